This design comes from an exercise in tuning for a short achievable clock period and few clock cycles on the open sky130 flow, not from production work.
The RTL was checked by simulation tests, not by an equivalence proof against the original design.
Order is by start time. A run may have started before the one above it ended, and the first run may already hold edits.
Some runs may be left out. An edit can pass the tests and still lose a function that they never use.

$ cat design.v
module pc(
    input wire clk,
    input wire rst,
    input wire branchEnable_i,
    input wire [31:0] branchAddr_i,
    input wire [5:0] stall,
    output reg [31:0] pc_o
    );
    always @ (posedge clk) begin
        if(rst == 1'b1) begin
            pc_o <= 32'h80000000;
        end else if(stall[0] == 1'b0) begin
            if(branchEnable_i == 1'b1) begin
                pc_o <= branchAddr_i;
            end else begin
                pc_o <= pc_o + 4'h4;
            end
        end 
    end
 endmodule
module IF_ID(
    input wire clk,
    input wire rst,
    input wire [31:0] pc_i,
    input wire [31:0] inst_i,
    input wire [5:0] stall,
    output reg [31:0] pc_o,
    output reg [31:0] inst_o
);
    always @ (posedge clk) begin
        if(rst == 1'b1) begin
            pc_o <= 32'b0;
            inst_o <= 32'b0;
        end else if(stall[2] == 1'b0 && stall[1] == 1'b1) begin
        	pc_o <= 32'b0;
        	inst_o <= 32'b0;
        end else if(stall[1] == 1'b0) begin
            pc_o <= pc_i;
            inst_o <= inst_i;
        end
    end
endmodule
module ID(
    input wire clk,
    input wire rst,
    input wire [31:0] inst_i,
    input wire [31:0] pc_i,
    input wire [31:0] readData1_i,
    input wire [31:0] readData2_i,
    input wire [31:0] HI_data_i,
    input wire [31:0] LO_data_i,
    input wire [4:0] EX_writeAddr_i,
    input wire EX_writeEnable_i,
    input wire[1:0] EX_writeHILO_i,
    input wire [31:0] EX_writeHI_data_i,
    input wire [31:0] EX_writeLO_data_i,
    input wire [4:0] MEM_writeAddr_i,
    input wire MEM_writeEnable_i,
    input wire [1:0] MEM_writeHILO_i,
    input wire [31:0] MEM_writeHI_data_i,
    input wire [31:0] MEM_writeLO_data_i,
    input wire [3:0] EX_ramOp_i,
    output reg [4:0] readAddr1_o,
    output reg [4:0] readAddr2_o,
    output reg readEnable1_o,
    output reg readEnable2_o,
    output reg [4:0] writeAddr_o,
    output reg writeEnable_o,
    output reg [1:0] writeHILO_o,
    output reg [31:0] oprand1_o,
    output reg [31:0] oprand2_o,
    output reg branchEnable_o,
    output reg [31:0] branchAddr_o,
    output reg [4:0] ALUop_o,
    output reg signed_o,
    output wire [31:0] inst_o,
    output wire [31:0] pc_o,
    output reg pauseRequest
);
	assign inst_o = inst_i;
	assign pc_o = pc_i;
    wire [5:0] inst_op = inst_i[31:26];
    wire [4:0] inst_rs = inst_i[25:21];
    wire [4:0] inst_rt = inst_i[20:16];
    wire [4:0] inst_rd = inst_i[15:11];
    wire [4:0] inst_shamt = inst_i[10:6];
    wire [5:0] inst_func = inst_i[5:0];
    reg [1:0] readHILO;
    reg [31:0] imm;
    wire load_conflict;
    wire [31:0] pc_plus_4, pc_plus_8;
    assign pc_plus_4 = pc_i + 32'h4;
    assign pc_plus_8 = pc_i + 32'h8;
    assign load_conflict = (EX_ramOp_i == 4'b1000) || 
    					   (EX_ramOp_i == 4'b0110) || 
    					   (EX_ramOp_i == 4'b0111) || 
    					   (EX_ramOp_i == 4'b0100) || 
    					   (EX_ramOp_i == 4'b0101);
    always @(*) begin
    	if(rst == 1'b1) begin
    		pauseRequest <= 1'b0;
    	end else begin
    		if(EX_writeAddr_i == readAddr1_o && readEnable1_o == 1'b1 || 
    		   EX_writeAddr_i == readAddr2_o && readEnable2_o == 1'b1) begin
    			pauseRequest <= load_conflict;
    		end else begin
    			pauseRequest <= 1'b0;
    		end
    	end
    end
    always @ (*) begin
    	if (rst == 1'b1) begin
    		oprand1_o <= 32'b0;
    	end else if(readHILO == 2'b10 && EX_writeHILO_i[1] == 1'b1) begin
    		oprand1_o <= EX_writeHI_data_i;
    	end else if(readHILO == 2'b01 && EX_writeHILO_i[0] == 1'b1) begin
    		oprand1_o <= EX_writeLO_data_i;
    	end else if(readHILO == 2'b10 && MEM_writeHILO_i[1] == 1'b1) begin
    		oprand1_o <= MEM_writeHI_data_i;
    	end else if(readHILO == 2'b01 && MEM_writeHILO_i[0] == 1'b1) begin
    		oprand1_o <= MEM_writeLO_data_i;
    	end else if(readHILO == 2'b10) begin
    		oprand1_o <= HI_data_i;
    	end else if(readHILO == 2'b01) begin
    		oprand1_o <= LO_data_i;	
    	end else if(readEnable1_o == 1'b1 && EX_writeEnable_i == 1'b1 &&
    				EX_writeAddr_i == readAddr1_o && readAddr1_o != 5'b0) begin
    		oprand1_o <= EX_writeLO_data_i;
  		end else if(readEnable1_o == 1'b1 && MEM_writeEnable_i == 1'b1 &&
  					MEM_writeAddr_i == readAddr1_o && readAddr1_o != 5'b0) begin
  			oprand1_o <= MEM_writeLO_data_i;
  		end else if(readEnable1_o == 1'b1) begin
  			oprand1_o <= readData1_i;
  		end else if(readEnable1_o == 1'b0) begin
  			oprand1_o <= imm;
  		end else begin
  			oprand1_o <= 32'b0;
  		end
  	end
  	always @ (*) begin
		if (rst == 1'b1) begin
			oprand2_o <= 32'b0;
		end else if(readEnable2_o == 1'b1 && EX_writeEnable_i == 1'b1 &&
					EX_writeAddr_i == readAddr2_o && readAddr2_o != 5'b0) begin
			oprand2_o <= EX_writeLO_data_i;
		end else if(readEnable2_o == 1'b1 && MEM_writeEnable_i == 1'b1 &&
					MEM_writeAddr_i == readAddr2_o && readAddr2_o != 5'b0) begin
			oprand2_o <= MEM_writeLO_data_i;
		end else if(readEnable2_o == 1'b1) begin
			oprand2_o <= readData2_i;
		end else if(readEnable2_o == 1'b0) begin
			oprand2_o <= imm;
		end else begin
			oprand2_o <= 32'b0;
		end
	end
    always @ (*) begin
        if(rst == 1'b1) begin
            readAddr1_o <= 5'b0;
            readAddr2_o <= 5'b0;
            readEnable1_o <= 1'b0;
            readEnable2_o <= 1'b0;
            readHILO <= 2'b00;
            imm <= 32'b0;
            writeAddr_o <= 4'b0;
            writeEnable_o <= 1'b0;
            branchEnable_o <= 1'b0;
            branchAddr_o <= 32'b0;
            writeHILO_o <= 2'b00;
            ALUop_o <= 5'b00000;
            signed_o <= 1'b0;
         end else begin
			readAddr1_o <= 5'b0;
			readAddr2_o <= 5'b0;
			readEnable1_o <= 1'b0;
			readEnable2_o <= 1'b0;
			readHILO <= 2'b00;
			imm <= 32'b0;
			writeAddr_o <= 5'b0;
			writeEnable_o <= 1'b0;
			branchEnable_o <= 1'b0;
			branchAddr_o <= 32'b0;
			ALUop_o <= 5'b00000;
			writeHILO_o <= 2'b00;
			signed_o <= 1'b0;
          	case (inst_op)
                6'b101011: begin
                	readEnable1_o <= 1'b1;
                	readAddr1_o <= inst_rs;
                	readEnable2_o <= 1'b1;
                	readAddr2_o <= inst_rt;
                	ALUop_o <= 5'b01110;	
                end
                6'b101000: begin
                	readEnable1_o <= 1'b1;
                	readAddr1_o <= inst_rs;
                	readEnable2_o <= 1'b1;
                	readAddr2_o <= inst_rt;
                	ALUop_o <= 5'b01100;
                end
                6'b101001: begin
					readEnable1_o <= 1'b1;
					readAddr1_o <= inst_rs;
					readEnable2_o <= 1'b1;
					readAddr2_o <= inst_rt;
					ALUop_o <= 5'b01101;
				end
                6'b100011: begin
                	readEnable1_o <= 1'b1;
                	readAddr1_o <= inst_rs;
                	writeEnable_o <= 1'b1;
                	writeAddr_o <= inst_rt;
                	imm <= {{16{inst_i[15]}}, inst_i[15:0]};
                	ALUop_o <= 5'b10011;
                end
                6'b100000: begin
					readEnable1_o <= 1'b1;
					readAddr1_o <= inst_rs;
					writeEnable_o <= 1'b1;
					writeAddr_o <= inst_rt;
					imm <= {{16{inst_i[15]}}, inst_i[15:0]};
					ALUop_o <= 5'b10001;
				end
				6'b100001: begin
					readEnable1_o <= 1'b1;
					readAddr1_o <= inst_rs;
					writeEnable_o <= 1'b1;
					writeAddr_o <= inst_rt;
					imm <= {{16{inst_i[15]}}, inst_i[15:0]};
					ALUop_o <= 5'b10010;
				end
				6'b100100: begin
					readEnable1_o <= 1'b1;
					readAddr1_o <= inst_rs;
					writeEnable_o <= 1'b1;
					writeAddr_o <= inst_rt;
					imm <= {{16{inst_i[15]}}, inst_i[15:0]};
					ALUop_o <= 5'b01111;
				end
				6'b100101: begin
					readEnable1_o <= 1'b1;
					readAddr1_o <= inst_rs;
					writeEnable_o <= 1'b1;
					writeAddr_o <= inst_rt;
					imm <= {{16{inst_i[15]}}, inst_i[15:0]};
					ALUop_o <= 5'b10000;
				end
                6'b001000: begin
                	readEnable1_o <= 1'b1;
                	readAddr1_o <= inst_rs;
                	writeEnable_o <= 1'b1;
                	writeAddr_o <= inst_rt;
                	imm <= {{16{inst_i[15]}}, inst_i[15:0]};
                	signed_o <= 1'b1;
                	ALUop_o <= 5'b00010;
                end
                6'b001001: begin
                	readEnable1_o <= 1'b1;
					readAddr1_o <= inst_rs;
					writeEnable_o <= 1'b1;
					writeAddr_o <= inst_rt;
					imm <= {{16{inst_i[15]}}, inst_i[15:0]};
					ALUop_o <= 5'b00010;
				end
				6'b001010: begin
					readEnable1_o <= 1'b1;
					readAddr1_o <= inst_rs;
					writeEnable_o <= 1'b1;
					writeAddr_o <= inst_rt;
					imm <= {{16{inst_i[15]}}, inst_i[15:0]};
					signed_o <= 1'b1;
					ALUop_o <= 5'b10110;
				end
				6'b001011: begin
					readEnable1_o <= 1'b1;
					readAddr1_o <= inst_rs;
					writeEnable_o <= 1'b1;
					writeAddr_o <= inst_rt;
					imm <= {{16{inst_i[15]}}, inst_i[15:0]};
					ALUop_o <= 5'b10110;
				end
				6'b001100: begin
					readEnable1_o <= 1'b1;
					readAddr1_o <= inst_rs;
					imm <= {16'b0, inst_i[15:0]};
					writeEnable_o <= 1'b1;
					writeAddr_o <= inst_rt;
					ALUop_o <= 5'b00101;
				end
                6'b001101: begin
					readEnable1_o <= 1'b1;
					readAddr1_o <= inst_rs;
					imm <= {16'b0, inst_i[15:0]};
					writeEnable_o <= 1'b1;
					writeAddr_o <= inst_rt;
					ALUop_o <= 5'b00110;	
				end
				6'b001110: begin
					readEnable1_o <= 1'b1;
					readAddr1_o <= inst_rs;
					imm <= {16'b0, inst_i[15:0]};
					writeEnable_o <= 1'b1;
					writeAddr_o <= inst_rt;
					ALUop_o <= 5'b00111;	
				end
				6'b001111: begin
					imm <= {inst_i[15:0], 16'b0};
					writeEnable_o <= 1'b1;
					writeAddr_o <= inst_rt;
					ALUop_o <= 5'b00001;
				end
				6'b000010: begin
    				branchEnable_o <= 1'b1;
    				branchAddr_o <= {pc_plus_4[31:28], inst_i[25:0], 2'b0};
    			end
    			6'b000011: begin
    				branchEnable_o <= 1'b1;
					writeEnable_o <= 1'b1;
					writeAddr_o <= 5'd31;
					ALUop_o <= 5'b10101;
					imm <= pc_plus_8;
    				branchAddr_o <= {pc_plus_4[31:28], inst_i[25:0], 2'b0};
    			end
    			6'b000100: begin
    				readEnable1_o <= 1'b1;
    				readAddr1_o <= inst_rs;
    				readEnable2_o <= 1'b1;
    				readAddr2_o <= inst_rt;
    				if(oprand1_o == oprand2_o) begin
    					branchEnable_o <= 1'b1;
    					branchAddr_o <= pc_plus_4 + {{14{inst_i[15]}}, inst_i[15:0], 2'b0};
    				end else begin
    					branchEnable_o <= 1'b0;
    				end
    			end
    			6'b000101: begin
					readEnable1_o <= 1'b1;
					readAddr1_o <= inst_rs;
					readEnable2_o <= 1'b1;
					readAddr2_o <= inst_rt;
					if(oprand1_o != oprand2_o) begin
						branchEnable_o <= 1'b1;
						branchAddr_o <= pc_plus_4 + {{14{inst_i[15]}}, inst_i[15:0], 2'b0};
					end else begin
						branchEnable_o <= 1'b0;
					end
				end
    			6'b000110: begin
    				readEnable1_o <= 1'b1;
    				readAddr1_o <= inst_rs;
    				if(oprand1_o[31] == 1'b1 || oprand1_o == 32'b0) begin
    					branchEnable_o <= 1'b1;
    					branchAddr_o <= pc_plus_4 + {{14{inst_i[15]}}, inst_i[15:0], 2'b0};
					end else begin
						branchEnable_o <= 1'b0;
					end
				end
    			6'b000111: begin
					readEnable1_o <= 1'b1;
					readAddr1_o <= inst_rs;
					if(oprand1_o[31] != 1'b1 && oprand1_o != 32'b0) begin
						branchEnable_o <= 1'b1;
						branchAddr_o <= pc_plus_4 + {{14{inst_i[15]}}, inst_i[15:0], 2'b0};
					end else begin
						branchEnable_o <= 1'b0;
					end
				end
            	6'b000000: begin
            		case(inst_func)
            			6'b100000: begin
            				readEnable1_o <= 1'b1;
            				readAddr1_o <= inst_rs;
            				readEnable2_o <= 1'b1;
            				readAddr2_o <= inst_rt;
            				writeEnable_o <= 1'b1;
            				writeAddr_o <= inst_rd;
            				signed_o <= 1'b1;
            				ALUop_o <= 5'b00010;
            			end
            			6'b100001: begin
							readEnable1_o <= 1'b1;
							readAddr1_o <= inst_rs;
							readEnable2_o <= 1'b1;
							readAddr2_o <= inst_rt;
							writeEnable_o <= 1'b1;
							writeAddr_o <= inst_rd;
							ALUop_o <= 5'b00010;
						end
						6'b100010: begin
							readEnable1_o <= 1'b1;
							readAddr1_o <= inst_rs;
							readEnable2_o <= 1'b1;
							readAddr2_o <= inst_rt;
							writeEnable_o <= 1'b1;
							writeAddr_o <= inst_rd;
							signed_o <= 1'b1;
							ALUop_o <= 5'b00011;
						end
            			6'b100011: begin
							readEnable1_o <= 1'b1;
							readAddr1_o <= inst_rs;
							readEnable2_o <= 1'b1;
							readAddr2_o <= inst_rt;
							writeEnable_o <= 1'b1;
							writeAddr_o <= inst_rd;
							ALUop_o <= 5'b00011;
						end
						6'b100100: begin
							readEnable1_o <= 1'b1;
							readAddr1_o <= inst_rs;
							readEnable2_o <= 1'b1;
							readAddr2_o <= inst_rt;
							writeEnable_o <= 1'b1;
							writeAddr_o <= inst_rd;
							ALUop_o <= 5'b00101;
						end
						6'b100101: begin
							readEnable1_o <= 1'b1;
							readAddr1_o <= inst_rs;
							readEnable2_o <= 1'b1;
							readAddr2_o <= inst_rt;
							writeEnable_o <= 1'b1;
							writeAddr_o <= inst_rd;
							ALUop_o <= 5'b00110;
						end
						6'b100110: begin
							readEnable1_o <= 1'b1;
							readAddr1_o <= inst_rs;
							readEnable2_o <= 1'b1;
							readAddr2_o <= inst_rt;
							writeEnable_o <= 1'b1;
							writeAddr_o <= inst_rd;
							ALUop_o <= 5'b00111;
						end	
						6'b100111: begin
							readEnable1_o <= 1'b1;
							readAddr1_o <= inst_rs;
							readEnable2_o <= 1'b1;
							readAddr2_o <= inst_rt;
							writeEnable_o <= 1'b1;
							writeAddr_o <= inst_rd;
							ALUop_o <= 5'b01000;
						end	
						6'b101010: begin
							readEnable1_o <= 1'b1;
							readAddr1_o <= inst_rs;
							readEnable2_o <= 1'b1;
							readAddr2_o <= inst_rt;
							writeEnable_o <= 1'b1;
							writeAddr_o <= inst_rd;
							signed_o <= 1'b1;
							ALUop_o <= 5'b10110;
						end	
						6'b101011: begin
							readEnable1_o <= 1'b1;
							readAddr1_o <= inst_rs;
							readEnable2_o <= 1'b1;
							readAddr2_o <= inst_rt;
							writeEnable_o <= 1'b1;
							writeAddr_o <= inst_rd;
							ALUop_o <= 5'b10110;
						end	
						6'b000000: begin	
							readEnable1_o <= 1'b1;
							readAddr1_o <= inst_rt;
							imm <= inst_shamt;
							writeEnable_o <= 1'b1;
							writeAddr_o <= inst_rd;
							ALUop_o <= 5'b01001;
						end
						6'b000010: begin	
							readEnable1_o <= 1'b1;
							readAddr1_o <= inst_rt;
							imm <= inst_shamt;
							writeEnable_o <= 1'b1;
							writeAddr_o <= inst_rd;
							ALUop_o <= 5'b01010;
						end
						6'b000011: begin	
							readEnable1_o <= 1'b1;
							readAddr1_o <= inst_rt;
							imm <= inst_shamt;
							writeEnable_o <= 1'b1;
							writeAddr_o <= inst_rd;
							ALUop_o <= 5'b01011;
						end
						6'b000100: begin	
							readEnable1_o <= 1'b1;
							readAddr1_o <= inst_rt;
							readEnable2_o <= 1'b1;
							readAddr2_o <= inst_rs;
							writeEnable_o <= 1'b1;
							writeAddr_o <= inst_rd;
							ALUop_o <= 5'b01001;
						end
						6'b000110: begin	
							readEnable1_o <= 1'b1;
							readAddr1_o <= inst_rt;
							readEnable2_o <= 1'b1;
							readAddr2_o <= inst_rs;
							writeEnable_o <= 1'b1;
							writeAddr_o <= inst_rd;
							ALUop_o <= 5'b01010;
						end
						6'b000111: begin	
							readEnable1_o <= 1'b1;
							readAddr1_o <= inst_rt;
							readEnable2_o <= 1'b1;
							readAddr2_o <= inst_rs;
							writeEnable_o <= 1'b1;
							writeAddr_o <= inst_rd;
							ALUop_o <= 5'b01011;
						end
						6'b011000: begin
            				writeHILO_o <= 2'b11;
            				readEnable1_o <= 1'b1;
            				readAddr1_o <= inst_rs;
            				readEnable2_o <= 1'b1;
            				readAddr2_o <= inst_rt;
							signed_o <= 1'b1;
            				ALUop_o <= 5'b10100;
            			end
						6'b011001: begin
							writeHILO_o <= 2'b11;
            				readEnable1_o <= 1'b1;
            				readAddr1_o <= inst_rs;
            				readEnable2_o <= 1'b1;
            				readAddr2_o <= inst_rt;
            				ALUop_o <= 5'b10100;
            			end
						6'b011010: begin
            				writeHILO_o <= 2'b11;
            				readEnable1_o <= 1'b1;
            				readAddr1_o <= inst_rs;
            				readEnable2_o <= 1'b1;
            				readAddr2_o <= inst_rt;
							signed_o <= 1'b1;
            				ALUop_o <= 5'b00100;
            			end
						6'b011011: begin
            				writeHILO_o <= 2'b11;
            				readEnable1_o <= 1'b1;
            				readAddr1_o <= inst_rs;
            				readEnable2_o <= 1'b1;
            				readAddr2_o <= inst_rt;
            				ALUop_o <= 5'b00100;
            			end
            			6'b010000: begin
            				readHILO <= 2'b10;
            				writeEnable_o <= 1'b1;
            				writeAddr_o <= inst_rd;
            				ALUop_o <= 5'b00001;
            			end
            			6'b010001: begin
							readEnable1_o <= 1'b1;
							readAddr1_o <= inst_rs;
            				writeHILO_o <= 2'b10;
            				ALUop_o <= 5'b00001;
            			end
            			6'b010010: begin
            				readHILO <= 2'b01;
            				writeEnable_o <= 1'b1;
            				writeAddr_o <= inst_rd;
            				ALUop_o <= 5'b00001;
            			end
            			6'b010011: begin
							readEnable1_o <= 1'b1;
							readAddr1_o <= inst_rs;
            				writeHILO_o <= 2'b01;
            				ALUop_o <= 5'b00001;
            			end
						6'b001000: begin
							readEnable1_o <= 1'b1;
							readAddr1_o <= inst_rs;
							branchEnable_o <= 1'b1;
							branchAddr_o <= oprand1_o;
						end
						6'b001001: begin
							readEnable1_o <= 1'b1;
							readAddr1_o <= inst_rs;
							writeEnable_o <= 1'b1;
							writeAddr_o <= inst_rd;
							imm <= pc_plus_8;
							ALUop_o <= 5'b10101;
							branchEnable_o <= 1'b1;
							branchAddr_o <= oprand1_o;
						end
            		endcase
            	end
				6'b000001: begin
					case(inst_rt) 
						5'b00000: begin
							readEnable1_o <= 1'b1;
							readAddr1_o <= inst_rs;
							if(oprand1_o[31] == 1'b1) begin
								branchEnable_o <= 1'b1;
								branchAddr_o <= pc_plus_4 + {{14{inst_i[15]}}, inst_i[15:0], 2'b0};
							end else begin
								branchEnable_o <= 1'b0;
							end
						end
						5'b00001: begin
							readEnable1_o <= 1'b1;
							readAddr1_o <= inst_rs;
							if(oprand1_o[31] == 1'b0) begin
								branchEnable_o <= 1'b1;
								branchAddr_o <= pc_plus_4 + {{14{inst_i[15]}}, inst_i[15:0], 2'b0};
							end else begin
								branchEnable_o <= 1'b0;
							end
						end
						5'b10000: begin
							readEnable1_o <= 1'b1;
							readAddr1_o <= inst_rs;
							writeEnable_o <= 1'b1;
							writeAddr_o <= 5'd31;
							imm <= pc_plus_8;
							ALUop_o <= 5'b10101;
							if(oprand1_o[31] == 1) begin
								branchEnable_o <= 1'b1;
								branchAddr_o <= pc_plus_4 + {{14{inst_i[15]}}, inst_i[15:0], 2'b0};
							end else begin
								branchEnable_o <= 1'b0;
							end
						end
						5'b10001: begin
							readEnable1_o <= 1'b1;
							readAddr1_o <= inst_rs;
							writeEnable_o <= 1'b1;
							writeAddr_o <= 5'd31;
							imm <= pc_plus_8;
							ALUop_o <= 5'b10101;
							if(oprand1_o[31] == 0) begin
								branchEnable_o <= 1'b1;
								branchAddr_o <= pc_plus_4 + {{14{inst_i[15]}}, inst_i[15:0], 2'b0};
							end else begin
								branchEnable_o <= 1'b0;
							end
						end
					endcase
				end
            endcase
        end
    end
endmodule
module registers(
    input wire clk,
    input wire rst,
    input wire readEnable1_i,
    input wire readEnable2_i,
    input wire[4:0] readAddr1_i,
    input wire[4:0] readAddr2_i,
    input wire writeEnable_i,
    input wire[4:0] writeAddr_i,
    input wire[31:0] writeData_i,
    output reg[31:0] readData1_o,
    output reg[31:0] readData2_o
);
    reg[31:0] register[31:0];
    always @ (posedge clk) begin
        if(rst == 1'b0) begin
            if(writeEnable_i == 1'b1 && writeAddr_i != 5'b0) begin
                register[writeAddr_i] <= writeData_i;
            end
        end
    end
    always @ (*) begin
        if(rst == 1'b1) begin
            readData1_o <= 32'b0;
        end else if(readEnable1_i == 1'b0) begin
            readData1_o <= 32'b0;
        end else if(readAddr1_i == 5'b0) begin
            readData1_o <= 32'b0;
        end else if(readAddr1_i == writeAddr_i && writeEnable_i == 1'b1) begin
        	readData1_o <= writeData_i;
        end else begin
            readData1_o <= register[readAddr1_i];
        end
    end
    always @ (*) begin
		if(rst == 1'b1) begin
			readData2_o <= 32'b0;
		end else if(readEnable2_i == 1'b0) begin
			readData2_o <= 32'b0;
		end else if(readAddr2_i == 5'b0) begin
			readData2_o <= 32'b0;
		end else if(readAddr2_i == writeAddr_i && writeEnable_i == 1'b1) begin
			readData2_o <= writeData_i;
		end else begin
			readData2_o <= register[readAddr2_i];
		end
     end
endmodule            
module ID_EX(
    input wire clk,
    input wire rst,
    input wire [4:0] ALUop_i,
    input wire [31:0] oprand1_i,
    input wire [31:0] oprand2_i,
    input wire [4:0] writeAddr_i,
    input wire writeEnable_i,
    input wire [1:0] writeHILO_i,
    input wire [5:0] stall,
    input wire signed_i,
    input wire [31:0] inst_i,
    input wire [31:0] pc_i,
    output reg [4:0] ALUop_o,
    output reg [31:0] oprand1_o,
    output reg [31:0] oprand2_o,
    output reg [4:0] writeAddr_o,
    output reg writeEnable_o,
    output reg [1:0] writeHILO_o,
    output reg signed_o,
    output reg [31:0] inst_o,
    output reg [31:0] pc_o
);
    always @ (posedge clk) begin
        if(rst == 1'b1) begin
            ALUop_o <= 5'b00000;
            oprand1_o <= 32'b0;
            oprand2_o <= 32'b0;
            writeAddr_o <= 5'b0;
            writeEnable_o <= 1'b0;
            writeHILO_o <= 2'b0;
            signed_o <= 1'b0;
            inst_o <= 32'b0;
            pc_o <= 32'b0;
        end else if(stall[2] == 1'b1 && stall[3] == 1'b0) begin
        	ALUop_o <= 5'b00000;
			oprand1_o <= 32'b0;
			oprand2_o <= 32'b0;
			writeAddr_o <= 5'b0;
			writeEnable_o <= 1'b0;
			writeHILO_o <= 2'b0;
			signed_o <= 1'b0;
			inst_o <= 32'b0;
			pc_o <= 32'b0;
        end else if(stall[2] == 1'b0) begin
            ALUop_o <= ALUop_i;
            oprand1_o <= oprand1_i;
            oprand2_o <= oprand2_i;
            writeEnable_o <= writeEnable_i;
            writeAddr_o <= writeAddr_i;
            writeHILO_o <= writeHILO_i; 
            signed_o <= signed_i;
            inst_o <= inst_i;
            pc_o <= pc_i;
        end
    end
endmodule
module EX(
    input wire clk,
    input wire rst,
    input wire [4:0] ALUop_i,
    input wire [31:0] oprand1_i,
    input wire [31:0] oprand2_i,
    input wire [4:0] writeAddr_i,
    input wire writeEnable_i,
    input wire [1:0] writeHILO_i,
    input wire signed_i,
    input wire [63:0] result_div_i,
    input wire success_i,
    input wire [31:0] inst_i,
    input wire [31:0] pc_i,
    output reg [4:0] writeAddr_o,
    output reg writeEnable_o,
    output reg [1:0] writeHILO_o,
    output reg [31:0] HI_data_o,
    output reg [31:0] LO_data_o,
    output reg signed_o,
    output reg [31:0] dividend_o,
    output reg [31:0] divider_o,
    output reg start_o,
    output reg pauseRequest,
    output reg [31:0] storeData_o,
    output reg [3:0] ramOp_o,
    output reg [31:0] pc_o
);
    wire [32:0] temp = {1'b0, oprand1_i} - {1'b0, oprand2_i};
    always @ (*) begin
        if(rst == 1'b1) begin
            writeAddr_o <= 5'b0;
            writeEnable_o <= 1'b0;
            writeHILO_o <= 2'b00;
            HI_data_o <= 32'b0;
            LO_data_o <= 32'b0;
            signed_o <= 1'b0;
            dividend_o <= 32'b0;
            divider_o <= 32'b0;
            start_o <= 32'b0;
            storeData_o <= 32'b0;
            pc_o <= 32'b0;
            ramOp_o <= 4'b0000;
            pauseRequest <= 1'b0;
        end else begin
			writeAddr_o <= writeAddr_i;
			writeEnable_o <= writeEnable_i;
			writeHILO_o <= writeHILO_i;
			pc_o <= pc_i;
			HI_data_o <= 32'b0;
			LO_data_o <= 32'b0;
			signed_o <= 1'b0;
			dividend_o <= 32'b0;
			divider_o <= 32'b0;
			start_o <= 32'b0;
            storeData_o <= 32'b0;
			ramOp_o <= 4'b0000;
			pauseRequest <= 1'b0;
            case (ALUop_i)
				5'b00001: begin
					if(writeHILO_i == 2'b10) begin
						HI_data_o <= oprand1_i;
					end else if(writeHILO_i == 2'b01) begin
						LO_data_o <= oprand1_i;
					end else begin
						LO_data_o <= oprand1_i;
					end
				end
				5'b00010: begin
					{HI_data_o, LO_data_o} <= oprand1_i + oprand2_i;
				end
				5'b00011: begin
					{HI_data_o, LO_data_o} <= {oprand1_i[31], oprand1_i} - {oprand2_i[31], oprand2_i};
				end
				5'b00101: begin
					{HI_data_o, LO_data_o} <= oprand1_i & oprand2_i;
				end
                5'b00110: begin
					{HI_data_o, LO_data_o} <= oprand1_i | oprand2_i;
			 	end
				5'b00111: begin
					{HI_data_o, LO_data_o} <= oprand1_i ^ oprand2_i;
			 	end
				5'b01000: begin
					{HI_data_o, LO_data_o} <= ~(oprand1_i | oprand2_i);
			 	end
                5'b01001: begin
					{HI_data_o, LO_data_o} <= oprand1_i << oprand2_i;
				end
				5'b01010: begin
					{HI_data_o, LO_data_o} <= oprand1_i >> oprand2_i;
				end
				5'b01011: begin
					{HI_data_o, LO_data_o} <= ($signed(oprand1_i)) >>> oprand2_i;
				end
				5'b10101: begin
					{HI_data_o, LO_data_o} <= oprand2_i;
				end
				5'b10110: begin
					if(signed_i == 1'b1) begin
						if(oprand1_i[31] == 1'b1 && oprand2_i[31] == 1'b0) begin
							LO_data_o <= 1'b1;
						end else if(oprand1_i[31] == 1'b0 && oprand2_i[31] == 1'b1) begin
							LO_data_o <= 1'b0;
						end else begin
							LO_data_o <= (oprand1_i < oprand2_i);
						end
					end else begin
						LO_data_o <= temp[32];
					end
				end
                5'b10100: begin
					if(signed_i == 1'b1) begin
                		{HI_data_o, LO_data_o} <= ($signed(oprand1_i)) * ($signed(oprand2_i));
					end else begin
						{HI_data_o, LO_data_o} <= {1'b0, oprand1_i} * {1'b0, oprand2_i};
					end
                end
                5'b00100: begin
                	if(success_i == 1'b0) begin
                		dividend_o <= oprand1_i;
                		divider_o <= oprand2_i;
                		signed_o <= signed_i;
                		start_o <= 1'b1;
                		pauseRequest <= 1'b1;
                	end else if(success_i == 1'b1) begin
                		start_o <= 1'b0;
                		pauseRequest <= 1'b0;
                		{HI_data_o, LO_data_o} <= result_div_i;
               		end 
               	end
               	5'b01110: begin
               		storeData_o <= oprand2_i;
               		LO_data_o <= oprand1_i + {{16{inst_i[15]}}, inst_i[15:0]};
               		ramOp_o <= 4'b0011;
               	end
               	5'b01100: begin
               		storeData_o <= oprand2_i;
               		LO_data_o <= oprand1_i + {{16{inst_i[15]}}, inst_i[15:0]};
               		ramOp_o <= 4'b0001;
               	end
               	5'b01101: begin
					storeData_o <= oprand2_i;
					LO_data_o <= oprand1_i + {{16{inst_i[15]}}, inst_i[15:0]};
					ramOp_o <= 4'b0010;
				end
               	5'b10011: begin
               		LO_data_o <= oprand1_i + oprand2_i;
               		ramOp_o <= 4'b1000;
               	end	
				5'b10001: begin
					LO_data_o <= oprand1_i + oprand2_i;
					ramOp_o <= 4'b0110;
				end	
				5'b10010: begin
					LO_data_o <= oprand1_i + oprand2_i;
					ramOp_o <= 4'b0111;
				end	
				5'b01111: begin
					LO_data_o <= oprand1_i + oprand2_i;
					ramOp_o <= 4'b0100;
				end	
				5'b10000: begin
					LO_data_o <= oprand1_i + oprand2_i;
					ramOp_o <= 4'b0101;
				end	
				5'b10101: begin
					LO_data_o <= oprand2_i;
               	end
                default: begin
                end
            endcase
        end
    end
endmodule
module EX_MEM(
    input wire clk,
    input wire rst,
    input wire [31:0] HI_data_i,
    input wire [31:0] LO_data_i,
    input wire [4:0] writeAddr_i,
    input wire writeEnable_i,
    input wire [1:0] writeHILO_i,
    input wire [5:0] stall,
    input wire [3:0] ramOp_i,
    input wire [31:0] storeData_i,
    input wire [31:0] pc_i,
    output reg [4:0] writeAddr_o,
    output reg writeEnable_o,
    output reg [1:0] writeHILO_o,
    output reg [31:0] HI_data_o,
    output reg [31:0] LO_data_o,
    output reg [3:0] ramOp_o,
    output reg [31:0] storeData_o,
    output reg [31:0] pc_o
);
    always @ (posedge clk) begin
        if (rst == 1'b1) begin 
            HI_data_o <= 32'b0;
            LO_data_o <= 32'b0;
            writeEnable_o <= 1'b0;
            writeAddr_o <= 5'b0;
            writeHILO_o <= 2'b00;
            ramOp_o <= 4'b0000;
            storeData_o <= 32'b0;
        end else if(stall[3] == 1'b1 && stall[4] == 1'b0) begin
        	HI_data_o <= 32'b0;
			LO_data_o <= 32'b0;
			writeEnable_o <= 1'b0;
			writeAddr_o <= 5'b0;
			writeHILO_o <= 2'b00;
			ramOp_o <= 4'b0000;
			storeData_o <= 32'b0;
        end else if(stall[3] == 1'b0) begin
            HI_data_o <= HI_data_i;
            LO_data_o <= LO_data_i;
            writeEnable_o <= writeEnable_i;
            writeAddr_o <= writeAddr_i;
            writeHILO_o <= writeHILO_i;
            ramOp_o <= ramOp_i;
            storeData_o <= storeData_i;
        end
    end
endmodule
module MEM(
    input wire clk,
    input wire rst,
    input wire [4:0] writeAddr_i,
    input wire writeEnable_i,
    input wire [1:0] writeHILO_i,
    input wire [31:0] HI_data_i,
    input wire [31:0] LO_data_i,
    input wire [31:0] storeData_i,
    input wire [3:0] ramOp_i,
    input wire success_i,
    input wire [31:0] load_data_i,
    output reg [4:0] writeAddr_o,
    output reg writeEnable_o,
    output reg [1:0] writeHILO_o,
    output reg [31:0] HI_data_o,
    output reg [31:0] LO_data_o,
    output reg [3:0] ramOp_o,
    output reg [31:0] ramAddr_o,
 	output reg [31:0] storeData_o,
    output reg pauseRequest
);
    always @ (*) begin
        if (rst == 1'b1) begin 
            HI_data_o <= 32'b0;
            LO_data_o <= 32'b0;
            writeEnable_o <= 1'b0;
            writeAddr_o <= 5'b0;
            writeHILO_o <= 2'b00;
            ramOp_o <= 4'b0000;
            ramAddr_o <= 32'b0;
            storeData_o <= 32'b0;
            pauseRequest <= 1'b0;
        end else begin
            HI_data_o <= HI_data_i;
            LO_data_o <= LO_data_i;
            writeEnable_o <= writeEnable_i;
            writeAddr_o <= writeAddr_i;
            writeHILO_o <= writeHILO_i;
            ramOp_o <= ramOp_i;
            ramAddr_o <= LO_data_i;
            storeData_o <= storeData_i;
            if(ramOp_i == 4'b0000) begin
            	pauseRequest <= 1'b0;
            end else if(success_i == 1'b0) begin
            	pauseRequest <= 1'b1;
            end	else begin
            	pauseRequest <= 1'b0;
            	LO_data_o <= load_data_i;
            end
        end
    end
endmodule
module MEM_WB(
    input wire clk,
    input wire rst,
    input wire [4:0] writeAddr_i,
    input wire writeEnable_i,
    input wire [1:0] writeHILO_i,
    input wire [31:0] HI_data_i,
    input wire [31:0] LO_data_i,
    input wire [5:0] stall,
    output reg [4:0] writeAddr_o,
    output reg writeEnable_o,
    output reg [1:0] writeHILO_o,
    output reg [31:0] HI_data_o,
    output reg [31:0] LO_data_o
);
    always @ (posedge clk) begin
        if (rst == 1'b1) begin 
            HI_data_o <= 32'b0;
            LO_data_o <= 32'b0;
            writeEnable_o <= 1'b0;
            writeAddr_o <= 5'b0;
            writeHILO_o <= 2'b00;
        end else if(stall[4] == 1'b1 && stall[5] == 1'b0) begin
        	HI_data_o <= 32'b0;
			LO_data_o <= 32'b0;
			writeEnable_o <= 1'b0;
			writeAddr_o <= 5'b0;
			writeHILO_o <= 2'b00;
        end else if(stall[4] == 1'b0) begin
            HI_data_o <= HI_data_i;
            LO_data_o <= LO_data_i;
            writeEnable_o <= writeEnable_i;
            writeAddr_o <= writeAddr_i;
            writeHILO_o <= writeHILO_i;
        end
    end
endmodule
module HILO(
	input wire clk,
	input wire rst,
	input wire [1:0] writeEnable_i,
	input wire [31:0] HI_data_i,
	input wire [31:0] LO_data_i,
	output reg [31:0] HI_data_o,
	output reg [31:0] LO_data_o
);
	reg [63:0] HILO;
	always @(*) begin
		if(rst == 1'b1) begin
			HI_data_o <= 32'b0;
			LO_data_o <= 32'b0;
		end else if(writeEnable_i == 2'b10) begin
			HI_data_o <= HI_data_i;
			LO_data_o <= HILO[31:0];
		end else if(writeEnable_i == 2'b01) begin
			HI_data_o <= HILO[63:32];
			LO_data_o <= LO_data_i;
		end else if(writeEnable_i == 2'b11) begin
			HI_data_o <= HI_data_i;
			LO_data_o <= LO_data_i;	
		end else begin
			HI_data_o <= HILO[63:32];
			LO_data_o <= HILO[31:0];
		end
	end
	always @(posedge clk) begin
		if(rst == 1'b0) begin 
			if(writeEnable_i == 2'b11) begin
				HILO <= {HI_data_i, LO_data_i};
			end else if(writeEnable_i == 2'b10) begin
				HILO[63:32] <= HI_data_i;
			end else if(writeEnable_i == 2'b01) begin
				HILO[31:0] <= LO_data_i;
			end
		end
	end
endmodule
module control(
	input wire rst,
	input wire stall_from_exe, 
	input wire stall_from_id,
	input wire stall_from_mem,
	output reg [5:0] stall
);
	always @(*) begin
		if(rst == 1'b1) begin
			stall <= 6'b0;
		end else if(stall_from_mem == 1'b1) begin
			stall <= 6'b011111;	
		end else if(stall_from_exe == 1'b1) begin
			stall <= 6'b001111;
		end else if(stall_from_id == 1'b1) begin
			stall <= 6'b000111;
		end else begin
			stall <= 6'b0;
		end
	end
endmodule
module div(
	input wire clk,
	input wire rst,
	input wire signed_i,
	input wire [31:0] dividend_i,
	input wire [31:0] divider_i,
	input wire concell_i,
	input wire start_i,
	output reg [63:0] result_o,
	output reg success_o
);
	wire [32:0] div_temp;
	reg [31:0] divider;
	reg [64:0] dividend;
	reg [5:0] cnt;
	reg [1:0] state, nstate;
	wire [31:0] temp_dividend;
	wire [31:0] temp_divider;
	assign div_temp = {1'b0, dividend[63:32]} - {1'b0, divider};
	assign temp_dividend = (signed_i == 1'b1 && dividend_i[31] == 1'b1) ? (~dividend_i + 1'b1) : dividend_i;
	assign temp_divider = (signed_i == 1'b1 && divider_i[31] == 1'b1) ? (~divider_i + 1'b1) : divider_i;
	parameter DIV_FREE = 2'b00,
			  DIV_ZERO = 2'b01,
			  DIV_ON = 2'b10,
			  DIV_END = 2'b11;
	always @(posedge clk) begin
		if(rst == 1'b1) begin
			state <= DIV_FREE;
		end else begin
			state <= nstate;
		end
	end
	always @(*) begin
		case(state) 
			DIV_FREE: begin
				if(start_i == 1'b1 && divider_i == 32'b0 && concell_i == 1'b0) begin
					nstate <= DIV_ZERO;
				end else if(start_i == 1'b1 && divider_i != 32'b0 && concell_i == 1'b0) begin
					nstate <= DIV_ON;
				end else begin
					nstate <= DIV_FREE;
				end
			end
			DIV_ZERO: begin
				nstate <= DIV_END;
			end
			DIV_ON: begin
				if(concell_i == 1'b0 && cnt[5] == 1'b0) begin
					nstate <= DIV_ON;
				end else if(concell_i == 1'b0 && cnt[5] == 1'b1) begin
					nstate <= DIV_END;
				end else begin
					nstate <= DIV_FREE;
				end
			end
			DIV_END: begin
				if(start_i == 1'b0) begin
					nstate <= DIV_FREE;
				end else begin
					nstate <= DIV_END;
				end
			end
		endcase
	end
	always @(posedge clk) begin
		if(rst == 1'b1) begin
			result_o <= 64'b0;
			success_o <= 1'b0;
		end else begin
			case(state) 
				DIV_FREE: begin
				    if(start_i == 1'b1 && divider_i != 32'b0 && concell_i == 1'b0) begin
                        cnt <= 6'b0;
                        divider <= temp_divider;
                        dividend <= {32'b0, temp_dividend, 1'b0};
                    end
					success_o <= 1'b0;
					result_o <= 64'b0; 
				end
				DIV_ZERO: begin
					result_o <= 64'b0;
					success_o <= 1'b0;
				end
				DIV_ON: begin
				    if(concell_i == 1'b0 && cnt[5] == 1'b0) begin
                        if(div_temp[32] == 1'b1) begin
                            dividend <= {dividend[63:0], 1'b0};
                        end else begin
                            dividend <= {div_temp[31:0], dividend[31:0], 1'b1};
                        end
                        cnt <= cnt + 1'b1;
                    end else if(concell_i == 1'b0 && cnt[5] == 1'b1) begin
                        if(signed_i == 1'b1 && dividend_i[31] != divider_i[31]) begin
                            dividend[31:0] <= ~dividend[31:0] + 1'b1;
                        end
                        if(signed_i == 1'b1 && dividend_i[31] ^ dividend[64] == 1'b1) begin
                            dividend[64:33] <= ~dividend[64:33] + 1'b1;
                        end 
                        cnt <= 6'b0;
                    end
					result_o <= 64'b0;
					success_o <= 1'b0;
				end
				DIV_END: begin
					result_o <= {dividend[64:33], dividend[31:0]};
					success_o <= ~success_o;
				end
			endcase	
		end	
	end			
endmodule
module MMU(
	input wire clk,
	input wire rst,
	input wire [31:0] data_ramAddr_i,
	input wire [31:0] inst_ramAddr_i,
	input wire [3:0] ramOp_i,
	input wire [31:0] storeData_i,
	input wire [31:0] load_data_i,
	input wire [31:0] load_inst_i,
	output reg [3:0] ramOp_o,
	output reg [31:0] load_data_o,
	output reg [31:0] load_inst_o,
	output reg [31:0] storeData_o,
	output reg [19:0] instAddr_o,
	output reg [19:0] dataAddr_o
);
	always @(*) begin 
		if(rst == 1'b1) begin
			ramOp_o <= 4'b0000;
			load_data_o <= 32'b0;
			load_inst_o <= 32'b0;
			storeData_o <= 32'b0;
			instAddr_o <= 20'b0;
			dataAddr_o <= 20'b0;
		end else begin
			ramOp_o <= ramOp_i;
			load_data_o <= load_data_i;
			load_inst_o <= load_inst_i;
			storeData_o <= storeData_i;
			instAddr_o <= inst_ramAddr_i[21:2];
			dataAddr_o <= data_ramAddr_i[21:2];
		end
	end
endmodule
module sram_control (
	input wire clk50,
	input wire rst,
	input wire [19:0] ramAddr_i,
	input wire [31:0] storeData_i,
	input wire [3:0] ramOp_i,
	output reg [31:0] loadData_o,
	output reg WE_n_o,
	output reg OE_n_o,
	output reg CE_n_o,
	output reg [3:0] be_n_o,
	output reg [19:0] ramAddr_o,
	output reg success_o,
	output wire [31:0] data_o,
	input wire [31:0] data_i
);	
	reg [2:0] state, nstate;
	reg [31:0] readData;
	reg [31:0] loadData_r;
	parameter IDLE = 3'b00,
			  READ = 3'b01,
			  WRITE = 3'b10,
			  READEND = 3'b11,
			  WRITEEND = 3'b100;
	assign data_o = storeData_i;
	always @(posedge clk50) begin
		if(rst == 1'b1 || ramOp_i == 4'b0) begin
			state <= IDLE;
		end else begin
			state <= nstate;
		end
	end
	always @(*) begin
		case(ramOp_i) 
			4'b0110: begin
				readData = {{24{data_i[7]}}, data_i[7:0]};
			end
			4'b0100: begin
				readData = {24'b0, data_i[31:24]};
			end
			4'b0111: begin
				readData = {{16{data_i[15]}}, data_i[15:0]};
			end
			4'b0101: begin
				readData = {16'b0, data_i[31:16]};
			end
			default: begin
				readData = data_i;
			end
		endcase
	end
	always @(posedge clk50) begin
		if(state == READ) begin
			loadData_r <= readData;
		end
	end
    always @(*) begin
		WE_n_o = 1'b1;
		CE_n_o = 1'b1;
		OE_n_o = 1'b1;
		be_n_o = 4'b1111;
		ramAddr_o = 20'b0;
		loadData_o = 32'b0;
		success_o = 1'b0;
		nstate = IDLE;
    	if(rst == 1'b0 && ramOp_i != 4'b0) begin
			CE_n_o = 1'b0;
			ramAddr_o = ramAddr_i;
			case(state) 
				IDLE: begin
					case(ramOp_i) 
						4'b1000, 4'b0110, 4'b0111, 4'b0100, 4'b0101: begin
							nstate = READ;
						end
						4'b0011, 4'b0001, 4'b0010: begin
							nstate = WRITE;
						end
						default: begin
							nstate = IDLE;
						end
					endcase
				end
				READ: begin
					OE_n_o = 1'b0;
					be_n_o = 4'b0;
					loadData_o = readData;
					nstate = READEND;
				end
				WRITE: begin
					WE_n_o = 1'b0;
					case(ramOp_i)
						4'b0010: be_n_o = 4'b1100;
						4'b0001: be_n_o = 4'b1110;
						default: be_n_o = 4'b0000;
					endcase
					nstate = WRITEEND;
				end
				READEND: begin
					OE_n_o = 1'b0;
					be_n_o = 4'b0;
					loadData_o = loadData_r;
					success_o = 1'b1;
					nstate = IDLE;
				end
				WRITEEND: begin
					success_o = 1'b1;
					nstate = IDLE;
				end
				default: begin
					nstate = IDLE;
				end
			endcase
		end			
    end
endmodule	
module CPU(
    input wire clk,
    input wire rst,
    output wire [19:0] instAddr_o,
    input wire [31:0] inst_i,
    output wire [19:0] dataAddr_o,
    output wire data_WE_n_o,
    output wire data_OE_n_o,
    output wire data_CE_n_o,
    output wire [3:0] data_be_n_o,
    output wire [31:0] data_o,
    input wire [31:0] data_i
);
    wire [31:0] pc_pc_o;
    wire [31:0] IF_ID_pc_o;
    wire [31:0] IF_ID_inst_o;
    wire [31:0] reg_readData1_o, reg_readData2_o;
    wire [31:0] HILO_HI_data_o, HILO_LO_data_o;
    wire [4:0] ID_readAddr1_o, ID_readAddr2_o;
    wire ID_readEnable1_o, ID_readEnable2_o;
    wire ID_writeEnable_o;
    wire [4:0] ID_writeAddr_o;
    wire [31:0] ID_oprand1_o, ID_oprand2_o;
    wire [4:0] ID_ALUop_o;
    wire ID_branchEnable_o;
    wire [31:0] ID_branchAddr_o;
    wire [1:0] ID_writeHILO_o;
    wire ID_signed_o;
    wire [31:0] ID_inst_o, ID_pc_o;
    wire ID_pause_o;
    wire [4:0] ID_EX_ALUop_o;
    wire [31:0] ID_EX_oprand1_o, ID_EX_oprand2_o;
    wire [4:0] ID_EX_writeAddr_o;
    wire ID_EX_writeEnable_o;
    wire [1:0] ID_EX_writeHILO_o;
    wire ID_EX_signed_o;
    wire [31:0] ID_EX_inst_o, ID_EX_pc_o;
    wire [31:0] EX_HI_data_o, EX_LO_data_o;
    wire [4:0] EX_writeAddr_o;
    wire EX_writeEnable_o;
    wire [1:0] EX_writeHILO_o;
    wire [31:0] EX_dividend_o, EX_divider_o;
    wire EX_pause_o, EX_signed_o, EX_start_o;
    wire [31:0] EX_storeData_o;
    wire [3:0] EX_ramOp_o;
    wire [31:0] EX_MEM_HI_data_o, EX_MEM_LO_data_o;
    wire [4:0] EX_MEM_writeAddr_o;
    wire EX_MEM_writeEnable_o;
    wire [1:0] EX_MEM_writeHILO_o;
    wire [31:0] EX_MEM_storeData_o;
    wire [3:0] EX_MEM_ramOp_o;
    wire [31:0] MEM_HI_data_o, MEM_LO_data_o;
    wire [4:0] MEM_writeAddr_o;
    wire MEM_writeEnable_o;
    wire [1:0] MEM_writeHILO_o;
    wire [3:0] MEM_ramOp_o;
    wire [31:0] MEM_ramAddr_o;
    wire [31:0] MEM_storeData_o;
    wire MEM_pause_o;
    wire [31:0] MEM_WB_HI_data_o, MEM_WB_LO_data_o;
    wire [4:0] MEM_WB_writeAddr_o;
    wire MEM_WB_writeEnable_o; 
    wire [1:0] MEM_WB_writeHILO_o;
    wire [5:0] ctr_stall_o;
    wire [63:0] DIV_result_o;
    wire DIV_success_o;
     wire [31:0] ext_load_data_o; 
     wire [19:0] ext_ramAddr_o;
     wire ext_success_o, ext_CE_n_o, ext_WE_n_o, ext_OE_n_o;
     wire [3:0] ext_be_n_o;
    wire [31:0] MMU_load_data_o, MMU_load_inst_o, MMU_storeData_o;
    wire [3:0] MMU_ramOp_o;
    wire [19:0] MMU_instAddr_o, MMU_dataAddr_o;
    assign instAddr_o = MMU_instAddr_o;
	assign data_CE_n_o = ext_CE_n_o,  data_WE_n_o = ext_WE_n_o, 
		   data_OE_n_o = ext_OE_n_o;
	assign data_be_n_o = ext_be_n_o;
	assign dataAddr_o = ext_ramAddr_o;
    pc pc0(
        .clk(clk),                              .rst(rst), 
        .branchEnable_i(ID_branchEnable_o),    	.branchAddr_i(ID_branchAddr_o), 
        .pc_o(pc_pc_o),							.stall(ctr_stall_o)
    );
    IF_ID IF_ID0(
        .clk(clk),                              .rst(rst), 
        .pc_i(pc_pc_o),                         .inst_i(MMU_load_inst_o), 
        .pc_o(IF_ID_pc_o),                      .inst_o(IF_ID_inst_o),
        .stall(ctr_stall_o)
    );
    ID ID0(
        .clk(clk),                              .rst(rst), 
        .inst_i(IF_ID_inst_o),                  .pc_i(IF_ID_pc_o), 
        .readData1_i(reg_readData1_o),          .readData2_i(reg_readData2_o),
        .HI_data_i(HILO_HI_data_o),				.LO_data_i(HILO_LO_data_o),
        .EX_writeEnable_i(EX_writeEnable_o),	.EX_writeAddr_i(EX_writeAddr_o),
        .EX_writeHI_data_i(EX_HI_data_o),		.EX_writeLO_data_i(EX_LO_data_o),
        .EX_writeHILO_i(EX_writeHILO_o),		.MEM_writeEnable_i(MEM_writeEnable_o),
        .MEM_writeAddr_i(MEM_writeAddr_o), 		.MEM_writeHI_data_i(MEM_HI_data_o),
        .MEM_writeLO_data_i(MEM_LO_data_o),		.MEM_writeHILO_i(MEM_writeHILO_o),
        .readAddr1_o(ID_readAddr1_o),           .readAddr2_o(ID_readAddr2_o), 
        .readEnable1_o(ID_readEnable1_o),       .readEnable2_o(ID_readEnable2_o), 
        .writeEnable_o(ID_writeEnable_o),       .writeAddr_o(ID_writeAddr_o),
        .oprand1_o(ID_oprand1_o),               .oprand2_o(ID_oprand2_o), 
        .branchEnable_o(ID_branchEnable_o),     .branchAddr_o(ID_branchAddr_o), 
        .ALUop_o(ID_ALUop_o),					.writeHILO_o(ID_writeHILO_o),
        .signed_o(ID_signed_o),					.inst_o(ID_inst_o),
        .pc_o(ID_pc_o),							.pauseRequest(ID_pause_o),
        .EX_ramOp_i(EX_ramOp_o)
    );
    registers regs0(
        .clk(clk),                              .rst(rst), 
        .readEnable1_i(ID_readEnable1_o),       .readEnable2_i(ID_readEnable2_o), 
        .readAddr1_i(ID_readAddr1_o),           .readAddr2_i(ID_readAddr2_o),
        .writeEnable_i(MEM_WB_writeEnable_o),   .writeAddr_i(MEM_WB_writeAddr_o), 
        .writeData_i(MEM_WB_LO_data_o),         .readData1_o(reg_readData1_o), 
        .readData2_o(reg_readData2_o)
    );
    ID_EX ID_EX0(
        .clk(clk),                              .rst(rst), 
        .ALUop_i(ID_ALUop_o),                   .oprand1_i(ID_oprand1_o), 
        .oprand2_i(ID_oprand2_o),               .writeAddr_i(ID_writeAddr_o),
        .writeEnable_i(ID_writeEnable_o),       .ALUop_o(ID_EX_ALUop_o), 
        .oprand1_o(ID_EX_oprand1_o),            .oprand2_o(ID_EX_oprand2_o), 
        .writeAddr_o(ID_EX_writeAddr_o),        .writeEnable_o(ID_EX_writeEnable_o),
        .writeHILO_i(ID_writeHILO_o),			.writeHILO_o(ID_EX_writeHILO_o),
        .stall(ctr_stall_o),					.signed_o(ID_EX_signed_o),
        .signed_i(ID_signed_o),					.inst_i(ID_inst_o),
        .pc_i(ID_pc_o),							.inst_o(ID_EX_inst_o),
        .pc_o(ID_EX_pc_o)
    );
    EX EX0(
    	.clk(clk), 								.rst(rst), 
    	.ALUop_i(ID_EX_ALUop_o),				.writeHILO_i(ID_EX_writeHILO_o),
    	.oprand1_i(ID_EX_oprand1_o),			.oprand2_i(ID_EX_oprand2_o), 			
    	.writeAddr_i(ID_EX_writeAddr_o),		.writeEnable_i(ID_EX_writeEnable_o), 	
    	.HI_data_o(EX_HI_data_o),				.LO_data_o(EX_LO_data_o),				
    	.writeHILO_o(EX_writeHILO_o),			.writeAddr_o(EX_writeAddr_o),			
    	.writeEnable_o(EX_writeEnable_o),		.signed_o(EX_signed_o),
    	.start_o(EX_start_o),					.divider_o(EX_divider_o),
    	.dividend_o(EX_dividend_o),				.result_div_i(DIV_result_o),
    	.success_i(DIV_success_o),				.pauseRequest(EX_pause_o),
    	.signed_i(ID_EX_signed_o),				.inst_i(ID_EX_inst_o),
    	.pc_i(ID_EX_pc_o),						.ramOp_o(EX_ramOp_o),
    	.storeData_o(EX_storeData_o)
    );
    EX_MEM EX_MEM0(
    	.clk(clk), 								.rst(rst), 
    	.HI_data_i(EX_HI_data_o),				.LO_data_i(EX_LO_data_o),
    	.writeAddr_i(EX_writeAddr_o), 			.writeHILO_i(EX_writeHILO_o),
    	.writeEnable_i(EX_writeEnable_o), 		.HI_data_o(EX_MEM_HI_data_o),
    	.LO_data_o(EX_MEM_LO_data_o),			.writeHILO_o(EX_MEM_writeHILO_o),
    	.writeAddr_o(EX_MEM_writeAddr_o), 		.writeEnable_o(EX_MEM_writeEnable_o),
    	.stall(ctr_stall_o),					.storeData_i(EX_storeData_o),
    	.ramOp_i(EX_ramOp_o),					.storeData_o(EX_MEM_storeData_o),
    	.ramOp_o(EX_MEM_ramOp_o)
    );
    MEM MEM0(
    	.clk(clk), 								.rst(rst), 
        .HI_data_i(EX_MEM_HI_data_o),			.LO_data_i(EX_MEM_LO_data_o),			
        .writeAddr_i(EX_MEM_writeAddr_o), 		.writeHILO_i(EX_MEM_writeHILO_o),
        .LO_data_o(MEM_LO_data_o),				.HI_data_o(MEM_HI_data_o),
        .writeEnable_i(EX_MEM_writeEnable_o), 	.writeHILO_o(MEM_writeHILO_o),
        .writeAddr_o(MEM_writeAddr_o), 			.writeEnable_o(MEM_writeEnable_o),
        .storeData_i(EX_MEM_storeData_o),		.ramOp_i(EX_MEM_ramOp_o),
        .storeData_o(MEM_storeData_o),			.ramOp_o(MEM_ramOp_o),
        .ramAddr_o(MEM_ramAddr_o),				.load_data_i(MMU_load_data_o),
        .success_i(ext_success_o),				.pauseRequest(MEM_pause_o)
    );
   	MEM_WB MEM_WB0(
		.clk(clk), 								.rst(rst), 
		.HI_data_i(MEM_HI_data_o),				.LO_data_i(MEM_LO_data_o),			
		.writeAddr_i(MEM_writeAddr_o), 			.writeHILO_i(MEM_writeHILO_o),
		.LO_data_o(MEM_WB_LO_data_o),			.HI_data_o(MEM_WB_HI_data_o),
		.writeEnable_i(MEM_writeEnable_o), 		.writeHILO_o(MEM_WB_writeHILO_o),
		.writeAddr_o(MEM_WB_writeAddr_o), 		.writeEnable_o(MEM_WB_writeEnable_o),
		.stall(ctr_stall_o)
        );
    HILO HILO0(
    	.clk(clk),								.rst(rst),
    	.writeEnable_i(MEM_WB_writeHILO_o),		.HI_data_i(MEM_WB_HI_data_o),
    	.LO_data_i(MEM_WB_LO_data_o),			.HI_data_o(HILO_HI_data_o),
    	.LO_data_o(HILO_LO_data_o)
    );
    control control0(
    	.rst(rst),								.stall_from_exe(EX_pause_o),
    	.stall(ctr_stall_o),					.stall_from_id(ID_pause_o),
    	.stall_from_mem(MEM_pause_o)
    );
    div div0(
    	.clk(clk),								.rst(rst),
    	.signed_i(EX_signed_o),					.dividend_i(EX_dividend_o),
    	.divider_i(EX_divider_o),				.start_i(EX_start_o),
    	.concell_i(1'b0),						.result_o(DIV_result_o),
    	.success_o(DIV_success_o)
    );
    sram_control sram_control0(
    	.clk50(clk),							.rst(rst),
    	.ramAddr_i(MMU_dataAddr_o),				.storeData_i(MMU_storeData_o),
    	.ramOp_i(MMU_ramOp_o),					.loadData_o(ext_load_data_o),
    	.CE_n_o(ext_CE_n_o),					.WE_n_o(ext_WE_n_o),						
    	.OE_n_o(ext_OE_n_o),					.be_n_o(ext_be_n_o),
    	.data_o(data_o),						.data_i(data_i),
    	.success_o(ext_success_o),
    	.ramAddr_o(ext_ramAddr_o)
    );
    MMU MMU0(
    	.rst(rst),
    	.data_ramAddr_i(MEM_ramAddr_o),
    	.inst_ramAddr_i(pc_pc_o),
    	.ramOp_i(MEM_ramOp_o),
    	.storeData_i(MEM_storeData_o),
    	.load_data_i(ext_load_data_o),
    	.load_inst_i(inst_i),
    	.ramOp_o(MMU_ramOp_o),
    	.load_data_o(MMU_load_data_o),
    	.load_inst_o(MMU_load_inst_o),
    	.storeData_o(MMU_storeData_o),
    	.instAddr_o(MMU_instAddr_o),
    	.dataAddr_o(MMU_dataAddr_o)
    );
endmodule
$ cat run.sh
#!/bin/bash
# synth_recipe.tcl (not shown) runs the flow's synth.tcl, then flattens the netlist and writes it again
# the make line also repeats each setting of config.mk as NAME=value (left out here)
make -C /OpenROAD-flow-scripts/flow DESIGN_CONFIG=/design/flow/config.mk WORK_HOME=/design/flow/orfs CLKGATE_MAP_FILE= SYNTH_SCRIPT=/design/flow/synth_recipe.tcl finish
$ cat config.mk
export PLATFORM = sky130hd
export DESIGN_NAME = CPU
export DESIGN_NICKNAME = CPU
export VERILOG_FILES = /design/flow/design.v
export SDC_FILE = /design/flow/constraint.sdc
export NUM_CORES = 8
export LEC_CHECK = 0
export CAP_MARGIN = 50
export CORE_MARGIN = 2
export CORE_UTILIZATION = 40
export PLACE_DENSITY = 0.6
export SLEW_MARGIN = 50
$ cat constraint.sdc
create_clock -name core_clock -period 17.0 [get_ports {clk}]
set_input_delay 3.4000 -clock core_clock [delete_from_list [all_inputs] [get_ports {clk}]]
set_output_delay 3.4000 -clock core_clock [all_outputs]
set_load 0.01 [all_outputs]
==> summary.md, run 1 <==
| Metric | Value |
|---|---|
| Fin. Hold Viols | `0` |
| RSZ-0062 raised after global routing | `no` |
| Fillers | `38475` |
| Drt total wl | `881 mm` |
| CTS Buf Count | `191` |
| Multi-input gate area | `102000 um2` |
| Register-to-Register Path Depth | `33` |
| Post-Route Setup TNS | `0 ns` |
| Commonest non-fill, non-tap cell in the layout | `nand2_1` |
| Core area | `393000 um2` |
| Die area | `399000 um2` |
| XOR/XNOR Fraction of Synth Area | `2.07%` |
| Max Slew Vio Count | `0` |
| Setup bufs post-CTS | `0` |
| Slew headroom | `40.3%` |
| Initial drt markers | `24272` |
| DP Area | `168000 um2` |
| Largest net degree at the start of global routing | `135` |
| Vias per inst | `6.72` |
| Post-synthesis mux area share | `4.09%` |
| Fin Hold WS | `0.410 ns` |
| Starting Density | `40.2%` |
| Synth unique cells | `124` |
| Gr usage total | `43.0%` |
| Worst-Margin Slew | `0.887 ns` |
| Syn-to-layout area delta | `11.0%` |
| WHS Endpoint | `HILO0.HILO[37]` |
| Total number of yosys warnings | `14` |
| Post-Place Cells | `22405` |
| Final Setup Violations | `0` |
| Clock tree buffer depth | `4` |
| Hold buffer count at cts | `0` |
| Sink Count | `1663` |
| Worst-Skew Late Latency | `0.95 ns` |
| DRC | `0` |
| Nets | `19523` |
| H-tree levels | `4` |
| Register area share after synthesis | `28.9%` |
| Grt total ovfl | `0` |
| Yosys reg bits | `1663` |
| Post-synthesis cell count | `17604` |
| Vias in the first global route | `145474` |
| Simple-gate share of the synthesized area | `17.4%` |
| Wirelength per Cell | `38.6 um` |
| Crit path max-delay cell type | `dfxtp_4` |
| Cell Rows | `230` |
| Ys async rst share | `0%` |
| TritonCTS clock tree | `yes` |
| Biggest area consumer among synthesized cells | `edfxtp_1` |
| Worst reg2reg startpoint | `ID_EX0.oprand2_o[2]` |
| Final cell count without fillers | `22846` |
| Fmax | `0.0715 GHz` |
| Post-route minimum period | `13.99 ns` |
| Crit path DAT | `14.72 ns` |
| Clk_skew | `0.122 ns` |
| Reg2reg end | `pc0.pc_o[28]` |
| Clk pin slew, worst setup/hold paths | `0.07 ns` |
| TritonRoute pass-1 iters | `14` |
| I/O pins | `145` |
| Setup slack, reg-to-reg | `3.01 ns` |
| Critical path launch point type | `register` |
| Vias | `153440` |
| Synth Area in Adders | `23.4%` |
| Post-Syn Area per Cell | `8.96 um2` |
| Synth Area in Compound Gates | `16.4%` |
| CP Capture Type | `register` |
| Largest family of logic cells by synthesized area | `adder cells` |
| Worst Path Max Fanout | `31` |
| Worst hold path class | `reg -> reg` |
| Routed Antenna Nets | `0` |
| Most frequent cells in the layout | `nand2_1 (2565), inv_1 (1770), fa_1 (1476)` |
| Die Span Y | `632 um` |
| Max-cap violations | `0` |
| Synth top area cells | `edfxtp_1 (23%), fa_1 (19%), nand2_1 (6.1%)` |
| Share of cells above drive strength 1 | `10.0%` |
| GPL Wtd Cong | `1.12` |
| Most Frequent Cell on Critical Path | `fa_1` |
| Clk Tree Root Cell | `clkbuf_16` |
| Register Area | `45600 um2` |
| Yosys top cell area share | `23.3%` |
| CTS resizes | `0` |
| CP max stage delay | `0.73 ns` |
| Outcome | `complete, no violations` |
| Die X | `632 um` |
| # port buffers | `144` |
| Hold Path Stages | `0` |
| Hold_sp | `MEM_WB0.HI_data_o[5]` |
| Synth Flop Type | `edfxtp_1` |
| Finished Cell Area | `175000 um2` |
| Setup CP Type | `reg -> reg` |
| Post-synth EDFFs | `1223` |
| Tcrit/Tclk final | `82.3%` |
| Global-route wire length before repair | `1200 mm` |
| Worst path required time | `17.73 ns` |
| Dpl hpwl | `639 mm` |
| Post-Syn Area | `158000 um2` |
| Antenna violations before repair | `106` |
==> worst max-delay path: cells and delay by family (launching register included) <==
| family | cells | cell delay, ns |
|---|---|---|
| xor+xnor | 2 | 0.35 |
| fa+ha+maj | 9 | 4.76 |
| buf+inv | 6 | 1.71 |
| simple gates | 13 | 4.90 |
| compound gates | 3 | 1.23 |
| flops | 1 | 0.73 |
==> layout make-up <==
| cell class | count | share of cell area, % |
|---|---|---|
| Antenna cell | 91 | 0.130 |
| Tap cell | 5220 | 3.73 |
| Clock buffer | 227 | 2.86 |
| Clock inverter | 107 | 0.669 |
| Inverter | 1822 | 3.91 |
| Sequential cell | 1663 | 26.1 |
| Timing Repair Buffer | 863 | 4.30 |
| Multi-Input combinational cell | 12853 | 58.3 |
==> synth_stat cells, drive strengths merged (45+ instances only) <==
library cell	n
a211o	47
a21o	142
clkbuf	754
o22ai	159
a31oi	218
nor2b	113
nand4	139
inv	1796
a221o	51
buf	543
nand2b	65
a22o	61
ha	586
a222oi	45
mux2	124
edfxtp	1223
nor4	102
o31ai	85
o21ai	640
a221oi	117
xnor2	259
nand3	737
o211ai	137
o2111ai	47
nor3	240
mux2i	304
xor2	114
fa	1477
o221ai	77
a21oi	856
dfxtp	440
a311oi	135
a2111oi	71
a211oi	274
nor2	1425
and2	177
and3	252
or3	71
o21a	62
mux4	89
a22oi	119
nand2	2586
==> metrics by stage <==
| step | setup WS, ns | util, % |
|---|---|---|
| after floorplan | 4.80 | - |
| after global placement | 2.22 | 42.4 |
| after detailed placement | 3.66 | 42.8 |
| after CTS | 3.53 | 44.4 |
| after global routing | 2.46 | 44.5 |
| final | 3.01 | 44.6 |
==> routing by layer <==
| metal | routed length, um | track usage, % |
|---|---|---|
| met1 | 304000 | 50.7 |
| met2 | 361000 | 61.6 |
| met3 | 121000 | 16.1 |
| met4 | 94000 | 37.1 |
| met5 | 641 | 0.592 |
==> flip-flops by register name, summed over array words and instances (netlist names), 64 cells and up <==
| signal | flops |
|---|---|
| regs0.register | 1024 |
| div0.result_o | 64 |
| HILO0.HILO | 64 |
| div0.dividend | 65 |
==> cell families (layout without fill, tap and decap cells) <==
| group | Yosys count | count (layout) |
|---|---|---|
| buf+inv | 3119 | 3019 |
| flops | 1663 | 1663 |
| fa+ha+maj | 2063 | 2063 |
| simple gates | 6095 | 6095 |
| xor+xnor | 373 | 373 |
| mux | 517 | 517 |
| other cells | 1 | 123 |
| compound gates | 3773 | 3773 |
==> worst max path at each step <==
| stage | startpoint | to | slack (ns) | depth (start not counted) |
|---|---|---|---|---|
| finish | ID_EX0.oprand2_o[2] | pc0.pc_o[28] | 3.01 | 33 |
| global route | ID_EX0.oprand2_o[2] | pc0.pc_o[28] | 2.46 | 33 |
| CTS | ID_EX0.oprand2_o[2] | pc0.pc_o[31] | 3.53 | 33 |
| detailed placement | ID_EX0.oprand2_o[2] | pc0.pc_o[31] | 3.66 | 33 |
| global placement | ID_EX0.oprand1_o[31] | pc0.pc_o[31] | 2.22 | 33 |
| floorplan | ID_EX0.oprand2_o[3] | pc0.pc_o[5] | 4.80 | 47 |
Testbench counts, summed over its fixed seeds: cycles 62,224.
Power of run 1 is not shown: the default activity estimate is doubtful for this run.
==> run 2: too many edits to list; what changed since run 1 <==
design.v: 1606 -> 2487 lines; modules unchanged: 0
  mul2s: new, 1968 lines, shown in part
  ksadd: new, 31 lines
  mdiv: new, 72 lines
  CPU: edited, 221 -> 416 lines
  removed: pc, IF_ID, ID, registers, ID_EX, EX, EX_MEM, MEM, MEM_WB, HILO, control, div, MMU, sram_control
==> module mul2s as of run 2, first 117 of 1968 lines <==
module mul2s(
    input wire clk,
    input wire sgn,
    input wire [31:0] a,
    input wire [31:0] b,
    output wire [63:0] p
);
    wire xs = sgn & a[31];
    wire ys = sgn & b[31];
    reg r0_0;
    reg r0_1;
    reg r1_0;
    reg r2_0;
    reg r2_1;
    reg r3_0;
    reg r3_1;
    reg r4_0;
    reg r4_1;
    reg r5_0;
    reg r5_1;
    reg r6_0;
    reg r6_1;
    reg r7_0;
    reg r7_1;
    reg r8_0;
    reg r8_1;
    reg r9_0;
    reg r9_1;
    reg r10_0;
    reg r10_1;
    reg r11_0;
    reg r11_1;
    reg r12_0;
    reg r12_1;
    reg r13_0;
    reg r13_1;
    reg r14_0;
    reg r14_1;
    reg r15_0;
    reg r15_1;
    reg r16_0;
    reg r16_1;
    reg r17_0;
    reg r17_1;
    reg r18_0;
    reg r18_1;
    reg r19_0;
    reg r19_1;
    reg r20_0;
    reg r20_1;
    reg r21_0;
    reg r21_1;
    reg r22_0;
    reg r22_1;
    reg r23_0;
    reg r23_1;
    reg r24_0;
    reg r24_1;
    reg r25_0;
    reg r25_1;
    reg r26_0;
    reg r26_1;
    reg r27_0;
    reg r27_1;
    reg r28_0;
    reg r28_1;
    reg r29_0;
    reg r29_1;
    reg r30_0;
    reg r30_1;
    reg r31_0;
    reg r31_1;
    reg r32_0;
    reg r32_1;
    reg r33_0;
    reg r33_1;
    reg r34_0;
    reg r34_1;
    reg r35_0;
    reg r35_1;
    reg r36_0;
    reg r36_1;
    reg r37_0;
    reg r37_1;
    reg r38_0;
    reg r38_1;
    reg r39_0;
    reg r39_1;
    reg r40_0;
    reg r40_1;
    reg r41_0;
    reg r41_1;
    reg r42_0;
    reg r42_1;
    reg r43_0;
    reg r43_1;
    reg r44_0;
    reg r44_1;
    reg r45_0;
    reg r45_1;
    reg r46_0;
    reg r46_1;
    reg r47_0;
    reg r47_1;
    reg r48_0;
    reg r48_1;
    reg r49_0;
    reg r49_1;
    reg r50_0;
    reg r50_1;
    reg r51_0;
    reg r51_1;
    reg r52_0;
    reg r52_1;
    reg r53_0;
    reg r53_1;
    reg r54_0;
==> module ksadd as of run 2 <==
module ksadd #(parameter W = 32) (
    input wire [W-1:0] a,
    input wire [W-1:0] b,
    input wire ci,
    output wire [W-1:0] s,
    output wire co
);
    localparam L = (W <= 2) ? 1 : (W <= 4) ? 2 : (W <= 8) ? 3 : (W <= 16) ? 4 :
                   (W <= 32) ? 5 : (W <= 64) ? 6 : 7;
    wire [W-1:0] p0 = a ^ b;
    wire [W-1:0] g [0:L];
    wire [W-1:0] p [0:L];
    assign g[0] = {a[W-1:1] & b[W-1:1], (a[0] & b[0]) | (p0[0] & ci)};
    assign p[0] = p0;
    genvar i, j;
    generate
        for (i = 0; i < L; i = i + 1) begin : lvl
            for (j = 0; j < W; j = j + 1) begin : bitj
                if (j >= (1 << i)) begin : comb
                    assign g[i+1][j] = g[i][j] | (p[i][j] & g[i][j - (1 << i)]);
                    assign p[i+1][j] = p[i][j] & p[i][j - (1 << i)];
                end else begin : pass
                    assign g[i+1][j] = g[i][j];
                    assign p[i+1][j] = p[i][j];
                end
            end
        end
    endgenerate
    assign s = p0 ^ {g[L][W-2:0], ci};
    assign co = g[L][W-1];
endmodule
==> module mdiv as of run 2 <==
module mdiv(
    input wire clk,
    input wire rst,
    input wire start,           
    input wire [31:0] na,       
    input wire [31:0] nb,       
    output wire busy,           
    output wire done,           
    output wire [31:0] q,
    output wire [31:0] r
);
    reg        run;
    reg [31:0] rr, qq;
    reg [31:0] bb;              
    reg [33:0] b3;              
    reg [4:0]  digits;          
    function [5:0] clz;
        input [31:0] v;
        integer i;
        begin
            clz = 6'd32;
            for (i = 0; i < 32; i = i + 1)
                if (v[i]) clz = 6'd31 - i[5:0];
        end
    endfunction
    wire [5:0] zn = clz(na);
    wire [5:0] zd = clz(nb);
    wire       dsmall = zd < zn;          
    wire [5:0] kk = zd - zn;
    wire [4:0] m  = {kk[4:1], 1'b0};      
    wire [31:0] b0 = nb << m;
    wire [33:0] nb3;
    ksadd #(34) mul3(.a({2'b0, nb}), .b({1'b0, nb, 1'b0}), .ci(1'b0), .s(nb3), .co());
    wire [33:0] b30 = nb3 << m;
    wire [4:0] nd0 = {1'b0, m[4:1]} + 5'd1;
    wire [33:0] d1, d2, d3;
    wire c1, c2, c3;            
    ksadd #(34) sub1(.a({2'b0, rr}), .b(~{2'b0, bb}), .ci(1'b1), .s(d1), .co(c1));
    ksadd #(34) sub2(.a({2'b0, rr}), .b(~{1'b0, bb, 1'b0}), .ci(1'b1), .s(d2), .co(c2));
    ksadd #(34) sub3(.a({2'b0, rr}), .b(~b3), .ci(1'b1), .s(d3), .co(c3));
    wire [1:0]  dig = c3 ? 2'd3 : c2 ? 2'd2 : c1 ? 2'd1 : 2'd0;
    wire [31:0] rn  = c3 ? d3[31:0] : c2 ? d2[31:0] : c1 ? d1[31:0] : rr;
    wire last = digits == 5'd1;
    assign busy = run;
    assign done = (start && dsmall) || (run && last);
    assign q = run ? {qq[29:0], dig} : 32'b0;
    assign r = run ? rn : na;
    always @(posedge clk) begin
        if (rst) begin
            run <= 1'b0;
        end else if (start) begin
            run <= !dsmall;
        end else if (run && last) begin
            run <= 1'b0;
        end
    end
    always @(posedge clk) begin
        if (start) begin
            rr <= na;
            qq <= 32'b0;
            bb <= b0;
            b3 <= b30;
            digits <= nd0;
        end else if (run) begin
            rr <= rn;
            qq <= {qq[29:0], dig};
            bb <= bb >> 2;
            b3 <= b3 >> 2;
            digits <= digits - 5'd1;
        end
    end
endmodule
==> module CPU as of run 2 <==
module CPU(
    input wire clk,
    input wire rst,
    output wire [19:0] instAddr_o,
    input wire [31:0] inst_i,
    output wire [19:0] dataAddr_o,
    output wire data_WE_n_o,
    output wire data_OE_n_o,
    output wire data_CE_n_o,
    output wire [3:0] data_be_n_o,
    output wire [31:0] data_o,
    input wire [31:0] data_i
);
    reg [31:0] pc;
    reg [31:0] d_inst, d_pc, d_pc4;
    reg        e_wen;           
    reg [4:0]  e_dst;
    reg        e_load;
    reg [2:0]  e_ltype;         
    reg        e_store;
    reg [1:0]  e_stype;         
    reg [15:0] e_imm;
    reg [31:0] e_a, e_b;
    reg        e_fa_m, e_fa_w, e_fb_m, e_fb_w;
    reg [13:0] e_op;            
    reg        e_mthi, e_mtlo, e_mult, e_div, e_sgn;
    reg [31:0] e_ma, e_mb;      
    reg        e_msgn;
    reg [31:0] e_da, e_db;      
    reg        e_nq, e_nr;      
    reg        e_late;          
    reg        e_brl;           
    reg [2:0]  e_cond;
    reg        e_pred;          
    reg [31:0] e_alt;           
    reg        e_lhi;
    reg        m_wen;
    reg [4:0]  m_dst;
    reg        m_load;
    reg [2:0]  m_ltype;
    reg [31:0] m_res;
    reg [19:0] m_addr;
    reg [31:0] m_sdata;
    reg        m_we_n, m_oe_n, m_ce_n;
    reg [3:0]  m_be_n;
    reg        m_mult;
    reg        m_late, m_lhi;
    reg        w_wen;
    reg [4:0]  w_dst;
    reg [31:0] w_res;
    reg [31:0] hi, lo;          
    reg        hi_n, lo_n;      
    reg        dv_nq, dv_nr;
    reg [31:0] rf [0:31];
    localparam OP_ADD = 0, OP_SUB = 1, OP_AND = 2, OP_OR = 3, OP_XOR = 4,
               OP_NOR = 5, OP_SLT = 6, OP_SLTU = 7, OP_SLL = 8, OP_SRL = 9,
               OP_SRA = 10, OP_PASSB = 11, OP_MFHI = 12, OP_MFLO = 13;
    assign instAddr_o = pc[21:2];
    wire [5:0]  op     = d_inst[31:26];
    wire [4:0]  rs     = d_inst[25:21];
    wire [4:0]  rt     = d_inst[20:16];
    wire [4:0]  rd     = d_inst[15:11];
    wire [4:0]  shamt  = d_inst[10:6];
    wire [5:0]  funct  = d_inst[5:0];
    wire [15:0] imm16  = d_inst[15:0];
    wire [31:0] simm   = {{16{imm16[15]}}, imm16};
    wire [31:0] zimm   = {16'b0, imm16};
    wire [31:0] pc4    = d_pc4;
    wire [31:0] pc8    = d_pc4 + 32'd4;
    reg        rs_use, rt_use;  
    reg [1:0]  a_sel;           
    reg [1:0]  b_sel;           
    reg [31:0] b_imm;
    reg        i_wen;
    reg [4:0]  i_dst;
    reg        i_load, i_store;
    reg [2:0]  i_ltype;
    reg [1:0]  i_stype;
    reg [13:0] i_op;
    reg        i_mthi, i_mtlo, i_mult, i_div, i_sgn, i_mf;
    reg        i_br, i_jr, i_j;        
    reg [2:0]  i_cond;                 
    always @(*) begin
        rs_use = 1'b0; rt_use = 1'b0; a_sel = 2'd2; b_sel = 2'd2;
        b_imm = 32'b0;
        i_wen = 1'b0; i_dst = rd;
        i_load = 1'b0; i_store = 1'b0; i_ltype = 3'd0; i_stype = 2'd0;
        i_op = 14'b0;
        i_mthi = 1'b0; i_mtlo = 1'b0; i_mult = 1'b0; i_div = 1'b0; i_sgn = 1'b0; i_mf = 1'b0;
        i_br = 1'b0; i_jr = 1'b0; i_j = 1'b0; i_cond = 3'd0;
        case (op)
            6'h00: begin
                case (funct)
                    6'h20, 6'h21: begin rs_use = 1; a_sel = 0; rt_use = 1; b_sel = 0; i_wen = 1; i_op[OP_ADD] = 1; end
                    6'h22, 6'h23: begin rs_use = 1; a_sel = 0; rt_use = 1; b_sel = 0; i_wen = 1; i_op[OP_SUB] = 1; end
                    6'h24: begin rs_use = 1; a_sel = 0; rt_use = 1; b_sel = 0; i_wen = 1; i_op[OP_AND] = 1; end
                    6'h25: begin rs_use = 1; a_sel = 0; rt_use = 1; b_sel = 0; i_wen = 1; i_op[OP_OR] = 1; end
                    6'h26: begin rs_use = 1; a_sel = 0; rt_use = 1; b_sel = 0; i_wen = 1; i_op[OP_XOR] = 1; end
                    6'h27: begin rs_use = 1; a_sel = 0; rt_use = 1; b_sel = 0; i_wen = 1; i_op[OP_NOR] = 1; end
                    6'h2A: begin rs_use = 1; a_sel = 0; rt_use = 1; b_sel = 0; i_wen = 1; i_op[OP_SLT] = 1; end
                    6'h2B: begin rs_use = 1; a_sel = 0; rt_use = 1; b_sel = 0; i_wen = 1; i_op[OP_SLTU] = 1; end
                    6'h00: begin rt_use = 1; a_sel = 1; b_imm = {27'b0, shamt}; i_wen = 1; i_op[OP_SLL] = 1; end
                    6'h02: begin rt_use = 1; a_sel = 1; b_imm = {27'b0, shamt}; i_wen = 1; i_op[OP_SRL] = 1; end
                    6'h03: begin rt_use = 1; a_sel = 1; b_imm = {27'b0, shamt}; i_wen = 1; i_op[OP_SRA] = 1; end
                    6'h04: begin rt_use = 1; a_sel = 1; rs_use = 1; b_sel = 1; i_wen = 1; i_op[OP_SLL] = 1; end
                    6'h06: begin rt_use = 1; a_sel = 1; rs_use = 1; b_sel = 1; i_wen = 1; i_op[OP_SRL] = 1; end
                    6'h07: begin rt_use = 1; a_sel = 1; rs_use = 1; b_sel = 1; i_wen = 1; i_op[OP_SRA] = 1; end
                    6'h18: begin rs_use = 1; a_sel = 0; rt_use = 1; b_sel = 0; i_mult = 1; i_sgn = 1; end
                    6'h19: begin rs_use = 1; a_sel = 0; rt_use = 1; b_sel = 0; i_mult = 1; end
                    6'h1A: begin rs_use = 1; a_sel = 0; rt_use = 1; b_sel = 0; i_div = 1; i_sgn = 1; end
                    6'h1B: begin rs_use = 1; a_sel = 0; rt_use = 1; b_sel = 0; i_div = 1; end
                    6'h10: begin i_wen = 1; i_op[OP_MFHI] = 1; i_mf = 1; end
                    6'h12: begin i_wen = 1; i_op[OP_MFLO] = 1; i_mf = 1; end
                    6'h11: begin rs_use = 1; a_sel = 0; i_mthi = 1; end
                    6'h13: begin rs_use = 1; a_sel = 0; i_mtlo = 1; end
                    6'h08: begin rs_use = 1; a_sel = 0; i_jr = 1; end
                    6'h09: begin rs_use = 1; a_sel = 0; i_jr = 1; i_wen = 1; b_imm = pc8; i_op[OP_PASSB] = 1; end
                    default: ;
                endcase
            end
            6'h01: begin
                case (rt)
                    5'h00: begin rs_use = 1; a_sel = 0; i_br = 1; i_cond = 3'd4; end
                    5'h01: begin rs_use = 1; a_sel = 0; i_br = 1; i_cond = 3'd5; end
                    5'h10: begin rs_use = 1; a_sel = 0; i_br = 1; i_cond = 3'd4; i_wen = 1; i_dst = 5'd31; b_imm = pc8; i_op[OP_PASSB] = 1; end
                    5'h11: begin rs_use = 1; a_sel = 0; i_br = 1; i_cond = 3'd5; i_wen = 1; i_dst = 5'd31; b_imm = pc8; i_op[OP_PASSB] = 1; end
                    default: ;
                endcase
            end
            6'h02: begin i_j = 1; end
            6'h03: begin i_j = 1; i_wen = 1; i_dst = 5'd31; b_imm = pc8; i_op[OP_PASSB] = 1; end
            6'h04: begin rs_use = 1; a_sel = 0; rt_use = 1; b_sel = 0; i_br = 1; i_cond = 3'd0; end
            6'h05: begin rs_use = 1; a_sel = 0; rt_use = 1; b_sel = 0; i_br = 1; i_cond = 3'd1; end
            6'h06: begin rs_use = 1; a_sel = 0; i_br = 1; i_cond = 3'd2; end
            6'h07: begin rs_use = 1; a_sel = 0; i_br = 1; i_cond = 3'd3; end
            6'h08, 6'h09: begin rs_use = 1; a_sel = 0; b_imm = simm; i_wen = 1; i_dst = rt; i_op[OP_ADD] = 1; end
            6'h0A: begin rs_use = 1; a_sel = 0; b_imm = simm; i_wen = 1; i_dst = rt; i_op[OP_SLT] = 1; end
            6'h0B: begin rs_use = 1; a_sel = 0; b_imm = simm; i_wen = 1; i_dst = rt; i_op[OP_SLTU] = 1; end
            6'h0C: begin rs_use = 1; a_sel = 0; b_imm = zimm; i_wen = 1; i_dst = rt; i_op[OP_AND] = 1; end
            6'h0D: begin rs_use = 1; a_sel = 0; b_imm = zimm; i_wen = 1; i_dst = rt; i_op[OP_OR] = 1; end
            6'h0E: begin rs_use = 1; a_sel = 0; b_imm = zimm; i_wen = 1; i_dst = rt; i_op[OP_XOR] = 1; end
            6'h0F: begin b_imm = {imm16, 16'b0}; i_wen = 1; i_dst = rt; i_op[OP_PASSB] = 1; end
            6'h23: begin rs_use = 1; a_sel = 0; i_wen = 1; i_dst = rt; i_load = 1; i_ltype = 3'd0; end
            6'h20: begin rs_use = 1; a_sel = 0; i_wen = 1; i_dst = rt; i_load = 1; i_ltype = 3'd1; end
            6'h24: begin rs_use = 1; a_sel = 0; i_wen = 1; i_dst = rt; i_load = 1; i_ltype = 3'd2; end
            6'h21: begin rs_use = 1; a_sel = 0; i_wen = 1; i_dst = rt; i_load = 1; i_ltype = 3'd3; end
            6'h25: begin rs_use = 1; a_sel = 0; i_wen = 1; i_dst = rt; i_load = 1; i_ltype = 3'd4; end
            6'h2B: begin rs_use = 1; a_sel = 0; rt_use = 1; b_sel = 0; i_store = 1; i_stype = 2'd0; end
            6'h28: begin rs_use = 1; a_sel = 0; rt_use = 1; b_sel = 0; i_store = 1; i_stype = 2'd1; end
            6'h29: begin rs_use = 1; a_sel = 0; rt_use = 1; b_sel = 0; i_store = 1; i_stype = 2'd2; end
            default: ;
        endcase
    end
    wire i_wen_nz = i_wen && (i_dst != 5'd0);
    wire s_nz = rs_use && (rs != 5'd0);
    wire t_nz = rt_use && (rt != 5'd0);
    wire s_hit_e = s_nz && e_wen && (e_dst == rs);
    wire t_hit_e = t_nz && e_wen && (e_dst == rt);
    wire e_lres = e_load | e_late;    
    wire m_lres = m_load | m_late;
    wire s_hit_m = s_nz && m_wen && (m_dst == rs);
    wire t_hit_m = t_nz && m_wen && (m_dst == rt);
    wire s_hit_w = s_nz && w_wen && (w_dst == rs);
    wire t_hit_w = t_nz && w_wen && (w_dst == rt);
    wire [31:0] rf_s = rf[rs];
    wire [31:0] rf_t = rf[rt];
    wire [31:0] id_s = !s_nz ? 32'b0 :
                       (s_hit_m && !m_lres) ? m_res :
                       s_hit_w ? w_res : rf_s;
    wire [31:0] id_t = !t_nz ? 32'b0 :
                       (t_hit_m && !m_lres) ? m_res :
                       t_hit_w ? w_res : rf_t;
    wire [31:0] id_a = (a_sel == 2'd0) ? id_s : (a_sel == 2'd1) ? id_t : 32'b0;
    wire [31:0] id_b = (b_sel == 2'd0) ? id_t : (b_sel == 2'd1) ? id_s : b_imm;
    wire a_hit_e = (a_sel == 2'd0) ? s_hit_e : (a_sel == 2'd1) ? t_hit_e : 1'b0;
    wire b_hit_e = (b_sel == 2'd0) ? t_hit_e : (b_sel == 2'd1) ? s_hit_e : 1'b0;
    wire a_hit_ml = m_lres && ((a_sel == 2'd0) ? s_hit_m : (a_sel == 2'd1) ? t_hit_m : 1'b0);
    wire b_hit_ml = m_lres && ((b_sel == 2'd0) ? t_hit_m : (b_sel == 2'd1) ? s_hit_m : 1'b0);
    wire [31:0] ex_a = e_fa_m ? m_res : e_fa_w ? w_res : e_a;
    wire [31:0] ex_b = e_fb_m ? m_res : e_fb_w ? w_res : e_b;
    wire [31:0] hi_v = hi_n ? (32'b0 - hi) : hi;
    wire [31:0] lo_v = lo_n ? (32'b0 - lo) : lo;
    wire [31:0] ex_sum, ex_dif;
    wire        ex_geu;
    ksadd #(32) alu_add(.a(ex_a), .b(ex_b), .ci(1'b0), .s(ex_sum), .co());
    ksadd #(32) alu_sub(.a(ex_a), .b(~ex_b), .ci(1'b1), .s(ex_dif), .co(ex_geu));
    wire        ex_ltu = !ex_geu;
    wire        ex_lts = (ex_a[31] != ex_b[31]) ? ex_a[31] : ex_ltu;
    wire        sh_big = |ex_b[31:5];
    wire [31:0] ex_sll = sh_big ? 32'b0 : (ex_a << ex_b[4:0]);
    wire [31:0] ex_srl = sh_big ? 32'b0 : (ex_a >> ex_b[4:0]);
    wire signed [31:0] ex_sra0 = $signed(ex_a) >>> ex_b[4:0];
    wire [31:0] ex_sra = sh_big ? {32{ex_a[31]}} : ex_sra0;
    wire [31:0] ex_res =
          ({32{e_op[OP_ADD]}}   & ex_sum)
        | ({32{e_op[OP_SUB]}}   & ex_dif)
        | ({32{e_op[OP_AND]}}   & (ex_a & ex_b))
        | ({32{e_op[OP_OR]}}    & (ex_a | ex_b))
        | ({32{e_op[OP_XOR]}}   & (ex_a ^ ex_b))
        | ({32{e_op[OP_NOR]}}   & ~(ex_a | ex_b))
        | ({32{e_op[OP_SLT]}}   & {31'b0, ex_lts})
        | ({32{e_op[OP_SLTU]}}  & {31'b0, ex_ltu})
        | ({32{e_op[OP_SLL]}}   & ex_sll)
        | ({32{e_op[OP_SRL]}}   & ex_srl)
        | ({32{e_op[OP_SRA]}}   & ex_sra)
        | ({32{e_op[OP_PASSB]}} & ex_b)
        | ({32{e_op[OP_MFHI]}}  & hi_v)
        | ({32{e_op[OP_MFLO]}}  & lo_v);
    reg taken_ex;
    always @(*) begin
        case (e_cond)
            3'd0: taken_ex = (ex_a == ex_b);
            3'd1: taken_ex = (ex_a != ex_b);
            3'd2: taken_ex = ex_a[31] || (ex_a == 32'b0);
            3'd3: taken_ex = !ex_a[31] && (ex_a != 32'b0);
            3'd4: taken_ex = ex_a[31];
            default: taken_ex = !ex_a[31];
        endcase
    end
    wire mispredict = e_brl && (taken_ex != e_pred);
    wire [21:0] ex_addr;
    ksadd #(22) agu(.a(ex_a[21:0]), .b({{6{e_imm[15]}}, e_imm}), .ci(1'b0), .s(ex_addr), .co());
    wire [63:0] mul_res;
    mul2s mul0(.clk(clk), .sgn(e_msgn), .a(e_ma), .b(e_mb), .p(mul_res));
    assign dataAddr_o  = m_addr;
    assign data_o      = m_sdata;
    assign data_WE_n_o = m_we_n;
    assign data_OE_n_o = m_oe_n;
    assign data_CE_n_o = m_ce_n;
    assign data_be_n_o = m_be_n;
    reg [31:0] ld_val;
    always @(*) begin
        case (m_ltype)
            3'd1: ld_val = {{24{data_i[7]}}, data_i[7:0]};
            3'd2: ld_val = {24'b0, data_i[31:24]};
            3'd3: ld_val = {{16{data_i[15]}}, data_i[15:0]};
            3'd4: ld_val = {16'b0, data_i[31:16]};
            default: ld_val = data_i;
        endcase
    end
    wire        dv_busy, dv_done;
    wire [31:0] dv_q, dv_r;
    mdiv div0(
        .clk(clk), .rst(rst),
        .start(e_div), .na(e_da), .nb(e_db),
        .busy(dv_busy), .done(dv_done), .q(dv_q), .r(dv_r)
    );
    wire i_hilo = i_mf | i_mthi | i_mtlo | i_mult | i_div;
    wire stall_load = e_lres && (s_hit_e || t_hit_e);
    wire i_ctl_reg = i_br | i_jr;
    wire i_regop = i_mult | i_div;
    wire br_late = i_br && (s_hit_e || t_hit_e) && !e_lres;
    wire stall_br = (i_ctl_reg && m_lres && (s_hit_m || t_hit_m))
                  || (i_jr && s_hit_e)
                  || i_regop && ((m_lres && (s_hit_m || t_hit_m)) || s_hit_e || t_hit_e)
                  || (e_brl && (i_br || i_jr || i_j));
    wire stall_hilo = i_hilo && (e_div || (dv_busy && !dv_done));
    wire stall = stall_load || stall_br || stall_hilo;
    wire [31:0] br_a = id_s;
    wire [31:0] br_b = id_t;
    reg taken;
    always @(*) begin
        case (i_cond)
            3'd0: taken = (br_a == br_b);
            3'd1: taken = (br_a != br_b);
            3'd2: taken = br_a[31] || (br_a == 32'b0);
            3'd3: taken = !br_a[31] && (br_a != 32'b0);
            3'd4: taken = br_a[31];
            default: taken = !br_a[31];
        endcase
    end
    wire [31:0] br_target;
    ksadd #(32) bta(.a(pc4), .b({simm[29:0], 2'b00}), .ci(1'b0), .s(br_target), .co());
    wire [31:0] j_target  = {pc4[31:28], d_inst[25:0], 2'b00};
    wire pred = simm[31];       
    always @(posedge clk) begin
        if (rst) begin
            pc <= 32'h80000000;
            d_inst <= 32'b0;
            d_pc <= 32'b0;
            d_pc4 <= 32'b0;
        end else begin
            if (mispredict) pc <= e_alt;
            else if (!stall) begin
                if (i_j) pc <= j_target;
                else if (i_jr) pc <= br_a;
                else if (i_br && (br_late ? pred : taken)) pc <= br_target;
                else pc <= pc + 32'd4;
            end
            if (!stall) begin
                d_inst <= mispredict ? 32'b0 : inst_i;
                d_pc <= pc;
                d_pc4 <= pc + 32'd4;
            end
        end
    end
    always @(posedge clk) begin
        if (rst || stall) begin
            e_wen <= 1'b0;
            e_load <= 1'b0;
            e_store <= 1'b0;
            e_mthi <= 1'b0;
            e_mtlo <= 1'b0;
            e_mult <= 1'b0;
            e_div <= 1'b0;
            e_late <= 1'b0;
            e_brl <= 1'b0;
            e_op <= 14'b0;
        end else begin
            e_brl <= br_late;
            e_late <= i_mf && e_mult;
            e_wen <= i_wen_nz;
            e_load <= i_load;
            e_store <= i_store;
            e_mthi <= i_mthi;
            e_mtlo <= i_mtlo;
            e_mult <= i_mult;
            e_div <= i_div;
            e_op <= i_op;
        end
        e_dst <= i_dst;
        e_ltype <= i_ltype;
        e_stype <= i_stype;
        e_imm <= imm16;
        e_sgn <= i_sgn;
        e_a <= id_a;
        e_b <= id_b;
        e_lhi <= i_op[OP_MFHI];
        e_cond <= i_cond;
        e_pred <= pred;
        e_alt <= pred ? pc + 32'd4 : br_target;
        if (!stall && i_mult) begin
            e_ma <= id_s;
            e_mb <= id_t;
            e_msgn <= i_sgn;
        end
        if (!stall && i_div) begin
            e_da <= (i_sgn && id_s[31]) ? (32'b0 - id_s) : id_s;
            e_db <= (i_sgn && id_t[31]) ? (32'b0 - id_t) : id_t;
            e_nq <= i_sgn && (id_s[31] ^ id_t[31]);
            e_nr <= i_sgn && id_s[31];
        end
        e_fa_m <= a_hit_e;
        e_fb_m <= b_hit_e;
        e_fa_w <= a_hit_ml && !a_hit_e;
        e_fb_w <= b_hit_ml && !b_hit_e;
    end
    always @(posedge clk) begin
        if (rst) begin
            m_wen <= 1'b0;
            m_load <= 1'b0;
            m_mult <= 1'b0;
            m_late <= 1'b0;
            m_we_n <= 1'b1;
            m_oe_n <= 1'b1;
            m_ce_n <= 1'b1;
            m_be_n <= 4'b1111;
        end else begin
            m_wen <= e_wen;
            m_load <= e_load;
            m_mult <= e_mult;
            m_late <= e_late;
            m_we_n <= !e_store;
            m_oe_n <= !e_load;
            m_ce_n <= !(e_load || e_store);
            m_be_n <= !e_store ? 4'b1111 :
                      (e_stype == 2'd1) ? 4'b1110 :
                      (e_stype == 2'd2) ? 4'b1100 : 4'b0000;
        end
        m_dst <= e_dst;
        m_lhi <= e_lhi;
        m_ltype <= e_ltype;
        m_res <= ex_res;
        m_addr <= ex_addr[21:2];
        m_sdata <= ex_b;
    end
    always @(posedge clk) begin
        if (rst) begin
            w_wen <= 1'b0;
        end else begin
            w_wen <= m_wen;
        end
        w_dst <= m_dst;
        w_res <= m_load ? ld_val :
                 m_late ? (m_lhi ? mul_res[63:32] : mul_res[31:0]) : m_res;
    end
    always @(posedge clk) begin
        if (w_wen) rf[w_dst] <= w_res;
    end
    always @(posedge clk) begin
        if (e_div) begin
            dv_nq <= e_nq;
            dv_nr <= e_nr;
        end
        if (!rst) begin
            if (e_mthi) begin
                hi <= ex_a; hi_n <= 1'b0;
            end else if (e_div && dv_done) begin
                hi <= dv_r; hi_n <= e_nr;
            end else if (m_mult) begin
                hi <= mul_res[63:32]; hi_n <= 1'b0;
            end else if (dv_done) begin
                hi <= dv_r; hi_n <= dv_nr;
            end
            if (e_mtlo) begin
                lo <= ex_a; lo_n <= 1'b0;
            end else if (e_div && dv_done) begin
                lo <= dv_q; lo_n <= e_nq;
            end else if (m_mult) begin
                lo <= mul_res[31:0]; lo_n <= 1'b0;
            end else if (dv_done) begin
                lo <= dv_q; lo_n <= dv_nq;
            end
        end
    end
endmodule
removed: run.sh
==> flow/run.sh (new file) <==
#!/bin/bash
# The standard layout (standard.sh: the standard flow's own synthesis and ORFS steps),
# with the timing repair aiming for more setup slack than the default, so
# that the layout is optimised well below the design's clock period. The
# clock period and all constraints are the design's (constraint.sdc).
set -euo pipefail
bash standard.sh SETUP_SLACK_MARGIN=13 finish > standard_flow.log 2>&1
==> standard.sh (new file) <==
#!/bin/bash
# synth_recipe.tcl (not shown) runs the flow's synth.tcl, then flattens the netlist and writes it again
# the make line also repeats each setting of config.mk as NAME=value (left out here)
make -C /OpenROAD-flow-scripts/flow DESIGN_CONFIG=/design/flow/config.mk WORK_HOME=/design/flow/orfs CLKGATE_MAP_FILE= SYNTH_SCRIPT=/design/flow/synth_recipe.tcl "${@:-finish}"
==> summary.md, run 2 <==
| Metric | Value |
|---|---|
| Outcome | `complete, no violations` |
| Share of cells above drive strength 1 | `31.0% (+21 points)` |
| Post-Syn Area | `141000 um2 (-11%)` |
| Routed Antenna Nets | `0 (unchanged)` |
| Post-synth EDFFs | `1326 (+8.4%)` |
| Cell Rows | `217 (-5.7%)` |
| Worst-Margin Slew | `0.942 ns (+0.0550 ns)` |
| Biggest area consumer among synthesized cells | `edfxtp_1` |
| Worst-Skew Late Latency | `0.95 ns (about the same)` |
| Grt total ovfl | `0 (unchanged)` |
| I/O pins | `145 (unchanged)` |
| Post-synthesis cell count | `14975 (-15%)` |
| Vias in the first global route | `128583 (-12%)` |
| Synth unique cells | `105 (-15%)` |
| Vias | `141597 (-7.7%)` |
| Synth Area in Compound Gates | `20.1% (+3.7 points)` |
| Clk pin slew, worst setup/hold paths | `0.06 ns (about the same)` |
| Dpl hpwl | `449 mm (-30%)` |
| Largest net degree at the start of global routing | `123 (-8.9%)` |
| Gr usage total | `40.0% (-3.0 points)` |
| Yosys top cell area share | `28.3% (+5.0 points)` |
| Final Setup Violations | `0 (unchanged)` |
| Highest routed layer | `met5` |
| Ys async rst share | `0% (unchanged)` |
| Register name with the most flops | `rf` |
| Yosys reg bits | `1884 (+13%)` |
| Clk_skew | `0.112 ns (-0.0103 ns)` |
| Top cells by count, synth | `nor2_1 (1411), edfxtp_1 (1326), nand2_1 (1322)` |
| Post-synthesis mux area share | `10.8% (+6.7 points)` |
| XOR/XNOR Fraction of Synth Area | `3.43% (+1.4 points)` |
| Clk Tree Root Cell | `clkbuf_16` |
| Max-cap violations | `0 (unchanged)` |
| Post-Route Setup TNS | `0 ns (unchanged)` |
| Die X | `597 um (-5.4%)` |
| Wirelength per Cell | `36.5 um (-5.3%)` |
| Crit path DAT | `6.30 ns (-8.42 ns)` |
| Worst path required time | `17.61 ns (-0.12 ns)` |
| Global-route wire length before repair | `1010 mm (-15%)` |
| Setup CP Type | `reg -> reg` |
| Most Frequent Cell on Critical Path | `nor3_1` |
| Hold buffer count at cts | `0 (unchanged)` |
| Met2 routed WL | `306 mm (-15%)` |
| # port buffers | `144 (unchanged)` |
| Die area | `357000 um2 (-11%)` |
| Core area | `350000 um2 (-11%)` |
| Crit path max-delay cell type | `edfxtp_1` |
| Initial drt markers | `24814 (+2.2%)` |
| H-tree levels | `4 (unchanged)` |
| Routed length on met3 | `114 mm (-5.5%)` |
| Total number of yosys warnings | `7 (-7)` |
| Top-count cell post-synth | `nor2_1` |
| RSZ-0062 raised after global routing | `yes` |
| CP Capture Type | `register` |
| Max Slew Vio Count | `0 (unchanged)` |
| Max reg flops | `1024 (unchanged)` |
| Setup slack, reg-to-reg | `11.31 ns (+8.30 ns)` |
| Commonest non-fill, non-tap cell in the layout | `edfxtp_1` |
| Clock tree buffer depth | `4 (unchanged)` |
| Syn-to-layout area delta | `33.2%` |
| Vias per inst | `6.84 (+1.9%)` |
| Post-Syn Area per Cell | `9.41 um2 (+5.0%)` |
| Synth Area in Adders | `11.2% (-12 points)` |
| Met1 WL | `261 mm (-14%)` |
| Top flop regs | `rf: 1024 flops, div0.b3: 34 flops` |
| TritonRoute pass-1 iters | `31 (+17)` |
| Synth top area cells | `edfxtp_1 (28%), dfxtp_1 (7.9%), mux4_2 (6.9%)` |
| Synth Flop Type | `edfxtp_1` |
| Die Span Y | `597 um (-5.4%)` |
| Largest family of logic cells by synthesized area | `compound AO/OA/AOI/OAI gates` |
| Starting Density | `40.3% (+0.081 points)` |
| Sink Count | `1884 (+13%)` |
| CP max stage delay | `0.53 ns (-0.20 ns)` |
| CTS Buf Count | `208 (+8.9%)` |
| Critical path launch point type | `register` |
| Drt total wl | `756 mm (-14%)` |
| Tcrit/Tclk final | `33.5% (-49 points)` |
| TritonCTS clock tree | `yes` |
| Simple-gate share of the synthesized area | `12.2% (-5.2 points)` |
| Worst Path Max Fanout | `5 (-84%)` |
| GPL Wtd Cong | `1.03 (-7.9%)` |
| Fmax | `0.176 GHz (+150%)` |
| Nets | `16839 (-14%)` |
| Register area share after synthesis | `36.2% (+7.3 points)` |
| Fin. Hold Viols | `0 (unchanged)` |
| DRC | `0 (unchanged)` |
| Worst hold path class | `reg -> reg` |
| Most frequent cells in the layout | `edfxtp_1 (1326), nand2_1 (1255), nor2_1 (1250)` |
| Slew headroom | `37.2% (-3.0 points)` |
| Antenna violations before repair | `64 (-40%)` |
| Post-route minimum period | `5.69 ns (-8.30 ns)` |
run 2: cell count changes in the layout (fill, tap and decap cells not counted), moves of 164 or more:
cell     delta
a22oi_1   +190
a31oi_1   -164
and3_1    -211
buf_12    +229
buf_4     +270
buf_6     +388
fa_1     -1203
fa_2      +191
ha_1      -228
inv_1    -1093
mux4_2    +344
nand2_1  -1310
nand3_1   -476
o21ai_0   +235
run 2: kinds of logic after synthesis:
group / after synthesis
AO/OA/AOI/OAI: 4462
AND/OR/NAND/NOR: 3896
buffers and inverters: 2206
flip-flops: 1884
adder cells (fa/ha/maj): 1002
multiplexers: 974
XOR/XNOR: 551
run 2: final cells by class:
class                   count  area, um2
clock inverters           125       1350
flip-flops and latches   1884      51300
inverters                 872       3520
repair buffers           2033      26600
fillers                 29734     162000
multi-input cells       10896      93600
clock buffers             251       5530
well taps                4599       5750
diodes                     27       67.6
run 2: path summary, 6_finish.rpt:
path,start,to,cells past startpoint
worst min register to register,e_ltype[1],m_ltype[1],0
worst min-delay path,e_ltype[1],m_ltype[1],0
worst max-delay path,e_db[0],hi[8],32
worst max register to register,e_db[0],hi[8],32
run 2: routing by layer:
layer,vias up,global-route usage (%)
met3,3323,15.1
met1,69124,49.3
met2,12181,56.7
met5,-,0.541
met4,74,29.6
li1,56895,-
run 2: critical path, delay by kind of cell (launching register included):
kind	cells	cell delay [ns]
AND/OR/NAND/NOR	19	2.38
flip-flops	1	0.53
adder cells (fa/ha/maj)	2	0.64
AO/OA/AOI/OAI	6	1.25
buffers and inverters	5	0.63
run 2: what timing repair did:
| item | in CTS | in global routing |
|---|---|---|
| pin swaps | 633 | 590 |
| buffers inserted | 883 | 332 |
| gates cloned | 208 | 31 |
| setup endpoints to repair | 925 | 749 |
| resized for setup | 2905 | 1034 |
run 2: through the flow:
stage               setup WS [ns]  utilization [%]  std cells  hold WS, ns  area [um2]
finish                      11.31             53.6      20687        0.332      188000
global route                11.04             53.6      20664        0.337      188000
detailed placement           9.02             42.7      18827        0.312      149000
floorplan                   12.18                -      14975        0.310      144000
global placement             8.43             42.3      18803        0.311      148000
CTS                         11.61             51.4      20294        0.333      180000
Testbench counts for the RTL of run 2, summed over its fixed seeds: cycles 36,446.
Power of run 2 is not shown: the default activity estimate is doubtful for this run.
==> run 3, diff against run 2 <==
--- a/design.v
+++ b/design.v
@@ -2007,2 +2007,3 @@
     output wire done,           
+    output wire zero_q,         
     output wire [31:0] q,
@@ -2012,34 +2013,78 @@
     reg [31:0] rr, qq;
-    reg [31:0] bb;              
-    reg [33:0] b3;              
-    reg [4:0]  digits;          
-    function [5:0] clz;
-        input [31:0] v;
-        integer i;
-        begin
-            clz = 6'd32;
-            for (i = 0; i < 32; i = i + 1)
-                if (v[i]) clz = 6'd31 - i[5:0];
-        end
-    endfunction
-    wire [5:0] zn = clz(na);
-    wire [5:0] zd = clz(nb);
-    wire       dsmall = zd < zn;          
+    reg [33:0] bo1;           
+    reg [33:0] bo3;           
+    reg [5:0]  digits;          
+    wire [5:0] zn, zd;
+    lzc32 lzn(.v(na), .n(zn));
+    lzc32 lzd(.v(nb), .n(zd));
+    wire       nge;
+    ksadd #(32) cmp0(.a(na), .b(~nb), .ci(1'b1), .s(), .co(nge));   
+    assign zero_q = !nge;
     wire [5:0] kk = zd - zn;
-    wire [4:0] m  = {kk[4:1], 1'b0};      
-    wire [31:0] b0 = nb << m;
-    wire [33:0] nb3;
-    ksadd #(34) mul3(.a({2'b0, nb}), .b({1'b0, nb, 1'b0}), .ci(1'b0), .s(nb3), .co());
-    wire [33:0] b30 = nb3 << m;
-    wire [4:0] nd0 = {1'b0, m[4:1]} + 5'd1;
-    wire [33:0] d1, d2, d3;
-    wire c1, c2, c3;            
-    ksadd #(34) sub1(.a({2'b0, rr}), .b(~{2'b0, bb}), .ci(1'b1), .s(d1), .co(c1));
-    ksadd #(34) sub2(.a({2'b0, rr}), .b(~{1'b0, bb, 1'b0}), .ci(1'b1), .s(d2), .co(c2));
-    ksadd #(34) sub3(.a({2'b0, rr}), .b(~b3), .ci(1'b1), .s(d3), .co(c3));
-    wire [1:0]  dig = c3 ? 2'd3 : c2 ? 2'd2 : c1 ? 2'd1 : 2'd0;
-    wire [31:0] rn  = c3 ? d3[31:0] : c2 ? d2[31:0] : c1 ? d1[31:0] : rr;
-    wire last = digits == 5'd1;
+    reg  [5:0] m, nd0;          
+    always @(*) begin
+        case (kk)
+            6'd0: begin m = 6'd0; nd0 = 6'd1; end
+            6'd1: begin m = 6'd0; nd0 = 6'd1; end
+            6'd2: begin m = 6'd2; nd0 = 6'd2; end
+            6'd3: begin m = 6'd2; nd0 = 6'd2; end
+            6'd4: begin m = 6'd4; nd0 = 6'd3; end
+            6'd5: begin m = 6'd4; nd0 = 6'd3; end
+            6'd6: begin m = 6'd6; nd0 = 6'd4; end
+            6'd7: begin m = 6'd6; nd0 = 6'd4; end
+            6'd8: begin m = 6'd8; nd0 = 6'd5; end
+            6'd9: begin m = 6'd8; nd0 = 6'd5; end
+            6'd10: begin m = 6'd10; nd0 = 6'd6; end
+            6'd11: begin m = 6'd10; nd0 = 6'd6; end
+            6'd12: begin m = 6'd12; nd0 = 6'd7; end
+            6'd13: begin m = 6'd12; nd0 = 6'd7; end
+            6'd14: begin m = 6'd14; nd0 = 6'd8; end
+            6'd15: begin m = 6'd14; nd0 = 6'd8; end
+            6'd16: begin m = 6'd16; nd0 = 6'd9; end
+            6'd17: begin m = 6'd16; nd0 = 6'd9; end
+            6'd18: begin m = 6'd18; nd0 = 6'd10; end
+            6'd19: begin m = 6'd18; nd0 = 6'd10; end
+            6'd20: begin m = 6'd20; nd0 = 6'd11; end
+            6'd21: begin m = 6'd20; nd0 = 6'd11; end
+            6'd22: begin m = 6'd22; nd0 = 6'd12; end
+            6'd23: begin m = 6'd22; nd0 = 6'd12; end
+            6'd24: begin m = 6'd24; nd0 = 6'd13; end
+            6'd25: begin m = 6'd24; nd0 = 6'd13; end
+            6'd26: begin m = 6'd26; nd0 = 6'd14; end
+            6'd27: begin m = 6'd26; nd0 = 6'd14; end
+            6'd28: begin m = 6'd28; nd0 = 6'd15; end
+            6'd29: begin m = 6'd28; nd0 = 6'd15; end
+            6'd30: begin m = 6'd30; nd0 = 6'd16; end
+            6'd31: begin m = 6'd30; nd0 = 6'd16; end
+            6'd32: begin m = 6'd32; nd0 = 6'd17; end
+            default: begin m = 6'd0; nd0 = 6'd1; end
+        endcase
+    end
+    wire [33:0] b1 = {2'b0, nb};
+    wire [33:0] b3;
+    ksadd #(34) mk3(.a(b1 << 2), .b(~b1), .ci(1'b1), .s(b3), .co());
+    wire [33:0] bm1 = bo1;
+    wire [33:0] df1;
+    wire ge1;
+    ksadd #(34) sub1(.a({2'b0, rr}), .b(~bm1), .ci(1'b1), .s(df1), .co(ge1));
+    wire [33:0] bm2 = (bo1 << 1);
+    wire [33:0] df2;
+    wire ge2;
+    ksadd #(34) sub2(.a({2'b0, rr}), .b(~bm2), .ci(1'b1), .s(df2), .co(ge2));
+    wire [33:0] bm3 = bo3;
+    wire [33:0] df3;
+    wire ge3;
+    ksadd #(34) sub3(.a({2'b0, rr}), .b(~bm3), .ci(1'b1), .s(df3), .co(ge3));
+    wire sel0 = 1'b1 & ~ge1;
+    wire sel1 = ge1 & ~ge2;
+    wire sel2 = ge2 & ~ge3;
+    wire sel3 = ge3 & ~1'b0;
+    wire [1:0] dig = {(sel2 | sel3), (sel1 | sel3)};
+    wire [31:0] rn = ({32{sel0}} & rr)
+                   | ({32{sel1}} & df1[31:0])
+                   | ({32{sel2}} & df2[31:0])
+                   | ({32{sel3}} & df3[31:0]);
+    wire last = digits == 6'd1;
     assign busy = run;
-    assign done = (start && dsmall) || (run && last);
+    assign done = (start && zero_q) || (run && last);
     assign q = run ? {qq[29:0], dig} : 32'b0;
@@ -2050,3 +2095,3 @@
         end else if (start) begin
-            run <= !dsmall;
+            run <= !zero_q;
         end else if (run && last) begin
@@ -2059,4 +2104,4 @@
             qq <= 32'b0;
-            bb <= b0;
-            b3 <= b30;
+            bo1 <= b1 << m;
+            bo3 <= b3 << m;
             digits <= nd0;
@@ -2065,5 +2110,5 @@
             qq <= {qq[29:0], dig};
-            bb <= bb >> 2;
-            b3 <= b3 >> 2;
-            digits <= digits - 5'd1;
+            bo1 <= bo1 >> 2;
+            bo3 <= bo3 >> 2;
+            digits <= digits - 6'd1;
         end
@@ -2071,2 +2116,35 @@
 endmodule
+module lzc32(
+    input wire [31:0] v,
+    output wire [5:0] n
+);
+    wire [7:0] z4;
+    wire [15:0] c4;             
+    genvar i;
+    generate
+        for (i = 0; i < 8; i = i + 1) begin : nib
+            wire [3:0] x = v[4*i +: 4];
+            assign z4[i] = ~|x;
+            assign c4[2*i +: 2] = x[3] ? 2'd0 : x[2] ? 2'd1 : x[1] ? 2'd2 : 2'd3;
+        end
+    endgenerate
+    wire [3:0] z8;
+    wire [11:0] c8;             
+    generate
+        for (i = 0; i < 4; i = i + 1) begin : byt
+            assign z8[i] = z4[2*i+1] & z4[2*i];
+            assign c8[3*i +: 3] = z4[2*i+1] ? {1'b1, c4[4*i +: 2]} : {1'b0, c4[4*i+2 +: 2]};
+        end
+    endgenerate
+    wire [1:0] z16;
+    wire [7:0] c16;             
+    generate
+        for (i = 0; i < 2; i = i + 1) begin : hlf
+            assign z16[i] = z8[2*i+1] & z8[2*i];
+            assign c16[4*i +: 4] = z8[2*i+1] ? {1'b1, c8[6*i +: 3]} : {1'b0, c8[6*i+3 +: 3]};
+        end
+    endgenerate
+    wire [4:0] c32 = z16[1] ? {1'b1, c16[3:0]} : {1'b0, c16[7:4]};
+    assign n = (z16[1] & z16[0]) ? 6'd32 : {1'b0, c32};
+endmodule
 module CPU(
@@ -2092,3 +2170,6 @@
     reg [1:0]  e_stype;         
-    reg [15:0] e_imm;
+    reg [19:0] e_addr;          
+    reg [31:0] e_sdata;
+    reg        e_we_n, e_oe_n, e_ce_n;
+    reg [3:0]  e_be_n;
     reg [31:0] e_a, e_b;
@@ -2109,9 +2190,3 @@
     reg [4:0]  m_dst;
-    reg        m_load;
-    reg [2:0]  m_ltype;
     reg [31:0] m_res;
-    reg [19:0] m_addr;
-    reg [31:0] m_sdata;
-    reg        m_we_n, m_oe_n, m_ce_n;
-    reg [3:0]  m_be_n;
     reg        m_mult;
@@ -2140,50 +2215,56 @@
     wire [31:0] pc8    = d_pc4 + 32'd4;
-    reg        rs_use, rt_use;  
-    reg [1:0]  a_sel;           
-    reg [1:0]  b_sel;           
-    reg [31:0] b_imm;
-    reg        i_wen;
-    reg [4:0]  i_dst;
-    reg        i_load, i_store;
-    reg [2:0]  i_ltype;
-    reg [1:0]  i_stype;
-    reg [13:0] i_op;
-    reg        i_mthi, i_mtlo, i_mult, i_div, i_sgn, i_mf;
-    reg        i_br, i_jr, i_j;        
-    reg [2:0]  i_cond;                 
+    wire [31:0] f_inst  = inst_i;
+    wire [5:0]  f_op    = f_inst[31:26];
+    wire [4:0]  f_rs    = f_inst[25:21];
+    wire [4:0]  f_rt    = f_inst[20:16];
+    wire [4:0]  f_rd    = f_inst[15:11];
+    wire [5:0]  f_funct = f_inst[5:0];
+    reg        f_rs_use, f_rt_use;  
+    reg [1:0]  f_a_sel;           
+    reg [1:0]  f_b_sel;           
+    reg [2:0]  f_b_kind;          
+    reg        f_i_wen;
+    reg [4:0]  f_i_dst;
+    reg        f_i_load, f_i_store;
+    reg [2:0]  f_i_ltype;
+    reg [1:0]  f_i_stype;
+    reg [13:0] f_i_op;
+    reg        f_i_mthi, f_i_mtlo, f_i_mult, f_i_div, f_i_sgn, f_i_mf;
+    reg        f_i_br, f_i_jr, f_i_j;        
+    reg [2:0]  f_i_cond;                 
     always @(*) begin
-        rs_use = 1'b0; rt_use = 1'b0; a_sel = 2'd2; b_sel = 2'd2;
-        b_imm = 32'b0;
-        i_wen = 1'b0; i_dst = rd;
-        i_load = 1'b0; i_store = 1'b0; i_ltype = 3'd0; i_stype = 2'd0;
-        i_op = 14'b0;
-        i_mthi = 1'b0; i_mtlo = 1'b0; i_mult = 1'b0; i_div = 1'b0; i_sgn = 1'b0; i_mf = 1'b0;
-        i_br = 1'b0; i_jr = 1'b0; i_j = 1'b0; i_cond = 3'd0;
-        case (op)
+        f_rs_use = 1'b0; f_rt_use = 1'b0; f_a_sel = 2'd2; f_b_sel = 2'd2;
+        f_b_kind = 3'd0;
+        f_i_wen = 1'b0; f_i_dst = f_rd;
+        f_i_load = 1'b0; f_i_store = 1'b0; f_i_ltype = 3'd0; f_i_stype = 2'd0;
+        f_i_op = 14'b0;
+        f_i_mthi = 1'b0; f_i_mtlo = 1'b0; f_i_mult = 1'b0; f_i_div = 1'b0; f_i_sgn = 1'b0; f_i_mf = 1'b0;
+        f_i_br = 1'b0; f_i_jr = 1'b0; f_i_j = 1'b0; f_i_cond = 3'd0;
+        case (f_op)
             6'h00: begin
-                case (funct)
-                    6'h20, 6'h21: begin rs_use = 1; a_sel = 0; rt_use = 1; b_sel = 0; i_wen = 1; i_op[OP_ADD] = 1; end
-                    6'h22, 6'h23: begin rs_use = 1; a_sel = 0; rt_use = 1; b_sel = 0; i_wen = 1; i_op[OP_SUB] = 1; end
-                    6'h24: begin rs_use = 1; a_sel = 0; rt_use = 1; b_sel = 0; i_wen = 1; i_op[OP_AND] = 1; end
-                    6'h25: begin rs_use = 1; a_sel = 0; rt_use = 1; b_sel = 0; i_wen = 1; i_op[OP_OR] = 1; end
-                    6'h26: begin rs_use = 1; a_sel = 0; rt_use = 1; b_sel = 0; i_wen = 1; i_op[OP_XOR] = 1; end
-                    6'h27: begin rs_use = 1; a_sel = 0; rt_use = 1; b_sel = 0; i_wen = 1; i_op[OP_NOR] = 1; end
-                    6'h2A: begin rs_use = 1; a_sel = 0; rt_use = 1; b_sel = 0; i_wen = 1; i_op[OP_SLT] = 1; end
-                    6'h2B: begin rs_use = 1; a_sel = 0; rt_use = 1; b_sel = 0; i_wen = 1; i_op[OP_SLTU] = 1; end
-                    6'h00: begin rt_use = 1; a_sel = 1; b_imm = {27'b0, shamt}; i_wen = 1; i_op[OP_SLL] = 1; end
-                    6'h02: begin rt_use = 1; a_sel = 1; b_imm = {27'b0, shamt}; i_wen = 1; i_op[OP_SRL] = 1; end
-                    6'h03: begin rt_use = 1; a_sel = 1; b_imm = {27'b0, shamt}; i_wen = 1; i_op[OP_SRA] = 1; end
-                    6'h04: begin rt_use = 1; a_sel = 1; rs_use = 1; b_sel = 1; i_wen = 1; i_op[OP_SLL] = 1; end
-                    6'h06: begin rt_use = 1; a_sel = 1; rs_use = 1; b_sel = 1; i_wen = 1; i_op[OP_SRL] = 1; end
-                    6'h07: begin rt_use = 1; a_sel = 1; rs_use = 1; b_sel = 1; i_wen = 1; i_op[OP_SRA] = 1; end
-                    6'h18: begin rs_use = 1; a_sel = 0; rt_use = 1; b_sel = 0; i_mult = 1; i_sgn = 1; end
-                    6'h19: begin rs_use = 1; a_sel = 0; rt_use = 1; b_sel = 0; i_mult = 1; end
-                    6'h1A: begin rs_use = 1; a_sel = 0; rt_use = 1; b_sel = 0; i_div = 1; i_sgn = 1; end
-                    6'h1B: begin rs_use = 1; a_sel = 0; rt_use = 1; b_sel = 0; i_div = 1; end
-                    6'h10: begin i_wen = 1; i_op[OP_MFHI] = 1; i_mf = 1; end
-                    6'h12: begin i_wen = 1; i_op[OP_MFLO] = 1; i_mf = 1; end
-                    6'h11: begin rs_use = 1; a_sel = 0; i_mthi = 1; end
-                    6'h13: begin rs_use = 1; a_sel = 0; i_mtlo = 1; end
-                    6'h08: begin rs_use = 1; a_sel = 0; i_jr = 1; end
-                    6'h09: begin rs_use = 1; a_sel = 0; i_jr = 1; i_wen = 1; b_imm = pc8; i_op[OP_PASSB] = 1; end
+                case (f_funct)
+                    6'h20, 6'h21: begin f_rs_use = 1; f_a_sel = 0; f_rt_use = 1; f_b_sel = 0; f_i_wen = 1; f_i_op[OP_ADD] = 1; end
+                    6'h22, 6'h23: begin f_rs_use = 1; f_a_sel = 0; f_rt_use = 1; f_b_sel = 0; f_i_wen = 1; f_i_op[OP_SUB] = 1; end
+                    6'h24: begin f_rs_use = 1; f_a_sel = 0; f_rt_use = 1; f_b_sel = 0; f_i_wen = 1; f_i_op[OP_AND] = 1; end
+                    6'h25: begin f_rs_use = 1; f_a_sel = 0; f_rt_use = 1; f_b_sel = 0; f_i_wen = 1; f_i_op[OP_OR] = 1; end
+                    6'h26: begin f_rs_use = 1; f_a_sel = 0; f_rt_use = 1; f_b_sel = 0; f_i_wen = 1; f_i_op[OP_XOR] = 1; end
+                    6'h27: begin f_rs_use = 1; f_a_sel = 0; f_rt_use = 1; f_b_sel = 0; f_i_wen = 1; f_i_op[OP_NOR] = 1; end
+                    6'h2A: begin f_rs_use = 1; f_a_sel = 0; f_rt_use = 1; f_b_sel = 0; f_i_wen = 1; f_i_op[OP_SLT] = 1; end
+                    6'h2B: begin f_rs_use = 1; f_a_sel = 0; f_rt_use = 1; f_b_sel = 0; f_i_wen = 1; f_i_op[OP_SLTU] = 1; end
+                    6'h00: begin f_rt_use = 1; f_a_sel = 1; f_b_kind = 3'd1; f_i_wen = 1; f_i_op[OP_SLL] = 1; end
+                    6'h02: begin f_rt_use = 1; f_a_sel = 1; f_b_kind = 3'd1; f_i_wen = 1; f_i_op[OP_SRL] = 1; end
+                    6'h03: begin f_rt_use = 1; f_a_sel = 1; f_b_kind = 3'd1; f_i_wen = 1; f_i_op[OP_SRA] = 1; end
+                    6'h04: begin f_rt_use = 1; f_a_sel = 1; f_rs_use = 1; f_b_sel = 1; f_i_wen = 1; f_i_op[OP_SLL] = 1; end
+                    6'h06: begin f_rt_use = 1; f_a_sel = 1; f_rs_use = 1; f_b_sel = 1; f_i_wen = 1; f_i_op[OP_SRL] = 1; end
+                    6'h07: begin f_rt_use = 1; f_a_sel = 1; f_rs_use = 1; f_b_sel = 1; f_i_wen = 1; f_i_op[OP_SRA] = 1; end
+                    6'h18: begin f_rs_use = 1; f_a_sel = 0; f_rt_use = 1; f_b_sel = 0; f_i_mult = 1; f_i_sgn = 1; end
+                    6'h19: begin f_rs_use = 1; f_a_sel = 0; f_rt_use = 1; f_b_sel = 0; f_i_mult = 1; end
+                    6'h1A: begin f_rs_use = 1; f_a_sel = 0; f_rt_use = 1; f_b_sel = 0; f_i_div = 1; f_i_sgn = 1; end
+                    6'h1B: begin f_rs_use = 1; f_a_sel = 0; f_rt_use = 1; f_b_sel = 0; f_i_div = 1; end
+                    6'h10: begin f_i_wen = 1; f_i_op[OP_MFHI] = 1; f_i_mf = 1; end
+                    6'h12: begin f_i_wen = 1; f_i_op[OP_MFLO] = 1; f_i_mf = 1; end
+                    6'h11: begin f_rs_use = 1; f_a_sel = 0; f_i_mthi = 1; end
+                    6'h13: begin f_rs_use = 1; f_a_sel = 0; f_i_mtlo = 1; end
+                    6'h08: begin f_rs_use = 1; f_a_sel = 0; f_i_jr = 1; end
+                    6'h09: begin f_rs_use = 1; f_a_sel = 0; f_i_jr = 1; f_i_wen = 1; f_b_kind = 3'd5; f_i_op[OP_PASSB] = 1; end
                     default: ;
@@ -2192,7 +2273,7 @@
             6'h01: begin
-                case (rt)
-                    5'h00: begin rs_use = 1; a_sel = 0; i_br = 1; i_cond = 3'd4; end
-                    5'h01: begin rs_use = 1; a_sel = 0; i_br = 1; i_cond = 3'd5; end
-                    5'h10: begin rs_use = 1; a_sel = 0; i_br = 1; i_cond = 3'd4; i_wen = 1; i_dst = 5'd31; b_imm = pc8; i_op[OP_PASSB] = 1; end
-                    5'h11: begin rs_use = 1; a_sel = 0; i_br = 1; i_cond = 3'd5; i_wen = 1; i_dst = 5'd31; b_imm = pc8; i_op[OP_PASSB] = 1; end
+                case (f_rt)
+                    5'h00: begin f_rs_use = 1; f_a_sel = 0; f_i_br = 1; f_i_cond = 3'd4; end
+                    5'h01: begin f_rs_use = 1; f_a_sel = 0; f_i_br = 1; f_i_cond = 3'd5; end
+                    5'h10: begin f_rs_use = 1; f_a_sel = 0; f_i_br = 1; f_i_cond = 3'd4; f_i_wen = 1; f_i_dst = 5'd31; f_b_kind = 3'd5; f_i_op[OP_PASSB] = 1; end
+                    5'h11: begin f_rs_use = 1; f_a_sel = 0; f_i_br = 1; f_i_cond = 3'd5; f_i_wen = 1; f_i_dst = 5'd31; f_b_kind = 3'd5; f_i_op[OP_PASSB] = 1; end
                     default: ;
@@ -2200,23 +2281,23 @@
             end
-            6'h02: begin i_j = 1; end
-            6'h03: begin i_j = 1; i_wen = 1; i_dst = 5'd31; b_imm = pc8; i_op[OP_PASSB] = 1; end
-            6'h04: begin rs_use = 1; a_sel = 0; rt_use = 1; b_sel = 0; i_br = 1; i_cond = 3'd0; end
-            6'h05: begin rs_use = 1; a_sel = 0; rt_use = 1; b_sel = 0; i_br = 1; i_cond = 3'd1; end
-            6'h06: begin rs_use = 1; a_sel = 0; i_br = 1; i_cond = 3'd2; end
-            6'h07: begin rs_use = 1; a_sel = 0; i_br = 1; i_cond = 3'd3; end
-            6'h08, 6'h09: begin rs_use = 1; a_sel = 0; b_imm = simm; i_wen = 1; i_dst = rt; i_op[OP_ADD] = 1; end
-            6'h0A: begin rs_use = 1; a_sel = 0; b_imm = simm; i_wen = 1; i_dst = rt; i_op[OP_SLT] = 1; end
-            6'h0B: begin rs_use = 1; a_sel = 0; b_imm = simm; i_wen = 1; i_dst = rt; i_op[OP_SLTU] = 1; end
-            6'h0C: begin rs_use = 1; a_sel = 0; b_imm = zimm; i_wen = 1; i_dst = rt; i_op[OP_AND] = 1; end
-            6'h0D: begin rs_use = 1; a_sel = 0; b_imm = zimm; i_wen = 1; i_dst = rt; i_op[OP_OR] = 1; end
-            6'h0E: begin rs_use = 1; a_sel = 0; b_imm = zimm; i_wen = 1; i_dst = rt; i_op[OP_XOR] = 1; end
-            6'h0F: begin b_imm = {imm16, 16'b0}; i_wen = 1; i_dst = rt; i_op[OP_PASSB] = 1; end
-            6'h23: begin rs_use = 1; a_sel = 0; i_wen = 1; i_dst = rt; i_load = 1; i_ltype = 3'd0; end
-            6'h20: begin rs_use = 1; a_sel = 0; i_wen = 1; i_dst = rt; i_load = 1; i_ltype = 3'd1; end
-            6'h24: begin rs_use = 1; a_sel = 0; i_wen = 1; i_dst = rt; i_load = 1; i_ltype = 3'd2; end
-            6'h21: begin rs_use = 1; a_sel = 0; i_wen = 1; i_dst = rt; i_load = 1; i_ltype = 3'd3; end
-            6'h25: begin rs_use = 1; a_sel = 0; i_wen = 1; i_dst = rt; i_load = 1; i_ltype = 3'd4; end
-            6'h2B: begin rs_use = 1; a_sel = 0; rt_use = 1; b_sel = 0; i_store = 1; i_stype = 2'd0; end
-            6'h28: begin rs_use = 1; a_sel = 0; rt_use = 1; b_sel = 0; i_store = 1; i_stype = 2'd1; end
-            6'h29: begin rs_use = 1; a_sel = 0; rt_use = 1; b_sel = 0; i_store = 1; i_stype = 2'd2; end
+            6'h02: begin f_i_j = 1; end
+            6'h03: begin f_i_j = 1; f_i_wen = 1; f_i_dst = 5'd31; f_b_kind = 3'd5; f_i_op[OP_PASSB] = 1; end
+            6'h04: begin f_rs_use = 1; f_a_sel = 0; f_rt_use = 1; f_b_sel = 0; f_i_br = 1; f_i_cond = 3'd0; end
+            6'h05: begin f_rs_use = 1; f_a_sel = 0; f_rt_use = 1; f_b_sel = 0; f_i_br = 1; f_i_cond = 3'd1; end
+            6'h06: begin f_rs_use = 1; f_a_sel = 0; f_i_br = 1; f_i_cond = 3'd2; end
+            6'h07: begin f_rs_use = 1; f_a_sel = 0; f_i_br = 1; f_i_cond = 3'd3; end
+            6'h08, 6'h09: begin f_rs_use = 1; f_a_sel = 0; f_b_kind = 3'd2; f_i_wen = 1; f_i_dst = f_rt; f_i_op[OP_ADD] = 1; end
+            6'h0A: begin f_rs_use = 1; f_a_sel = 0; f_b_kind = 3'd2; f_i_wen = 1; f_i_dst = f_rt; f_i_op[OP_SLT] = 1; end
+            6'h0B: begin f_rs_use = 1; f_a_sel = 0; f_b_kind = 3'd2; f_i_wen = 1; f_i_dst = f_rt; f_i_op[OP_SLTU] = 1; end
+            6'h0C: begin f_rs_use = 1; f_a_sel = 0; f_b_kind = 3'd3; f_i_wen = 1; f_i_dst = f_rt; f_i_op[OP_AND] = 1; end
+            6'h0D: begin f_rs_use = 1; f_a_sel = 0; f_b_kind = 3'd3; f_i_wen = 1; f_i_dst = f_rt; f_i_op[OP_OR] = 1; end
+            6'h0E: begin f_rs_use = 1; f_a_sel = 0; f_b_kind = 3'd3; f_i_wen = 1; f_i_dst = f_rt; f_i_op[OP_XOR] = 1; end
+            6'h0F: begin f_b_kind = 3'd4; f_i_wen = 1; f_i_dst = f_rt; f_i_op[OP_PASSB] = 1; end
+            6'h23: begin f_rs_use = 1; f_a_sel = 0; f_i_wen = 1; f_i_dst = f_rt; f_i_load = 1; f_i_ltype = 3'd0; end
+            6'h20: begin f_rs_use = 1; f_a_sel = 0; f_i_wen = 1; f_i_dst = f_rt; f_i_load = 1; f_i_ltype = 3'd1; end
+            6'h24: begin f_rs_use = 1; f_a_sel = 0; f_i_wen = 1; f_i_dst = f_rt; f_i_load = 1; f_i_ltype = 3'd2; end
+            6'h21: begin f_rs_use = 1; f_a_sel = 0; f_i_wen = 1; f_i_dst = f_rt; f_i_load = 1; f_i_ltype = 3'd3; end
+            6'h25: begin f_rs_use = 1; f_a_sel = 0; f_i_wen = 1; f_i_dst = f_rt; f_i_load = 1; f_i_ltype = 3'd4; end
+            6'h2B: begin f_rs_use = 1; f_a_sel = 0; f_rt_use = 1; f_b_sel = 0; f_i_store = 1; f_i_stype = 2'd0; end
+            6'h28: begin f_rs_use = 1; f_a_sel = 0; f_rt_use = 1; f_b_sel = 0; f_i_store = 1; f_i_stype = 2'd1; end
+            6'h29: begin f_rs_use = 1; f_a_sel = 0; f_rt_use = 1; f_b_sel = 0; f_i_store = 1; f_i_stype = 2'd2; end
             default: ;
@@ -2224,9 +2305,32 @@
     end
-    wire i_wen_nz = i_wen && (i_dst != 5'd0);
-    wire s_nz = rs_use && (rs != 5'd0);
-    wire t_nz = rt_use && (rt != 5'd0);
+    wire f_wen_nz = f_i_wen && (f_i_dst != 5'd0);
+    wire f_s_nz = f_rs_use && (f_rs != 5'd0);
+    wire f_t_nz = f_rt_use && (f_rt != 5'd0);
+    reg        s_nz, t_nz;
+    reg [1:0]  a_sel, b_sel;
+    reg [2:0]  b_kind;
+    reg        i_wen_nz;
+    reg [4:0]  i_dst;
+    reg        i_load, i_store;
+    reg [2:0]  i_ltype;
+    reg [1:0]  i_stype;
+    reg [13:0] i_op;
+    reg        i_mthi, i_mtlo, i_mult, i_div, i_sgn, i_mf;
+    reg        i_br, i_jr, i_j;
+    reg [2:0]  i_cond;
+    reg [31:0] b_imm;
+    always @(*) begin
+        case (b_kind)
+            3'd1: b_imm = {27'b0, shamt};
+            3'd2: b_imm = simm;
+            3'd3: b_imm = zimm;
+            3'd4: b_imm = {imm16, 16'b0};
+            3'd5: b_imm = pc8;
+            default: b_imm = 32'b0;
+        endcase
+    end
     wire s_hit_e = s_nz && e_wen && (e_dst == rs);
     wire t_hit_e = t_nz && e_wen && (e_dst == rt);
-    wire e_lres = e_load | e_late;    
-    wire m_lres = m_load | m_late;
+    wire e_lres = e_late;       
+    wire m_lres = m_late;
     wire s_hit_m = s_nz && m_wen && (m_dst == rs);
@@ -2235,4 +2339,5 @@
     wire t_hit_w = t_nz && w_wen && (w_dst == rt);
-    wire [31:0] rf_s = rf[rs];
-    wire [31:0] rf_t = rf[rt];
+    reg  [31:0] d_sv, d_tv;
+    wire [31:0] rf_s = d_sv;
+    wire [31:0] rf_t = d_tv;
     wire [31:0] id_s = !s_nz ? 32'b0 :
@@ -2291,15 +2396,26 @@
     wire mispredict = e_brl && (taken_ex != e_pred);
-    wire [21:0] ex_addr;
-    ksadd #(22) agu(.a(ex_a[21:0]), .b({{6{e_imm[15]}}, e_imm}), .ci(1'b0), .s(ex_addr), .co());
+    wire e_logic = e_op[OP_AND] | e_op[OP_OR] | e_op[OP_XOR] | e_op[OP_NOR] | e_op[OP_PASSB]
+                 | e_op[OP_MFHI] | e_op[OP_MFLO];
+    wire [31:0] ex_logic =
+          ({32{e_op[OP_AND]}}   & (ex_a & ex_b))
+        | ({32{e_op[OP_OR]}}    & (ex_a | ex_b))
+        | ({32{e_op[OP_XOR]}}   & (ex_a ^ ex_b))
+        | ({32{e_op[OP_NOR]}}   & ~(ex_a | ex_b))
+        | ({32{e_op[OP_PASSB]}} & ex_b)
+        | ({32{e_op[OP_MFHI]}}  & hi_v)
+        | ({32{e_op[OP_MFLO]}}  & lo_v);
+    wire [31:0] sum_t = (ex_a ^ ex_b) ^ {ex_a[30:0] | ex_b[30:0], 1'b0};
+    wire        sum_zero = ~|sum_t;    
+    wire        sum_neg = ex_sum[31];
     wire [63:0] mul_res;
     mul2s mul0(.clk(clk), .sgn(e_msgn), .a(e_ma), .b(e_mb), .p(mul_res));
-    assign dataAddr_o  = m_addr;
-    assign data_o      = m_sdata;
-    assign data_WE_n_o = m_we_n;
-    assign data_OE_n_o = m_oe_n;
-    assign data_CE_n_o = m_ce_n;
-    assign data_be_n_o = m_be_n;
+    assign dataAddr_o  = e_addr;
+    assign data_o      = e_sdata;
+    assign data_WE_n_o = e_we_n;
+    assign data_OE_n_o = e_oe_n;
+    assign data_CE_n_o = e_ce_n;
+    assign data_be_n_o = e_be_n;
     reg [31:0] ld_val;
     always @(*) begin
-        case (m_ltype)
+        case (e_ltype)
             3'd1: ld_val = {{24{data_i[7]}}, data_i[7:0]};
@@ -2311,3 +2427,3 @@
     end
-    wire        dv_busy, dv_done;
+    wire        dv_busy, dv_done, dv_zero_q;
     wire [31:0] dv_q, dv_r;
@@ -2316,3 +2432,3 @@
         .start(e_div), .na(e_da), .nb(e_db),
-        .busy(dv_busy), .done(dv_done), .q(dv_q), .r(dv_r)
+        .busy(dv_busy), .done(dv_done), .zero_q(dv_zero_q), .q(dv_q), .r(dv_r)
     );
@@ -2320,13 +2436,25 @@
     wire stall_load = e_lres && (s_hit_e || t_hit_e);
+    wire i_mem = i_load | i_store;
+    wire [31:0] agu_base = s_hit_e ? ex_logic : id_s;    
+    wire [21:0] id_addr;
+    ksadd #(22) agu(.a(agu_base[21:0]), .b(simm[21:0]), .ci(1'b0), .s(id_addr), .co());
+    wire stall_mem = (i_mem && ((s_hit_e && !e_logic) || (s_hit_m && m_lres)))
+                   || (i_store && ((t_hit_e && !e_logic) || (t_hit_m && m_lres)));
+    wire [31:0] fs = s_hit_e ? ex_logic : id_s;
+    wire [31:0] ft = t_hit_e ? ex_logic : id_t;
     wire i_ctl_reg = i_br | i_jr;
     wire i_regop = i_mult | i_div;
-    wire br_late = i_br && (s_hit_e || t_hit_e) && !e_lres;
+    wire br_zadd = (i_cond[2] | i_cond[1]) && s_hit_e && e_op[OP_ADD];
+    wire jr_fwd = i_jr && s_hit_e && e_logic;
+    wire br_late = i_br && (s_hit_e || t_hit_e) && !e_lres && !br_zadd;
     wire stall_br = (i_ctl_reg && m_lres && (s_hit_m || t_hit_m))
-                  || (i_jr && s_hit_e)
-                  || i_regop && ((m_lres && (s_hit_m || t_hit_m)) || s_hit_e || t_hit_e)
+                  || (i_jr && s_hit_e && !e_logic)
+                  || i_regop && ((m_lres && (s_hit_m || t_hit_m)) || ((s_hit_e || t_hit_e) && !e_logic))
                   || (e_brl && (i_br || i_jr || i_j));
-    wire stall_hilo = i_hilo && (e_div || (dv_busy && !dv_done));
-    wire stall = stall_load || stall_br || stall_hilo;
+    wire stall_hilo = i_hilo && ((e_div && !dv_zero_q) || (dv_busy && !dv_done));
+    wire stall = stall_load || stall_br || stall_hilo || stall_mem;
     wire [31:0] br_a = id_s;
     wire [31:0] br_b = id_t;
+    wire ba_neg  = br_zadd ? sum_neg : br_a[31];
+    wire ba_zero = br_zadd ? sum_zero : (br_a == 32'b0);
     reg taken;
@@ -2336,6 +2464,6 @@
             3'd1: taken = (br_a != br_b);
-            3'd2: taken = br_a[31] || (br_a == 32'b0);
-            3'd3: taken = !br_a[31] && (br_a != 32'b0);
-            3'd4: taken = br_a[31];
-            default: taken = !br_a[31];
+            3'd2: taken = ba_neg || ba_zero;
+            3'd3: taken = !ba_neg && !ba_zero;
+            3'd4: taken = ba_neg;
+            default: taken = !ba_neg;
         endcase
@@ -2352,2 +2480,7 @@
             d_pc4 <= 32'b0;
+            s_nz <= 1'b0; t_nz <= 1'b0; a_sel <= 2'd2; b_sel <= 2'd2; b_kind <= 3'd0;
+            i_wen_nz <= 1'b0; i_dst <= 5'd0; i_load <= 1'b0; i_store <= 1'b0;
+            i_ltype <= 3'd0; i_stype <= 2'd0; i_op <= 14'b0;
+            i_mthi <= 1'b0; i_mtlo <= 1'b0; i_mult <= 1'b0; i_div <= 1'b0; i_sgn <= 1'b0; i_mf <= 1'b0;
+            i_br <= 1'b0; i_jr <= 1'b0; i_j <= 1'b0; i_cond <= 3'd0;
         end else begin
@@ -2356,3 +2489,3 @@
                 if (i_j) pc <= j_target;
-                else if (i_jr) pc <= br_a;
+                else if (i_jr) pc <= jr_fwd ? ex_logic : br_a;
                 else if (i_br && (br_late ? pred : taken)) pc <= br_target;
@@ -2361,2 +2494,9 @@
             if (!stall) begin
+                d_sv <= (w_wen && w_dst == f_rs) ? w_res : rf[f_rs];
+                d_tv <= (w_wen && w_dst == f_rt) ? w_res : rf[f_rt];
+            end else begin
+                if (w_wen && w_dst == rs) d_sv <= w_res;
+                if (w_wen && w_dst == rt) d_tv <= w_res;
+            end
+            if (!stall) begin
                 d_inst <= mispredict ? 32'b0 : inst_i;
@@ -2364,2 +2504,24 @@
                 d_pc4 <= pc + 32'd4;
+                s_nz <= f_s_nz && !mispredict;
+                t_nz <= f_t_nz && !mispredict;
+                a_sel <= f_a_sel;
+                b_sel <= f_b_sel;
+                b_kind <= f_b_kind;
+                i_wen_nz <= f_wen_nz && !mispredict;
+                i_dst <= f_i_dst;
+                i_load <= f_i_load && !mispredict;
+                i_store <= f_i_store && !mispredict;
+                i_ltype <= f_i_ltype;
+                i_stype <= f_i_stype;
+                i_op <= mispredict ? 14'b0 : f_i_op;
+                i_mthi <= f_i_mthi && !mispredict;
+                i_mtlo <= f_i_mtlo && !mispredict;
+                i_mult <= f_i_mult && !mispredict;
+                i_div <= f_i_div && !mispredict;
+                i_sgn <= f_i_sgn;
+                i_mf <= f_i_mf && !mispredict;
+                i_br <= f_i_br && !mispredict;
+                i_jr <= f_i_jr && !mispredict;
+                i_j <= f_i_j && !mispredict;
+                i_cond <= f_i_cond;
             end
@@ -2372,2 +2534,6 @@
             e_store <= 1'b0;
+            e_we_n <= 1'b1;
+            e_oe_n <= 1'b1;
+            e_ce_n <= 1'b1;
+            e_be_n <= 4'b1111;
             e_mthi <= 1'b0;
@@ -2385,2 +2551,8 @@
             e_store <= i_store;
+            e_we_n <= !i_store;
+            e_oe_n <= !i_load;
+            e_ce_n <= !(i_load || i_store);
+            e_be_n <= !i_store ? 4'b1111 :
+                      (i_stype == 2'd1) ? 4'b1110 :
+                      (i_stype == 2'd2) ? 4'b1100 : 4'b0000;
             e_mthi <= i_mthi;
@@ -2394,3 +2566,4 @@
         e_stype <= i_stype;
-        e_imm <= imm16;
+        e_addr <= id_addr[21:2];
+        e_sdata <= ft;
         e_sgn <= i_sgn;
@@ -2402,12 +2575,12 @@
         e_alt <= pred ? pc + 32'd4 : br_target;
-        if (!stall && i_mult) begin
-            e_ma <= id_s;
-            e_mb <= id_t;
+        if (i_mult) begin
+            e_ma <= fs;
+            e_mb <= ft;
             e_msgn <= i_sgn;
         end
-        if (!stall && i_div) begin
-            e_da <= (i_sgn && id_s[31]) ? (32'b0 - id_s) : id_s;
-            e_db <= (i_sgn && id_t[31]) ? (32'b0 - id_t) : id_t;
-            e_nq <= i_sgn && (id_s[31] ^ id_t[31]);
-            e_nr <= i_sgn && id_s[31];
+        if (i_div) begin
+            e_da <= (i_sgn && fs[31]) ? (32'b0 - fs) : fs;
+            e_db <= (i_sgn && ft[31]) ? (32'b0 - ft) : ft;
+            e_nq <= i_sgn && (fs[31] ^ ft[31]);
+            e_nr <= i_sgn && fs[31];
         end
@@ -2421,20 +2594,8 @@
             m_wen <= 1'b0;
-            m_load <= 1'b0;
             m_mult <= 1'b0;
             m_late <= 1'b0;
-            m_we_n <= 1'b1;
-            m_oe_n <= 1'b1;
-            m_ce_n <= 1'b1;
-            m_be_n <= 4'b1111;
         end else begin
             m_wen <= e_wen;
-            m_load <= e_load;
             m_mult <= e_mult;
             m_late <= e_late;
-            m_we_n <= !e_store;
-            m_oe_n <= !e_load;
-            m_ce_n <= !(e_load || e_store);
-            m_be_n <= !e_store ? 4'b1111 :
-                      (e_stype == 2'd1) ? 4'b1110 :
-                      (e_stype == 2'd2) ? 4'b1100 : 4'b0000;
         end
@@ -2442,6 +2603,3 @@
         m_lhi <= e_lhi;
-        m_ltype <= e_ltype;
-        m_res <= ex_res;
-        m_addr <= ex_addr[21:2];
-        m_sdata <= ex_b;
+        m_res <= e_load ? ld_val : ex_res;
     end
@@ -2454,4 +2612,3 @@
         w_dst <= m_dst;
-        w_res <= m_load ? ld_val :
-                 m_late ? (m_lhi ? mul_res[63:32] : mul_res[31:0]) : m_res;
+        w_res <= m_late ? (m_lhi ? mul_res[63:32] : mul_res[31:0]) : m_res;
     end
==> summary.md, run 3 <==
| Metric | Value |
|---|---|
| Outcome | `complete, no violations` |
| Yosys top cell area share | `28.1% (-0.17 points)` |
| Top flop regs | `rf: 1024 flops, div0.bo1: 34 flops, div0.bo3: 34 flops` |
| Core area | `371000 um2 (+6.1%)` |
| Synth unique cells | `122 (+16%)` |
| Max reg flops | `1024 (unchanged)` |
| Critical path launch point type | `register` |
| Antenna violations before repair | `74 (+16%)` |
| Tcrit/Tclk final | `31.0% (-2.5 points)` |
| Post-synth EDFFs | `1393 (+5.1%)` |
| Die X | `614 um (+2.8%)` |
| Crit path from | `e_fb_w` |
| Gr usage total | `38.0% (-1.9 points)` |
| Vias per inst | `6.78 (-0.94%)` |
| Worst-Skew Late Latency | `1.03 ns (+0.08 ns)` |
| Post-Syn Area | `149000 um2 (+5.7%)` |
| Wirelength per Cell | `35.3 um (-3.2%)` |
| Worst-Margin Slew | `0.926 ns (-0.0162 ns)` |
| Dpl hpwl | `455 mm (+1.3%)` |
| DRC | `0 (unchanged)` |
| Most frequent cells in the layout | `edfxtp_1 (1393), nor2_1 (1249), nand2_1 (1211)` |
| Largest net degree at the start of global routing | `177 (+44%)` |
| Starting Density | `40.1% (-0.15 points)` |
| Clk Tree Root Cell | `clkbuf_16` |
| Share of cells above drive strength 1 | `34.3% (+3.3 points)` |
| Biggest area consumer among synthesized cells | `edfxtp_1` |
| Post-Route Setup TNS | `0 ns (unchanged)` |
| Top cells by count, synth | `nor2_1 (1394), edfxtp_1 (1393), a21oi_1 (1332)` |
| GPL Wtd Cong | `1.05 (+1.9%)` |
| Total number of yosys warnings | `7 (unchanged)` |
| Post-route minimum period | `5.27 ns (-0.418 ns)` |
| Setup slack, reg-to-reg | `11.73 ns (+0.42 ns)` |
| Vias | `147332 (+4.1%)` |
| Fmax | `0.190 GHz (+7.9%)` |
| Slew headroom | `37.8% (+0.63 points)` |
| Hold_sp | `e_lhi` |
| Clk pin slew, worst setup/hold paths | `0.07 ns (about the same)` |
| Yosys reg bits | `1961 (+4.1%)` |
| Clock tree buffer depth | `4 (unchanged)` |
| Commonest non-fill, non-tap cell in the layout | `edfxtp_1` |
| Post-Syn Area per Cell | `9.64 um2 (+2.5%)` |
| Cell Rows | `224 (+3.2%)` |
| Synth Flop Type | `edfxtp_1` |
| Worst Path Max Fanout | `5 (unchanged)` |
| Fillers | `31135 (+4.7%)` |
| Register name with the most flops | `rf` |
| Crit path DAT | `6.06 ns (-0.24 ns)` |
| # port buffers | `144 (unchanged)` |
| TritonCTS clock tree | `yes` |
| Initial drt markers | `24714 (-0.40%)` |
| I/O pins | `145 (unchanged)` |
| Die area | `377000 um2 (+5.7%)` |
| RSZ-0062 raised after global routing | `yes` |
| Syn-to-layout area delta | `34.8%` |
| Max-cap violations | `0 (unchanged)` |
| Final Setup Violations | `0 (unchanged)` |
| Max Slew Vio Count | `0 (unchanged)` |
| Grt total ovfl | `0 (unchanged)` |
| CTS Buf Count | `220 (+5.8%)` |
| Worst hold path class | `reg -> reg` |
| CP Capture Type | `register` |
| Fin. Hold Viols | `0 (unchanged)` |
| TritonRoute pass-1 iters | `10 (-68%)` |
| Die Span Y | `614 um (+2.8%)` |
| Post-synthesis cell count | `15450 (+3.2%)` |
| Vias in the first global route | `133142 (+3.5%)` |
| Worst path required time | `17.78 ns (+0.17 ns)` |
| Top-count cell post-synth | `nor2_1` |
| Register area share after synthesis | `35.7% (-0.47 points)` |
| Sink Count | `1961 (+4.1%)` |
| Clk_skew | `0.132 ns (+0.0198 ns)` |
| Setup CP Type | `reg -> reg` |
| Ys async rst share | `0% (unchanged)` |
| Synth top area cells | `edfxtp_1 (28%), mux4_2 (9.8%), dfxtp_1 (7.6%)` |
| Worst reg2reg startpoint | `e_fb_w` |
| Global-route wire length before repair | `1030 mm (+1.8%)` |
| Drt total wl | `768 mm (+1.6%)` |
| Nets | `17498 (+3.9%)` |
| H-tree levels | `4 (unchanged)` |
| Routed Antenna Nets | `0 (unchanged)` |
run 3: changes by cell type after synthesis, sizes merged, moves of 56 or more:
cell    change
mux4      +216
a21oi     +212
a22oi     -138
mux2i     -126
o21ai      -79
edfxtp     +67
xnor2      +59
a31oi      +56
run 3: metrics by stage:
step / instance area (um2) / utilization [%] / hold slack [ns] / setup slack [ns] / std cells
final: 201000 / 54.1 / 0.326 / 11.73 / 21730
after global routing: 201000 / 54.0 / 0.330 / 11.73 / 21690
after CTS: 191000 / 51.5 / 0.327 / 12.00 / 21268
after detailed placement: 158000 / 42.5 / 0.314 / 9.91 / 19612
after global placement: 156000 / 42.1 / 0.314 / 8.53 / 19573
after floorplan: 153000 / - / 0.310 / 11.73 / 15450
run 3: layout make-up:
cell class	count	area [um2]	share of cell area (%)
diodes	44	110	0.0548
clock buffers	274	6080	3.03
clock inverters	135	1700	0.846
inverters	894	3670	1.83
multi-input cells	11236	101000	50.3
flip-flops and latches	1961	53500	26.7
well taps	4972	6220	3.10
repair buffers	2211	28400	14.1
repair inverters	3	41.3	0.0206
run 3: layer usage:
layer,up-vias,part of all wire [%],track usage [%]
li1,59544,-,-
met1,71634,34,47.5
met2,12554,41,54.8
met4,54,9.9,27.8
met5,-,0.048,0
met3,3546,15,12.7
run 3: what timing repair did:
action / 4_1_cts / 5_1_grt
gates resized for setup: 2993 / 1173
hold buffers: 0 / 0
endpoints found under the setup margin: 929 / 745
setup buffers: 1021 / 362
gates cloned: 226 / 46
pin swaps: 664 / 624
run 3: cell families (layout without fill, tap and decap cells):
logic type               after synthesis  in the layout  share of synthesized area (%)
AND/OR/NAND/NOR                     3914           3936                           11.7
flip-flops                          1961           1961                           35.7
multiplexers                        1100           1100                           12.9
other                                  0             44                              0
XOR/XNOR                             579            579                           3.43
AO/OA/AOI/OAI                       4576           4579                           19.4
buffers and inverters               2278           3517                           5.92
adder cells (fa/ha/maj)             1042           1042                           10.9
run 3: worst paths after layout:
kind                                  to  cells after the start
worst min-delay path               m_lhi                      0
worst max-delay path            e_db[31]                     25
worst min register to register     m_lhi                      0
worst max register to register  e_db[31]                     25
run 3: critical path: stages (launching register included):
cell	delay, ns
dfxtp_4	0.35
buf_12	0.14
mux2_4	0.30
mux2i_4	0.17
buf_12	0.16
ha_4	0.14
mux2_4	0.30
a221oi_4	0.23
o21ai_1	0.11
a221o_2	0.46
buf_6	0.17
buf_6	0.10
buf_6	0.10
buf_6	0.11
buf_6	0.10
buf_8	0.13
buf_8	0.14
or3_4	0.34
o31ai_4	0.07
o211ai_1	0.13
buf_4	0.21
nor3_4	0.22
nor2b_4	0.27
nand3_4	0.16
or3_1	0.35
a21oi_1	0.12
Testbench counts for the RTL of run 3, summed over its fixed seeds: cycles 34,970.
Power of run 3 is not shown: the default activity estimate is doubtful for this run.
==> run 4, diff against run 3 <==
--- a/design.v
+++ b/design.v
@@ -2175,3 +2175,2 @@
     reg [31:0] e_a, e_b;
-    reg        e_fa_m, e_fa_w, e_fb_m, e_fb_w;
     reg [13:0] e_op;            
@@ -2354,4 +2353,4 @@
     wire b_hit_ml = m_lres && ((b_sel == 2'd0) ? t_hit_m : (b_sel == 2'd1) ? s_hit_m : 1'b0);
-    wire [31:0] ex_a = e_fa_m ? m_res : e_fa_w ? w_res : e_a;
-    wire [31:0] ex_b = e_fb_m ? m_res : e_fb_w ? w_res : e_b;
+    wire [31:0] ex_a = e_a;
+    wire [31:0] ex_b = e_b;
     wire [31:0] hi_v = hi_n ? (32'b0 - hi) : hi;
@@ -2427,2 +2426,4 @@
     end
+    wire [31:0] ex_out = e_load ? ld_val : ex_res;
+    wire [31:0] late_res = m_lhi ? mul_res[63:32] : mul_res[31:0];
     wire        dv_busy, dv_done, dv_zero_q;
@@ -2569,4 +2570,4 @@
         e_sgn <= i_sgn;
-        e_a <= id_a;
-        e_b <= id_b;
+        e_a <= a_hit_e ? ex_out : a_hit_ml ? late_res : id_a;
+        e_b <= b_hit_e ? ex_out : b_hit_ml ? late_res : id_b;
         e_lhi <= i_op[OP_MFHI];
@@ -2586,6 +2587,2 @@
         end
-        e_fa_m <= a_hit_e;
-        e_fb_m <= b_hit_e;
-        e_fa_w <= a_hit_ml && !a_hit_e;
-        e_fb_w <= b_hit_ml && !b_hit_e;
     end
@@ -2603,3 +2600,3 @@
         m_lhi <= e_lhi;
-        m_res <= e_load ? ld_val : ex_res;
+        m_res <= ex_out;
     end
@@ -2612,3 +2609,3 @@
         w_dst <= m_dst;
-        w_res <= m_late ? (m_lhi ? mul_res[63:32] : mul_res[31:0]) : m_res;
+        w_res <= m_late ? late_res : m_res;
     end
--- a/config.mk
+++ b/config.mk
@@ -9,4 +9,4 @@
 export CORE_MARGIN = 2
-export CORE_UTILIZATION = 40
-export PLACE_DENSITY = 0.6
+export CORE_UTILIZATION = 30
+export PLACE_DENSITY = 0.5
 export SLEW_MARGIN = 50
==> summary.md, run 4 <==
| Metric | Value |
|---|---|
| Outcome | `complete, no violations` |
| Cell Rows | `258 (+15%)` |
| Core area | `494000 um2 (+33%)` |
| Hold buffer count at cts | `0 (unchanged)` |
| Setup CP Type | `reg -> reg` |
| Yosys reg bits | `1957 (-0.20%)` |
| Sink Count | `1957 (-0.20%)` |
| Antenna violations before repair | `53 (-28%)` |
| Crit path max-delay cell type | `a311oi_2` |
| Post-Route Setup TNS | `0 ns (unchanged)` |
| Post-synth EDFFs | `1393 (unchanged)` |
| Fin. Hold Viols | `0 (unchanged)` |
| Die X | `709 um (+15%)` |
| Critical path cell sequence | `buf_12 > clkinvlp_4 > ha_4 > a222oi_1 > o211ai_1 > nor2_2 > buf_6 > nor2_4 > nor2_4 > inv_2 > buf_6 > ha_4 > nand4_1 > o41ai_4 > a311oi_2 > o211ai_1 > o211a_1 > a211o_1 > a31o_4 > or3_1 > a31oi_1 > xnor3_1` |
| H-tree levels | `4 (unchanged)` |
| Fmax | `0.198 GHz (+4.6%)` |
| DRC | `0 (unchanged)` |
| TritonCTS clock tree | `yes` |
| Critical path launch point type | `register` |
| Final Setup Violations | `0 (unchanged)` |
| Post-Syn Area | `149000 um2 (about the same)` |
| Commonest non-fill, non-tap cell in the layout | `edfxtp_1` |
| Synth unique cells | `97 (-20%)` |
| Vias | `144561 (-1.9%)` |
| Crit path max-delay family | `compound AO/OA/AOI/OAI gates` |
| Initial drt markers | `20428 (-17%)` |
| Starting Density | `30.1% (-9.9 points)` |
| Max-cap violations | `0 (unchanged)` |
| Largest net degree at the start of global routing | `85 (-52%)` |
| CP Capture Type | `register` |
| Crit path DAT | `5.82 ns (-0.24 ns)` |
| Worst Path Max Fanout | `4 (-1)` |
| Routed Antenna Nets | `0 (unchanged)` |
| Clk pin slew, worst setup/hold paths | `0.07 ns (about the same)` |
| Die Span Y | `709 um (+15%)` |
| Biggest area consumer among synthesized cells | `edfxtp_1` |
| Register area share after synthesis | `35.7% (-0.052 points)` |
| Post-synthesis cell count | `15479 (+0.19%)` |
| Fillers | `46771 (+50%)` |
| RSZ-0062 raised after global routing | `yes` |
| Dpl hpwl | `505 mm (+11%)` |
| Register name with the most flops | `rf` |
| Global-route wire length before repair | `1080 mm (+4.9%)` |
| Tcrit/Tclk final | `29.6% (-1.4 points)` |
| Worst-Skew Late Latency | `0.98 ns (-0.05 ns)` |
| Max Slew Vio Count | `0 (unchanged)` |
| Clk Tree Root Cell | `clkbuf_16` |
| Die area | `502000 um2 (+33%)` |
| Yosys top cell area share | `28.1% (about the same)` |
| Top-count cell post-synth | `nor2_1` |
| I/O pins | `145 (unchanged)` |
| Most frequent cells in the layout | `edfxtp_1 (1393), nor2_1 (1308), nand2_1 (1145)` |
| Wirelength per Cell | `34.5 um (-2.5%)` |
| Ys async rst share | `0% (unchanged)` |
| Post-route minimum period | `5.04 ns (-0.233 ns)` |
| # port buffers | `144 (unchanged)` |
| CP max stage delay | `0.46 ns (about the same)` |
| Top cells by count, synth | `nor2_1 (1465), edfxtp_1 (1393), a21oi_1 (1286)` |
| Worst Path Buf+Inv | `5 (-5)` |
| Synth top area cells | `edfxtp_1 (28%), mux4_2 (10%), dfxtp_1 (7.6%)` |
| Drt total wl | `804 mm (+4.7%)` |
| Clk_skew | `0.105 ns (-0.0268 ns)` |
| Worst path required time | `17.79 ns (about the same)` |
| Max reg flops | `1024 (unchanged)` |
| Worst hold path class | `reg -> reg` |
| Total number of yosys warnings | `7 (unchanged)` |
| TritonRoute pass-1 iters | `8 (-2)` |
| Vias per inst | `6.19 (-8.7%)` |
| Nets | `17593 (+0.54%)` |
| Grt total ovfl | `0 (unchanged)` |
| CTS Buf Count | `219 (-0.45%)` |
| Clock tree buffer depth | `4 (unchanged)` |
| Vias in the first global route | `134383 (+0.93%)` |
| Post-Syn Area per Cell | `9.62 um2 (-0.19%)` |
| GPL Wtd Cong | `1.02 (-3.2%)` |
| Share of cells above drive strength 1 | `33.0% (-1.3 points)` |
| Gr usage total | `30.3% (-7.8 points)` |
| Top flop regs | `rf: 1024 flops, div0.bo1: 34 flops, div0.bo3: 34 flops` |
| Synth Flop Type | `edfxtp_1` |
| Slew headroom | `40.2% (+2.3 points)` |
| Syn-to-layout area delta | `36.0%` |
| Worst-Margin Slew | `0.891 ns (-0.0349 ns)` |
-- run 4: cell families (layout without fill, tap and decap cells) --
kind of cell | Yosys count | count (layout) | synth area share, %
flops | 1957 | 1957 | 35.7
simple gates | 3945 | 3969 | 11.8
compound gates | 4622 | 4623 | 19.7
other cells | 0 | 34 | 0
fa+ha+maj | 1044 | 1044 | 10.9
xor+xnor | 591 | 591 | 3.49
mux | 1047 | 1047 | 12.7
buf+inv | 2273 | 3579 | 5.80
-- run 4: metrics by stage --
step	instance area [um2]	utilization (%)	setup slack, ns	hold slack (ns)	instances
floorplan	153000	-	11.73	0.310	15479
global placement	159000	32.2	8.60	0.313	21261
detailed placement	161000	32.6	9.97	0.313	21318
CTS	193000	39.1	12.06	0.327	22882
global route	202000	41.0	11.96	0.337	23314
finish	203000	41.0	11.96	0.327	23344
-- run 4: routing by layer --
metal,vias up,track usage (%),part of all wire (%)
met5,-,0.0673,0.025
met4,32,21.6,9.3
met3,2846,7.69,11
met2,9732,46.3,43
met1,71906,37.1,36
li1,60045,-,-
-- run 4: path summary, 6_finish.rpt --
check             startpoint    endpoint  slack, ns  cells past startpoint
hold / removal         e_lhi       m_lhi       0.33                      0
setup reg to reg      e_a[1]  e_addr[19]      11.96                     22
hold reg to reg        e_lhi       m_lhi       0.33                      0
setup / recovery      e_a[1]  e_addr[19]      11.96                     22
-- run 4: layout make-up --
type                       count  area (um2)  area share (%)
tap                         6500        8130            4.02
clock inverter               111        1250           0.616
clock buffer                 298        6190            3.06
inverter                     887        3630            1.79
antenna                       34        85.1          0.0420
sequential                  1957       53400            26.4
multi-input combinational  11274      100000            49.4
timing repair inverter         1        7.51         0.00371
timing repair buffer        2282       29900            14.7
-- run 4: repair_timing --
action,4_1_cts,5_1_grt
gates cloned,245,47
resized for setup,3031,1151
setup buffers,910,379
pin swaps,567,608
endpoints found under the hold margin,0,0
endpoints found under the setup margin,947,734
Testbench counts for the RTL of run 4, summed over its fixed seeds: cycles 34,970.
Power of run 4 is not shown: the default activity estimate is doubtful for this run.
==> run 5, diff against run 4 <==
--- a/design.v
+++ b/design.v
@@ -2438,9 +2438,14 @@
     wire i_mem = i_load | i_store;
-    wire [31:0] agu_base = s_hit_e ? ex_logic : id_s;    
-    wire [21:0] id_addr;
-    ksadd #(22) agu(.a(agu_base[21:0]), .b(simm[21:0]), .ci(1'b0), .s(id_addr), .co());
-    wire stall_mem = (i_mem && ((s_hit_e && !e_logic) || (s_hit_m && m_lres)))
+    wire e_orp = e_op[OP_OR] | e_op[OP_AND] | e_op[OP_PASSB];
+    wire [31:0] ex_orp = ({32{e_op[OP_OR]}} & (ex_a | ex_b))
+                       | ({32{e_op[OP_AND]}} & (ex_a & ex_b))
+                       | ({32{e_op[OP_PASSB]}} & ex_b);
+    wire [31:0] fs = s_hit_e ? ex_orp : id_s;
+    wire [31:0] ft = t_hit_e ? ex_orp : id_t;
+    wire [31:0] id_addr;
+    ksadd #(22) agu(.a(fs[21:0]), .b(simm[21:0]), .ci(1'b0), .s(id_addr[21:0]), .co());
+    assign id_addr[31:22] = 10'b0;
+    wire stall_mem = (i_mem && ((s_hit_e && !e_orp) || (s_hit_m && m_lres)))
                    || (i_store && ((t_hit_e && !e_logic) || (t_hit_m && m_lres)));
-    wire [31:0] fs = s_hit_e ? ex_logic : id_s;
-    wire [31:0] ft = t_hit_e ? ex_logic : id_t;
+    wire [31:0] sd = t_hit_e ? ex_logic : id_t;
     wire i_ctl_reg = i_br | i_jr;
@@ -2452,3 +2457,3 @@
                   || (i_jr && s_hit_e && !e_logic)
-                  || i_regop && ((m_lres && (s_hit_m || t_hit_m)) || ((s_hit_e || t_hit_e) && !e_logic))
+                  || i_regop && ((m_lres && (s_hit_m || t_hit_m)) || ((s_hit_e || t_hit_e) && !e_orp))
                   || (e_brl && (i_br || i_jr || i_j));
@@ -2568,3 +2573,3 @@
         e_addr <= id_addr[21:2];
-        e_sdata <= ft;
+        e_sdata <= sd;
         e_sgn <= i_sgn;
==> summary.md, run 5 <==
| Metric | Value |
|---|---|
| Dpl ws | `9.71 ns (-0.267 ns)` |
| Setup CP Type | `reg -> out` |
| Global-route wire length before repair | `1070 mm (-0.84%)` |
| Critical path cell sequence | `buf_6` |
| Cell Rows | `257 (-0.39%)` |
| Critical path launch point type | `register` |
| DP Area | `159000 um2 (-0.99%)` |
| Hold buffer count at cts | `0 (unchanged)` |
| TritonRoute pass-1 iters | `9 (+1)` |
| Commonest non-fill, non-tap cell in the layout | `edfxtp_1` |
| CP max stage delay | `0.48 ns (+0.02 ns)` |
| Register name with the most flops | `rf` |
| Yosys reg bits | `1957 (unchanged)` |
| Synth unique cells | `100 (+3.1%)` |
| Drt total wl | `793 mm (-1.4%)` |
| Register area share after synthesis | `36.0% (+0.29 points)` |
| RSZ-0062 raised after global routing | `yes` |
| Syn-to-layout area delta | `34.8%` |
| Nets | `17321 (-1.5%)` |
| Tcrit/Tclk final | `29.4% (-0.26 points)` |
| Sink Count | `1957 (unchanged)` |
| Crit path DAT | `1.59 ns (-4.23 ns)` |
| Worst-Skew Late Latency | `0.98 ns (about the same)` |
| I/O pins | `145 (unchanged)` |
| H-tree levels | `4 (unchanged)` |
| Top cells by count, synth | `nor2_1 (1490), edfxtp_1 (1393), a21oi_1 (1346)` |
| Max-cap violations | `0 (unchanged)` |
| Ys async rst share | `0% (unchanged)` |
| Die X | `706 um (-0.41%)` |
| Yosys top cell area share | `28.3% (+0.23 points)` |
| Crit path max-delay cell type | `dfxtp_4` |
| DRC | `0 (unchanged)` |
| Outcome | `complete, no violations` |
| Post-synthesis cell count | `15334 (-0.94%)` |
| Max Slew Vio Count | `0 (unchanged)` |
| Core area | `490000 um2 (-0.78%)` |
| Vias | `143355 (-0.83%)` |
| Top flop regs | `rf: 1024 flops, div0.bo1: 34 flops, div0.bo3: 34 flops` |
| Total number of yosys warnings | `7 (unchanged)` |
| Vias per inst | `6.22 (+0.42%)` |
| Finished Cell Area | `199000 um2 (-1.7%)` |
| Die Span Y | `706 um (-0.41%)` |
| Die area | `498000 um2 (-0.81%)` |
| Clk_skew | `0.125 ns (+0.0203 ns)` |
| Gr usage total | `30.2% (-0.090 points)` |
| Post-Route Setup TNS | `0 ns (unchanged)` |
| Clock tree buffer depth | `4 (unchanged)` |
| Slew headroom | `38.8% (-1.4 points)` |
| Final Worst Setup Slack | `12.01 ns (+0.0434 ns)` |
| Worst path required time | `13.60 ns (-4.19 ns)` |
| Share of cells above drive strength 1 | `33.1% (+0.046 points)` |
| Post-Syn Area | `148000 um2 (-0.82%)` |
| Biggest area consumer among synthesized cells | `edfxtp_1` |
| Post-route minimum period | `4.99 ns (-0.0434 ns)` |
| Crit path max-delay family | `flip-flops` |
| Worst hold path class | `reg -> reg` |
| CTS Buf Count | `223 (+1.8%)` |
| Wirelength per Cell | `34.4 um (-0.15%)` |
| Clk Tree Root Cell | `clkbuf_16` |
| Worst-Margin Slew | `0.909 ns (+0.0179 ns)` |
| Vias in the first global route | `132316 (-1.5%)` |
| Post-synth EDFFs | `1393 (unchanged)` |
| Worst Path Max Fanout | `2 (-2)` |
| Most frequent cells in the layout | `edfxtp_1 (1393), nor2_1 (1346), nand2_1 (1112)` |
| GPL Wtd Cong | `1.06 (+4.0%)` |
| Routed Antenna Nets | `0 (unchanged)` |
| Starting Density | `30.1% (about the same)` |
| CP Capture Type | `output port` |
| Grt total ovfl | `0 (unchanged)` |
| Top-count cell post-synth | `nor2_1` |
| Synth top area cells | `edfxtp_1 (28%), mux4_2 (10%), dfxtp_1 (7.6%)` |
| Synth Flop Type | `edfxtp_1` |
| Post-Syn Area per Cell | `9.63 um2 (+0.12%)` |
| # port buffers | `144 (unchanged)` |
| Largest net degree at the start of global routing | `131 (+54%)` |
| TritonCTS clock tree | `yes` |
| Max reg flops | `1024 (unchanged)` |
| Antenna violations before repair | `57 (+7.5%)` |
| Worst Path Buf+Inv | `1 (-4)` |
| Final Setup Violations | `0 (unchanged)` |
| Initial drt markers | `20763 (+1.6%)` |
| Clk pin slew, worst setup/hold paths | `0.06 ns (about the same)` |
| Fin. Hold Viols | `0 (unchanged)` |
| Dpl hpwl | `500 mm (-0.94%)` |
| Fmax | `0.200 GHz (+0.87%)` |
## run 5: changes by cell type after synthesis, moves of 40 or more
cell / previous run / this run
mux2i_1: 317 / 262
clkbuf_1: 1098 / 1058
xnor2_1: 363 / 427
xor2_1: 227 / 185
a21oi_1: 1286 / 1346
## run 5: path summary, 6_finish.rpt
kind / start / endpoint / slack (ns) / cells past startpoint
min: e_lhi / m_lhi / 0.33 / 0
min reg2reg: e_lhi / m_lhi / 0.33 / 0
max: e_addr[7] / dataAddr_o[7] / 12.01 / 1
max reg2reg: e_da[6] / div0.bo1[18] / 12.03 / 26
## run 5: cell families (layout without fill, tap and decap cells)
kind of cell / after synthesis / in the layout / share of synthesized area (%)
AND/OR/NAND/NOR: 3838 / 3845 / 11.4
flip-flops: 1957 / 1957 / 36.0
multiplexers: 1001 / 1001 / 12.5
XOR/XNOR: 612 / 612 / 3.63
other: 0 / 41 / 0
adder cells (fa/ha/maj): 1044 / 1044 / 11.0
buffers and inverters: 2284 / 3477 / 5.93
AO/OA/AOI/OAI: 4598 / 4600 / 19.5
## run 5: per-stage QoR
step	util (%)	cells	hold WS, ns
3_3_place_gp	32.2	21074	0.312
5_1_grt	40.6	23015	0.340
3_5_place_dp	32.5	21110	0.322
2_1_floorplan	-	15334	0.310
4_1_cts	39.0	22643	0.333
6_report	40.6	23052	0.332
## run 5: cell type report
class                           count  area [um2]
Clock buffer                      278        5990
Timing Repair Buffer             2167       27900
Clock inverter                    133        1650
Fill cell                       46746      291000
Sequential cell                  1957       53500
Antenna cell                       41         103
Timing Repair inverter              1        8.76
Multi-Input combinational cell  11102       98200
Inverter                          898        3590
Tap cell                         6475        8100
## run 5: what timing repair did
item                                     CTS  global route
cloned                                   206            44
gates resized for setup                 3045           954
pin swaps                                603           554
buffers inserted                         916           319
endpoints found under the setup margin   855           685
## run 5: metal layers
metal / vias to the layer above / global-route usage (%) / routed length [um]
met5: - / 0 / 194
met4: 28 / 20.7 / 72700
met3: 2800 / 7.74 / 91300
met2: 10121 / 46.3 / 344000
met1: 71400 / 37.2 / 285000
li1: 59006 / - / -
Testbench counts for the RTL of run 5, summed over its fixed seeds: cycles 34,976.
Power of run 5 is not shown: the default activity estimate is doubtful for this run.
==> run 6, diff against run 5 <==
--- a/design.v
+++ b/design.v
@@ -14,2 +14,3 @@
     reg r2_1;
+    reg r2_2;
     reg r3_0;
@@ -18,112 +19,168 @@
     reg r4_1;
+    reg r4_2;
     reg r5_0;
     reg r5_1;
+    reg r5_2;
     reg r6_0;
     reg r6_1;
+    reg r6_2;
     reg r7_0;
     reg r7_1;
+    reg r7_2;
     reg r8_0;
     reg r8_1;
+    reg r8_2;
     reg r9_0;
     reg r9_1;
+    reg r9_2;
     reg r10_0;
     reg r10_1;
+    reg r10_2;
     reg r11_0;
     reg r11_1;
+    reg r11_2;
     reg r12_0;
     reg r12_1;
+    reg r12_2;
     reg r13_0;
     reg r13_1;
+    reg r13_2;
     reg r14_0;
     reg r14_1;
+    reg r14_2;
     reg r15_0;
     reg r15_1;
+    reg r15_2;
     reg r16_0;
     reg r16_1;
+    reg r16_2;
     reg r17_0;
     reg r17_1;
+    reg r17_2;
     reg r18_0;
     reg r18_1;
+    reg r18_2;
     reg r19_0;
     reg r19_1;
+    reg r19_2;
     reg r20_0;
     reg r20_1;
+    reg r20_2;
     reg r21_0;
     reg r21_1;
+    reg r21_2;
     reg r22_0;
     reg r22_1;
+    reg r22_2;
     reg r23_0;
     reg r23_1;
+    reg r23_2;
     reg r24_0;
     reg r24_1;
+    reg r24_2;
     reg r25_0;
     reg r25_1;
+    reg r25_2;
     reg r26_0;
     reg r26_1;
+    reg r26_2;
     reg r27_0;
     reg r27_1;
+    reg r27_2;
     reg r28_0;
     reg r28_1;
+    reg r28_2;
     reg r29_0;
     reg r29_1;
+    reg r29_2;
     reg r30_0;
     reg r30_1;
+    reg r30_2;
     reg r31_0;
     reg r31_1;
+    reg r31_2;
     reg r32_0;
     reg r32_1;
+    reg r32_2;
     reg r33_0;
     reg r33_1;
+    reg r33_2;
     reg r34_0;
     reg r34_1;
+    reg r34_2;
     reg r35_0;
     reg r35_1;
+    reg r35_2;
     reg r36_0;
     reg r36_1;
+    reg r36_2;
     reg r37_0;
     reg r37_1;
+    reg r37_2;
     reg r38_0;
     reg r38_1;
+    reg r38_2;
     reg r39_0;
     reg r39_1;
+    reg r39_2;
     reg r40_0;
     reg r40_1;
+    reg r40_2;
     reg r41_0;
     reg r41_1;
+    reg r41_2;
     reg r42_0;
     reg r42_1;
+    reg r42_2;
     reg r43_0;
     reg r43_1;
+    reg r43_2;
     reg r44_0;
     reg r44_1;
+    reg r44_2;
     reg r45_0;
     reg r45_1;
+    reg r45_2;
     reg r46_0;
     reg r46_1;
+    reg r46_2;
     reg r47_0;
     reg r47_1;
+    reg r47_2;
     reg r48_0;
     reg r48_1;
+    reg r48_2;
     reg r49_0;
     reg r49_1;
+    reg r49_2;
     reg r50_0;
     reg r50_1;
+    reg r50_2;
     reg r51_0;
     reg r51_1;
+    reg r51_2;
     reg r52_0;
     reg r52_1;
+    reg r52_2;
     reg r53_0;
     reg r53_1;
+    reg r53_2;
     reg r54_0;
     reg r54_1;
+    reg r54_2;
     reg r55_0;
     reg r55_1;
+    reg r55_2;
     reg r56_0;
     reg r56_1;
+    reg r56_2;
     reg r57_0;
     reg r57_1;
+    reg r57_2;
     reg r58_0;
     reg r58_1;
+    reg r58_2;
     reg r59_0;
     reg r59_1;
+    reg r59_2;
     reg r60_0;
@@ -132,2 +189,3 @@
     reg r61_1;
+    reg r61_2;
     reg r62_0;
@@ -136,2 +194,3 @@
     reg r63_1;
+    reg r63_2;
     wire one0 = b[0] ^ 1'b0;
@@ -1711,126 +1770,2 @@
     wire c930 = pp15_32 & pp16_30;
-    wire s931 = pp0_2 ^ pp1_0;
-    wire c932 = pp0_2 & pp1_0;
-    wire s933 = pp0_3 ^ pp1_1;
-    wire c934 = pp0_3 & pp1_1;
-    wire s935 = s813 ^ pp2_0 ^ neg2;
-    wire c936 = (s813 & pp2_0) | (s813 & neg2) | (pp2_0 & neg2);
-    wire s937 = c814 ^ s815 ^ pp2_1;
-    wire c938 = (c814 & s815) | (c814 & pp2_1) | (s815 & pp2_1);
-    wire s939 = c816 ^ s817 ^ neg3;
-    wire c940 = (c816 & s817) | (c816 & neg3) | (s817 & neg3);
-    wire s941 = c818 ^ s819 ^ pp3_1;
-    wire c942 = (c818 & s819) | (c818 & pp3_1) | (s819 & pp3_1);
-    wire s943 = c820 ^ s821 ^ neg4;
-    wire c944 = (c820 & s821) | (c820 & neg4) | (s821 & neg4);
-    wire s945 = c822 ^ s823 ^ s611;
-    wire c946 = (c822 & s823) | (c822 & s611) | (s823 & s611);
-    wire s947 = c824 ^ s825 ^ s615;
-    wire c948 = (c824 & s825) | (c824 & s615) | (s825 & s615);
-    wire s949 = c826 ^ s827 ^ s619;
-    wire c950 = (c826 & s827) | (c826 & s619) | (s827 & s619);
-    wire s951 = c828 ^ s829 ^ s623;
-    wire c952 = (c828 & s829) | (c828 & s623) | (s829 & s623);
-    wire s953 = c830 ^ s831 ^ s627;
-    wire c954 = (c830 & s831) | (c830 & s627) | (s831 & s627);
-    wire s955 = c832 ^ s833 ^ s631;
-    wire c956 = (c832 & s833) | (c832 & s631) | (s833 & s631);
-    wire s957 = c834 ^ s835 ^ s635;
-    wire c958 = (c834 & s835) | (c834 & s635) | (s835 & s635);
-    wire s959 = c836 ^ s837 ^ s639;
-    wire c960 = (c836 & s837) | (c836 & s639) | (s837 & s639);
-    wire s961 = c838 ^ s839 ^ s643;
-    wire c962 = (c838 & s839) | (c838 & s643) | (s839 & s643);
-    wire s963 = c840 ^ s841 ^ s647;
-    wire c964 = (c840 & s841) | (c840 & s647) | (s841 & s647);
-    wire s965 = c842 ^ s843 ^ s651;
-    wire c966 = (c842 & s843) | (c842 & s651) | (s843 & s651);
-    wire s967 = c844 ^ s845 ^ s655;
-    wire c968 = (c844 & s845) | (c844 & s655) | (s845 & s655);
-    wire s969 = c846 ^ s847 ^ s659;
-    wire c970 = (c846 & s847) | (c846 & s659) | (s847 & s659);
-    wire s971 = c848 ^ s849 ^ s663;
-    wire c972 = (c848 & s849) | (c848 & s663) | (s849 & s663);
-    wire s973 = c850 ^ s851 ^ s667;
-    wire c974 = (c850 & s851) | (c850 & s667) | (s851 & s667);
-    wire s975 = c852 ^ s853 ^ s671;
-    wire c976 = (c852 & s853) | (c852 & s671) | (s853 & s671);
-    wire s977 = c854 ^ s855 ^ s675;
-    wire c978 = (c854 & s855) | (c854 & s675) | (s855 & s675);
-    wire s979 = c856 ^ s857 ^ s679;
-    wire c980 = (c856 & s857) | (c856 & s679) | (s857 & s679);
-    wire s981 = c858 ^ s859 ^ s683;
-    wire c982 = (c858 & s859) | (c858 & s683) | (s859 & s683);
-    wire s983 = c860 ^ s861 ^ s687;
-    wire c984 = (c860 & s861) | (c860 & s687) | (s861 & s687);
-    wire s985 = c862 ^ s863 ^ s691;
-    wire c986 = (c862 & s863) | (c862 & s691) | (s863 & s691);
-    wire s987 = c864 ^ s865 ^ s695;
-    wire c988 = (c864 & s865) | (c864 & s695) | (s865 & s695);
-    wire s989 = c866 ^ s867 ^ s699;
-    wire c990 = (c866 & s867) | (c866 & s699) | (s867 & s699);
-    wire s991 = c868 ^ s869 ^ s703;
-    wire c992 = (c868 & s869) | (c868 & s703) | (s869 & s703);
-    wire s993 = c870 ^ s871 ^ s707;
-    wire c994 = (c870 & s871) | (c870 & s707) | (s871 & s707);
-    wire s995 = c872 ^ s873 ^ s711;
-    wire c996 = (c872 & s873) | (c872 & s711) | (s873 & s711);
-    wire s997 = c874 ^ s875 ^ s715;
-    wire c998 = (c874 & s875) | (c874 & s715) | (s875 & s715);
-    wire s999 = c876 ^ s877 ^ s719;
-    wire c1000 = (c876 & s877) | (c876 & s719) | (s877 & s719);
-    wire s1001 = c878 ^ s879 ^ s723;
-    wire c1002 = (c878 & s879) | (c878 & s723) | (s879 & s723);
-    wire s1003 = c880 ^ s881 ^ s727;
-    wire c1004 = (c880 & s881) | (c880 & s727) | (s881 & s727);
-    wire s1005 = c882 ^ s883 ^ s731;
-    wire c1006 = (c882 & s883) | (c882 & s731) | (s883 & s731);
-    wire s1007 = c884 ^ s885 ^ s735;
-    wire c1008 = (c884 & s885) | (c884 & s735) | (s885 & s735);
-    wire s1009 = c886 ^ s887 ^ s739;
-    wire c1010 = (c886 & s887) | (c886 & s739) | (s887 & s739);
-    wire s1011 = c888 ^ s889 ^ s743;
-    wire c1012 = (c888 & s889) | (c888 & s743) | (s889 & s743);
-    wire s1013 = c890 ^ s891 ^ s747;
-    wire c1014 = (c890 & s891) | (c890 & s747) | (s891 & s747);
-    wire s1015 = c892 ^ s893 ^ s751;
-    wire c1016 = (c892 & s893) | (c892 & s751) | (s893 & s751);
-    wire s1017 = c894 ^ s895 ^ s755;
-    wire c1018 = (c894 & s895) | (c894 & s755) | (s895 & s755);
-    wire s1019 = c896 ^ s897 ^ s759;
-    wire c1020 = (c896 & s897) | (c896 & s759) | (s897 & s759);
-    wire s1021 = c898 ^ s899 ^ s763;
-    wire c1022 = (c898 & s899) | (c898 & s763) | (s899 & s763);
-    wire s1023 = c900 ^ s901 ^ s767;
-    wire c1024 = (c900 & s901) | (c900 & s767) | (s901 & s767);
-    wire s1025 = c902 ^ s903 ^ s771;
-    wire c1026 = (c902 & s903) | (c902 & s771) | (s903 & s771);
-    wire s1027 = c904 ^ s905 ^ s775;
-    wire c1028 = (c904 & s905) | (c904 & s775) | (s905 & s775);
-    wire s1029 = c906 ^ s907 ^ s779;
-    wire c1030 = (c906 & s907) | (c906 & s779) | (s907 & s779);
-    wire s1031 = c908 ^ s909 ^ s783;
-    wire c1032 = (c908 & s909) | (c908 & s783) | (s909 & s783);
-    wire s1033 = c910 ^ s911 ^ s787;
-    wire c1034 = (c910 & s911) | (c910 & s787) | (s911 & s787);
-    wire s1035 = c912 ^ s913 ^ s791;
-    wire c1036 = (c912 & s913) | (c912 & s791) | (s913 & s791);
-    wire s1037 = c914 ^ s915 ^ s795;
-    wire c1038 = (c914 & s915) | (c914 & s795) | (s915 & s795);
-    wire s1039 = c916 ^ s917 ^ s799;
-    wire c1040 = (c916 & s917) | (c916 & s799) | (s917 & s799);
-    wire s1041 = c918 ^ s919 ^ s803;
-    wire c1042 = (c918 & s919) | (c918 & s803) | (s919 & s803);
-    wire s1043 = c920 ^ s921 ^ s807;
-    wire c1044 = (c920 & s921) | (c920 & s807) | (s921 & s807);
-    wire s1045 = c922 ^ s923 ^ pp16_27;
-    wire c1046 = (c922 & s923) | (c922 & pp16_27) | (s923 & pp16_27);
-    wire s1047 = c924 ^ s925 ^ 1'b1;
-    wire c1048 = (c924 & s925) | (c924 & 1'b1) | (s925 & 1'b1);
-    wire s1049 = c926 ^ s927 ^ pp16_29;
-    wire c1050 = (c926 & s927) | (c926 & pp16_29) | (s927 & pp16_29);
-    wire s1051 = c928 ^ s929 ^ 1'b1;
-    wire c1052 = (c928 & s929) | (c928 & 1'b1) | (s929 & 1'b1);
-    wire s1053 = c930 ^ npp15 ^ pp16_31;
-    wire c1054 = (c930 & npp15) | (c930 & pp16_31) | (npp15 & pp16_31);
     always @(posedge clk) begin
@@ -1839,129 +1774,312 @@
         r1_0 <= pp0_1;
-        r2_0 <= s931;
-        r2_1 <= neg1;
-        r3_0 <= c932;
-        r3_1 <= s933;
-        r4_0 <= c934;
-        r4_1 <= s935;
-        r5_0 <= c936;
-        r5_1 <= s937;
-        r6_0 <= c938;
-        r6_1 <= s939;
-        r7_0 <= c940;
-        r7_1 <= s941;
-        r8_0 <= c942;
-        r8_1 <= s943;
-        r9_0 <= c944;
-        r9_1 <= s945;
-        r10_0 <= c946;
-        r10_1 <= s947;
-        r11_0 <= c948;
-        r11_1 <= s949;
-        r12_0 <= c950;
-        r12_1 <= s951;
-        r13_0 <= c952;
-        r13_1 <= s953;
-        r14_0 <= c954;
-        r14_1 <= s955;
-        r15_0 <= c956;
-        r15_1 <= s957;
-        r16_0 <= c958;
-        r16_1 <= s959;
-        r17_0 <= c960;
-        r17_1 <= s961;
-        r18_0 <= c962;
-        r18_1 <= s963;
-        r19_0 <= c964;
-        r19_1 <= s965;
-        r20_0 <= c966;
-        r20_1 <= s967;
-        r21_0 <= c968;
-        r21_1 <= s969;
-        r22_0 <= c970;
-        r22_1 <= s971;
-        r23_0 <= c972;
-        r23_1 <= s973;
-        r24_0 <= c974;
-        r24_1 <= s975;
-        r25_0 <= c976;
-        r25_1 <= s977;
-        r26_0 <= c978;
-        r26_1 <= s979;
-        r27_0 <= c980;
-        r27_1 <= s981;
-        r28_0 <= c982;
-        r28_1 <= s983;
-        r29_0 <= c984;
-        r29_1 <= s985;
-        r30_0 <= c986;
-        r30_1 <= s987;
-        r31_0 <= c988;
-        r31_1 <= s989;
-        r32_0 <= c990;
-        r32_1 <= s991;
-        r33_0 <= c992;
-        r33_1 <= s993;
-        r34_0 <= c994;
-        r34_1 <= s995;
-        r35_0 <= c996;
-        r35_1 <= s997;
-        r36_0 <= c998;
-        r36_1 <= s999;
-        r37_0 <= c1000;
-        r37_1 <= s1001;
-        r38_0 <= c1002;
-        r38_1 <= s1003;
-        r39_0 <= c1004;
-        r39_1 <= s1005;
-        r40_0 <= c1006;
-        r40_1 <= s1007;
-        r41_0 <= c1008;
-        r41_1 <= s1009;
-        r42_0 <= c1010;
-        r42_1 <= s1011;
-        r43_0 <= c1012;
-        r43_1 <= s1013;
-        r44_0 <= c1014;
-        r44_1 <= s1015;
-        r45_0 <= c1016;
-        r45_1 <= s1017;
-        r46_0 <= c1018;
-        r46_1 <= s1019;
-        r47_0 <= c1020;
-        r47_1 <= s1021;
-        r48_0 <= c1022;
-        r48_1 <= s1023;
-        r49_0 <= c1024;
-        r49_1 <= s1025;
-        r50_0 <= c1026;
-        r50_1 <= s1027;
-        r51_0 <= c1028;
-        r51_1 <= s1029;
-        r52_0 <= c1030;
-        r52_1 <= s1031;
-        r53_0 <= c1032;
-        r53_1 <= s1033;
-        r54_0 <= c1034;
-        r54_1 <= s1035;
-        r55_0 <= c1036;
-        r55_1 <= s1037;
-        r56_0 <= c1038;
-        r56_1 <= s1039;
-        r57_0 <= c1040;
-        r57_1 <= s1041;
-        r58_0 <= c1042;
-        r58_1 <= s1043;
-        r59_0 <= c1044;
-        r59_1 <= s1045;
-        r60_0 <= c1046;
-        r60_1 <= s1047;
-        r61_0 <= c1048;
-        r61_1 <= s1049;
-        r62_0 <= c1050;
-        r62_1 <= s1051;
-        r63_0 <= c1052;
-        r63_1 <= s1053;
+        r2_0 <= pp0_2;
+        r2_1 <= pp1_0;
+        r2_2 <= neg1;
+        r3_0 <= pp0_3;
+        r3_1 <= pp1_1;
+        r4_0 <= s813;
+        r4_1 <= pp2_0;
+        r4_2 <= neg2;
+        r5_0 <= c814;
+        r5_1 <= s815;
+        r5_2 <= pp2_1;
+        r6_0 <= c816;
+        r6_1 <= s817;
+        r6_2 <= neg3;
+        r7_0 <= c818;
+        r7_1 <= s819;
+        r7_2 <= pp3_1;
+        r8_0 <= c820;
+        r8_1 <= s821;
+        r8_2 <= neg4;
+        r9_0 <= c822;
+        r9_1 <= s823;
+        r9_2 <= s611;
+        r10_0 <= c824;
+        r10_1 <= s825;
+        r10_2 <= s615;
+        r11_0 <= c826;
+        r11_1 <= s827;
+        r11_2 <= s619;
+        r12_0 <= c828;
+        r12_1 <= s829;
+        r12_2 <= s623;
+        r13_0 <= c830;
+        r13_1 <= s831;
+        r13_2 <= s627;
+        r14_0 <= c832;
+        r14_1 <= s833;
+        r14_2 <= s631;
+        r15_0 <= c834;
+        r15_1 <= s835;
+        r15_2 <= s635;
+        r16_0 <= c836;
+        r16_1 <= s837;
+        r16_2 <= s639;
+        r17_0 <= c838;
+        r17_1 <= s839;
+        r17_2 <= s643;
+        r18_0 <= c840;
+        r18_1 <= s841;
+        r18_2 <= s647;
+        r19_0 <= c842;
+        r19_1 <= s843;
+        r19_2 <= s651;
+        r20_0 <= c844;
+        r20_1 <= s845;
+        r20_2 <= s655;
+        r21_0 <= c846;
+        r21_1 <= s847;
+        r21_2 <= s659;
+        r22_0 <= c848;
+        r22_1 <= s849;
+        r22_2 <= s663;
+        r23_0 <= c850;
+        r23_1 <= s851;
+        r23_2 <= s667;
+        r24_0 <= c852;
+        r24_1 <= s853;
+        r24_2 <= s671;
+        r25_0 <= c854;
+        r25_1 <= s855;
+        r25_2 <= s675;
+        r26_0 <= c856;
+        r26_1 <= s857;
+        r26_2 <= s679;
+        r27_0 <= c858;
+        r27_1 <= s859;
+        r27_2 <= s683;
+        r28_0 <= c860;
+        r28_1 <= s861;
+        r28_2 <= s687;
+        r29_0 <= c862;
+        r29_1 <= s863;
+        r29_2 <= s691;
+        r30_0 <= c864;
+        r30_1 <= s865;
+        r30_2 <= s695;
+        r31_0 <= c866;
+        r31_1 <= s867;
+        r31_2 <= s699;
+        r32_0 <= c868;
+        r32_1 <= s869;
+        r32_2 <= s703;
+        r33_0 <= c870;
+        r33_1 <= s871;
+        r33_2 <= s707;
+        r34_0 <= c872;
+        r34_1 <= s873;
+        r34_2 <= s711;
+        r35_0 <= c874;
+        r35_1 <= s875;
+        r35_2 <= s715;
+        r36_0 <= c876;
+        r36_1 <= s877;
+        r36_2 <= s719;
+        r37_0 <= c878;
+        r37_1 <= s879;
+        r37_2 <= s723;
+        r38_0 <= c880;
+        r38_1 <= s881;
+        r38_2 <= s727;
+        r39_0 <= c882;
+        r39_1 <= s883;
+        r39_2 <= s731;
+        r40_0 <= c884;
+        r40_1 <= s885;
+        r40_2 <= s735;
+        r41_0 <= c886;
+        r41_1 <= s887;
+        r41_2 <= s739;
+        r42_0 <= c888;
+        r42_1 <= s889;
+        r42_2 <= s743;
+        r43_0 <= c890;
+        r43_1 <= s891;
+        r43_2 <= s747;
+        r44_0 <= c892;
+        r44_1 <= s893;
+        r44_2 <= s751;
+        r45_0 <= c894;
+        r45_1 <= s895;
+        r45_2 <= s755;
+        r46_0 <= c896;
+        r46_1 <= s897;
+        r46_2 <= s759;
+        r47_0 <= c898;
+        r47_1 <= s899;
+        r47_2 <= s763;
+        r48_0 <= c900;
+        r48_1 <= s901;
+        r48_2 <= s767;
+        r49_0 <= c902;
+        r49_1 <= s903;
+        r49_2 <= s771;
+        r50_0 <= c904;
+        r50_1 <= s905;
+        r50_2 <= s775;
+        r51_0 <= c906;
+        r51_1 <= s907;
+        r51_2 <= s779;
+        r52_0 <= c908;
+        r52_1 <= s909;
+        r52_2 <= s783;
+        r53_0 <= c910;
+        r53_1 <= s911;
+        r53_2 <= s787;
+        r54_0 <= c912;
+        r54_1 <= s913;
+        r54_2 <= s791;
+        r55_0 <= c914;
+        r55_1 <= s915;
+        r55_2 <= s795;
+        r56_0 <= c916;
+        r56_1 <= s917;
+        r56_2 <= s799;
+        r57_0 <= c918;
+        r57_1 <= s919;
+        r57_2 <= s803;
+        r58_0 <= c920;
+        r58_1 <= s921;
+        r58_2 <= s807;
+        r59_0 <= c922;
+        r59_1 <= s923;
+        r59_2 <= pp16_27;
+        r60_0 <= c924;
+        r60_1 <= s925;
+        r61_0 <= c926;
+        r61_1 <= s927;
+        r61_2 <= pp16_29;
+        r62_0 <= c928;
+        r62_1 <= s929;
+        r63_0 <= c930;
+        r63_1 <= npp15;
+        r63_2 <= pp16_31;
     end
-    wire [63:0] row0 = {r63_0, r62_0, r61_0, r60_0, r59_0, r58_0, r57_0, r56_0, r55_0, r54_0, r53_0, r52_0, r51_0, r50_0, r49_0, r48_0, r47_0, r46_0, r45_0, r44_0, r43_0, r42_0, r41_0, r40_0, r39_0, r38_0, r37_0, r36_0, r35_0, r34_0, r33_0, r32_0, r31_0, r30_0, r29_0, r28_0, r27_0, r26_0, r25_0, r24_0, r23_0, r22_0, r21_0, r20_0, r19_0, r18_0, r17_0, r16_0, r15_0, r14_0, r13_0, r12_0, r11_0, r10_0, r9_0, r8_0, r7_0, r6_0, r5_0, r4_0, r3_0, r2_0, r1_0, r0_0};
-    wire [63:0] row1 = {r63_1, r62_1, r61_1, r60_1, r59_1, r58_1, r57_1, r56_1, r55_1, r54_1, r53_1, r52_1, r51_1, r50_1, r49_1, r48_1, r47_1, r46_1, r45_1, r44_1, r43_1, r42_1, r41_1, r40_1, r39_1, r38_1, r37_1, r36_1, r35_1, r34_1, r33_1, r32_1, r31_1, r30_1, r29_1, r28_1, r27_1, r26_1, r25_1, r24_1, r23_1, r22_1, r21_1, r20_1, r19_1, r18_1, r17_1, r16_1, r15_1, r14_1, r13_1, r12_1, r11_1, r10_1, r9_1, r8_1, r7_1, r6_1, r5_1, r4_1, r3_1, r2_1, 1'b0, r0_1};
+    wire s931 = r2_0 ^ r2_1;
+    wire c932 = r2_0 & r2_1;
+    wire s933 = r3_0 ^ r3_1;
+    wire c934 = r3_0 & r3_1;
+    wire s935 = r4_0 ^ r4_1 ^ r4_2;
+    wire c936 = (r4_0 & r4_1) | (r4_0 & r4_2) | (r4_1 & r4_2);
+    wire s937 = r5_0 ^ r5_1 ^ r5_2;
+    wire c938 = (r5_0 & r5_1) | (r5_0 & r5_2) | (r5_1 & r5_2);
+    wire s939 = r6_0 ^ r6_1 ^ r6_2;
+    wire c940 = (r6_0 & r6_1) | (r6_0 & r6_2) | (r6_1 & r6_2);
+    wire s941 = r7_0 ^ r7_1 ^ r7_2;
+    wire c942 = (r7_0 & r7_1) | (r7_0 & r7_2) | (r7_1 & r7_2);
+    wire s943 = r8_0 ^ r8_1 ^ r8_2;
+    wire c944 = (r8_0 & r8_1) | (r8_0 & r8_2) | (r8_1 & r8_2);
+    wire s945 = r9_0 ^ r9_1 ^ r9_2;
+    wire c946 = (r9_0 & r9_1) | (r9_0 & r9_2) | (r9_1 & r9_2);
+    wire s947 = r10_0 ^ r10_1 ^ r10_2;
+    wire c948 = (r10_0 & r10_1) | (r10_0 & r10_2) | (r10_1 & r10_2);
+    wire s949 = r11_0 ^ r11_1 ^ r11_2;
+    wire c950 = (r11_0 & r11_1) | (r11_0 & r11_2) | (r11_1 & r11_2);
+    wire s951 = r12_0 ^ r12_1 ^ r12_2;
+    wire c952 = (r12_0 & r12_1) | (r12_0 & r12_2) | (r12_1 & r12_2);
+    wire s953 = r13_0 ^ r13_1 ^ r13_2;
+    wire c954 = (r13_0 & r13_1) | (r13_0 & r13_2) | (r13_1 & r13_2);
+    wire s955 = r14_0 ^ r14_1 ^ r14_2;
+    wire c956 = (r14_0 & r14_1) | (r14_0 & r14_2) | (r14_1 & r14_2);
+    wire s957 = r15_0 ^ r15_1 ^ r15_2;
+    wire c958 = (r15_0 & r15_1) | (r15_0 & r15_2) | (r15_1 & r15_2);
+    wire s959 = r16_0 ^ r16_1 ^ r16_2;
+    wire c960 = (r16_0 & r16_1) | (r16_0 & r16_2) | (r16_1 & r16_2);
+    wire s961 = r17_0 ^ r17_1 ^ r17_2;
+    wire c962 = (r17_0 & r17_1) | (r17_0 & r17_2) | (r17_1 & r17_2);
+    wire s963 = r18_0 ^ r18_1 ^ r18_2;
+    wire c964 = (r18_0 & r18_1) | (r18_0 & r18_2) | (r18_1 & r18_2);
+    wire s965 = r19_0 ^ r19_1 ^ r19_2;
+    wire c966 = (r19_0 & r19_1) | (r19_0 & r19_2) | (r19_1 & r19_2);
+    wire s967 = r20_0 ^ r20_1 ^ r20_2;
+    wire c968 = (r20_0 & r20_1) | (r20_0 & r20_2) | (r20_1 & r20_2);
+    wire s969 = r21_0 ^ r21_1 ^ r21_2;
+    wire c970 = (r21_0 & r21_1) | (r21_0 & r21_2) | (r21_1 & r21_2);
+    wire s971 = r22_0 ^ r22_1 ^ r22_2;
+    wire c972 = (r22_0 & r22_1) | (r22_0 & r22_2) | (r22_1 & r22_2);
+    wire s973 = r23_0 ^ r23_1 ^ r23_2;
+    wire c974 = (r23_0 & r23_1) | (r23_0 & r23_2) | (r23_1 & r23_2);
+    wire s975 = r24_0 ^ r24_1 ^ r24_2;
+    wire c976 = (r24_0 & r24_1) | (r24_0 & r24_2) | (r24_1 & r24_2);
+    wire s977 = r25_0 ^ r25_1 ^ r25_2;
+    wire c978 = (r25_0 & r25_1) | (r25_0 & r25_2) | (r25_1 & r25_2);
+    wire s979 = r26_0 ^ r26_1 ^ r26_2;
+    wire c980 = (r26_0 & r26_1) | (r26_0 & r26_2) | (r26_1 & r26_2);
+    wire s981 = r27_0 ^ r27_1 ^ r27_2;
+    wire c982 = (r27_0 & r27_1) | (r27_0 & r27_2) | (r27_1 & r27_2);
+    wire s983 = r28_0 ^ r28_1 ^ r28_2;
+    wire c984 = (r28_0 & r28_1) | (r28_0 & r28_2) | (r28_1 & r28_2);
+    wire s985 = r29_0 ^ r29_1 ^ r29_2;
+    wire c986 = (r29_0 & r29_1) | (r29_0 & r29_2) | (r29_1 & r29_2);
+    wire s987 = r30_0 ^ r30_1 ^ r30_2;
+    wire c988 = (r30_0 & r30_1) | (r30_0 & r30_2) | (r30_1 & r30_2);
+    wire s989 = r31_0 ^ r31_1 ^ r31_2;
+    wire c990 = (r31_0 & r31_1) | (r31_0 & r31_2) | (r31_1 & r31_2);
+    wire s991 = r32_0 ^ r32_1 ^ r32_2;
+    wire c992 = (r32_0 & r32_1) | (r32_0 & r32_2) | (r32_1 & r32_2);
+    wire s993 = r33_0 ^ r33_1 ^ r33_2;
+    wire c994 = (r33_0 & r33_1) | (r33_0 & r33_2) | (r33_1 & r33_2);
+    wire s995 = r34_0 ^ r34_1 ^ r34_2;
+    wire c996 = (r34_0 & r34_1) | (r34_0 & r34_2) | (r34_1 & r34_2);
+    wire s997 = r35_0 ^ r35_1 ^ r35_2;
+    wire c998 = (r35_0 & r35_1) | (r35_0 & r35_2) | (r35_1 & r35_2);
+    wire s999 = r36_0 ^ r36_1 ^ r36_2;
+    wire c1000 = (r36_0 & r36_1) | (r36_0 & r36_2) | (r36_1 & r36_2);
+    wire s1001 = r37_0 ^ r37_1 ^ r37_2;
+    wire c1002 = (r37_0 & r37_1) | (r37_0 & r37_2) | (r37_1 & r37_2);
+    wire s1003 = r38_0 ^ r38_1 ^ r38_2;
+    wire c1004 = (r38_0 & r38_1) | (r38_0 & r38_2) | (r38_1 & r38_2);
+    wire s1005 = r39_0 ^ r39_1 ^ r39_2;
+    wire c1006 = (r39_0 & r39_1) | (r39_0 & r39_2) | (r39_1 & r39_2);
+    wire s1007 = r40_0 ^ r40_1 ^ r40_2;
+    wire c1008 = (r40_0 & r40_1) | (r40_0 & r40_2) | (r40_1 & r40_2);
+    wire s1009 = r41_0 ^ r41_1 ^ r41_2;
+    wire c1010 = (r41_0 & r41_1) | (r41_0 & r41_2) | (r41_1 & r41_2);
+    wire s1011 = r42_0 ^ r42_1 ^ r42_2;
+    wire c1012 = (r42_0 & r42_1) | (r42_0 & r42_2) | (r42_1 & r42_2);
+    wire s1013 = r43_0 ^ r43_1 ^ r43_2;
+    wire c1014 = (r43_0 & r43_1) | (r43_0 & r43_2) | (r43_1 & r43_2);
+    wire s1015 = r44_0 ^ r44_1 ^ r44_2;
+    wire c1016 = (r44_0 & r44_1) | (r44_0 & r44_2) | (r44_1 & r44_2);
+    wire s1017 = r45_0 ^ r45_1 ^ r45_2;
+    wire c1018 = (r45_0 & r45_1) | (r45_0 & r45_2) | (r45_1 & r45_2);
+    wire s1019 = r46_0 ^ r46_1 ^ r46_2;
+    wire c1020 = (r46_0 & r46_1) | (r46_0 & r46_2) | (r46_1 & r46_2);
+    wire s1021 = r47_0 ^ r47_1 ^ r47_2;
+    wire c1022 = (r47_0 & r47_1) | (r47_0 & r47_2) | (r47_1 & r47_2);
+    wire s1023 = r48_0 ^ r48_1 ^ r48_2;
+    wire c1024 = (r48_0 & r48_1) | (r48_0 & r48_2) | (r48_1 & r48_2);
+    wire s1025 = r49_0 ^ r49_1 ^ r49_2;
+    wire c1026 = (r49_0 & r49_1) | (r49_0 & r49_2) | (r49_1 & r49_2);
+    wire s1027 = r50_0 ^ r50_1 ^ r50_2;
+    wire c1028 = (r50_0 & r50_1) | (r50_0 & r50_2) | (r50_1 & r50_2);
+    wire s1029 = r51_0 ^ r51_1 ^ r51_2;
+    wire c1030 = (r51_0 & r51_1) | (r51_0 & r51_2) | (r51_1 & r51_2);
+    wire s1031 = r52_0 ^ r52_1 ^ r52_2;
+    wire c1032 = (r52_0 & r52_1) | (r52_0 & r52_2) | (r52_1 & r52_2);
+    wire s1033 = r53_0 ^ r53_1 ^ r53_2;
+    wire c1034 = (r53_0 & r53_1) | (r53_0 & r53_2) | (r53_1 & r53_2);
+    wire s1035 = r54_0 ^ r54_1 ^ r54_2;
+    wire c1036 = (r54_0 & r54_1) | (r54_0 & r54_2) | (r54_1 & r54_2);
+    wire s1037 = r55_0 ^ r55_1 ^ r55_2;
+    wire c1038 = (r55_0 & r55_1) | (r55_0 & r55_2) | (r55_1 & r55_2);
+    wire s1039 = r56_0 ^ r56_1 ^ r56_2;
+    wire c1040 = (r56_0 & r56_1) | (r56_0 & r56_2) | (r56_1 & r56_2);
+    wire s1041 = r57_0 ^ r57_1 ^ r57_2;
+    wire c1042 = (r57_0 & r57_1) | (r57_0 & r57_2) | (r57_1 & r57_2);
+    wire s1043 = r58_0 ^ r58_1 ^ r58_2;
+    wire c1044 = (r58_0 & r58_1) | (r58_0 & r58_2) | (r58_1 & r58_2);
+    wire s1045 = r59_0 ^ r59_1 ^ r59_2;
+    wire c1046 = (r59_0 & r59_1) | (r59_0 & r59_2) | (r59_1 & r59_2);
+    wire s1047 = r60_0 ^ r60_1 ^ 1'b1;
+    wire c1048 = (r60_0 & r60_1) | (r60_0 & 1'b1) | (r60_1 & 1'b1);
+    wire s1049 = r61_0 ^ r61_1 ^ r61_2;
+    wire c1050 = (r61_0 & r61_1) | (r61_0 & r61_2) | (r61_1 & r61_2);
+    wire s1051 = r62_0 ^ r62_1 ^ 1'b1;
+    wire c1052 = (r62_0 & r62_1) | (r62_0 & 1'b1) | (r62_1 & 1'b1);
+    wire s1053 = r63_0 ^ r63_1 ^ r63_2;
+    wire c1054 = (r63_0 & r63_1) | (r63_0 & r63_2) | (r63_1 & r63_2);
+    wire [63:0] row0 = {c1052, c1050, c1048, c1046, c1044, c1042, c1040, c1038, c1036, c1034, c1032, c1030, c1028, c1026, c1024, c1022, c1020, c1018, c1016, c1014, c1012, c1010, c1008, c1006, c1004, c1002, c1000, c998, c996, c994, c992, c990, c988, c986, c984, c982, c980, c978, c976, c974, c972, c970, c968, c966, c964, c962, c960, c958, c956, c954, c952, c950, c948, c946, c944, c942, c940, c938, c936, c934, c932, s931, r1_0, r0_0};
+    wire [63:0] row1 = {s1053, s1051, s1049, s1047, s1045, s1043, s1041, s1039, s1037, s1035, s1033, s1031, s1029, s1027, s1025, s1023, s1021, s1019, s1017, s1015, s1013, s1011, s1009, s1007, s1005, s1003, s1001, s999, s997, s995, s993, s991, s989, s987, s985, s983, s981, s979, s977, s975, s973, s971, s969, s967, s965, s963, s961, s959, s957, s955, s953, s951, s949, s947, s945, s943, s941, s939, s937, s935, s933, r2_2, 1'b0, r0_1};
     ksadd #(64) cpa(.a(row0), .b(row1), .ci(1'b0), .s(p), .co());
@@ -2016,2 +2134,6 @@
     reg [5:0]  digits;          
+    reg        align;           
+    reg [5:0]  a_kk;
+    reg [33:0] a_b1;
+    reg [33:0] a_b3;
     wire [5:0] zn, zd;
@@ -2025,3 +2147,3 @@
     always @(*) begin
-        case (kk)
+        case (a_kk)
             6'd0: begin m = 6'd0; nd0 = 6'd1; end
@@ -2087,3 +2209,3 @@
     wire last = digits == 6'd1;
-    assign busy = run;
+    assign busy = run | align;
     assign done = (start && zero_q) || (run && last);
@@ -2094,4 +2216,8 @@
             run <= 1'b0;
+            align <= 1'b0;
         end else if (start) begin
-            run <= !zero_q;
+            align <= !zero_q;
+        end else if (align) begin
+            align <= 1'b0;
+            run <= 1'b1;
         end else if (run && last) begin
@@ -2104,4 +2230,8 @@
             qq <= 32'b0;
-            bo1 <= b1 << m;
-            bo3 <= b3 << m;
+            a_kk <= kk;
+            a_b1 <= b1;
+            a_b3 <= b3;
+        end else if (align) begin
+            bo1 <= a_b1 << m;
+            bo3 <= a_b3 << m;
             digits <= nd0;
@@ -2330,10 +2460,11 @@
     end
-    wire s_hit_e = s_nz && e_wen && (e_dst == rs);
-    wire t_hit_e = t_nz && e_wen && (e_dst == rt);
+    reg  h_se, h_te, h_sm, h_tm, h_sw, h_tw;
+    wire s_hit_e = h_se;
+    wire t_hit_e = h_te;
     wire e_lres = e_late;       
     wire m_lres = m_late;
-    wire s_hit_m = s_nz && m_wen && (m_dst == rs);
-    wire t_hit_m = t_nz && m_wen && (m_dst == rt);
-    wire s_hit_w = s_nz && w_wen && (w_dst == rs);
-    wire t_hit_w = t_nz && w_wen && (w_dst == rt);
+    wire s_hit_m = h_sm;
+    wire t_hit_m = h_tm;
+    wire s_hit_w = h_sw;
+    wire t_hit_w = h_tw;
     reg  [31:0] d_sv, d_tv;
@@ -2491,3 +2622,19 @@
             i_br <= 1'b0; i_jr <= 1'b0; i_j <= 1'b0; i_cond <= 3'd0;
+            h_se <= 1'b0; h_te <= 1'b0; h_sm <= 1'b0; h_tm <= 1'b0; h_sw <= 1'b0; h_tw <= 1'b0;
         end else begin
+            if (!stall) begin
+                h_se <= f_s_nz && !mispredict && i_wen_nz && (i_dst == f_rs);
+                h_te <= f_t_nz && !mispredict && i_wen_nz && (i_dst == f_rt);
+                h_sm <= f_s_nz && !mispredict && e_wen && (e_dst == f_rs);
+                h_tm <= f_t_nz && !mispredict && e_wen && (e_dst == f_rt);
+                h_sw <= f_s_nz && !mispredict && m_wen && (m_dst == f_rs);
+                h_tw <= f_t_nz && !mispredict && m_wen && (m_dst == f_rt);
+            end else begin
+                h_se <= 1'b0;
+                h_te <= 1'b0;
+                h_sm <= s_nz && e_wen && (e_dst == rs);
+                h_tm <= t_nz && e_wen && (e_dst == rt);
+                h_sw <= s_nz && m_wen && (m_dst == rs);
+                h_tw <= t_nz && m_wen && (m_dst == rt);
+            end
             if (mispredict) pc <= e_alt;
==> summary.md, run 6 <==
| Metric | Value |
|---|---|
| CP Capture Type | `output port` |
| Sink Count | `2104 (+7.5%)` |
| Setup slack, reg-to-reg | `12.55 ns (+0.52 ns)` |
| DRC | `0 (unchanged)` |
| Die X | `716 um (+1.5%)` |
| Final Worst Setup Slack | `11.99 ns (-0.0127 ns)` |
| Share of cells above drive strength 1 | `29.6% (-3.4 points)` |
| Post-route minimum period | `5.01 ns (+0.0127 ns)` |
| Synth top area cells | `edfxtp_1 (29%), mux4_2 (10%), dfxtp_1 (8.4%)` |
| Worst-Skew Late Latency | `1.03 ns (+0.05 ns)` |
| Top cells by count, synth | `edfxtp_1 (1464), nor2_1 (1332), a21oi_1 (1282)` |
| Routed Antenna Nets | `0 (unchanged)` |
| Post-synthesis cell count | `15236 (-0.64%)` |
| Post-Route Setup TNS | `0 ns (unchanged)` |
| Worst Path Max Fanout | `1 (-1)` |
| Register area share after synthesis | `37.3% (+1.4 points)` |
| Post-synth EDFFs | `1464 (+5.1%)` |
| Global-route wire length before repair | `1090 mm (+1.3%)` |
| Critical path launch point type | `register` |
| Post-Syn Area per Cell | `9.98 um2 (+3.7%)` |
| Worst reg2reg startpoint | `div0.rr[0]` |
| Nets | `16937 (-2.2%)` |
| Syn-to-layout area delta | `30.4%` |
| Worst hold path class | `reg -> reg` |
| RSZ-0062 raised after global routing | `yes` |
| Synth Area in Compound Gates | `18.5% (-1.0 points)` |
| Synth unique cells | `92 (-8.0%)` |
| Register-to-Register Path Depth | `18 (-31%)` |
| H-tree levels | `4 (unchanged)` |
| Yosys reg bits | `2104 (+7.5%)` |
| Vias | `140816 (-1.8%)` |
| Gr usage total | `30.1% (-0.076 points)` |
| Outcome | `complete, no violations` |
| Max reg flops | `1024 (unchanged)` |
| Vias per inst | `6.14 (-1.2%)` |
| # port buffers | `144 (unchanged)` |
| XOR/XNOR Fraction of Synth Area | `3.64% (+0.015 points)` |
| Fin. Hold Viols | `0 (unchanged)` |
| Cell Rows | `261 (+1.6%)` |
| Total number of yosys warnings | `7 (unchanged)` |
| WHS Endpoint | `m_lhi` |
| Antenna violations before repair | `81 (+42%)` |
| Tcrit/Tclk final | `29.5% (+0.075 points)` |
| Clk_skew | `0.127 ns (+0.00209 ns)` |
| GPL Wtd Cong | `1.03 (-2.5%)` |
| Worst path required time | `13.60 ns (about the same)` |
| Clk pin slew, worst setup/hold paths | `0.07 ns (about the same)` |
| Max Slew Vio Count | `0 (unchanged)` |
| Post-Syn Area | `152000 um2 (+3.0%)` |
| Dpl hpwl | `517 mm (+3.3%)` |
| Setup CP Type | `reg -> out` |
| TritonRoute pass-1 iters | `9 (unchanged)` |
| Fmax | `0.200 GHz (-0.25%)` |
| Hold buffer count at cts | `0 (unchanged)` |
| Hold Path Stages | `0 (unchanged)` |
| Max-cap violations | `0 (unchanged)` |
| Register name with the most flops | `rf` |
| Wirelength per Cell | `35.2 um (+2.2%)` |
| Clock tree buffer depth | `4 (unchanged)` |
| Most frequent cells in the layout | `edfxtp_1 (1464), nand2_1 (1215), nor2_1 (1215)` |
| Yosys top cell area share | `28.9% (+0.58 points)` |
| CP max stage delay | `0.47 ns (about the same)` |
| Drt total wl | `806 mm (+1.6%)` |
| Die Span Y | `716 um (+1.5%)` |
| CTS Buf Count | `234 (+4.9%)` |
| I/O pins | `145 (unchanged)` |
| Fillers | `48503 (+3.8%)` |
| Worst-Margin Slew | `0.884 ns (-0.0249 ns)` |
| Crit path DAT | `1.61 ns (+0.02 ns)` |
| Reg2reg end | `hi[1]` |
| Die area | `513000 um2 (+3.0%)` |
| Crit path max-delay cell type | `dfxtp_4` |
| Core area | `505000 um2 (+3.1%)` |
| Starting Density | `30.1% (about the same)` |
| Critical path cell sequence | `buf_6` |
| Biggest area consumer among synthesized cells | `edfxtp_1` |
| Synth Flop Type | `edfxtp_1` |
| Dpl ws | `10.27 ns (+0.559 ns)` |
| Simple-gate share of the synthesized area | `11.3% (-0.14 points)` |
| Largest family of logic cells by synthesized area | `compound AO/OA/AOI/OAI gates` |
| Worst Path Buf+Inv | `1 (unchanged)` |
| Clk Tree Root Cell | `clkbuf_16` |
| Synth Area in Adders | `10.5% (-0.52 points)` |
| Final Setup Violations | `0 (unchanged)` |
| Vias in the first global route | `131346 (-0.73%)` |
| Commonest non-fill, non-tap cell in the layout | `edfxtp_1` |
| Final Util | `39.3% (-1.3 points)` |
| Post-synthesis mux area share | `13.4% (+0.84 points)` |
| Largest net degree at the start of global routing | `109 (-17%)` |
| Grt total ovfl | `0 (unchanged)` |
| Slew headroom | `41.1% (+2.3 points)` |
| Ys async rst share | `0% (unchanged)` |
| Crit path max-delay family | `flip-flops` |
| TritonCTS clock tree | `yes` |
| Hold_sp | `e_lhi` |
| Initial drt markers | `19554 (-5.8%)` |
| Top-count cell post-synth | `edfxtp_1` |
run 6: layout make-up:
class                           instances  area, um2  share of cell area [%]
Clock inverter                        140       1600                   0.805
Clock buffer                          297       6460                    3.26
Antenna cell                           50        125                  0.0631
Tap cell                             6706       8390                    4.23
Inverter                              764       3060                    1.54
Timing Repair Buffer                 1886      24800                    12.5
Multi-Input combinational cell      10975      96900                    48.8
Sequential cell                      2104      57100                    28.8
run 6: how the worst max path moves through the flow:
stage / from / to / slack, ns / depth (start not counted)
2_1_floorplan: inst_i[21] / d_sv[17] / 11.73 / 7
3_3_place_gp: inst_i[17] / d_tv[18] / 9.79 / 7
3_5_place_dp: inst_i[17] / d_tv[9] / 10.27 / 7
4_1_cts: e_sdata[7] / data_o[7] / 11.96 / 1
5_1_grt: e_sdata[7] / data_o[7] / 11.97 / 1
6_report: e_sdata[7] / data_o[7] / 11.99 / 1
run 6: logic make-up after synthesis:
logic type | after synthesis
compound gates | 4378
simple gates | 3815
buf+inv | 2163
flops | 2104
mux | 1130
fa+ha+maj | 1013
xor+xnor | 633
run 6: per-stage QoR:
stage | instance area, um2 | hold slack [ns] | instances
final | 198000 | 0.216 | 22922
after global routing | 198000 | 0.234 | 22877
after CTS | 192000 | 0.190 | 22575
after detailed placement | 164000 | 0.315 | 21276
after global placement | 162000 | 0.317 | 21233
after floorplan | 155000 | 0.310 | 15236
run 6: layer usage:
layer,global-route usage (%),routed length [um],vias to the layer above
met5,0,300,-
met4,20.9,72100,36
met3,8.30,87300,2662
met2,46.3,352000,9227
met1,36.6,295000,70494
li1,-,-,58397
run 6: repair_timing:
item / in CTS / in global routing
gates resized for setup: 2497 / 870
setup endpoints to repair: 828 / 553
pin swaps: 449 / 442
buffers inserted: 661 / 273
gates cloned: 201 / 23
Testbench counts for the RTL of run 6, summed over its fixed seeds: cycles 35,080.
Power of run 6 is not shown: the default activity estimate is doubtful for this run.
==> run 7, diff against run 6 <==
--- a/design.v
+++ b/design.v
@@ -2435,2 +2435,12 @@
     wire f_wen_nz = f_i_wen && (f_i_dst != 5'd0);
+    reg [31:0] rf_fs, rf_ft;
+    integer ri;
+    always @(*) begin
+        rf_fs = 32'b0;
+        rf_ft = 32'b0;
+        for (ri = 1; ri < 32; ri = ri + 1) begin
+            rf_fs = rf_fs | (rf[ri] & {32{f_rs == ri[4:0]}});
+            rf_ft = rf_ft | (rf[ri] & {32{f_rt == ri[4:0]}});
+        end
+    end
     wire f_s_nz = f_rs_use && (f_rs != 5'd0);
@@ -2461,2 +2471,4 @@
     reg  h_se, h_te, h_sm, h_tm, h_sw, h_tw;
+    reg  h_sx, h_tx;            
+    reg  [31:0] x_res;
     wire s_hit_e = h_se;
@@ -2474,6 +2486,6 @@
                        (s_hit_m && !m_lres) ? m_res :
-                       s_hit_w ? w_res : rf_s;
+                       s_hit_w ? w_res : h_sx ? x_res : rf_s;
     wire [31:0] id_t = !t_nz ? 32'b0 :
                        (t_hit_m && !m_lres) ? m_res :
-                       t_hit_w ? w_res : rf_t;
+                       t_hit_w ? w_res : h_tx ? x_res : rf_t;
     wire [31:0] id_a = (a_sel == 2'd0) ? id_s : (a_sel == 2'd1) ? id_t : 32'b0;
@@ -2567,3 +2579,3 @@
     wire i_hilo = i_mf | i_mthi | i_mtlo | i_mult | i_div;
-    wire stall_load = e_lres && (s_hit_e || t_hit_e);
+    wire stall_load = (e_lres && (s_hit_e || t_hit_e)) || (m_lres && (s_hit_m || t_hit_m));
     wire i_mem = i_load | i_store;
@@ -2623,3 +2635,5 @@
             h_se <= 1'b0; h_te <= 1'b0; h_sm <= 1'b0; h_tm <= 1'b0; h_sw <= 1'b0; h_tw <= 1'b0;
+            h_sx <= 1'b0; h_tx <= 1'b0;
         end else begin
+            x_res <= w_res;
             if (!stall) begin
@@ -2631,2 +2645,4 @@
                 h_tw <= f_t_nz && !mispredict && m_wen && (m_dst == f_rt);
+                h_sx <= f_s_nz && !mispredict && w_wen && (w_dst == f_rs);
+                h_tx <= f_t_nz && !mispredict && w_wen && (w_dst == f_rt);
             end else begin
@@ -2638,2 +2654,4 @@
                 h_tw <= t_nz && m_wen && (m_dst == rt);
+                h_sx <= 1'b0;    
+                h_tx <= 1'b0;
             end
@@ -2647,7 +2665,9 @@
             if (!stall) begin
-                d_sv <= (w_wen && w_dst == f_rs) ? w_res : rf[f_rs];
-                d_tv <= (w_wen && w_dst == f_rt) ? w_res : rf[f_rt];
+                d_sv <= rf_fs;
+                d_tv <= rf_ft;
             end else begin
                 if (w_wen && w_dst == rs) d_sv <= w_res;
+                else if (h_sx) d_sv <= x_res;
                 if (w_wen && w_dst == rt) d_tv <= w_res;
+                else if (h_tx) d_tv <= x_res;
             end
@@ -2722,4 +2742,4 @@
         e_sgn <= i_sgn;
-        e_a <= a_hit_e ? ex_out : a_hit_ml ? late_res : id_a;
-        e_b <= b_hit_e ? ex_out : b_hit_ml ? late_res : id_b;
+        e_a <= a_hit_e ? ex_out : id_a;
+        e_b <= b_hit_e ? ex_out : id_b;
         e_lhi <= i_op[OP_MFHI];
--- a/config.mk
+++ b/config.mk
@@ -10,2 +10,4 @@
 export CORE_UTILIZATION = 30
+export CTS_CLUSTER_DIAMETER = 100
+export CTS_CLUSTER_SIZE = 20
 export PLACE_DENSITY = 0.5
==> summary.md, run 7 <==
| Metric | Value |
|---|---|
| Reg2reg end | `e_addr[16]` |
| Vias per inst | `6.62 (+7.8%)` |
| Clk_skew | `0.129 ns (+0.00160 ns)` |
| Post-Route Setup TNS | `0 ns (unchanged)` |
| Critical path cell sequence | `buf_6` |
| Post-Syn Area per Cell | `9.22 um2 (-7.7%)` |
| Outcome | `complete, no violations` |
| Top cells by count, synth | `edfxtp_1 (1464), nor2_1 (1387), nand2_1 (1302)` |
| Worst-Margin Slew | `0.927 ns (+0.0431 ns)` |
| Crit path from | `e_addr[12]` |
| CP endpoint | `dataAddr_o[12]` |
| Wirelength per Cell | `41.1 um (+17%)` |
| Setup CP Type | `reg -> out` |
| Clock tree buffer depth | `4 (unchanged)` |
| Die X | `703 um (-1.8%)` |
| Post-route minimum period | `5.03 ns (+0.0202 ns)` |
| Crit path max-delay family | `flip-flops` |
| Starting Density | `30.2% (+0.045 points)` |
| Fin. Hold Viols | `0 (unchanged)` |
| Finished Cell Area | `196000 um2 (-1.3%)` |
| Nets | `17818 (+5.2%)` |
| Clk Tree Root Cell | `clkbuf_16` |
| Post-synth EDFFs | `1464 (unchanged)` |
| Final Util | `40.2% (+0.96 points)` |
| Register name with the most flops | `rf` |
| CTS Buf Count | `151 (-35%)` |
| # port buffers | `144 (unchanged)` |
| Top-count cell post-synth | `edfxtp_1` |
| Drt total wl | `966 mm (+20%)` |
| Cell Rows | `256 (-1.9%)` |
| Ys async rst share | `0% (unchanged)` |
| CP Capture Type | `output port` |
| Syn-to-layout area delta | `33.4%` |
| Core area | `487000 um2 (-3.7%)` |
| GPL Wtd Cong | `1.10 (+6.1%)` |
| TritonCTS clock tree | `yes` |
| Global-route wire length before repair | `1270 mm (+17%)` |
| Slew headroom | `38.0% (-3.1 points)` |
| Hold_sp | `e_lhi` |
| CP max stage delay | `0.47 ns (about the same)` |
| Dpl hpwl | `600 mm (+16%)` |
| Worst Path Buf+Inv | `1 (unchanged)` |
| Synth unique cells | `101 (+9.8%)` |
| TritonRoute pass-1 iters | `13 (+4)` |
| Grt total ovfl | `0 (unchanged)` |
| Gr usage total | `37.4% (+7.3 points)` |
| Biggest area consumer among synthesized cells | `edfxtp_1` |
| Max reg flops | `992 (-3.1%)` |
| Die area | `495000 um2 (-3.5%)` |
| Initial drt markers | `26194 (+34%)` |
| Critical path launch point type | `register` |
| Worst hold path class | `reg -> reg` |
| Crit path DAT | `1.63 ns (+0.02 ns)` |
| Clk pin slew, worst setup/hold paths | `0.09 ns (+0.02 ns)` |
| Yosys reg bits | `2106 (+0.095%)` |
| Total number of yosys warnings | `7 (unchanged)` |
| Crit path max-delay cell type | `dfxtp_4` |
| Tcrit/Tclk final | `29.6% (+0.12 points)` |
| Synth Flop Type | `edfxtp_1` |
| Vias in the first global route | `140444 (+6.9%)` |
| I/O pins | `145 (unchanged)` |
| Yosys top cell area share | `30.0% (+1.1 points)` |
| Worst reg2reg startpoint | `e_op[3]` |
| Commonest non-fill, non-tap cell in the layout | `edfxtp_1` |
| Vias | `155555 (+10%)` |
| Max Slew Vio Count | `0 (unchanged)` |
| Register-to-Register Path Depth | `17 (-1)` |
| DP Area | `160000 um2 (-2.4%)` |
| Antenna violations before repair | `101 (+25%)` |
| Setup slack, reg-to-reg | `12.39 ns (-0.16 ns)` |
| Final Setup Violations | `0 (unchanged)` |
| Register area share after synthesis | `38.7% (+1.4 points)` |
| Synth top area cells | `edfxtp_1 (30%), dfxtp_1 (8.8%), fa_1 (6.4%)` |
| Worst Path Max Fanout | `1 (unchanged)` |
| H-tree levels | `4 (unchanged)` |
| Routed Antenna Nets | `0 (unchanged)` |
| Max-cap violations | `0 (unchanged)` |
| Share of cells above drive strength 1 | `28.4% (-1.2 points)` |
| Die Span Y | `703 um (-1.8%)` |
| Fmax | `0.199 GHz (-0.40%)` |
| Worst path required time | `13.60 ns (about the same)` |
| Post-Syn Area | `147000 um2 (-3.5%)` |
| Largest net degree at the start of global routing | `174 (+60%)` |
| Hold buffer count at cts | `0 (unchanged)` |
| Sink Count | `2106 (+0.095%)` |
| Levels on crit path | `1 (unchanged)` |
| RSZ-0062 raised after global routing | `yes` |
| Post-synthesis cell count | `15916 (+4.5%)` |
| DRC | `0 (unchanged)` |
| Most frequent cells in the layout | `edfxtp_1 (1464), nand2_1 (1227), nor2_1 (1203)` |
| Worst-Skew Late Latency | `1.02 ns (about the same)` |
## run 7: cell types whose count changed after synthesis, moves of 36 or more
cell	before	now
a211oi_1	327	286
a221oi_1	192	485
a222oi_1	22	117
a22o_1	44	337
a22oi_1	275	506
clkbuf_1	1096	1152
mux4_2	707	25
nand2_1	1263	1302
nand3_1	215	273
nand4_1	88	218
nor2_1	1332	1387
nor3_1	158	243
o21ai_0	895	954
o22ai_1	235	271
## run 7: cell families (layout without fill, tap and decap cells)
kind of cell	count (synthesis)	count (layout)	share of synthesized area (%)
buffers and inverters	2238	3255	5.82
adders and majority gates	1013	1013	10.8
AOI/OAI and AO/OA	5342	5343	24.7
xor gates and xnor gates	649	649	3.87
other	0	102	0
and+or+nand+nor	4124	4129	12.7
muxes	444	444	3.35
DFF	2106	2106	38.7
## run 7: routing by layer
layer | wire length (um) | global-route usage [%] | share of wire [%]
met4 | 115000 | 34.0 | 12
met5 | 485 | 0.476 | 0.050
met3 | 124000 | 15.3 | 13
met1 | 327000 | 41.5 | 34
met2 | 400000 | 54.7 | 41
## run 7: final cells by class
type                            instances  area [um2]
Clock buffer                          193        4090
Fill cell                           46936      291000
Tap cell                             6450        8070
Inverter                              794        3210
Clock inverter                         53         602
Timing Repair inverter                  1        8.76
Sequential cell                      2106       57100
Timing Repair Buffer                 2214       28000
Antenna cell                          102         255
Multi-Input combinational cell      11578       94400
## run 7: worst min path at each step
stage | end | cells past startpoint
after floorplan | m_lhi | 0
after global placement | m_lhi | 0
after detailed placement | m_lhi | 0
after CTS | m_lhi | 0
after global routing | m_lhi | 0
final | m_lhi | 0
## run 7: through the flow
step | hold slack (ns) | cells | setup WS [ns]
2_1_floorplan | 0.310 | 15916 | 11.99
3_3_place_gp | 0.312 | 21670 | 9.74
3_5_place_dp | 0.329 | 21731 | 10.07
4_1_cts | 0.316 | 23015 | 12.03
5_1_grt | 0.316 | 23405 | 12.02
6_report | 0.320 | 23491 | 11.97
## run 7: what timing repair did
action / in CTS / in global routing
gates cloned: 173 / 24
setup endpoints to repair: 922 / 654
pin swaps: 731 / 660
gates resized for setup: 2956 / 992
buffers inserted: 865 / 334
Testbench counts for the RTL of run 7, summed over its fixed seeds: cycles 35,090.
Power of run 7 is not shown: the default activity estimate is doubtful for this run.
==> run 8, diff against run 7 <==
--- a/design.v
+++ b/design.v
@@ -2494,4 +2494,2 @@
     wire b_hit_e = (b_sel == 2'd0) ? t_hit_e : (b_sel == 2'd1) ? s_hit_e : 1'b0;
-    wire a_hit_ml = m_lres && ((a_sel == 2'd0) ? s_hit_m : (a_sel == 2'd1) ? t_hit_m : 1'b0);
-    wire b_hit_ml = m_lres && ((b_sel == 2'd0) ? t_hit_m : (b_sel == 2'd1) ? s_hit_m : 1'b0);
     wire [31:0] ex_a = e_a;
--- a/config.mk
+++ b/config.mk
@@ -10,4 +10,2 @@
 export CORE_UTILIZATION = 30
-export CTS_CLUSTER_DIAMETER = 100
-export CTS_CLUSTER_SIZE = 20
 export PLACE_DENSITY = 0.5
==> summary.md, run 8 <==
| Metric | Value |
|---|---|
| Drt total wl | `1040 mm (+7.2%)` |
| Max reg flops | `992 (unchanged)` |
| Biggest area consumer among synthesized cells | `edfxtp_1` |
| Worst-Skew Late Latency | `1.07 ns (+0.05 ns)` |
| Worst-Margin Slew | `0.887 ns (-0.0400 ns)` |
| GPL Wtd Cong | `1.06 (-3.0%)` |
| Post-route minimum period | `4.98 ns (-0.0513 ns)` |
| Nets | `17952 (+0.75%)` |
| Critical path launch point type | `register` |
| Post-Route Setup TNS | `0 ns (unchanged)` |
| Clk pin slew, worst setup/hold paths | `0.06 ns (-0.03 ns)` |
| Crit path DAT | `1.58 ns (-0.05 ns)` |
| CP Capture Type | `output port` |
| Hold_sp | `e_lhi` |
| Fillers | `47417 (+1.0%)` |
| Crit path max-delay cell type | `dfxtp_4` |
| Routed Antenna Nets | `0 (unchanged)` |
| Antenna violations before repair | `146 (+45%)` |
| Share of cells above drive strength 1 | `29.2% (+0.72 points)` |
| Die Span Y | `707 um (+0.47%)` |
| Worst hold path class | `reg -> reg` |
| Critical path cell sequence | `buf_6` |
| Top-count cell post-synth | `edfxtp_1` |
| Setup CP Type | `reg -> out` |
| H-tree levels | `5 (+1)` |
| Clk Tree Root Cell | `clkbuf_16` |
| Crit path from | `e_addr[19]` |
| Largest net degree at the start of global routing | `175 (+0.57%)` |
| CP max stage delay | `0.40 ns (-0.07 ns)` |
| Starting Density | `30.1% (-0.086 points)` |
| Fmax | `0.201 GHz (+1.0%)` |
| Post-synth EDFFs | `1464 (unchanged)` |
| I/O pins | `145 (unchanged)` |
| Fin. Hold Viols | `0 (unchanged)` |
| Yosys top cell area share | `29.7% (-0.28 points)` |
| Post-Syn Area | `148000 um2 (+0.96%)` |
| Register area share after synthesis | `38.4% (-0.37 points)` |
| Vias | `159848 (+2.8%)` |
| Core area | `493000 um2 (+1.2%)` |
| Clk_skew | `0.159 ns (+0.0304 ns)` |
| Worst path required time | `13.60 ns (about the same)` |
| Dpl hpwl | `637 mm (+6.2%)` |
| DRC | `0 (unchanged)` |
| Ys async rst share | `0% (unchanged)` |
| Outcome | `complete, no violations` |
| Synth unique cells | `114 (+13%)` |
| Hold buffer count at cts | `0 (unchanged)` |
| Worst Path Buf+Inv | `1 (unchanged)` |
| Crit path max-delay family | `flip-flops` |
| Global-route wire length before repair | `1340 mm (+5.1%)` |
| Post-Syn Area per Cell | `9.32 um2 (+1.1%)` |
| CTS Buf Count | `266 (+76%)` |
| RSZ-0062 raised after global routing | `yes` |
| Tcrit/Tclk final | `29.3% (-0.30 points)` |
| Most frequent cells in the layout | `edfxtp_1 (1464), nor2_1 (1215), nand2_1 (1174)` |
| Vias per inst | `6.71 (+1.3%)` |
| Top cells by count, synth | `edfxtp_1 (1464), nor2_1 (1381), a21oi_1 (1223)` |
| # port buffers | `144 (unchanged)` |
| Grt total ovfl | `0 (unchanged)` |
| Die X | `707 um (+0.47%)` |
| Synth top area cells | `edfxtp_1 (30%), dfxtp_1 (8.7%), fa_1 (6.3%)` |
| Sink Count | `2106 (unchanged)` |
| Post-synthesis cell count | `15891 (-0.16%)` |
| Slew headroom | `40.4% (+2.4 points)` |
| Final Setup Violations | `0 (unchanged)` |
| TritonRoute pass-1 iters | `13 (unchanged)` |
| TritonCTS clock tree | `yes` |
| Wirelength per Cell | `43.5 um (+5.6%)` |
| Max-cap violations | `0 (unchanged)` |
| Register name with the most flops | `rf` |
| Initial drt markers | `25362 (-3.2%)` |
| Vias in the first global route | `143594 (+2.2%)` |
| Final Util | `41.0% (+0.79 points)` |
| Clock tree buffer depth | `4 (unchanged)` |
| Syn-to-layout area delta | `36.5%` |
| Max Slew Vio Count | `0 (unchanged)` |
| Die area | `499000 um2 (+0.95%)` |
| Yosys reg bits | `2106 (unchanged)` |
| Worst reg2reg startpoint | `e_a[26]` |
| Gr usage total | `39.1% (+1.7 points)` |
| Total number of yosys warnings | `7 (unchanged)` |
| Worst Path Max Fanout | `1 (unchanged)` |
| Commonest non-fill, non-tap cell in the layout | `edfxtp_1` |
| Cell Rows | `258 (+0.78%)` |
| Synth Flop Type | `edfxtp_1` |
run 8: layout make-up:
class / count / area (um2) / area share [%]
Antenna cell: 133 / 333 / 0.165
Multi-Input combinational cell: 11548 / 95400 / 47.2
Timing Repair Buffer: 2267 / 28900 / 14.3
Clock buffer: 316 / 7080 / 3.50
Tap cell: 6500 / 8130 / 4.02
Inverter: 791 / 3240 / 1.60
Sequential cell: 2106 / 57100 / 28.2
Clock inverter: 166 / 2000 / 0.990
run 8: per-stage QoR:
stage / instance area [um2] / setup WS, ns / hold slack (ns) / instances
2_1_floorplan: 151000 / 11.98 / 0.310 / 15891
3_3_place_gp: 159000 / 9.57 / 0.319 / 21700
3_5_place_dp: 161000 / 10.08 / 0.322 / 21766
4_1_cts: 193000 / 12.01 / 0.335 / 23241
5_1_grt: 202000 / 12.03 / 0.339 / 23732
6_report: 202000 / 12.02 / 0.335 / 23827
run 8: timing repair:
action | 4_1_cts | 5_1_grt
pin swaps | 687 | 654
hold endpoints to repair | 0 | 0
buffers inserted | 821 | 415
setup endpoints to repair | 765 | 543
cloned | 172 | 30
gates resized for setup | 2924 | 918
run 8: logic make-up after synthesis:
| logic type | synth area share (%) |
|---|---|
| XOR/XNOR | 3.70 |
| flip-flops | 38.4 |
| buffers and inverters | 5.86 |
| multiplexers | 3.56 |
| AO/OA/AOI/OAI | 25.4 |
| AND/OR/NAND/NOR | 12.3 |
| adder cells (fa/ha/maj) | 10.7 |
run 8: worst paths after layout:
check / slack, ns / to / depth (start not counted)
worst min-delay path: 0.34 / m_lhi / 0
worst max-delay path: 12.02 / dataAddr_o[19] / 1
worst max register to register: 12.49 / pc[4] / 16
worst min register to register: 0.34 / m_lhi / 0
run 8: per-layer routing:
metal / part of all wire [%] / routed length, um / global-route usage, % / vias up
li1: - / - / - / 62186
met1: 34 / 349000 / 43.1 / 78740
met2: 41 / 429000 / 57.6 / 13726
met3: 12 / 129000 / 15.3 / 5130
met4: 12 / 127000 / 36.6 / 66
met5: 0.13 / 1350 / 0.721 / -
Testbench counts for the RTL of run 8, summed over its fixed seeds: cycles 35,090.
Power of run 8 is not shown: the default activity estimate is doubtful for this run.
==> run 9, diff against run 8 <==
--- a/config.mk
+++ b/config.mk
@@ -9,4 +9,4 @@
 export CORE_MARGIN = 2
-export CORE_UTILIZATION = 30
-export PLACE_DENSITY = 0.5
+export CORE_UTILIZATION = 40
+export PLACE_DENSITY = 0.55
 export SLEW_MARGIN = 50
==> summary.md, run 9 <==
| Metric | Value |
|---|---|
| CP endpoint | `d_tv[20]` |
| Yosys top cell area share | `29.7% (unchanged)` |
| Antenna violations before repair | `130 (-11%)` |
| Biggest area consumer among synthesized cells | `edfxtp_1` |
| Register-to-Register Path Depth | `13 (-3)` |
| Most frequent cells in the layout | `edfxtp_1 (1464), nor2_1 (1197), nand2_1 (1168)` |
| Gr usage total | `50.6% (+11 points)` |
| Worst Path Max Fanout | `6 (+5)` |
| Post-Route Setup TNS | `0 ns (unchanged)` |
| Ys async rst share | `0% (unchanged)` |
| Worst Path Buf+Inv | `6 (+5)` |
| Grt total ovfl | `0 (unchanged)` |
| Wirelength per Cell | `44.4 um (+2.1%)` |
| Routed Antenna Nets | `0 (unchanged)` |
| Synth Flop Type | `edfxtp_1` |
| Commonest non-fill, non-tap cell in the layout | `edfxtp_1` |
| Synth unique cells | `114 (unchanged)` |
| Hold buffer count at cts | `0 (unchanged)` |
| Crit path max-delay family | `simple AND/OR/NAND/NOR gates` |
| Met1 WL | `326 mm (-6.6%)` |
| Share of cells above drive strength 1 | `29.2% (about the same)` |
| GPL Wtd Cong | `1.05 (-0.98%)` |
| CTS Buf Count | `245 (-7.9%)` |
| Most Frequent Cell on Critical Path | `buf_12` |
| Slew headroom | `40.6% (+0.17 points)` |
| Die area | `375000 um2 (-25%)` |
| Worst-Margin Slew | `0.874 ns (-0.0130 ns)` |
| Highest routed layer | `met5` |
| Post-synthesis cell count | `15891 (unchanged)` |
| Met2 routed WL | `398 mm (-7.2%)` |
| I/O pins | `145 (unchanged)` |
| Top-count cell post-synth | `edfxtp_1` |
| Core area | `369000 um2 (-25%)` |
| Levels on crit path | `12 (+11)` |
| Post-synth EDFFs | `1464 (unchanged)` |
| CP max stage delay | `0.48 ns (+0.08 ns)` |
| Max Slew Vio Count | `0 (unchanged)` |
| Critical path cell sequence | `buf_12 > buf_12 > or3b_4 > buf_6 > nor2_4 > buf_12 > buf_6 > buf_16 > a222oi_1 > nand4_1 > nor3_2 > a21oi_1` |
| Die Span Y | `613 um (-13%)` |
| Yosys reg bits | `2106 (unchanged)` |
| CP Capture Type | `register` |
| Worst hold path class | `reg -> reg` |
| Syn-to-layout area delta | `34.2%` |
| Synth top area cells | `edfxtp_1 (30%), dfxtp_1 (8.7%), fa_1 (6.3%)` |
| Clk_skew | `0.105 ns (-0.0543 ns)` |
| Top cells by count, synth | `edfxtp_1 (1464), nor2_1 (1381), a21oi_1 (1223)` |
| Initial drt markers | `28614 (+13%)` |
| Vias in the first global route | `143422 (-0.12%)` |
| Outcome | `complete, no violations` |
| Crit path max-delay cell type | `a222oi_1` |
| Final Setup Violations | `0 (unchanged)` |
| Clock tree buffer depth | `4 (unchanged)` |
| DRC | `0 (unchanged)` |
| Worst-Skew Late Latency | `1.03 ns (-0.04 ns)` |
| Setup slack, reg-to-reg | `12.50 ns (about the same)` |
| Hold Path Stages | `0 (unchanged)` |
| Tcrit/Tclk final | `29.3% (+0.045 points)` |
| Nets | `17845 (-0.60%)` |
| Vias | `159716 (-0.083%)` |
| H-tree levels | `4 (-1)` |
| Drt total wl | `984 mm (-5.0%)` |
| Cell Rows | `223 (-14%)` |
| Worst path required time | `17.74 ns (+4.14 ns)` |
| Die X | `613 um (-13%)` |
| Post-Syn Area per Cell | `9.32 um2 (unchanged)` |
| Vias per inst | `7.21 (+7.4%)` |
| Global-route wire length before repair | `1300 mm (-3.0%)` |
| # port buffers | `144 (unchanged)` |
| TritonRoute pass-1 iters | `13 (unchanged)` |
| Routed length on met3 | `141 mm (+9.3%)` |
| Crit path from | `inst_i[18]` |
| Post-route minimum period | `4.98 ns (+0.00770 ns)` |
| Worst reg2reg startpoint | `e_mb[9]` |
| TritonCTS clock tree | `yes` |
| Sink Count | `2106 (unchanged)` |
| Fin. Hold Viols | `0 (unchanged)` |
| Total number of yosys warnings | `7 (unchanged)` |
| Final Util | `53.9% (+13 points)` |
| Largest net degree at the start of global routing | `81 (-54%)` |
| Clk Tree Root Cell | `clkbuf_16` |
| Crit path DAT | `5.72 ns (+4.14 ns)` |
| Dpl hpwl | `601 mm (-5.7%)` |
| Critical path launch point type | `input pin` |
| Max reg flops | `992 (unchanged)` |
| Clk pin slew, worst setup/hold paths | `0.07 ns (about the same)` |
| RSZ-0062 raised after global routing | `yes` |
| Post-Syn Area | `148000 um2 (unchanged)` |
| Fmax | `0.201 GHz (-0.15%)` |
| Register name with the most flops | `rf` |
| Max-cap violations | `0 (unchanged)` |
| Starting Density | `40.2% (+10 points)` |
| Reg2reg end | `mul0.r42_1` |
| Fin Hold WS | `0.331 ns (-0.00413 ns)` |
| Setup CP Type | `in -> reg` |
| Register area share after synthesis | `38.4% (unchanged)` |
run 9: layout make-up:
cell class              instances  area (um2)
diodes                        136         340
clock buffers                 300        6600
clock inverters               154        1790
fillers                     32389      170000
inverters                     791        3190
multi-input cells           11553       95600
flip-flops and latches       2106       57100
well taps                    4950        6190
repair buffers               2176       27900
run 9: worst min-delay path by stage:
stage,from,endpoint
after floorplan,e_lhi,m_lhi
after global routing,e_lhi,m_lhi
final,e_lhi,m_lhi
after CTS,e_lhi,m_lhi
after detailed placement,e_lhi,m_lhi
after global placement,e_lhi,m_lhi
run 9: stage by stage:
step	area (um2)	setup WS [ns]	instances
2_1_floorplan	151000	11.98	15891
3_3_place_gp	157000	9.98	20114
3_5_place_dp	159000	10.18	20160
4_1_cts	190000	12.10	21641
5_1_grt	199000	12.11	22073
6_report	199000	12.02	22166
run 9: repair_timing:
item / in CTS / in global routing
cloned: 177 / 15
resized for setup: 2976 / 980
setup buffers: 850 / 361
endpoints found under the setup margin: 847 / 534
pin swaps: 693 / 625
run 9: routing by layer:
| layer | vias up | global-route usage, % |
|---|---|---|
| met1 | 77291 | 56.4 |
| met2 | 14984 | 71.9 |
| met4 | 58 | 46.1 |
| met3 | 5449 | 22.8 |
| li1 | 61934 | - |
| met5 | - | 0.839 |
run 9: kinds of logic after synthesis:
| group | synth area share [%] |
|---|---|
| muxes | 3.56 |
| DFF | 38.4 |
| and+or+nand+nor | 12.3 |
| buffers and inverters | 5.86 |
| AOI/OAI and AO/OA | 25.4 |
| xor gates and xnor gates | 3.70 |
| adders and majority gates | 10.7 |
Power of run 9 is not shown: the default activity estimate is doubtful for this run.
==> run 10, diff against run 9 <==
--- a/flow/run.sh
+++ b/flow/run.sh
@@ -6,2 +6,2 @@
 set -euo pipefail
-bash standard.sh SETUP_SLACK_MARGIN=13 finish > standard_flow.log 2>&1
+bash standard.sh SETUP_SLACK_MARGIN=14 finish > standard_flow.log 2>&1
--- a/config.mk
+++ b/config.mk
@@ -9,4 +9,4 @@
 export CORE_MARGIN = 2
-export CORE_UTILIZATION = 40
-export PLACE_DENSITY = 0.55
+export CORE_UTILIZATION = 30
+export PLACE_DENSITY = 0.5
 export SLEW_MARGIN = 50
==> summary.md, run 10 <==
| Metric | Value |
|---|---|
| Outcome | `complete, no violations` |
| Worst-Margin Slew | `1.08 ns (+0.209 ns)` |
| Drt total wl | `1080 mm (+9.6%)` |
| Worst hold path class | `reg -> reg` |
| Syn-to-layout area delta | `48.6%` |
| Die area | `499000 um2 (+33%)` |
| Crit path from | `pc[2]` |
| Share of cells above drive strength 1 | `38.6% (+9.4 points)` |
| Critical path cell sequence | `buf_6` |
| CP max stage delay | `0.37 ns (-0.11 ns)` |
| Fmax | `0.200 GHz (-0.25%)` |
| Most frequent cells in the layout | `edfxtp_1 (1464), buf_4 (1356), nor2_1 (1116)` |
| Top-count cell post-synth | `edfxtp_1` |
| Clk_skew | `0.121 ns (+0.0164 ns)` |
| Crit path max-delay family | `flip-flops` |
| Top cells by count, synth | `edfxtp_1 (1464), nor2_1 (1381), a21oi_1 (1223)` |
| Ys async rst share | `0% (unchanged)` |
| RSZ-0062 raised after global routing | `yes` |
| Dpl ws | `10.0 ns (-0.189 ns)` |
| H-tree levels | `5 (+1)` |
| Gr usage total | `40.6% (-9.9 points)` |
| Post-Syn Area per Cell | `9.32 um2 (unchanged)` |
| Max reg flops | `992 (unchanged)` |
| CTS Buf Count | `267 (+9.0%)` |
| Tcrit/Tclk final | `29.4% (+0.075 points)` |
| Synth top area cells | `edfxtp_1 (30%), dfxtp_1 (8.7%), fa_1 (6.3%)` |
| Yosys top cell area share | `29.7% (unchanged)` |
| Post-synth EDFFs | `1464 (unchanged)` |
| Total number of yosys warnings | `7 (unchanged)` |
| Worst Path Max Fanout | `2 (-4)` |
| Clk Tree Root Cell | `clkbuf_16` |
| Wirelength per Cell | `43.9 um (-1.2%)` |
| Worst-Skew Late Latency | `1.11 ns (+0.08 ns)` |
| Setup slack, reg-to-reg | `12.50 ns (about the same)` |
| Crit path max-delay cell type | `dfxtp_4` |
| Worst Path Buf+Inv | `1 (-5)` |
| Fin. Hold Viols | `0 (unchanged)` |
| Grt total ovfl | `0 (unchanged)` |
| Sink Count | `2106 (unchanged)` |
| Routed Antenna Nets | `0 (unchanged)` |
| Biggest area consumer among synthesized cells | `edfxtp_1` |
| TritonCTS clock tree | `yes` |
| Vias | `167353 (+4.8%)` |
| Final Worst Setup Slack | `12.00 ns (-0.0127 ns)` |
| Yosys reg bits | `2106 (unchanged)` |
| Initial drt markers | `27866 (-2.6%)` |
| Antenna violations before repair | `122 (-6.2%)` |
| Post-route minimum period | `5.00 ns (+0.0127 ns)` |
| CP Capture Type | `output port` |
| Vias per inst | `6.81 (-5.5%)` |
| Post-Route Setup TNS | `0 ns (unchanged)` |
| Crit path DAT | `1.60 ns (-4.12 ns)` |
| Synth Flop Type | `edfxtp_1` |
| Dpl hpwl | `633 mm (+5.3%)` |
| TritonRoute pass-1 iters | `14 (+1)` |
| Final Setup Violations | `0 (unchanged)` |
| I/O pins | `145 (unchanged)` |
| Max-cap violations | `0 (unchanged)` |
| Register name with the most flops | `rf` |
| Register area share after synthesis | `38.4% (unchanged)` |
| Post-Syn Area | `148000 um2 (unchanged)` |
| Max Slew Vio Count | `0 (unchanged)` |
| Setup CP Type | `reg -> out` |
| # port buffers | `144 (unchanged)` |
| Global-route wire length before repair | `1400 mm (+7.8%)` |
| Synth unique cells | `114 (unchanged)` |
| Clock tree buffer depth | `4 (unchanged)` |
| Starting Density | `30.1% (-10 points)` |
| Post-synthesis cell count | `15891 (unchanged)` |
| Cell Rows | `258 (+16%)` |
| Worst path required time | `13.60 ns (-4.14 ns)` |
| Die Span Y | `707 um (+15%)` |
| Die X | `707 um (+15%)` |
| GPL Wtd Cong | `1.05 (-0.27%)` |
| Hold_sp | `e_lhi` |
| Largest net degree at the start of global routing | `173 (+110%)` |
| Clk pin slew, worst setup/hold paths | `0.06 ns (about the same)` |
| Commonest non-fill, non-tap cell in the layout | `edfxtp_1` |
| Slew headroom | `27.8% (-13 points)` |
| DRC | `0 (unchanged)` |
| Core area | `493000 um2 (+34%)` |
| Critical path launch point type | `register` |
| Nets | `18724 (+4.9%)` |
| Worst reg2reg startpoint | `h_sx` |
| Vias in the first global route | `150764 (+5.1%)` |
[run 10: cell counts after synthesis]
No cell type changed its count.
[run 10: repair_timing]
| action | 4_1_cts | 5_1_grt |
|---|---|---|
| hold buffers | 0 | 0 |
| gates cloned | 264 | 35 |
| gates resized for setup | 4361 | 1314 |
| pin swaps | 1146 | 878 |
| endpoints found under the hold margin | 0 | 0 |
| buffers inserted | 1370 | 535 |
| setup endpoints to repair | 1064 | 987 |
[run 10: kinds of logic (layout without fill, tap and decap cells)]
logic type                 Yosys count  in the layout  share of synthesized area [%]
adders and majority gates         1014           1014                           10.7
other                                0            113                              0
and+or+nand+nor                   4013           4027                           12.3
DFF                               2106           2106                           38.4
xor gates and xnor gates           625            625                           3.70
muxes                              430            430                           3.56
AOI/OAI and AO/OA                 5464           5465                           25.4
buffers and inverters             2239           4294                           5.86
[run 10: layout make-up]
class                   instances  area [um2]
repair inverters                2        25.0
repair buffers               3023       39400
inverters                     791        3260
diodes                        113         283
clock inverters               144        1710
multi-input cells           11561      103000
well taps                    6500        8130
fillers                     45724      272000
flip-flops and latches       2106       57200
clock buffers                 334        7240
[run 10: metal layers]
metal,share of wire [%],global-route usage (%),vias to the layer above
met2,41,59.4,15342
met4,12,38.0,76
met1,33,44.2,82125
met5,0.15,1.40,-
li1,-,-,63774
met3,13,17.1,6036
[run 10: metrics by stage]
step                instance area [um2]  utilization [%]  hold slack, ns  std cells
finish                           220000             44.7           0.328      24574
global route                     220000             44.7           0.333      24497
CTS                              208000             42.2           0.327      23863
detailed placement               163000             33.2           0.316      21751
global placement                 161000             32.7           0.318      21683
floorplan                        155000                -           0.310      15891
[run 10: worst paths after layout]
path,end,depth (start not counted)
setup / recovery,instAddr_o[0],1
hold / removal,m_lhi,0
hold reg to reg,m_lhi,0
setup reg to reg,e_da[25],18
Power of run 10 is not shown: the default activity estimate is doubtful for this run.

[static timing again, ports no longer ideal]
Ports are ideal in the flow. The routed layouts listed here were re-timed in OpenROAD.
Step 1 assumes that a clkbuf_16 drives the clock port and a buf_2 every other input.
Step 2 moves the port delays by t, midway between the first and last clock arrival at a register: inputs arrive t later, outputs are due t later. That takes back most of the time a late clock gives input paths.
Three values: no drivers, after step 1, after step 2; two values: the first two.
run	t (ns)	slack for setup (ns)	hold WS [ns]	worst slew at a driven data input, ns
run 1	0.989	3.011 / 3.011 / 3.011	0.410 / 0.410 / 0.410	0.06
run 2	0.996	11.311 / 11.311 / 11.311	0.332 / 0.332 / 0.332	0.07
run 3	1.077	11.728 / 11.728 / 11.068	0.326 / 0.326 / 0.326	0.25
run 4	1.034	11.962 / 11.962 / 11.171	0.327 / 0.327 / 0.327	0.25
run 5	1.024	12.005 / 11.903 / 11.206	0.332 / 0.332 / 0.332	0.34
run 6	1.095	11.993 / 11.864 / 11.156	0.216 / 0.216 / 0.216	0.45
run 7	1.097	11.972 / 11.841 / 11.125	0.320 / 0.320 / 0.320	0.21
run 8	1.110	12.024 / 11.911 / 11.151	0.335 / 0.335 / 0.335	0.21
run 9	1.109	12.016 / 11.989 / 10.988	0.331 / 0.331 / 0.331	0.18
run 10	1.157	12.003 / 11.896 / 11.066	0.328 / 0.328 / 0.328	0.24
After both steps setup and hold are still met in every run listed. For run 9, which loses most, drivers alone change the setup slack by -0.027 ns; drivers and shift together by -1.028 ns.
